This is an optimization exercise on Yosys and OpenROAD, whose aim is small area, a short achievable clock period and few clock cycles per item, not a production implementation.
RTL that was checked went through simulation tests only; none was proved equivalent to the original.
Order is by start time. A run may have started before the one above it ended, and the first run may already hold edits.
Some runs may be left out. An edit can pass the tests and still lose a function that they never use.
The RTL of runs 3 and 6 to 8 was laid out without a check of its function.
Power and IR drop assume default switching activity.

File: design/flow/design.v
`timescale 1ns / 1ps
`default_nettype none
module Nbit_reg #(parameter n=1, r=0)
   (input  wire [n-1:0] in,
    output wire [n-1:0] out,
    input  wire         clk,
    input  wire         we,
    input  wire         gwe,
    input  wire         rst
    );
   reg [n-1:0] state;
   assign out = state;
   always @(posedge clk) 
     begin 
       if (gwe & rst) 
         state <= r;
       else if (gwe & we) 
         state <= in; 
     end
endmodule
`timescale 1ns / 1ps
`default_nettype none
module lc4_decoder(input  wire [15:0] insn,                
                   output wire [ 2:0] r1sel,               
                   output wire        r1re,                
                   output wire [ 2:0] r2sel,               
                   output wire        r2re,                
                   output wire [ 2:0] wsel,                
                   output wire        regfile_we,          
                   output wire        nzp_we,              
                   output wire        select_pc_plus_one,  
                   output wire        is_load,             
                   output wire        is_store,            
                   output wire        is_branch,           
                   output wire        is_control_insn      
                   );
   wire [3:0] opcode = insn[15:12];
   assign     is_branch = (opcode == 4'b0000 & insn != 0);
   wire       is_arith = (opcode == 4'b0001);
   wire       is_add = (is_arith & (insn[5:3] == 3'b000));
   wire       is_mul = (is_arith & (insn[5:3] == 3'b001));
   wire       is_sub = (is_arith & (insn[5:3] == 3'b010));
   wire       is_div = (is_arith & (insn[5:3] == 3'b011));
   wire       is_addi = (is_arith & insn[5]);
   wire       is_compare = (opcode == 4'b0010);
   wire       is_cmp = (is_compare & (insn[8:7] == 2'b00));
   wire       is_cmpu = (is_compare & (insn[8:7] == 2'b01));
   wire       is_cmpi = (is_compare & (insn[8:7] == 2'b10));
   wire       is_cmpiu = (is_compare & (insn[8:7] == 2'b11));
   wire       is_jsr = (insn[15:11] == 5'b01001);
   wire       is_jsrr = (insn[15:11] == 5'b01000);
   wire       is_logic = (opcode == 4'b0101);
   wire       is_and = (is_logic & (insn[5:3] == 3'b000));
   wire       is_not = (is_logic & (insn[5:3] == 3'b001));
   wire       is_or = (is_logic & (insn[5:3] == 3'b010));
   wire       is_xor = (is_logic & (insn[5:3] == 3'b011));
   wire       is_andi = (is_logic & insn[5]);
   wire       is_ldr = (opcode == 4'b0110);
   wire       is_str = (opcode == 4'b0111);
   wire       is_rti = (opcode == 4'b1000);
   wire       is_const = (opcode == 4'b1001);
   wire       is_shift = (opcode == 4'b1010);
   wire       is_sll = (is_shift & (insn[5:4] == 2'b00));
   wire       is_sra = (is_shift & (insn[5:4] == 2'b01));
   wire       is_srl = (is_shift & (insn[5:4] == 2'b10));
   wire       is_mod = (is_shift & (insn[5:4] == 2'b11));
   wire       is_jmpr = (insn[15:11] == 5'b11000);
   wire       is_jmp = (insn[15:11] == 5'b11001);
   wire       is_hiconst = (opcode == 4'b1101);
   wire       is_trap = (opcode == 4'b1111);
   assign r1sel = (is_compare | is_hiconst) ? insn[11:9] :   
                  (is_rti) ? 3'd7 : insn[8:6];
   assign r1re = is_arith | 
                 is_compare | 
                 is_jsrr | 
                 is_logic | 
                 is_ldr | 
                 is_str | 
                 is_rti | 
                 is_shift | 
                 is_jmpr |
                 is_hiconst
                 ;
   assign r2sel = (is_str) ? insn[11:9] : insn[2:0];  
   assign r2re = is_add | is_mul |  is_sub | is_div |
                 is_cmp | is_cmpu |
                 is_and | is_or | is_xor |
                 is_str |
                 is_mod;
   assign wsel = (is_jsr | is_jsrr | is_trap) ? 3'd7 : insn[11:9];   
   assign regfile_we = is_arith | is_jsr | is_jsrr | is_logic | is_ldr | is_const | is_shift | is_hiconst | is_trap;
   assign nzp_we = regfile_we | is_compare;
   assign select_pc_plus_one = is_trap | is_jsrr | is_jsr;
   assign is_load = is_ldr;
   assign is_store = is_str;
   assign is_control_insn =  is_jsr | is_jsrr | is_rti | is_jmpr | is_jmp | is_trap;
endmodule
`timescale 1ns / 1ps
`default_nettype none
module lc4_divider_one_iter(input  wire [15:0] i_dividend,
                            input  wire [15:0] i_divisor,
                            input  wire [15:0] i_remainder,
                            input  wire [15:0] i_quotient, 
                            output wire [15:0] o_dividend,
                            output wire [15:0] o_remainder,
                            output wire [15:0] o_quotient);
   wire [15:0] remainder_shift;
   wire [15:0] remainder_intermediate;
   wire [15:0] quotient_shift;
   wire dividend_msb;
   wire remainder_lt_divisor;
   assign remainder_shift = {i_remainder[14:0], 1'd0};
   assign dividend_msb = i_dividend[15];
   assign remainder_intermediate = remainder_shift | dividend_msb;
   assign quotient_shift = {i_quotient[14:0], 1'd0};
   assign remainder_lt_divisor = remainder_intermediate < i_divisor;
   assign o_quotient = remainder_lt_divisor ? (quotient_shift | 1'd0) : (quotient_shift | 1'd1);
   assign o_remainder = remainder_lt_divisor ? remainder_intermediate : remainder_intermediate - i_divisor;
   assign o_dividend = {i_dividend[14:0], 1'd0};
endmodule
module lc4_divider(input  wire [15:0] i_dividend,
                   input  wire [15:0] i_divisor,
                   output wire [15:0] o_remainder,
                   output wire [15:0] o_quotient);
   wire divisor_is_zero;
   wire [15:0] dividend_1, dividend_2, dividend_3, dividend_4, dividend_5, dividend_6, dividend_7, dividend_8,
               dividend_9, dividend_10, dividend_11, dividend_12, dividend_13, dividend_14, dividend_15, dividend_16;
   wire [15:0] remainder_1, remainder_2, remainder_3, remainder_4, remainder_5, remainder_6, remainder_7, remainder_8,
               remainder_9, remainder_10, remainder_11, remainder_12, remainder_13, remainder_14, remainder_15, remainder_16;
   wire [15:0] quotient_1, quotient_2, quotient_3, quotient_4, quotient_5, quotient_6, quotient_7, quotient_8,
               quotient_9, quotient_10, quotient_11, quotient_12, quotient_13, quotient_14, quotient_15, quotient_16;
   assign divisor_is_zero = i_divisor == 1'd0;
   assign o_remainder = divisor_is_zero ? 1'd0 : remainder_16;
   assign o_quotient = divisor_is_zero ? 1'd0 : quotient_16;
   lc4_divider_one_iter div1  (i_dividend, i_divisor, 1'd0, 1'd0, dividend_1, remainder_1, quotient_1);
   lc4_divider_one_iter div2  (dividend_1, i_divisor, remainder_1, quotient_1, dividend_2, remainder_2, quotient_2);
   lc4_divider_one_iter div3  (dividend_2, i_divisor, remainder_2, quotient_2, dividend_3, remainder_3, quotient_3);
   lc4_divider_one_iter div4  (dividend_3, i_divisor, remainder_3, quotient_3, dividend_4, remainder_4, quotient_4);
   lc4_divider_one_iter div5  (dividend_4, i_divisor, remainder_4, quotient_4, dividend_5, remainder_5, quotient_5);
   lc4_divider_one_iter div6  (dividend_5, i_divisor, remainder_5, quotient_5, dividend_6, remainder_6, quotient_6);
   lc4_divider_one_iter div7  (dividend_6, i_divisor, remainder_6, quotient_6, dividend_7, remainder_7, quotient_7);
   lc4_divider_one_iter div8  (dividend_7, i_divisor, remainder_7, quotient_7, dividend_8, remainder_8, quotient_8);
   lc4_divider_one_iter div9  (dividend_8, i_divisor, remainder_8, quotient_8, dividend_9, remainder_9, quotient_9);
   lc4_divider_one_iter div10 (dividend_9, i_divisor, remainder_9, quotient_9, dividend_10, remainder_10, quotient_10);
   lc4_divider_one_iter div11 (dividend_10, i_divisor, remainder_10, quotient_10, dividend_11, remainder_11, quotient_11);
   lc4_divider_one_iter div12 (dividend_11, i_divisor, remainder_11, quotient_11, dividend_12, remainder_12, quotient_12);
   lc4_divider_one_iter div13 (dividend_12, i_divisor, remainder_12, quotient_12, dividend_13, remainder_13, quotient_13);
   lc4_divider_one_iter div14 (dividend_13, i_divisor, remainder_13, quotient_13, dividend_14, remainder_14, quotient_14);
   lc4_divider_one_iter div15 (dividend_14, i_divisor, remainder_14, quotient_14, dividend_15, remainder_15, quotient_15);
   lc4_divider_one_iter div16 (dividend_15, i_divisor, remainder_15, quotient_15, dividend_16, remainder_16, quotient_16);
endmodule
`timescale 1ns / 1ps
`default_nettype none
module lc4_alu( input wire [15:0] i_isn,
                input wire [15:0] i_pc,
                input wire [15:0] i_r1data,
                input wire [15:0] i_r2data,
                output wire [15:0] o_result);
wire [3:0] opcode = i_isn[15:12];
wire [5:0] test = i_isn[5:0];
wire [2:0] subcode = i_isn[5:3];
wire add2_code = i_isn[5];
wire is_br = (opcode == 4'b0000);
wire is_arith = (opcode == 4'b0001);
wire is_add = is_arith ? (subcode == 3'b000) : 0;
wire is_mul = is_arith ? (subcode == 3'b001) : 0;
wire is_sub = is_arith ? (subcode == 3'b010) : 0;
wire is_div = is_arith ? (subcode == 3'b011) : 0;
wire is_add2 = is_arith ? (subcode[2] == 1) : 0; 
wire is_com = (opcode == 4'b0010);
wire [8:7] comcode = i_isn[8:7];
wire is_cmp = is_com ? (comcode == 3'b00) : 0;
wire is_cmpu = is_com ? (comcode == 3'b01) : 0;
wire is_cmpi = is_com ? (comcode == 3'b10) : 0;
wire is_cmpiu = is_com ? (comcode == 3'b11) : 0;
wire is_subrout = (opcode == 4'b0100);
wire is_jsrr = is_subrout ? (i_isn[11] == 0) : 0;
wire is_jsr = is_subrout ? (i_isn[11] == 1) : 0;
wire is_logic = (opcode == 4'b0101);
wire is_and = is_logic ? (subcode == 3'b000) : 0;
wire is_not = is_logic ? (subcode == 3'b001) : 0;
wire is_or = is_logic ? (subcode == 3'b010) : 0;
wire is_xor = is_logic ? (subcode == 3'b011) : 0;
wire is_and2 = is_logic ? (subcode[2] == 1) : 0;
wire is_shift = (opcode == 4'b1010);
wire [1:0] shift_code = subcode[2:1];
wire is_sll = is_shift ? (subcode[2:1] == 2'b00) : 0;
wire is_sra = is_shift ? (shift_code == 2'b01) : 0;
wire is_srl = is_shift ? (shift_code == 2'b10) : 0;
wire is_mod = is_shift ? (shift_code == 2'b11) : 0;
wire is_ldr = (opcode == 4'b0110);
wire is_str = (opcode == 4'b0111);
wire is_rti = (opcode == 4'b1000);
wire is_const = (opcode == 4'b1001);
wire is_jmpr = (opcode == 4'b1100) && (i_isn[11] == 0);
wire is_jmp = (opcode == 4'b1100) && (i_isn[11] == 1);
wire is_hicon = (opcode == 4'b1101);
wire is_trap = (opcode == 4'b1111); 
wire [15:0] calc_div;
wire [15:0] calc_mod;
lc4_divider divider (i_r1data, i_r2data, calc_mod, calc_div);                                                
wire [15:0] cmp_inst = {{9{i_isn[6]}},i_isn[6:0]};
wire [15:0] cmp_instu = {{9{1'b0}},i_isn[6:0]};
wire [15:0] calc_cmpu = (i_r1data > i_r2data) ? 1 :
                        (i_r2data > i_r1data) ? -1 :
                        0;
wire [15:0] calc_cmpiu =    (i_r1data > cmp_instu) ? 1 :
                            (cmp_instu > i_r1data) ? -1 :
                            0;
wire [15:0] calc_cmpii =   (i_r1data > cmp_inst) ? 1 :
                            (cmp_inst > i_r1data) ? -1 :
                            0;
wire [15:0] calc_cmpu_inv = (i_r2data > i_r1data) ? 1 :
                            (i_r1data > i_r2data) ? -1 :
                            0;                        
wire [15:0] calc_cmp = (i_r1data[15] == 0 && i_r2data[15] == 1) ? 1 :
                       (i_r1data[15] == 1 && i_r2data[15] == 0) ? -1 :
                       (i_r1data[15] == 0 && i_r2data[15] == 0) ? calc_cmpu : calc_cmpu;
wire [15:0] calc_cmpi = (i_r1data[15] == 0 && cmp_inst[15] == 1) ? 1 :
                        (i_r1data[15] == 1 && cmp_inst[15] == 0) ? -1 :
                        (i_r1data[15] == 0 && cmp_inst[15] == 0) ? (calc_cmpii) : calc_cmpii;
wire [15:0] calc_jsr;
lc4_sll jsr_sll({{5{1'b0}},i_isn[10:0]},16'b0000000000000100, calc_jsr);
wire [15:0] calc_sra;
lc4_sra sra(i_r1data,{{12{1'b0}},i_isn[3:0]},calc_sra);
wire [15:0] calc_srl;
lc4_srl srl(i_r1data,{{12{1'b0}},i_isn[3:0]},calc_srl);
wire [15:0] calc_sll;
lc4_sll sll(i_r1data,{{12{1'b0}},i_isn[3:0]},calc_sll);
wire [15:0] calc_hicon_sll;
lc4_sll hicon_sll({{8{1'b0}},i_isn[7:0]},16'b0000000000001000,calc_hicon_sll);
assign o_result =   (is_br)     ?   (i_pc + 1 + {{7{i_isn[8]}},i_isn[8:0]}) :
                    (is_add)    ?   (i_r1data + i_r2data) :
                    (is_mul)    ?   (i_r1data * i_r2data) :
                    (is_sub)    ?   (i_r1data - i_r2data) :
                    (is_div)    ?   (calc_div) :
                    (is_add2)   ?   (i_r1data + {{11{i_isn[4]}},i_isn[4:0]}) :                    
                    (is_cmp)    ?   (calc_cmp) :
                    (is_cmpu)   ?   (calc_cmpu) :
                    (is_cmpi)   ?   (calc_cmpi) :
                    (is_cmpiu)  ?   (calc_cmpiu) :
                    (is_jsrr)   ?   (i_r1data) :
                    (is_jsr)    ?   ({i_pc[15],calc_jsr[14:0]}) :
                    (is_and)    ?   (i_r1data & i_r2data) :
                    (is_not)    ?   (~ i_r1data) :
                    (is_or)     ?   (i_r1data | i_r2data) :
                    (is_xor)    ?   (i_r1data ^ i_r2data) :
                    (is_and2)   ?   (i_r1data & {{11{i_isn[4]}},i_isn[4:0]}) :
                    (is_ldr)    ?   (i_r1data + {{10{i_isn[5]}},i_isn[5:0]}) :
                    (is_str)    ?   (i_r1data + {{10{i_isn[5]}},i_isn[5:0]}) :
                    (is_rti)    ?   (i_r1data) :
                    (is_const)  ?   ({{7{i_isn[8]}},i_isn[8:0]}) :
                    (is_sll)    ?   (calc_sll) :
                    (is_sra)    ?   (calc_sra) :
                    (is_srl)    ?   (calc_srl) :  
                    (is_mod)    ?   (calc_mod) :
                    (is_jmpr)   ?   (i_r1data) :
                    (is_jmp)    ?   (i_pc + 1 + {{5{i_isn[10]}},i_isn[10:0]}) :
                    (is_hicon)  ?   ((i_r1data & 16'b0000000011111111) | calc_hicon_sll) :
                    (is_trap)   ?   (16'b1000000000000000 | {{8{1'b0}},i_isn[7:0]}) :
                        0;
endmodule
module lc4_sll( input wire [15:0] i_val,
                input wire [15:0] i_bit,
                output wire [15:0] o_shift);
wire [15:0] b1 = i_bit[3] ? {i_val[7:0],{8{1'b0}}} : i_val;
wire [15:0] b2 = i_bit[2] ? {b1[11:0], {4{1'b0}}} : b1; 
wire [15:0] b3 = i_bit[1] ? {b2[13:0], {2{1'b0}}} : b2;
wire [15:0] b4 = i_bit[0] ? {b3[14:0], {1{1'b0}}} : b3;
assign o_shift = b4;
endmodule
module lc4_srl( input wire [15:0] i_val,
                input wire [15:0] i_bit,
                output wire [15:0] o_shift);
wire [15:0] b1 = i_bit[3] ? {{8{1'b0}}, i_val[15:8]} : i_val;
wire [15:0] b2 = i_bit[2] ? {{4{1'b0}}, b1[15:4]} : b1; 
wire [15:0] b3 = i_bit[1] ? {{2{1'b0}}, b2[15:2]} : b2;
wire [15:0] b4 = i_bit[0] ? {{1{1'b0}}, b3[15:1]} : b3;
assign o_shift = b4;
endmodule
module lc4_sra( input wire [15:0] i_val,
                input wire [15:0] i_bit,
                output wire [15:0] o_shift);
wire [15:0] b1 = i_bit[3] ? {{8{i_val[15]}}, i_val[15:8]} : i_val;
wire [15:0] b2 = i_bit[2] ? {{4{b1[15]}}, b1[15:4]} : b1; 
wire [15:0] b3 = i_bit[1] ? {{2{b2[15]}}, b2[15:2]} : b2;
wire [15:0] b4 = i_bit[0] ? {{1{b3[15]}}, b3[15:1]} : b3;
assign o_shift = b4;
endmodule
`timescale 1ns / 1ps
`default_nettype none
module lc4_regfile #(parameter n = 16)
   (input  wire         clk,
    input  wire         gwe,
    input  wire         rst,
    input  wire [  2:0] i_rs,       
    output wire [n-1:0] o_rs_data,  
    input  wire [  2:0] i_rt,       
    output wire [n-1:0] o_rt_data,  
    input  wire [  2:0] i_rd,       
    input  wire [n-1:0] i_wdata,    
    input  wire         i_rd_we     
    );
   wire [n-1:0] r0v, r1v, r2v, r3v, r4v, r5v, r6v, r7v;
   Nbit_reg #(n) r0 (i_wdata, r0v, clk, (i_rd == 3'd0) & i_rd_we, gwe, rst);
   Nbit_reg #(n) r1 (i_wdata, r1v, clk, (i_rd == 3'd1) & i_rd_we, gwe, rst);
   Nbit_reg #(n) r2 (i_wdata, r2v, clk, (i_rd == 3'd2) & i_rd_we, gwe, rst);
   Nbit_reg #(n) r3 (i_wdata, r3v, clk, (i_rd == 3'd3) & i_rd_we, gwe, rst);
   Nbit_reg #(n) r4 (i_wdata, r4v, clk, (i_rd == 3'd4) & i_rd_we, gwe, rst);
   Nbit_reg #(n) r5 (i_wdata, r5v, clk, (i_rd == 3'd5) & i_rd_we, gwe, rst);
   Nbit_reg #(n) r6 (i_wdata, r6v, clk, (i_rd == 3'd6) & i_rd_we, gwe, rst);
   Nbit_reg #(n) r7 (i_wdata, r7v, clk, (i_rd == 3'd7) & i_rd_we, gwe, rst);
   Nbit_mux8to1 #(n) mux1 (i_rs, r0v, r1v, r2v, r3v, r4v, r5v, r6v, r7v, o_rs_data);
   Nbit_mux8to1 #(n) mux2 (i_rt, r0v, r1v, r2v, r3v, r4v, r5v, r6v, r7v, o_rt_data);
endmodule
module Nbit_mux8to1 #(parameter n = 16)
   (input  wire [  2:0] i_r,
    input  wire [n-1:0] r0v,
    input  wire [n-1:0] r1v,
    input  wire [n-1:0] r2v,
    input  wire [n-1:0] r3v,
    input  wire [n-1:0] r4v,
    input  wire [n-1:0] r5v,
    input  wire [n-1:0] r6v,
    input  wire [n-1:0] r7v,
    output wire [n-1:0] o_r_data
    );
    assign o_r_data = (i_r == 3'd0) ? r0v :
                      (i_r == 3'd1) ? r1v :
                      (i_r == 3'd2) ? r2v :
                      (i_r == 3'd3) ? r3v :
                      (i_r == 3'd4) ? r4v :
                      (i_r == 3'd5) ? r5v :
                      (i_r == 3'd6) ? r6v : r7v;
endmodule
`timescale 1ns / 1ps
`default_nettype none
module lc4_processor
(input  wire        clk,                 
 input  wire        rst,                 
 input  wire        gwe,                 
 output wire [15:0] o_cur_pc,            
 input  wire [15:0] i_cur_insn,          
 output wire [15:0] o_dmem_addr,         
 input  wire [15:0] i_cur_dmem_data,     
 output wire        o_dmem_we,           
 output wire [15:0] o_dmem_towrite,      
 output wire [1:0]  test_stall,          
 output wire [15:0] test_cur_pc,         
 output wire [15:0] test_cur_insn,       
 output wire        test_regfile_we,     
 output wire [2:0]  test_regfile_wsel,   
 output wire [15:0] test_regfile_data,   
 output wire        test_nzp_we,         
 output wire [2:0]  test_nzp_new_bits,   
 output wire        test_dmem_we,        
 output wire [15:0] test_dmem_addr,      
 output wire [15:0] test_dmem_data,      
 input  wire [7:0]  switch_data,         
 output wire [15:0] seven_segment_data,  
 output wire [7:0]  led_data             
 );
 wire [1:0] is_stall = 0;
 wire is_flush ;  
 wire [1:0] f_stall = 0;
 wire load_to_use_stall;
 wire [2:0]     w_wsel;
 wire           x_is_load;
 wire [2:0]     m_wsel;
 wire           m_nzp_we;
 wire           w_nzp_we;
 wire           w_regfile_we;
 wire [15:0] f_pc;
 wire [15:0] f_insn;
 wire [15:0] next_pc;
 Nbit_reg #(16, 16'h8200) f_pc_reg       (.in(next_pc), .out(f_pc), .clk(clk), .we(1'b1), .gwe(gwe), .rst(rst));  
 assign next_pc = (load_to_use_stall) ? f_pc : (is_flush) ? o_alu : f_pc + 1;   
 assign f_insn = (is_stall || load_to_use_stall) ? (d_insn) : 
 (is_flush) ? (16'h0000) : i_cur_insn;
 wire [15:0] f_temp_pc = (is_stall || load_to_use_stall) ? d_pc : f_pc;
 assign o_cur_pc = f_pc;
 wire [15:0] d_pc;
 wire [15:0] d_insn;    
 wire [1:0] d_stall;
 Nbit_reg #(16, 16'h0000)    d_pc_reg    (.in(f_temp_pc), .out(d_pc), .clk(clk), .we(1'b1), .gwe(gwe), .rst(rst));
 Nbit_reg #(16, 16'h0000)    d_insn_reg  (.in(f_insn), .out(d_insn), .clk(clk), .we(1'b1), .gwe(gwe), .rst(rst));
 wire [1:0] f_temp_stall = ( is_flush ) ? 2'd2 : f_stall;
 Nbit_reg #(2, 2'b10)        d_stall_reg (.in(f_temp_stall), .out(d_stall), .clk(clk), .we(1'b1), .gwe(gwe), .rst(rst));
 wire [2:0]     d_r1sel;
 wire [2:0]     d_r2sel;
 wire           d_r1re;
 wire           d_r2re;
 wire           d_select_pc_plus_one;
 wire           d_is_load;
 wire           d_is_store;
 wire           d_is_control_insn;
 wire           d_is_branch;
 wire [2:0]     d_wsel;
 wire           d_regfile_we;
 wire           d_nzp_we;
 wire [0:15]    d_ort_data;
 wire [0:15]    d_ors_data;
 wire [0:15]    d_rt_data;
 wire [0:15]    d_rs_data;
 lc4_decoder decoder (d_insn, d_r1sel, d_r1re, d_r2sel, d_r2re, d_wsel, d_regfile_we, d_nzp_we, d_select_pc_plus_one, d_is_load, d_is_store, d_is_branch, d_is_control_insn);
 lc4_regfile regfile (clk, gwe, rst, d_r1sel, d_ors_data, d_r2sel, d_ort_data, w_wsel, w_result, w_regfile_we);
 assign d_rs_data = (d_r1sel == w_wsel && w_regfile_we) ? w_result : d_ors_data;
 assign d_rt_data = (d_r2sel == w_wsel && w_regfile_we) ? w_result : d_ort_data;
 assign load_to_use_stall = ( x_is_load ) && (( d_r1sel == x_wsel && d_r1re ) || (( d_r2sel == x_wsel && d_r2re ) && (!d_is_store)) || d_is_branch);
 wire [15:0]    x_pc;
 wire [15:0]    x_insn;
 wire [2:0]     x_r1sel;
 wire [2:0]     x_r2sel;
 wire           x_r1re;
 wire           x_r2re;
 wire           x_select_pc_plus_one;
 wire           x_is_store;
 wire           x_is_control_insn;
 wire           x_is_branch;
 wire [2:0]     x_wsel;
 wire           x_regfile_we;
 wire           x_nzp_we;
 wire [15:0]    x_r1data;
 wire [15:0]    x_r2data;
 wire [1:0]     x_stall;
 wire [15:0] d_temp_insn =  ( d_stall ) ? (x_insn) : 
 (is_flush || load_to_use_stall) ? (16'h0000) : d_insn;
 wire xt_r1re = (is_flush || load_to_use_stall) ? 1'b0 : d_r1re;
 wire xt_r2re = (is_flush || load_to_use_stall) ? 1'b0 : d_r2re;
 wire xt_select_pc_plus_one  = (is_flush || load_to_use_stall) ? 1'b0 : d_select_pc_plus_one;
 wire xt_is_load = (is_flush || load_to_use_stall) ? 1'b0 : d_is_load;
 wire xt_is_store = (is_flush || load_to_use_stall) ? 1'b0 : d_is_store;
 wire xt_is_control_insn = (is_flush || load_to_use_stall) ? 1'b0 : d_is_control_insn;
 wire xt_is_branch = (is_flush || load_to_use_stall) ? 1'b0 : d_is_branch;
 wire xt_regfile_we = (is_flush || load_to_use_stall) ? 1'b0 : d_regfile_we;
 wire xt_nzp_we = (is_flush || load_to_use_stall) ? 1'b0 : d_nzp_we;
 Nbit_reg #(16, 16'h0000)    x_pc_reg                    (.in(d_pc), .out(x_pc), .clk(clk), .we(1'b1), .gwe(gwe), .rst(rst));
 Nbit_reg #(16, 16'h0000)    x_insn_reg                  (.in(d_temp_insn), .out(x_insn), .clk(clk), .we(1'b1), .gwe(gwe), .rst(rst));
 Nbit_reg #(3, 3'b000)       x_r1sel_reg                 (.in(d_r1sel), .out(x_r1sel), .clk(clk), .we(1'b1), .gwe(gwe), .rst(rst));
 Nbit_reg #(3, 3'b000)       x_r2sel_reg                 (.in(d_r2sel), .out(x_r2sel), .clk(clk), .we(1'b1), .gwe(gwe), .rst(rst));
 Nbit_reg #(1, 1'b0)         x_r1re_reg                  (.in(xt_r1re), .out(x_r1re), .clk(clk), .we(1'b1), .gwe(gwe), .rst(rst));
 Nbit_reg #(1, 1'b0)         x_r2re_reg                  (.in(xt_r2re), .out(x_r2re), .clk(clk), .we(1'b1), .gwe(gwe), .rst(rst));
 Nbit_reg #(1, 1'b0)         x_select_pc_plus_one_reg    (.in(xt_select_pc_plus_one), .out(x_select_pc_plus_one), .clk(clk), .we(1'b1), .gwe(gwe), .rst(rst));
 Nbit_reg #(1, 1'b0)         x_is_load_reg               (.in(xt_is_load), .out(x_is_load), .clk(clk), .we(1'b1), .gwe(gwe), .rst(rst));
 Nbit_reg #(1, 1'b0)         x_is_store_reg              (.in(xt_is_store), .out(x_is_store), .clk(clk), .we(1'b1), .gwe(gwe), .rst(rst));
 Nbit_reg #(1, 1'b0)         x_is_control_insn_reg       (.in(xt_is_control_insn), .out(x_is_control_insn), .clk(clk), .we(1'b1), .gwe(gwe), .rst(rst));
 Nbit_reg #(1, 1'b0)         x_is_branch_reg             (.in(xt_is_branch), .out(x_is_branch), .clk(clk), .we(1'b1), .gwe(gwe), .rst(rst));
 Nbit_reg #(3, 3'b000)       x_wsel_reg                  (.in(d_wsel), .out(x_wsel), .clk(clk), .we(1'b1), .gwe(gwe), .rst(rst));
 Nbit_reg #(3, 3'b000)       x_regfile_we_reg            (.in(xt_regfile_we), .out(x_regfile_we), .clk(clk), .we(1'b1), .gwe(gwe), .rst(rst));
 Nbit_reg #(1, 1'b0)         x_nzp_we_reg                (.in(xt_nzp_we), .out(x_nzp_we), .clk(clk), .we(1'b1), .gwe(gwe), .rst(rst));
 Nbit_reg #(16, 16'h0000)    x_r1data_reg                (.in(d_rs_data), .out(x_r1data), .clk(clk), .we(1'b1), .gwe(gwe), .rst(rst));
 Nbit_reg #(16, 16'h0000)    x_r2data_reg                (.in(d_rt_data), .out(x_r2data), .clk(clk), .we(1'b1), .gwe(gwe), .rst(rst));
 wire [1:0] d_temp_stall = ( load_to_use_stall ) ? 2'd3 : ( is_flush ) ? 2'd2 : d_stall;
 Nbit_reg #(2, 2'b10)         x_stall_reg                 (.in(d_temp_stall), .out(x_stall), .clk(clk), .we(1'b1), .gwe(gwe), .rst(rst));
 wire [2:0] curr_nzp;  
 wire [15:0] x_pc_plus_one = x_pc+1;
 wire [15:0] o_alu;
 wire [15:0] alu_1;
 assign alu_1 =  ( (x_r1sel == m_wsel) && (m_regfile_we) ) ? m_oresult : 
                 ( (x_r1sel == w_wsel) && (w_regfile_we) ) ? w_result : x_r1data;
 wire [15:0] alu_2;
 assign alu_2 = ( (x_r2sel == m_wsel) && (m_regfile_we) ) ? m_oresult :
                ( (x_r2sel == w_wsel) && (w_regfile_we) ) ? w_result : x_r2data;
 lc4_alu alu (x_insn, x_pc, alu_1, alu_2, o_alu);
 wire [15:0] x_oresult = ( x_select_pc_plus_one ) ? ( x_pc_plus_one ) : ( o_alu ); 
 wire [2:0] br_nzp;  
 assign br_nzp = ( m_nzp_we ) ? ( m_nzp_bits ) : 
 ( w_nzp_we ) ? ( w_temp_nzp_bits ) : ( curr_nzp );
 wire o_branch = !( ( x_insn[11:9] & br_nzp ) == 3'b000);
 assign is_flush = (( o_branch & x_is_branch ) | x_is_control_insn);  
 wire [2:0] x_nzp_bits;
 assign x_nzp_bits[2] = x_oresult[15];
 assign x_nzp_bits[1] = (x_oresult == 16'h0000);
 assign x_nzp_bits[0] = (!x_oresult[15]) & (!x_nzp_bits[1]);
 wire [15:0] x_temp_r2data = (x_is_store && x_r2sel == m_wsel && m_regfile_we) ? w_result : x_r2data;
 wire [15:0]    m_pc;
 wire [15:0]    m_insn;
 wire [2:0]     m_r1sel;
 wire [2:0]     m_r2sel;
 wire           m_is_load;
 wire           m_is_store;
  wire           m_regfile_we;
 wire [15:0]    m_r1data;
 wire [15:0]    m_r2data;
 wire [2:0]     m_nzp_bits;
 wire [15:0]    m_oresult;
 wire [15:0]    m_oalu;
 wire [15:0]    m_wdata;
 wire [1:0]     m_stall;
 Nbit_reg #(16, 16'h0000)    m_pc_reg                   (.in(x_pc), .out(m_pc), .clk(clk), .we(1'b1), .gwe(gwe), .rst(rst));
 Nbit_reg #(16, 16'h0000)    m_insn_reg                 (.in(x_insn), .out(m_insn), .clk(clk), .we(1'b1), .gwe(gwe), .rst(rst));
 Nbit_reg #(3, 3'b000)       m_r1sel_reg                (.in(x_r1sel), .out(m_r1sel), .clk(clk), .we(1'b1), .gwe(gwe), .rst(rst));
 Nbit_reg #(3, 3'b000)       m_r2sel_reg                (.in(x_r2sel), .out(m_r2sel), .clk(clk), .we(1'b1), .gwe(gwe), .rst(rst));
 Nbit_reg #(1, 1'b0)         m_is_load_reg              (.in(x_is_load), .out(m_is_load), .clk(clk), .we(1'b1), .gwe(gwe), .rst(rst));
 Nbit_reg #(1, 1'b0)         m_is_store_reg             (.in(x_is_store), .out(m_is_store), .clk(clk), .we(1'b1), .gwe(gwe), .rst(rst));
 Nbit_reg #(3, 3'b000)       m_wsel_reg                 (.in(x_wsel), .out(m_wsel), .clk(clk), .we(1'b1), .gwe(gwe), .rst(rst));
 Nbit_reg #(3, 3'b000)       m_regfile_we_reg           (.in(x_regfile_we), .out(m_regfile_we), .clk(clk), .we(1'b1), .gwe(gwe), .rst(rst));
 Nbit_reg #(1, 1'b0)         m_nzp_we_reg               (.in(x_nzp_we), .out(m_nzp_we), .clk(clk), .we(1'b1), .gwe(gwe), .rst(rst));
 Nbit_reg #(16, 16'h0000)    m_r1data_reg               (.in(alu_1), .out(m_r1data), .clk(clk), .we(1'b1), .gwe(gwe), .rst(rst));
 Nbit_reg #(16, 16'h0000)    m_r2data_reg               (.in(alu_2), .out(m_r2data), .clk(clk), .we(1'b1), .gwe(gwe), .rst(rst));
 Nbit_reg #(3, 3'b000)       m_nzp_reg                  (.in(x_nzp_bits), .out(m_nzp_bits), .clk(clk), .we(1'b1), .gwe(gwe), .rst(rst));
 Nbit_reg #(2, 2'b10)        m_stall_reg                (.in(x_stall), .out(m_stall), .clk(clk), .we(1'b1), .gwe(gwe), .rst(rst));
 Nbit_reg #(16, 16'h0000)    m_oresult_reg              (.in(x_oresult), .out(m_oresult), .clk(clk), .we(1'b1), .gwe(gwe), .rst(rst));
 Nbit_reg #(16, 16'h0000)    m_oalu_reg                 (.in(o_alu), .out(m_oalu), .clk(clk), .we(1'b1), .gwe(gwe), .rst(rst));
 wire [15:0]    m_dmem_data; 
 wire [15:0]    m_dmem_addr;
 wire [15:0]    m_dmem_towrite;
 wire           m_dmem_we;
 assign o_dmem_towrite = ( m_is_store ) ? ( ( w_regfile_we && ( w_wsel == m_r2sel ) ) ? w_result : m_r2data ) : 16'h0000;
 assign o_dmem_addr = ( m_is_load | m_is_store ) ? m_oalu : 16'h0000;
 assign o_dmem_we = m_is_store;
 assign m_dmem_towrite = o_dmem_towrite;
 assign m_dmem_data = ( m_is_load ) ? i_cur_dmem_data : 16'h0000;
 assign m_dmem_addr = o_dmem_addr;
 assign m_dmem_we = o_dmem_we;
 wire [15:0]    w_pc;
 wire [15:0]    w_insn;
 wire [2:0]     w_r1sel;
 wire [2:0]     w_r2sel;
 wire           w_is_load;
 wire [15:0]    w_r1data;
 wire [15:0]    w_r2data;
 wire [15:0]    w_wdata;
 wire [15:0]    w_oresult;
 wire [15:0]    w_result;
 wire [2:0]     w_nzp_bits;
 wire [15:0]    w_dmem_data; 
 wire [15:0]    w_dmem_towrite; 
 wire [15:0]    w_dmem_addr;
 wire           w_dmem_we;
 wire [1:0]     w_stall;
 Nbit_reg #(16, 16'h0000)    w_pc_reg                   (.in(m_pc), .out(w_pc), .clk(clk), .we(1'b1), .gwe(gwe), .rst(rst));
 Nbit_reg #(16, 16'h0000)    w_insn_reg                 (.in(m_insn), .out(w_insn), .clk(clk), .we(1'b1), .gwe(gwe), .rst(rst));
 Nbit_reg #(3, 3'b000)       w_r1sel_reg                (.in(m_r1sel), .out(w_r1sel), .clk(clk), .we(1'b1), .gwe(gwe), .rst(rst));
 Nbit_reg #(3, 3'b000)       w_r2sel_reg                (.in(m_r2sel), .out(w_r2sel), .clk(clk), .we(1'b1), .gwe(gwe), .rst(rst));
 Nbit_reg #(1, 1'b0)         w_is_load_reg              (.in(m_is_load), .out(w_is_load), .clk(clk), .we(1'b1), .gwe(gwe), .rst(rst));
 Nbit_reg #(3, 3'b000)       w_wsel_reg                 (.in(m_wsel), .out(w_wsel), .clk(clk), .we(1'b1), .gwe(gwe), .rst(rst));
 Nbit_reg #(3, 3'b000)       w_regfile_we_reg           (.in(m_regfile_we), .out(w_regfile_we), .clk(clk), .we(1'b1), .gwe(gwe), .rst(rst));
 Nbit_reg #(1, 1'b0)         w_nzp_we_reg               (.in(m_nzp_we), .out(w_nzp_we), .clk(clk), .we(1'b1), .gwe(gwe), .rst(rst));
 Nbit_reg #(16, 16'h0000)    w_r1data_reg               (.in(m_r1data), .out(w_r1data), .clk(clk), .we(1'b1), .gwe(gwe), .rst(rst));
 Nbit_reg #(16, 16'h0000)    w_r2data_reg               (.in(m_r2data), .out(w_r2data), .clk(clk), .we(1'b1), .gwe(gwe), .rst(rst));
 Nbit_reg #(3, 3'b000)       w_nzp_reg                  (.in(m_nzp_bits), .out(w_nzp_bits), .clk(clk), .we(1'b1), .gwe(gwe), .rst(rst));
 Nbit_reg #(2, 2'b10)        w_stall_reg                (.in(m_stall), .out(w_stall), .clk(clk), .we(1'b1), .gwe(gwe), .rst(rst));
 Nbit_reg #(16, 16'h0000)   w_oresult_reg               (.in(m_oresult), .out(w_oresult), .clk(clk), .we(1'b1), .gwe(gwe), .rst(rst));
 Nbit_reg #(16, 16'h0000)   w_dmem_data_reg             (.in(m_dmem_data), .out(w_dmem_data), .clk(clk), .we(1'b1), .gwe(gwe), .rst(rst));
 Nbit_reg #(16, 16'h0000)   w_dmem_towrite_reg          (.in(m_dmem_towrite), .out(w_dmem_towrite), .clk(clk), .we(1'b1), .gwe(gwe), .rst(rst));
 Nbit_reg #(16, 16'h0000)   w_dmem_addr_reg             (.in(m_dmem_addr), .out(w_dmem_addr), .clk(clk), .we(1'b1), .gwe(gwe), .rst(rst));
 Nbit_reg #(1, 1'b0)        w_dmem_we_reg               (.in(m_dmem_we), .out(w_dmem_we), .clk(clk), .we(1'b1), .gwe(gwe), .rst(rst));
 assign w_result = ( w_is_load ) ? w_dmem_data : w_oresult;
 wire [2:0] w_temp_nzp_bits;
 assign w_temp_nzp_bits[2] = ( w_is_load ) ? (w_result[15]) : (w_nzp_bits[2]);
 assign w_temp_nzp_bits[1] = ( w_is_load ) ? (w_result == 16'h0000) : w_nzp_bits[1];
 assign w_temp_nzp_bits[0] = ( w_is_load ) ? ((!w_result[15]) & (!w_temp_nzp_bits[1])) : w_nzp_bits[0];
 Nbit_reg #(3, 3'b000) nzp_reg (.in(w_temp_nzp_bits), .out(curr_nzp), .clk(clk), .we(w_nzp_we), .gwe(gwe), .rst(rst));    
 assign  test_stall = w_stall;                                       
 assign  test_cur_pc = w_pc;                                         
 assign  test_cur_insn = w_insn;                                     
 assign  test_regfile_we = w_regfile_we;                             
 assign  test_regfile_wsel = w_wsel;                                 
 assign  test_regfile_data = w_result;                               
 assign  test_nzp_we = w_nzp_we;                                     
 assign  test_nzp_new_bits[2] = w_temp_nzp_bits[2];                       
 assign  test_nzp_new_bits[1] = w_temp_nzp_bits[1];
 assign  test_nzp_new_bits[0] = w_temp_nzp_bits[0];
 assign  test_dmem_we = w_dmem_we;                                   
 assign  test_dmem_addr = w_dmem_addr;                               
 assign  test_dmem_data = w_is_load ? w_dmem_data : w_dmem_towrite;  
 assign seven_segment_data = 16'h0000;
 assign led_data = 8'h00;
 endmodule
File: design/flow/run.sh
#!/bin/bash
# synth_recipe.tcl (not shown) runs the flow's synth.tcl, then flattens the netlist and writes it again
# the make line also repeats each setting of config.mk as NAME=value (left out here)
make -C /OpenROAD-flow-scripts/flow DESIGN_CONFIG=/design/flow/config.mk WORK_HOME=/design/flow/orfs CLKGATE_MAP_FILE= SYNTH_SCRIPT=/design/flow/synth_recipe.tcl finish
File: design/flow/config.mk
export PLATFORM = sky130hd
export DESIGN_NAME = lc4_processor
export DESIGN_NICKNAME = lc4_processor
export VERILOG_FILES = /design/flow/design.v
export SDC_FILE = /design/flow/constraint.sdc
export NUM_CORES = 4
export LEC_CHECK = 0
export CAP_MARGIN = 20
export CORE_MARGIN = 2
export CORE_UTILIZATION = 40
export SLEW_MARGIN = 20
File: design/flow/constraint.sdc
create_clock -name core_clock -period 38.0 [get_ports {clk}]
set_input_delay 7.6000 -clock core_clock [delete_from_list [all_inputs] [get_ports {clk}]]
set_output_delay 7.6000 -clock core_clock [all_outputs]
set_load 0.01 [all_outputs]
==> impl_metrics.yaml, run 1 <==
cts:
  insertion_delay_ps: 620
  cts.path.max_buffers: 3
  cts-root-buf: "clkbuf_16"
  cts_tree: "yes"
  numCtsBuffers: 47
  htreeDepth: 2
  cts.sinks: 463
  clkSlewWorstSetupHoldPaths_ps: 60
worst_setup_path:
  r2r-end: "m_nzp_reg.state[0]$_SDFFE_PP0P_"
  reg2reg_setup_slack_ps: 2270
  worstPathMaxFanout: 16
  required_ps: 38450
  crit_path_start: "w_is_load_reg.state$_SDFFE_PP0P_"
  crit_path_max_incr_delay_ps: 620
  end_kind: "flip-flop"
  path_class: "flip-flop to flip-flop"
  reg2regPathDepth: 167
  rr_startpoint: "w_is_load_reg.state$_SDFFE_PP0P_"
  critPathLaunchType: "flip-flop"
  cp-endpoint: "m_nzp_reg.state[0]$_SDFFE_PP0P_"
  arrival_ps: 36180
  critPathSlowestCell: "o311ai_0"
  critPathMostFrequentCell: "o21ai_0"
cells_and_area:
  drive_gt1_share_pct: 14.83
  syn_to_final_growth_pct: 20.48
  fillers: 11950
  final_common_cell: "nand2_1"
  utilization_pct: 48.39
  final_cell_mix: "nand2_1 (777), buf_4 (712), nor2_1 (597), dfxtp_1 (456), ha_1 (421)"
  num-nets-final: 7498
  regArea_mm2: 0.009290
  stdcell_area_mm2: 0.05775
  multi_input_area_mm2: 0.03621
  fin_cells: 8590
floorplan:
  die-area_mm2: 0.1226
  core_area_mm2: 0.1193
  rows: 127
  die_w_um: 350.2
  initial_utilization_pct: 40.16
  io_pins: 207
  die_height_um: 350.2
synth:
  yosys_warnings: 12
  yosysTopAreaCellShare_pct: 19.34
  synth_top_family_by_area: "compound AO/OA/AOI/OAI gates"
  synthMuxAreaShare_pct: 3.119
  synth.yosys.seq_area_share_pct: 19.34
  synth_cell_type_count: 106
  synthCells: 6379
  synth-compound-area-share_pct: 31.70
  ys.flop_type: "dfxtp_1"
  ys_seq_elements: 463
  netlist_area_mm2: 0.04793
  synth_xor_area_share_pct: 5.432
  async_reset_ff_share_pct: 0
  synth_fa_ha_area_share_pct: 15.12
  synth_top_area_cell: "dfxtp_1"
  syn_area_per_cell_um2: 7.514
  synth_top_cells_by_area: "dfxtp_1 (19%), ha_1 (11%), nand2_1 (6.1%), nor2_1 (4.7%), a21oi_1 (4.2%)"
  synth-simple-area-share_pct: 18.96
  synth_edf_count: 0
sta:
  hold_viol_final: 0
  skew_ps: 42.00
  layout_min_cycle_time_ps: 35730
  fin_crit_sh_pct: 94.01
  setup_viol: 0
  tightest_slew_ps: 1298
  relSlewSlack_pct: 12.95
  finalMaxSlewViolations: 0
  fmax_ghz: 0.02799
  hold_slack_ps: 450.5
worst_hold_path:
  hold_class: "flip-flop to flip-flop"
flow_run:
  maxCapViolCount: 0
placed_design:
  portBuffers: 174
  place_congestion: 1.045
  dpl_cell_area_mm2: 0.05554
  dp.cells: 8465
  dp.final_hpwl_mm: 170.8
grt:
  grt_pass1_wl_mm: 332.3
  antenna_found_initial: 9
  grt-ovfl-total: 0
  globalRouteTotalUtil_pct: 36.00
  grt_max_degree: 146
  grt_pass1_vias: 50060
outcome:
  status: "finished clean"
route:
  drc: 0
  first_iter_violations: 5555
  via_per_inst: 6.160
  antenna_left: 0
  finalWirelength_mm: 228.6
  firstDrtPassIters: 6
  vias: 52910
  wl_per_cell_um: 26.62
stage by stage:
step	setup slack (ps)	TNS (ps)
2_1_floorplan	1273	0
3_3_place_gp	863.4	0
3_5_place_dp	589.9	0
4_1_cts	336.8	0
5_1_grt	-0.9024	-0.9024
6_report	2275	0
area by class of cell:
| class | instances | share of cell area [%] |
|---|---|---|
| Multi-Input combinational cell | 5178 | 62.70 |
| Sequential cell | 463 | 16.09 |
| Timing Repair Buffer | 896 | 12.54 |
| Tap cell | 1612 | 3.493 |
| Clock buffer | 68 | 2.398 |
| Inverter | 349 | 2.288 |
| Clock inverter | 19 | 0.4680 |
| Antenna cell | 5 | 0.02167 |
routing by layer:
| metal | global-route usage, % | up-vias | wire (um) |
|---|---|---|---|
| met5 | 0 | - | 13 |
| met4 | 19.52 | 2 | 14750 |
| met3 | 6.049 | 592 | 18180 |
| met2 | 58.12 | 2426 | 102200 |
| met1 | 45.72 | 25440 | 93510 |
| li1 | - | 24450 | - |
cell families after synthesis:
| logic type | count (synthesis) |
|---|---|
| fa+ha+maj | 520 |
| buf+inv | 769 |
| mux | 127 |
| simple gates | 2031 |
| xor+xnor | 290 |
| flops | 463 |
| compound gates | 2178 |
| other cells | 1 |
cells in the mapped netlist, types with 120 or more instances:
cell,count
dfxtp_1,463
clkbuf_1,337
o21ai_0,378
a22o_1,124
nand3_1,152
a211oi_1,211
a21o_1,120
a21oi_1,401
ha_1,421
xnor2_1,192
nor2_1,603
nand2_1,778
inv_1,325
o2bb2ai_1,127
timing repair:
item                       4_1_cts  5_1_grt
gates resized for setup          0       73
hold endpoints to repair         0        0
hold buffers                     0        0
buffers inserted                 0       31
setup endpoints to repair        0       50
worst max-delay path: cells and delay by family, from the launching register on:
family,cells,cell delay (ps)
AO/OA/AOI/OAI,86,18000
AND/OR/NAND/NOR,38,7590
adder cells (fa/ha/maj),15,3940
buffers and inverters,18,3270
multiplexers,5,1420
XOR/XNOR,5,810
flip-flops,1,480
worst min-delay path by stage:
stage / from / endpoint / slack (ps) / cells past startpoint
2_1_floorplan: w_nzp_reg.state[1]$_SDFFE_PP0P_ / w_nzp_reg.state[1]$_SDFFE_PP0P_ / 420 / 1
3_3_place_gp: x_insn_reg.state[3]$_SDFFE_PP0P_ / x_insn_reg.state[3]$_SDFFE_PP0P_ / 440 / 2
3_5_place_dp: x_stall_reg.state[0]$_SDFFE_PP0P_ / x_stall_reg.state[0]$_SDFFE_PP0P_ / 440 / 1
4_1_cts: x_insn_reg.state[3]$_SDFFE_PP0P_ / x_insn_reg.state[3]$_SDFFE_PP0P_ / 450 / 2
5_1_grt: d_pc_reg.state[7]$_SDFFE_PP0P_ / x_pc_reg.state[7]$_SDFFE_PP0P_ / 470 / 2
6_report: x_insn_reg.state[3]$_SDFFE_PP0P_ / x_insn_reg.state[3]$_SDFFE_PP0P_ / 450 / 2
Testbench counts, summed over its fixed seeds: cycles 81,432, instructions 64,000.
Power of run 1 is left out: the tool's default activity adds up to more than one toggle a clock period on the data nets, which glitch-free logic cannot reach.
==> run 2, diff against run 1 <==
==> design/flow/design.v (replaced) <==
`timescale 1ns / 1ps
`default_nettype none
`timescale 1ns / 1ps
`default_nettype none
module lc4_wdecode(input  wire [15:0] insn,
                   output wire        regfile_we,
                   output wire [2:0]  wsel,
                   output wire        nzp_we,
                   output wire        is_load,
                   output wire        is_store);
   wire [3:0] op = insn[15:12];
   wire       to_r7 = (op == 4'b0100) | (op == 4'b1111);      
   assign regfile_we = (op == 4'b0001) | (op == 4'b0101) | (op == 4'b0110) | (op == 4'b1001) |
                       (op == 4'b1010) | (op == 4'b1101) | to_r7;
   assign wsel   = to_r7 ? 3'd7 : insn[11:9];
   assign nzp_we = regfile_we | (op == 4'b0010);
   assign is_load  = (op == 4'b0110);
   assign is_store = (op == 4'b0111);
endmodule
module lc4_rdecode(input  wire [15:0] insn,
                   output wire [2:0]  r1sel,
                   output wire        r1re,
                   output wire [2:0]  r2sel,
                   output wire        r2re);
   wire [3:0] op = insn[15:12];
   wire is_arith = (op == 4'b0001);
   wire is_cmp   = (op == 4'b0010);
   wire is_jsrr  = (op == 4'b0100) & ~insn[11];
   wire is_logic = (op == 4'b0101);
   wire is_ldr   = (op == 4'b0110);
   wire is_str   = (op == 4'b0111);
   wire is_rti   = (op == 4'b1000);
   wire is_shift = (op == 4'b1010);
   wire is_jmpr  = (op == 4'b1100) & ~insn[11];
   wire is_hic   = (op == 4'b1101);
   assign r1sel = (is_cmp | is_hic) ? insn[11:9] : is_rti ? 3'd7 : insn[8:6];
   assign r2sel = is_str ? insn[11:9] : insn[2:0];
   assign r1re  = is_arith | is_cmp | is_jsrr | is_logic | is_ldr | is_str | is_rti |
                  is_shift | is_jmpr | is_hic;
   assign r2re  = (is_arith & ~insn[5]) | (is_cmp & ~insn[8]) | (is_logic & ~insn[5]) |
                  is_str | (is_shift & (insn[5:4] == 2'b11));
endmodule
`timescale 1ns / 1ps
`default_nettype none
module lc4_div_steps #(parameter K = 4)
   (input  wire [15:0]  r_in,
    input  wire [K-1:0] a_bits,
    input  wire [15:0]  b,
    output wire [15:0]  r_out,
    output wire [K-1:0] q_bits);
   wire [15:0] r [0:K];
   assign r[0] = r_in;
   genvar j;
   generate
      for (j = 0; j < K; j = j + 1) begin : step
         wire [16:0] sh = {r[j], a_bits[K-1-j]};
         wire [17:0] df = {1'b0, sh} - {2'b00, b};
         assign q_bits[K-1-j] = ~df[17];
         assign r[j+1] = df[17] ? sh[15:0] : df[15:0];
      end
   endgenerate
   assign r_out = r[K];
endmodule
`timescale 1ns / 1ps
`default_nettype none
module lc4_alu(input  wire [15:0] i_insn,
               input  wire [15:0] i_pc1,       
               input  wire [15:0] i_a,         
               input  wire [15:0] i_b,         
               output reg  [15:0] o_result);
   wire [3:0] op  = i_insn[15:12];
   wire [2:0] sub = i_insn[5:3];
   wire is_cmp   = (op == 4'b0010);
   wire cmp_sgn  = ~i_insn[7];
   wire [15:0] cmp_imm = {{9{i_insn[6] & cmp_sgn}}, i_insn[6:0]};
   wire [15:0] cmp_b   = i_insn[8] ? cmp_imm : i_b;
   wire do_sub = is_cmp | ((op == 4'b0001) & (sub == 3'b010));
   reg  [15:0] addb;
   always @(*) begin
      if (is_cmp)                   addb = cmp_b;
      else if (op == 4'b0001)       addb = i_insn[5] ? {{11{i_insn[4]}}, i_insn[4:0]} : i_b;
      else                          addb = {{10{i_insn[5]}}, i_insn[5:0]};
   end
   wire ea = is_cmp & cmp_sgn & i_a[15];
   wire eb = is_cmp & cmp_sgn & addb[15];
   wire [16:0] bx  = {eb, addb} ^ {17{do_sub}};
   wire [16:0] sum = {ea, i_a} + bx + {16'd0, do_sub};
   wire lt = sum[16];
   wire eq = (i_a == cmp_b);
   wire [15:0] cmp_res = lt ? 16'hFFFF : {15'd0, ~eq};
   wire left = (i_insn[5:4] == 2'b00);
   wire [15:0] a_rev, s_rev;
   genvar g;
   generate
      for (g = 0; g < 16; g = g + 1) begin : rev
         assign a_rev[g] = i_a[15-g];
      end
   endgenerate
   wire [15:0] s_in  = left ? a_rev : i_a;
   wire        fill  = (i_insn[5:4] == 2'b01) & i_a[15];
   wire [31:0] s_ext = {{16{fill}}, s_in} >> i_insn[3:0];
   wire [15:0] s_out = s_ext[15:0];
   generate
      for (g = 0; g < 16; g = g + 1) begin : rev2
         assign s_rev[g] = s_out[15-g];
      end
   endgenerate
   wire [15:0] shf = left ? s_rev : s_out;
   always @(*) begin
      case (op)
         4'b0001: o_result = (sub == 3'b001) ? i_a * i_b : sum[15:0];
         4'b0010: o_result = cmp_res;
         4'b0101: o_result = i_insn[5] ? (i_a & {{11{i_insn[4]}}, i_insn[4:0]}) :
                             (sub[1:0] == 2'b00) ? (i_a & i_b) :
                             (sub[1:0] == 2'b01) ? ~i_a :
                             (sub[1:0] == 2'b10) ? (i_a | i_b) : (i_a ^ i_b);
         4'b0110, 4'b0111: o_result = sum[15:0];
         4'b1001: o_result = {{7{i_insn[8]}}, i_insn[8:0]};
         4'b1010: o_result = shf;
         4'b1101: o_result = {i_insn[7:0], i_a[7:0]};
         default: o_result = i_pc1;         
      endcase
   end
endmodule
`timescale 1ns / 1ps
`default_nettype none
module lc4_regfile(input  wire        clk,
                   input  wire        gwe,
                   input  wire        rst,
                   input  wire [2:0]  i_rs,
                   output wire [15:0] o_rs_data,
                   input  wire [2:0]  i_rt,
                   output wire [15:0] o_rt_data,
                   input  wire [2:0]  i_rd,
                   input  wire [15:0] i_wdata,
                   input  wire        i_rd_we);
   reg [15:0] r [0:7];
   integer i;
   always @(posedge clk) begin
      if (gwe) begin
         for (i = 0; i < 8; i = i + 1) begin
            if (rst) r[i] <= 16'h0000;
            else if (i_rd_we && i_rd == i) r[i] <= i_wdata;
         end
      end
   end
   assign o_rs_data = r[i_rs];
   assign o_rt_data = r[i_rt];
endmodule
`timescale 1ns / 1ps
`default_nettype none
module lc4_processor
(input  wire        clk,
 input  wire        rst,
 input  wire        gwe,
 output wire [15:0] o_cur_pc,
 input  wire [15:0] i_cur_insn,
 output wire [15:0] o_dmem_addr,
 input  wire [15:0] i_cur_dmem_data,
 output wire        o_dmem_we,
 output wire [15:0] o_dmem_towrite,
 output wire [1:0]  test_stall,
 output wire [15:0] test_cur_pc,
 output wire [15:0] test_cur_insn,
 output wire        test_regfile_we,
 output wire [2:0]  test_regfile_wsel,
 output wire [15:0] test_regfile_data,
 output wire        test_nzp_we,
 output wire [2:0]  test_nzp_new_bits,
 output wire        test_dmem_we,
 output wire [15:0] test_dmem_addr,
 output wire [15:0] test_dmem_data,
 input  wire [7:0]  switch_data,
 output wire [15:0] seven_segment_data,
 output wire [7:0]  led_data);
   reg  [15:0] pc_f;
   reg         x_v;
   reg  [15:0] x_ir;
   reg  [2:0]  x_r1sel, x_r2sel;
   reg         x_r1re, x_r2re;
   reg         hit_a, hit_b;           
   reg         m_v;
   reg  [15:0] m_ir, m_pc, m_res, m_sd;
   reg         m_late;                 
   reg         m_dfast;                
   reg  [1:0]  m_alo, m_qhi;
   reg         w_v;
   reg  [15:0] w_ir, w_pc, w_data, w_addr;
   reg  [2:0]  nzp;
   reg  [3:0]  d_cnt;
   wire [2:0] f_r1sel, f_r2sel;
   wire       f_r1re, f_r2re;
   lc4_rdecode fdec (.insn(i_cur_insn), .r1sel(f_r1sel), .r1re(f_r1re),
                     .r2sel(f_r2sel), .r2re(f_r2re));
   wire [3:0] op = x_ir[15:12];
   wire is_br    = (op == 4'b0000);
   wire is_jsr   = (op == 4'b0100) &  x_ir[11];
   wire is_jsrr  = (op == 4'b0100) & ~x_ir[11];
   wire is_ldr   = (op == 4'b0110);
   wire is_rti   = (op == 4'b1000);
   wire is_jmpr  = (op == 4'b1100) & ~x_ir[11];
   wire is_jmp   = (op == 4'b1100) &  x_ir[11];
   wire is_trap  = (op == 4'b1111);
   wire is_div   = (op == 4'b0001) & (x_ir[5:3] == 3'b011);
   wire is_mod   = (op == 4'b1010) & (x_ir[5:4] == 2'b11);
   wire is_dm    = is_div | is_mod;
   wire is_ctl   = is_jsr | is_jsrr | is_rti | is_jmpr | is_jmp | is_trap;
   wire x_we, x_nzp_we, x_ld, x_st;
   wire [2:0] x_wsel;
   lc4_wdecode xdec (.insn(x_ir), .regfile_we(x_we), .wsel(x_wsel), .nzp_we(x_nzp_we),
                     .is_load(x_ld), .is_store(x_st));
   wire        m_we, m_nzp_we, m_ld, m_st;
   wire [2:0]  m_wsel;
   lc4_wdecode mdec (.insn(m_ir), .regfile_we(m_we), .wsel(m_wsel), .nzp_we(m_nzp_we),
                     .is_load(m_ld), .is_store(m_st));
   wire [15:0] mdv_r;
   wire [1:0]  mdv_q;
   lc4_div_steps #(2) mdv (.r_in(m_res), .a_bits(m_alo), .b(m_sd), .r_out(mdv_r), .q_bits(mdv_q));
   wire [15:0] m_div = (m_sd == 16'd0) ? 16'd0 :
                       (m_ir[15:12] == 4'b0001) ? {12'd0, m_qhi, mdv_q} : mdv_r;
   wire [15:0] m_alu = m_dfast ? m_div : m_res;
   wire [15:0] m_val = m_ld ? i_cur_dmem_data : m_alu;
   wire        wb_en = m_v & m_we;
   wire [15:0] rf_a, rf_b;
   lc4_regfile rf (.clk(clk), .gwe(gwe), .rst(rst),
                   .i_rs(x_r1sel), .o_rs_data(rf_a), .i_rt(x_r2sel), .o_rt_data(rf_b),
                   .i_rd(m_wsel), .i_wdata(m_val), .i_rd_we(wb_en));
   wire [15:0] opa = hit_a ? m_res : rf_a;
   wire [15:0] opb = hit_b ? m_res : rf_b;
   wire ld_stall = m_late & ((x_r1re & hit_a) | (x_r2re & hit_b) | is_br);
   wire first  = (d_cnt == 4'd0);
   wire last   = (d_cnt == 4'd8);
   wire b_zero = (opb == 16'd0);
   wire fast   = (opa[15:4] < opb) | b_zero;
   reg  [1:0] abits;
   always @(*) begin
      case (d_cnt[2:0])
         3'd1:    abits = opa[15:14];
         3'd2:    abits = opa[13:12];
         3'd3:    abits = opa[11:10];
         3'd4:    abits = opa[9:8];
         3'd5:    abits = opa[7:6];
         3'd6:    abits = opa[5:4];
         3'd7:    abits = opa[3:2];
         default: abits = first ? opa[3:2] : opa[1:0];
      endcase
   end
   wire [15:0] xdv_r;
   wire [1:0]  xdv_q;
   lc4_div_steps #(2) xdv (.r_in(first ? {4'd0, opa[15:4]} : m_res), .a_bits(abits), .b(opb),
                           .r_out(xdv_r), .q_bits(xdv_q));
   wire dm_done  = first ? fast : last;
   wire dm_stall = is_dm & ~dm_done;
   wire [15:0] pc1 = pc_f;
   wire [15:0] alu_res;
   lc4_alu alu (.i_insn(x_ir), .i_pc1(pc1), .i_a(opa), .i_b(opb), .o_result(alu_res));
   wire [15:0] x_res = ~is_dm ? alu_res :
                       first  ? xdv_r :
                       is_div ? {m_sd[13:0], xdv_q} : xdv_r;
   wire [2:0] cur_nzp = (m_v & m_nzp_we) ? {m_res[15], m_res == 16'd0, ~m_res[15] & (m_res != 16'd0)} : nzp;
   wire br_taken = |(x_ir[11:9] & cur_nzp);
   wire [15:0] rel = is_br ? {{7{x_ir[8]}}, x_ir[8:0]} : {{5{x_ir[10]}}, x_ir[10:0]};
   wire [15:0] rel_tgt = pc1 + rel;
   wire [15:0] x_pc = pc_f - 16'd1;
   reg  [15:0] target;
   always @(*) begin
      if (is_br | is_jmp)  target = rel_tgt;
      else if (is_jsr)     target = {x_pc[15], x_ir[10:0], 4'b0000};
      else if (is_trap)    target = {8'h80, x_ir[7:0]};
      else                 target = opa;                    
   end
   wire x_stall  = x_v & (ld_stall | dm_stall);
   wire x_go     = x_v & ~ld_stall & ~dm_stall;            
   wire redirect = x_go & (is_ctl | (is_br & br_taken));
   wire x_dm_run = x_v & is_dm & ~ld_stall;                 
   always @(posedge clk) begin
      if (gwe) begin
         if (rst) begin
            pc_f  <= 16'h8200;
            x_v   <= 1'b0;
            m_v   <= 1'b0;
            w_v   <= 1'b0;
            nzp   <= 3'b000;
            d_cnt <= 4'd0;
            hit_a <= 1'b0;
            hit_b <= 1'b0;
         end else begin
            if (redirect) begin
               pc_f <= target;
               x_v  <= 1'b0;
            end else if (!x_stall) begin
               pc_f <= pc_f + 16'd1;
               x_v  <= 1'b1;
            end
            if (x_dm_run)
               d_cnt <= dm_done ? 4'd0 : d_cnt + 4'd1;
            hit_a <= x_go & x_we & (x_wsel == f_r1sel);
            hit_b <= x_go & x_we & (x_wsel == f_r2sel);
            m_v <= x_go;
            w_v <= m_v;
            if (m_v & m_nzp_we) nzp <= {m_val[15], m_val == 16'd0, ~m_val[15] & (m_val != 16'd0)};
         end
         if (!x_stall) begin
            x_ir    <= i_cur_insn;
            x_r1sel <= f_r1sel;
            x_r2sel <= f_r2sel;
            x_r1re  <= f_r1re;
            x_r2re  <= f_r2re;
         end
         m_ir    <= x_ir;
         m_pc    <= x_pc;
         m_dfast <= x_go & is_dm & first;
         m_late  <= x_go & (x_ld | (is_dm & first));
         m_alo   <= opa[1:0];
         m_qhi   <= xdv_q;
         if (x_dm_run & ~first & ~dm_done) begin           
            m_res <= xdv_r;
            m_sd  <= {m_sd[13:0], xdv_q};
         end else if (x_dm_run & ~dm_done) begin  
            m_res <= 16'd0;
            m_sd  <= 16'd0;
         end else begin
            m_res <= x_res;
            m_sd  <= opb;
         end
         w_ir   <= m_ir;
         w_pc   <= m_pc;
         w_data <= m_st ? m_sd : m_val;
         w_addr <= (m_ld | m_st) ? m_res : 16'd0;
      end
   end
   assign o_cur_pc       = pc_f;
   assign o_dmem_addr    = m_res;
   assign o_dmem_we      = m_v & m_st;
   assign o_dmem_towrite = m_sd;
   wire w_we, w_nzp_we, w_ld, w_st;
   wire [2:0] w_wsel;
   lc4_wdecode wdec (.insn(w_ir), .regfile_we(w_we), .wsel(w_wsel), .nzp_we(w_nzp_we),
                     .is_load(w_ld), .is_store(w_st));
   assign test_stall        = w_v ? 2'd0 : 2'd2;
   assign test_cur_pc       = w_pc;
   assign test_cur_insn     = w_ir;
   assign test_regfile_we   = w_we;
   assign test_regfile_wsel = w_wsel;
   assign test_regfile_data = w_data;
   assign test_nzp_we       = w_nzp_we;
   assign test_nzp_new_bits = {w_data[15], w_data == 16'd0, ~w_data[15] & (w_data != 16'd0)};
   assign test_dmem_we      = w_st;
   assign test_dmem_addr    = w_addr;
   assign test_dmem_data    = (w_ld | w_st) ? w_data : 16'd0;
   assign seven_segment_data = 16'h0000;
   assign led_data = 8'h00;
endmodule
==> run 2 against run 1 <==
  * Sequential share of layout area rose by 12 points
  * Critical endpoint is now o_dmem_we
  * Hold slack got worse by 32 ps
  * Final cell count fell by 49%
  * Utilization fell by 2.7 points
  * Register-to-register slack improved by 26000 ps
  * Design area fell by 41%
  * Count of clock-buffer cells in the layout fell by 29
  * Maximum frequency rose to 3.3 times the previous value
  * Highest routed layer unchanged
  * Via count fell by 48%
  * Clock skew fell by 14 ps
  * Still clean on timing, DRC and antenna
  * Routed wire length fell by 48%
==> impl_metrics.yaml, run 2 <==
sta:
  fin_crit_sh_pct: 28.11
  rsz0062_at_grt: "false"
  finalSetupTns_ps: 0
  finalMaxSlewViolations: 0
  fmax_ghz: 0.09361
  skew_ps: 28.43
  setup_viol: 0
  layout_min_cycle_time_ps: 10680
  relSlewSlack_pct: 19.22
  tightest_slew_ps: 1181
  hold_viol_final: 0
worst_hold_path:
  hold_class: "flip-flop to flip-flop"
  min-delay-start: "m_pc[15]$_DFFE_PP_"
route:
  vias: 27670
  first_iter_violations: 3706
  finalWirelength_mm: 118.9
  drc: 0
  via_per_inst: 6.312
  antenna_left: 0
  firstDrtPassIters: 12
  wl_per_cell_um: 27.12
placed_design:
  place_congestion: 1.017
  portBuffers: 173
  dp.final_hpwl_mm: 85.27
worst_setup_path:
  critPathLaunchType: "flip-flop"
  path_class: "flip-flop to primary output"
  worstPathMaxFanout: 12
  crit_path_start: "m_ir[15]$_DFFE_PP_"
  rr_startpoint: "x_r2sel[1]$_DFFE_PP_"
  end_kind: "primary output"
  arrival_ps: 3080
  required_ps: 30400
synth:
  syn_area_per_cell_um2: 9.110
  synth.most_common_cell: "edfxtp_1"
  ys_seq_elements: 314
  synth_top_area_cell: "edfxtp_1"
  synth_edf_count: 314
  synth.yosys.seq_area_share_pct: 31.61
  async_reset_ff_share_pct: 0
  ys.flop_type: "edfxtp_1"
  synth_cell_type_count: 114
  yosysTopAreaCellShare_pct: 31.61
  synthCells: 3274
  yosys_warnings: 5
  synth_commonest_cells: "edfxtp_1 (314), nor2_1 (308), nand2_1 (259), inv_1 (240), a21oi_1 (204)"
  synth_top_cells_by_area: "edfxtp_1 (32%), ha_1 (8.3%), fa_1 (5.8%), nor2_1 (3.9%), a21oi_1 (3.4%)"
  netlist_area_mm2: 0.02982
cts:
  clkSlewWorstSetupHoldPaths_ps: 60
  cts_tree: "yes"
  hold_buffers: 0
  post_cts_resize_count: 0
  numCtsBuffers: 36
  cts.path.max_buffers: 3
  cts_setup_buffers: 0
  htreeDepth: 2
  insertion_delay_ps: 570
  cts-root-buf: "clkbuf_16"
  cts.sinks: 314
floorplan:
  io_pins: 207
  die_w_um: 277.1
  die-area_mm2: 0.07676
  core_area_mm2: 0.07407
  initial_utilization_pct: 40.27
  rows: 100
  die_height_um: 277.1
cells_and_area:
  final_common_cell: "edfxtp_1"
  largest_register_ffs: 128
  syn_to_final_growth_pct: 13.40
  final_cell_mix: "edfxtp_1 (314), nor2_1 (307), nand2_1 (259), inv_1 (240), a21oi_1 (203)"
  drive_gt1_share_pct: 8.878
  regMostFlops: "rf.r"
  num-nets-final: 3716
  fillers: 7176
grt:
  grt_pass1_wl_mm: 172.6
  use_met3_pct: 6.091
  globalRouteTotalUtil_pct: 30.04
  met2_usage_pct: 45.34
  grt_pass1_vias: 25880
  grtUsageMet1_pct: 40.50
  grt-ovfl-total: 0
  grt-busiest-layer: "met2"
  antenna_found_initial: 6
  grt_max_degree: 68
flow_run:
  maxCapViolCount: 0
outcome:
  status: "finished clean"
==> run 2: cell types whose count changed after synthesis, moves of 90 or more <==
cell / delta
nor2_1: -295
a21oi_1: -197
a21o_1: -90
nand3_1: -98
o2bb2ai_1: -123
a22o_1: -114
clkbuf_1: -208
xnor2_1: -103
nand2_1: -519
edfxtp_1: +314
ha_1: -222
a211oi_1: -164
o21ai_0: -179
dfxtp_1: -463
==> run 2: worst paths after layout <==
check | to | slack [ps] | depth (start not counted)
setup / recovery | o_dmem_we | 27320 | 4
hold reg to reg | w_pc[15]$_DFFE_PP_ | 420 | 0
setup reg to reg | m_res[15]$_DFFE_PP_ | 28220 | 25
hold / removal | w_pc[15]$_DFFE_PP_ | 420 | 0
==> run 2: worst max-delay path, cell delays in order (launching register included) <==
cell and delay, ps:
edfxtp_1 480, nand2b_1 390, nor2_1 830, and3_1 270, clkdlybuf4s50_1 540
==> run 2: logic make-up (layout without fill, tap and decap cells) <==
group,Yosys count,in the layout,share of synthesized area [%]
compound gates,915,915,21.04
xor+xnor,141,141,4.279
fa+ha+maj,285,285,14.12
buf+inv,472,587,6.771
flops,314,314,31.61
mux,142,142,5.936
other cells,1,26,0.01257
simple gates,1004,1004,16.22
==> run 2: layout make-up <==
type,count,area (um^2),area share (%)
diodes,1,2.502,0.007399
clock buffers,39,912.1,2.697
clock inverters,24,324.1,0.9581
multi-input cells,2512,18550,54.83
repair buffers,266,2426,7.173
flip-flops and latches,314,9429,27.88
well taps,969,1212,3.585
inverters,258,970.9,2.871
==> run 2: through the flow <==
stage	setup slack (ps)	cell area, um^2	hold slack [ps]	utilization [%]	instances
2_1_floorplan	27540	29910	400.3	-	3298
3_3_place_gp	27610	32570	400.2	43.98	4319
3_5_place_dp	27640	32570	404.5	43.98	4319
4_1_cts	27250	33810	419.1	45.65	4382
5_1_grt	27130	33820	425.7	45.66	4382
6_report	27320	33820	418.2	45.66	4383
==> run 2: routing by layer <==
metal  up-vias  wire [um]
met4         6       7257
li1      12220          -
met2      1798      51220
met1     13240      47030
met3       403      13320
met5         -         42
Testbench counts for the RTL of run 2, summed over its fixed seeds: cycles 73,498, instructions 64,000.
Power of run 2 is not shown: the default activity estimate is doubtful for this run.
==> run 3, diff against run 2 <==
--- a/design/flow/design.v
+++ b/design/flow/design.v
@@ -108,7 +108,7 @@
    wire [15:0] shf = left ? s_rev : s_out;
    always @(*) begin
       case (op)
-         4'b0001: o_result = (sub == 3'b001) ? i_a * i_b : sum[15:0];
+         4'b0001: o_result = sum[15:0];      
          4'b0010: o_result = cmp_res;
          4'b0101: o_result = i_insn[5] ? (i_a & {{11{i_insn[4]}}, i_insn[4:0]}) :
                              (sub[1:0] == 2'b00) ? (i_a & i_b) :
@@ -122,6 +122,431 @@
       endcase
    end
 endmodule
+module lc4_mul_csa(input wire [15:0] a, input wire [15:0] b,
+                   output wire [15:0] x, output wire [15:0] y);
+   wire [15:0] pp0 = a[15:0] & {16{b[0]}};
+   wire [14:0] pp1 = a[14:0] & {15{b[1]}};
+   wire [13:0] pp2 = a[13:0] & {14{b[2]}};
+   wire [12:0] pp3 = a[12:0] & {13{b[3]}};
+   wire [11:0] pp4 = a[11:0] & {12{b[4]}};
+   wire [10:0] pp5 = a[10:0] & {11{b[5]}};
+   wire [9:0] pp6 = a[9:0] & {10{b[6]}};
+   wire [8:0] pp7 = a[8:0] & {9{b[7]}};
+   wire [7:0] pp8 = a[7:0] & {8{b[8]}};
+   wire [6:0] pp9 = a[6:0] & {7{b[9]}};
+   wire [5:0] pp10 = a[5:0] & {6{b[10]}};
+   wire [4:0] pp11 = a[4:0] & {5{b[11]}};
+   wire [3:0] pp12 = a[3:0] & {4{b[12]}};
+   wire [2:0] pp13 = a[2:0] & {3{b[13]}};
+   wire [1:0] pp14 = a[1:0] & {2{b[14]}};
+   wire [0:0] pp15 = a[0:0] & {1{b[15]}};
+   wire t1;
+   wire t2;
+   wire t3;
+   wire t4;
+   wire t5;
+   wire t6;
+   wire t7;
+   wire t8;
+   wire t9;
+   wire t10;
+   wire t11;
+   wire t12;
+   wire t13;
+   wire t14;
+   wire t15;
+   wire t16;
+   wire t17;
+   wire t18;
+   wire t19;
+   wire t20;
+   wire t21;
+   wire t22;
+   wire t23;
+   wire t24;
+   wire t25;
+   wire t26;
+   wire t27;
+   wire t28;
+   wire t29;
+   wire t30;
+   wire t31;
+   wire t32;
+   wire t33;
+   wire t34;
+   wire t35;
+   wire t36;
+   wire t37;
+   wire t38;
+   wire t39;
+   wire t40;
+   wire t41;
+   wire t42;
+   wire t43;
+   wire t44;
+   wire t45;
+   wire t46;
+   wire t47;
+   wire t48;
+   wire t49;
+   wire t50;
+   wire t51;
+   wire t52;
+   wire t53;
+   wire t54;
+   wire t55;
+   wire t56;
+   wire t57;
+   wire t58;
+   wire t59;
+   wire t60;
+   wire t61;
+   wire t62;
+   wire t63;
+   wire t64;
+   wire t65;
+   wire t66;
+   wire t67;
+   wire t68;
+   wire t69;
+   wire t70;
+   wire t71;
+   wire t72;
+   wire t73;
+   wire t74;
+   wire t75;
+   wire t76;
+   wire t77;
+   wire t78;
+   wire t79;
+   wire t80;
+   wire t81;
+   wire t82;
+   wire t83;
+   wire t84;
+   wire t85;
+   wire t86;
+   wire t87;
+   wire t88;
+   wire t89;
+   wire t90;
+   wire t91;
+   wire t92;
+   wire t93;
+   wire t94;
+   wire t95;
+   wire t96;
+   wire t97;
+   wire t98;
+   wire t99;
+   wire t100;
+   wire t101;
+   wire t102;
+   wire t103;
+   wire t104;
+   wire t105;
+   wire t106;
+   wire t107;
+   wire t108;
+   wire t109;
+   wire t110;
+   wire t111;
+   wire t112;
+   wire t113;
+   wire t114;
+   wire t115;
+   wire t116;
+   wire t117;
+   wire t118;
+   wire t119;
+   wire t120;
+   wire t121;
+   wire t122;
+   wire t123;
+   wire t124;
+   wire t125;
+   wire t126;
+   wire t127;
+   wire t128;
+   wire t129;
+   wire t130;
+   wire t131;
+   wire t132;
+   wire t133;
+   wire t134;
+   wire t135;
+   wire t136;
+   wire t137;
+   wire t138;
+   wire t139;
+   wire t140;
+   wire t141;
+   wire t142;
+   wire t143;
+   wire t144;
+   wire t145;
+   wire t146;
+   wire t147;
+   wire t148;
+   wire t149;
+   wire t150;
+   wire t151;
+   wire t152;
+   wire t153;
+   wire t154;
+   wire t155;
+   wire t156;
+   wire t157;
+   wire t158;
+   wire t159;
+   wire t160;
+   wire t161;
+   wire t162;
+   wire t163;
+   wire t164;
+   wire t165;
+   wire t166;
+   wire t167;
+   wire t168;
+   wire t169;
+   wire t170;
+   wire t171;
+   wire t172;
+   wire t173;
+   wire t174;
+   wire t175;
+   wire t176;
+   wire t177;
+   wire t178;
+   wire t179;
+   wire t180;
+   wire t181;
+   wire t182;
+   wire t183;
+   wire t184;
+   wire t185;
+   wire t186;
+   wire t187;
+   wire t188;
+   wire t189;
+   wire t190;
+   wire t191;
+   wire t192;
+   wire t193;
+   wire t194;
+   wire t195;
+   wire t196;
+   wire t197;
+   wire t198;
+   wire t199;
+   wire t200;
+   wire t201;
+   wire t202;
+   assign t1 = pp0[2] ^ pp1[1] ^ pp2[0];
+   assign t2 = (pp0[2] & pp1[1]) | (pp0[2] & pp2[0]) | (pp1[1] & pp2[0]);
+   assign t3 = pp0[3] ^ pp1[2] ^ pp2[1];
+   assign t4 = (pp0[3] & pp1[2]) | (pp0[3] & pp2[1]) | (pp1[2] & pp2[1]);
+   assign t5 = pp0[4] ^ pp1[3] ^ pp2[2];
+   assign t6 = (pp0[4] & pp1[3]) | (pp0[4] & pp2[2]) | (pp1[3] & pp2[2]);
+   assign t7 = pp3[1] ^ pp4[0];
+   assign t8 = pp3[1] & pp4[0];
+   assign t9 = pp0[5] ^ pp1[4] ^ pp2[3];
+   assign t10 = (pp0[5] & pp1[4]) | (pp0[5] & pp2[3]) | (pp1[4] & pp2[3]);
+   assign t11 = pp3[2] ^ pp4[1] ^ pp5[0];
+   assign t12 = (pp3[2] & pp4[1]) | (pp3[2] & pp5[0]) | (pp4[1] & pp5[0]);
+   assign t13 = pp0[6] ^ pp1[5] ^ pp2[4];
+   assign t14 = (pp0[6] & pp1[5]) | (pp0[6] & pp2[4]) | (pp1[5] & pp2[4]);
+   assign t15 = pp3[3] ^ pp4[2] ^ pp5[1];
+   assign t16 = (pp3[3] & pp4[2]) | (pp3[3] & pp5[1]) | (pp4[2] & pp5[1]);
+   assign t17 = pp0[7] ^ pp1[6] ^ pp2[5];
+   assign t18 = (pp0[7] & pp1[6]) | (pp0[7] & pp2[5]) | (pp1[6] & pp2[5]);
+   assign t19 = pp3[4] ^ pp4[3] ^ pp5[2];
+   assign t20 = (pp3[4] & pp4[3]) | (pp3[4] & pp5[2]) | (pp4[3] & pp5[2]);
+   assign t21 = pp6[1] ^ pp7[0];
+   assign t22 = pp6[1] & pp7[0];
+   assign t23 = pp0[8] ^ pp1[7] ^ pp2[6];
+   assign t24 = (pp0[8] & pp1[7]) | (pp0[8] & pp2[6]) | (pp1[7] & pp2[6]);
+   assign t25 = pp3[5] ^ pp4[4] ^ pp5[3];
+   assign t26 = (pp3[5] & pp4[4]) | (pp3[5] & pp5[3]) | (pp4[4] & pp5[3]);
+   assign t27 = pp6[2] ^ pp7[1] ^ pp8[0];
+   assign t28 = (pp6[2] & pp7[1]) | (pp6[2] & pp8[0]) | (pp7[1] & pp8[0]);
+   assign t29 = pp0[9] ^ pp1[8] ^ pp2[7];
+   assign t30 = (pp0[9] & pp1[8]) | (pp0[9] & pp2[7]) | (pp1[8] & pp2[7]);
+   assign t31 = pp3[6] ^ pp4[5] ^ pp5[4];
+   assign t32 = (pp3[6] & pp4[5]) | (pp3[6] & pp5[4]) | (pp4[5] & pp5[4]);
+   assign t33 = pp6[3] ^ pp7[2] ^ pp8[1];
+   assign t34 = (pp6[3] & pp7[2]) | (pp6[3] & pp8[1]) | (pp7[2] & pp8[1]);
+   assign t35 = pp0[10] ^ pp1[9] ^ pp2[8];
+   assign t36 = (pp0[10] & pp1[9]) | (pp0[10] & pp2[8]) | (pp1[9] & pp2[8]);
+   assign t37 = pp3[7] ^ pp4[6] ^ pp5[5];
+   assign t38 = (pp3[7] & pp4[6]) | (pp3[7] & pp5[5]) | (pp4[6] & pp5[5]);
+   assign t39 = pp6[4] ^ pp7[3] ^ pp8[2];
+   assign t40 = (pp6[4] & pp7[3]) | (pp6[4] & pp8[2]) | (pp7[3] & pp8[2]);
+   assign t41 = pp9[1] ^ pp10[0];
+   assign t42 = pp9[1] & pp10[0];
+   assign t43 = pp0[11] ^ pp1[10] ^ pp2[9];
+   assign t44 = (pp0[11] & pp1[10]) | (pp0[11] & pp2[9]) | (pp1[10] & pp2[9]);
+   assign t45 = pp3[8] ^ pp4[7] ^ pp5[6];
+   assign t46 = (pp3[8] & pp4[7]) | (pp3[8] & pp5[6]) | (pp4[7] & pp5[6]);
+   assign t47 = pp6[5] ^ pp7[4] ^ pp8[3];
+   assign t48 = (pp6[5] & pp7[4]) | (pp6[5] & pp8[3]) | (pp7[4] & pp8[3]);
+   assign t49 = pp9[2] ^ pp10[1] ^ pp11[0];
+   assign t50 = (pp9[2] & pp10[1]) | (pp9[2] & pp11[0]) | (pp10[1] & pp11[0]);
+   assign t51 = pp0[12] ^ pp1[11] ^ pp2[10];
+   assign t52 = (pp0[12] & pp1[11]) | (pp0[12] & pp2[10]) | (pp1[11] & pp2[10]);
+   assign t53 = pp3[9] ^ pp4[8] ^ pp5[7];
+   assign t54 = (pp3[9] & pp4[8]) | (pp3[9] & pp5[7]) | (pp4[8] & pp5[7]);
+   assign t55 = pp6[6] ^ pp7[5] ^ pp8[4];
+   assign t56 = (pp6[6] & pp7[5]) | (pp6[6] & pp8[4]) | (pp7[5] & pp8[4]);
+   assign t57 = pp9[3] ^ pp10[2] ^ pp11[1];
+   assign t58 = (pp9[3] & pp10[2]) | (pp9[3] & pp11[1]) | (pp10[2] & pp11[1]);
+   assign t59 = pp0[13] ^ pp1[12] ^ pp2[11];
+   assign t60 = (pp0[13] & pp1[12]) | (pp0[13] & pp2[11]) | (pp1[12] & pp2[11]);
+   assign t61 = pp3[10] ^ pp4[9] ^ pp5[8];
+   assign t62 = (pp3[10] & pp4[9]) | (pp3[10] & pp5[8]) | (pp4[9] & pp5[8]);
+   assign t63 = pp6[7] ^ pp7[6] ^ pp8[5];
+   assign t64 = (pp6[7] & pp7[6]) | (pp6[7] & pp8[5]) | (pp7[6] & pp8[5]);
+   assign t65 = pp9[4] ^ pp10[3] ^ pp11[2];
+   assign t66 = (pp9[4] & pp10[3]) | (pp9[4] & pp11[2]) | (pp10[3] & pp11[2]);
+   assign t67 = pp12[1] ^ pp13[0];
+   assign t68 = pp12[1] & pp13[0];
+   assign t69 = pp0[14] ^ pp1[13] ^ pp2[12];
+   assign t70 = (pp0[14] & pp1[13]) | (pp0[14] & pp2[12]) | (pp1[13] & pp2[12]);
+   assign t71 = pp3[11] ^ pp4[10] ^ pp5[9];
+   assign t72 = (pp3[11] & pp4[10]) | (pp3[11] & pp5[9]) | (pp4[10] & pp5[9]);
+   assign t73 = pp6[8] ^ pp7[7] ^ pp8[6];
+   assign t74 = (pp6[8] & pp7[7]) | (pp6[8] & pp8[6]) | (pp7[7] & pp8[6]);
+   assign t75 = pp9[5] ^ pp10[4] ^ pp11[3];
+   assign t76 = (pp9[5] & pp10[4]) | (pp9[5] & pp11[3]) | (pp10[4] & pp11[3]);
+   assign t77 = pp12[2] ^ pp13[1] ^ pp14[0];
+   assign t78 = (pp12[2] & pp13[1]) | (pp12[2] & pp14[0]) | (pp13[1] & pp14[0]);
+   assign t79 = pp0[15] ^ pp1[14] ^ pp2[13];
+   assign t80 = pp3[12] ^ pp4[11] ^ pp5[10];
+   assign t81 = pp6[9] ^ pp7[8] ^ pp8[7];
+   assign t82 = pp9[6] ^ pp10[5] ^ pp11[4];
+   assign t83 = pp12[3] ^ pp13[2] ^ pp14[1];
+   assign t84 = t2 ^ t3 ^ pp3[0];
+   assign t85 = (t2 & t3) | (t2 & pp3[0]) | (t3 & pp3[0]);
+   assign t86 = t4 ^ t5 ^ t7;
+   assign t87 = (t4 & t5) | (t4 & t7) | (t5 & t7);
+   assign t88 = t6 ^ t8 ^ t9;
+   assign t89 = (t6 & t8) | (t6 & t9) | (t8 & t9);
+   assign t90 = t10 ^ t12 ^ t13;
+   assign t91 = (t10 & t12) | (t10 & t13) | (t12 & t13);
+   assign t92 = t15 ^ pp6[0];
+   assign t93 = t15 & pp6[0];
+   assign t94 = t14 ^ t16 ^ t17;
+   assign t95 = (t14 & t16) | (t14 & t17) | (t16 & t17);
+   assign t96 = t19 ^ t21;
+   assign t97 = t19 & t21;
+   assign t98 = t18 ^ t20 ^ t22;
+   assign t99 = (t18 & t20) | (t18 & t22) | (t20 & t22);
+   assign t100 = t23 ^ t25 ^ t27;
+   assign t101 = (t23 & t25) | (t23 & t27) | (t25 & t27);
+   assign t102 = t24 ^ t26 ^ t28;
+   assign t103 = (t24 & t26) | (t24 & t28) | (t26 & t28);
+   assign t104 = t29 ^ t31 ^ t33;
+   assign t105 = (t29 & t31) | (t29 & t33) | (t31 & t33);
+   assign t106 = t30 ^ t32 ^ t34;
+   assign t107 = (t30 & t32) | (t30 & t34) | (t32 & t34);
+   assign t108 = t35 ^ t37 ^ t39;
+   assign t109 = (t35 & t37) | (t35 & t39) | (t37 & t39);
+   assign t110 = t36 ^ t38 ^ t40;
+   assign t111 = (t36 & t38) | (t36 & t40) | (t38 & t40);
+   assign t112 = t42 ^ t43 ^ t45;
+   assign t113 = (t42 & t43) | (t42 & t45) | (t43 & t45);
+   assign t114 = t47 ^ t49;
+   assign t115 = t47 & t49;
+   assign t116 = t44 ^ t46 ^ t48;
+   assign t117 = (t44 & t46) | (t44 & t48) | (t46 & t48);
+   assign t118 = t50 ^ t51 ^ t53;
+   assign t119 = (t50 & t51) | (t50 & t53) | (t51 & t53);
+   assign t120 = t55 ^ t57 ^ pp12[0];
+   assign t121 = (t55 & t57) | (t55 & pp12[0]) | (t57 & pp12[0]);
+   assign t122 = t52 ^ t54 ^ t56;
+   assign t123 = (t52 & t54) | (t52 & t56) | (t54 & t56);
+   assign t124 = t58 ^ t59 ^ t61;
+   assign t125 = (t58 & t59) | (t58 & t61) | (t59 & t61);
+   assign t126 = t63 ^ t65 ^ t67;
+   assign t127 = (t63 & t65) | (t63 & t67) | (t65 & t67);
+   assign t128 = t60 ^ t62 ^ t64;
+   assign t129 = (t60 & t62) | (t60 & t64) | (t62 & t64);
+   assign t130 = t66 ^ t68 ^ t69;
+   assign t131 = (t66 & t68) | (t66 & t69) | (t68 & t69);
+   assign t132 = t71 ^ t73 ^ t75;
+   assign t133 = (t71 & t73) | (t71 & t75) | (t73 & t75);
+   assign t134 = t70 ^ t72 ^ t74;
+   assign t135 = t76 ^ t78 ^ t79;
+   assign t136 = t80 ^ t81 ^ t82;
+   assign t137 = t87 ^ t88 ^ t11;
+   assign t138 = (t87 & t88) | (t87 & t11) | (t88 & t11);
+   assign t139 = t89 ^ t90 ^ t92;
+   assign t140 = (t89 & t90) | (t89 & t92) | (t90 & t92);
+   assign t141 = t91 ^ t93 ^ t94;
+   assign t142 = (t91 & t93) | (t91 & t94) | (t93 & t94);
+   assign t143 = t95 ^ t97 ^ t98;
+   assign t144 = (t95 & t97) | (t95 & t98) | (t97 & t98);
+   assign t145 = t99 ^ t101 ^ t102;
+   assign t146 = (t99 & t101) | (t99 & t102) | (t101 & t102);
+   assign t147 = t104 ^ pp9[0];
+   assign t148 = t104 & pp9[0];
+   assign t149 = t103 ^ t105 ^ t106;
+   assign t150 = (t103 & t105) | (t103 & t106) | (t105 & t106);
+   assign t151 = t108 ^ t41;
+   assign t152 = t108 & t41;
+   assign t153 = t107 ^ t109 ^ t110;
+   assign t154 = (t107 & t109) | (t107 & t110) | (t109 & t110);
+   assign t155 = t112 ^ t114;
+   assign t156 = t112 & t114;
+   assign t157 = t111 ^ t113 ^ t115;
+   assign t158 = (t111 & t113) | (t111 & t115) | (t113 & t115);
+   assign t159 = t116 ^ t118 ^ t120;
+   assign t160 = (t116 & t118) | (t116 & t120) | (t118 & t120);
+   assign t161 = t117 ^ t119 ^ t121;
+   assign t162 = (t117 & t119) | (t117 & t121) | (t119 & t121);
+   assign t163 = t122 ^ t124 ^ t126;
+   assign t164 = (t122 & t124) | (t122 & t126) | (t124 & t126);
+   assign t165 = t123 ^ t125 ^ t127;
+   assign t166 = (t123 & t125) | (t123 & t127) | (t125 & t127);
+   assign t167 = t128 ^ t130 ^ t132;
+   assign t168 = (t128 & t130) | (t128 & t132) | (t130 & t132);
+   assign t169 = t129 ^ t131 ^ t133;
+   assign t170 = t134 ^ t135 ^ t136;
+   assign t171 = t140 ^ t141 ^ t96;
+   assign t172 = (t140 & t141) | (t140 & t96) | (t141 & t96);
+   assign t173 = t142 ^ t143 ^ t100;
+   assign t174 = (t142 & t143) | (t142 & t100) | (t143 & t100);
+   assign t175 = t144 ^ t145 ^ t147;
+   assign t176 = (t144 & t145) | (t144 & t147) | (t145 & t147);
+   assign t177 = t146 ^ t148 ^ t149;
+   assign t178 = (t146 & t148) | (t146 & t149) | (t148 & t149);
+   assign t179 = t150 ^ t152 ^ t153;
+   assign t180 = (t150 & t152) | (t150 & t153) | (t152 & t153);
+   assign t181 = t154 ^ t156 ^ t157;
+   assign t182 = (t154 & t156) | (t154 & t157) | (t156 & t157);
+   assign t183 = t158 ^ t160 ^ t161;
+   assign t184 = (t158 & t160) | (t158 & t161) | (t160 & t161);
+   assign t185 = t162 ^ t164 ^ t165;
+   assign t186 = (t162 & t164) | (t162 & t165) | (t164 & t165);
+   assign t187 = t167 ^ t77;
+   assign t188 = t167 & t77;
+   assign t189 = t166 ^ t168 ^ t169;
+   assign t190 = t170 ^ t83 ^ pp15[0];
+   assign t191 = t176 ^ t177 ^ t151;
+   assign t192 = (t176 & t177) | (t176 & t151) | (t177 & t151);
+   assign t193 = t178 ^ t179 ^ t155;
+   assign t194 = (t178 & t179) | (t178 & t155) | (t179 & t155);
+   assign t195 = t180 ^ t181 ^ t159;
+   assign t196 = (t180 & t181) | (t180 & t159) | (t181 & t159);
+   assign t197 = t182 ^ t183 ^ t163;
+   assign t198 = (t182 & t183) | (t182 & t163) | (t183 & t163);
+   assign t199 = t184 ^ t185 ^ t187;
+   assign t200 = (t184 & t185) | (t184 & t187) | (t185 & t187);
+   assign t201 = t186 ^ t188 ^ t189;
+   assign t202 = t200 ^ t201 ^ t190;
+   assign x = {t202, t198, t196, t194, t192, t191, t174, t172, t171, t138, t137, t85, t84, t1, pp0[1], pp0[0]};
+   assign y = {1'b0, t199, t197, t195, t193, 1'b0, t175, t173, 1'b0, t139, 1'b0, t86, 1'b0, 1'b0, pp1[0], 1'b0};
+endmodule
 `timescale 1ns / 1ps
 `default_nettype none
 module lc4_regfile(input  wire        clk,
@@ -175,36 +600,53 @@
  output wire [7:0]  led_data);
    reg  [15:0] pc_f;
    reg         x_v;
+   reg  [15:0] x_pc1;                  
+   reg         x_pred;                 
    reg  [15:0] x_ir;
    reg  [2:0]  x_r1sel, x_r2sel;
    reg         x_r1re, x_r2re;
    reg         hit_a, hit_b;           
    reg         m_v;
    reg  [15:0] m_ir, m_pc, m_res, m_sd;
+   reg         m_stw;                  
    reg         m_late;                 
-   reg         m_dfast;                
-   reg  [1:0]  m_alo, m_qhi;
+   reg         m_mul, m_dfast;
+   reg         m_alo;
+   reg  [1:0]  m_qhi;
    reg         w_v;
    reg  [15:0] w_ir, w_pc, w_data, w_addr;
+   reg         w_we, w_nzp_we, w_st, w_mem;
+   reg  [2:0]  w_wsel, w_nzp;
    reg  [2:0]  nzp;
    reg  [3:0]  d_cnt;
    wire [2:0] f_r1sel, f_r2sel;
    wire       f_r1re, f_r2re;
    lc4_rdecode fdec (.insn(i_cur_insn), .r1sel(f_r1sel), .r1re(f_r1re),
                      .r2sel(f_r2sel), .r2re(f_r2re));
+   wire [3:0]  f_op   = i_cur_insn[15:12];
+   wire        f_trap = (f_op == 4'b1111);
+   wire        f_jsr  = (f_op == 4'b0100) & i_cur_insn[11];
+   wire        f_jmp  = (f_op == 4'b1100) & i_cur_insn[11];
+   wire        f_brb  = (f_op == 4'b0000) & i_cur_insn[8] & (i_cur_insn[11:9] != 3'b000);
+   wire [15:0] f_rel  = f_jmp ? {{5{i_cur_insn[10]}}, i_cur_insn[10:0]} : {{7{i_cur_insn[8]}}, i_cur_insn[8:0]};
+   wire [15:0] f_pc1  = pc_f + 16'd1;
+   wire [15:0] f_rtgt = f_pc1 + f_rel;
+   wire        f_er   = f_trap | f_jsr | f_jmp | f_brb;
+   wire [15:0] f_tgt  = f_trap ? {8'h80, i_cur_insn[7:0]} :
+                        f_jsr  ? {pc_f[15], i_cur_insn[10:0], 4'b0000} : f_rtgt;
    wire [3:0] op = x_ir[15:12];
    wire is_br    = (op == 4'b0000);
    wire is_jsr   = (op == 4'b0100) &  x_ir[11];
    wire is_jsrr  = (op == 4'b0100) & ~x_ir[11];
-   wire is_ldr   = (op == 4'b0110);
    wire is_rti   = (op == 4'b1000);
    wire is_jmpr  = (op == 4'b1100) & ~x_ir[11];
    wire is_jmp   = (op == 4'b1100) &  x_ir[11];
    wire is_trap  = (op == 4'b1111);
+   wire is_mul   = (op == 4'b0001) & (x_ir[5:3] == 3'b001);
    wire is_div   = (op == 4'b0001) & (x_ir[5:3] == 3'b011);
    wire is_mod   = (op == 4'b1010) & (x_ir[5:4] == 2'b11);
    wire is_dm    = is_div | is_mod;
-   wire is_ctl   = is_jsr | is_jsrr | is_rti | is_jmpr | is_jmp | is_trap;
+   wire is_xctl  = is_jsrr | is_rti | is_jmpr;            
    wire x_we, x_nzp_we, x_ld, x_st;
    wire [2:0] x_wsel;
    lc4_wdecode xdec (.insn(x_ir), .regfile_we(x_we), .wsel(x_wsel), .nzp_we(x_nzp_we),
@@ -214,11 +656,11 @@
    lc4_wdecode mdec (.insn(m_ir), .regfile_we(m_we), .wsel(m_wsel), .nzp_we(m_nzp_we),
                      .is_load(m_ld), .is_store(m_st));
    wire [15:0] mdv_r;
-   wire [1:0]  mdv_q;
-   lc4_div_steps #(2) mdv (.r_in(m_res), .a_bits(m_alo), .b(m_sd), .r_out(mdv_r), .q_bits(mdv_q));
+   wire        mdv_q;
+   lc4_div_steps #(1) mdv (.r_in(m_res), .a_bits(m_alo), .b(m_sd), .r_out(mdv_r), .q_bits(mdv_q));
    wire [15:0] m_div = (m_sd == 16'd0) ? 16'd0 :
-                       (m_ir[15:12] == 4'b0001) ? {12'd0, m_qhi, mdv_q} : mdv_r;
-   wire [15:0] m_alu = m_dfast ? m_div : m_res;
+                       (m_ir[15:12] == 4'b0001) ? {13'd0, m_qhi, mdv_q} : mdv_r;
+   wire [15:0] m_alu = m_dfast ? m_div : m_mul ? m_res + m_sd : m_res;
    wire [15:0] m_val = m_ld ? i_cur_dmem_data : m_alu;
    wire        wb_en = m_v & m_we;
    wire [15:0] rf_a, rf_b;
@@ -231,7 +673,7 @@
    wire first  = (d_cnt == 4'd0);
    wire last   = (d_cnt == 4'd8);
    wire b_zero = (opb == 16'd0);
-   wire fast   = (opa[15:4] < opb) | b_zero;
+   wire fast   = (opa[15:3] < opb) | b_zero;
    reg  [1:0] abits;
    always @(*) begin
       case (d_cnt[2:0])
@@ -242,36 +684,27 @@
          3'd5:    abits = opa[7:6];
          3'd6:    abits = opa[5:4];
          3'd7:    abits = opa[3:2];
-         default: abits = first ? opa[3:2] : opa[1:0];
+         default: abits = first ? opa[2:1] : opa[1:0];
       endcase
    end
    wire [15:0] xdv_r;
    wire [1:0]  xdv_q;
-   lc4_div_steps #(2) xdv (.r_in(first ? {4'd0, opa[15:4]} : m_res), .a_bits(abits), .b(opb),
+   lc4_div_steps #(2) xdv (.r_in(first ? {3'd0, opa[15:3]} : m_res), .a_bits(abits), .b(opb),
                            .r_out(xdv_r), .q_bits(xdv_q));
    wire dm_done  = first ? fast : last;
    wire dm_stall = is_dm & ~dm_done;
-   wire [15:0] pc1 = pc_f;
-   wire [15:0] alu_res;
+   wire [15:0] pc1 = x_pc1;
+   wire [15:0] x_pc = x_pc1 - 16'd1;
+   wire [15:0] alu_res, mul_x, mul_y;
    lc4_alu alu (.i_insn(x_ir), .i_pc1(pc1), .i_a(opa), .i_b(opb), .o_result(alu_res));
-   wire [15:0] x_res = ~is_dm ? alu_res :
-                       first  ? xdv_r :
-                       is_div ? {m_sd[13:0], xdv_q} : xdv_r;
+   lc4_mul_csa mul (.a(opa), .b(opb), .x(mul_x), .y(mul_y));
    wire [2:0] cur_nzp = (m_v & m_nzp_we) ? {m_res[15], m_res == 16'd0, ~m_res[15] & (m_res != 16'd0)} : nzp;
    wire br_taken = |(x_ir[11:9] & cur_nzp);
-   wire [15:0] rel = is_br ? {{7{x_ir[8]}}, x_ir[8:0]} : {{5{x_ir[10]}}, x_ir[10:0]};
-   wire [15:0] rel_tgt = pc1 + rel;
-   wire [15:0] x_pc = pc_f - 16'd1;
-   reg  [15:0] target;
-   always @(*) begin
-      if (is_br | is_jmp)  target = rel_tgt;
-      else if (is_jsr)     target = {x_pc[15], x_ir[10:0], 4'b0000};
-      else if (is_trap)    target = {8'h80, x_ir[7:0]};
-      else                 target = opa;                    
-   end
+   wire [15:0] rel_tgt = pc1 + {{7{x_ir[8]}}, x_ir[8:0]};
+   wire [15:0] target = is_br ? (x_pred ? pc1 : rel_tgt) : opa;    
    wire x_stall  = x_v & (ld_stall | dm_stall);
    wire x_go     = x_v & ~ld_stall & ~dm_stall;            
-   wire redirect = x_go & (is_ctl | (is_br & br_taken));
+   wire redirect = x_go & (is_xctl | (is_br & (br_taken != x_pred)));
    wire x_dm_run = x_v & is_dm & ~ld_stall;                 
    always @(posedge clk) begin
       if (gwe) begin
@@ -279,6 +712,7 @@
             pc_f  <= 16'h8200;
             x_v   <= 1'b0;
             m_v   <= 1'b0;
+            m_stw <= 1'b0;
             w_v   <= 1'b0;
             nzp   <= 3'b000;
             d_cnt <= 4'd0;
@@ -289,19 +723,22 @@
                pc_f <= target;
                x_v  <= 1'b0;
             end else if (!x_stall) begin
-               pc_f <= pc_f + 16'd1;
+               pc_f <= f_er ? f_tgt : f_pc1;
                x_v  <= 1'b1;
             end
             if (x_dm_run)
                d_cnt <= dm_done ? 4'd0 : d_cnt + 4'd1;
             hit_a <= x_go & x_we & (x_wsel == f_r1sel);
             hit_b <= x_go & x_we & (x_wsel == f_r2sel);
-            m_v <= x_go;
-            w_v <= m_v;
+            m_v   <= x_go;
+            m_stw <= x_go & x_st;
+            w_v   <= m_v;
             if (m_v & m_nzp_we) nzp <= {m_val[15], m_val == 16'd0, ~m_val[15] & (m_val != 16'd0)};
          end
          if (!x_stall) begin
             x_ir    <= i_cur_insn;
+            x_pc1   <= f_pc1;
+            x_pred  <= f_brb;
             x_r1sel <= f_r1sel;
             x_r2sel <= f_r2sel;
             x_r1re  <= f_r1re;
@@ -309,45 +746,54 @@
          end
          m_ir    <= x_ir;
          m_pc    <= x_pc;
-         m_dfast <= x_go & is_dm & first;
-         m_late  <= x_go & (x_ld | (is_dm & first));
-         m_alo   <= opa[1:0];
+         m_mul   <= is_mul;
+         m_dfast <= is_dm & first;
+         m_late  <= x_go & (x_ld | is_mul | (is_dm & first));
+         m_alo   <= opa[0];
          m_qhi   <= xdv_q;
-         if (x_dm_run & ~first & ~dm_done) begin           
+         if (x_dm_run & ~first & ~dm_done) begin    
             m_res <= xdv_r;
             m_sd  <= {m_sd[13:0], xdv_q};
-         end else if (x_dm_run & ~dm_done) begin  
+         end else if (x_dm_run & ~dm_done) begin    
             m_res <= 16'd0;
             m_sd  <= 16'd0;
+         end else if (is_dm) begin                  
+            m_res <= first ? xdv_r : is_div ? {m_sd[13:0], xdv_q} : xdv_r;
+            m_sd  <= opb;
+         end else if (is_mul) begin
+            m_res <= mul_x;
+            m_sd  <= mul_y;
          end else begin
-            m_res <= x_res;
+            m_res <= alu_res;
             m_sd  <= opb;
          end
-         w_ir   <= m_ir;
-         w_pc   <= m_pc;
-         w_data <= m_st ? m_sd : m_val;
-         w_addr <= (m_ld | m_st) ? m_res : 16'd0;
+         w_ir     <= m_ir;
+         w_pc     <= m_pc;
+         w_data   <= m_st ? m_sd : m_val;
+         w_addr   <= (m_ld | m_st) ? m_res : 16'd0;
+         w_we     <= m_we;
+         w_wsel   <= m_wsel;
+         w_nzp_we <= m_nzp_we;
+         w_st     <= m_st;
+         w_mem    <= m_ld | m_st;
+         w_nzp    <= {m_val[15], m_val == 16'd0, ~m_val[15] & (m_val != 16'd0)};
       end
    end
    assign o_cur_pc       = pc_f;
    assign o_dmem_addr    = m_res;
-   assign o_dmem_we      = m_v & m_st;
+   assign o_dmem_we      = m_stw;
    assign o_dmem_towrite = m_sd;
-   wire w_we, w_nzp_we, w_ld, w_st;
-   wire [2:0] w_wsel;
-   lc4_wdecode wdec (.insn(w_ir), .regfile_we(w_we), .wsel(w_wsel), .nzp_we(w_nzp_we),
-                     .is_load(w_ld), .is_store(w_st));
-   assign test_stall        = w_v ? 2'd0 : 2'd2;
+   assign test_stall        = {~w_v, 1'b0};
    assign test_cur_pc       = w_pc;
    assign test_cur_insn     = w_ir;
    assign test_regfile_we   = w_we;
    assign test_regfile_wsel = w_wsel;
    assign test_regfile_data = w_data;
    assign test_nzp_we       = w_nzp_we;
-   assign test_nzp_new_bits = {w_data[15], w_data == 16'd0, ~w_data[15] & (w_data != 16'd0)};
+   assign test_nzp_new_bits = w_nzp;
    assign test_dmem_we      = w_st;
    assign test_dmem_addr    = w_addr;
-   assign test_dmem_data    = (w_ld | w_st) ? w_data : 16'd0;
+   assign test_dmem_data    = w_mem ? w_data : 16'd0;
    assign seven_segment_data = 16'h0000;
    assign led_data = 8'h00;
 endmodule
==> design/flow/flow/run.sh (new file) <==
#!/bin/bash
set -o pipefail
export SETUP_SLACK_MARGIN=${FLOW_MARGIN:-29}
bash standard.sh > standard.log 2>&1
==> design/flow/standard.sh (new file) <==
#!/bin/bash
# synth_recipe.tcl (not shown) runs the flow's synth.tcl, then flattens the netlist and writes it again
# the make line also repeats each setting of config.mk as NAME=value (left out here)
make -C /OpenROAD-flow-scripts/flow DESIGN_CONFIG=/design/flow/config.mk WORK_HOME=/design/flow/orfs CLKGATE_MAP_FILE= SYNTH_SCRIPT=/design/flow/synth_recipe.tcl "${@:-finish}"
removed: design/flow/run.sh
==> run 3 against run 2 <==
  * Still clean
  * Synthesized cell count rose by 0.67%
  * Maximum frequency rose by 7.9%
  * Flip-flop and latch count rose by 28
  * Area after synthesis rose by 2.6%
==> impl_metrics.yaml, run 3 <==
floorplan:
  core_area_mm2: 0.07582
  initial_utilization_pct: 40.37
  rows: 101
  die_w_um: 280.6
  io_pins: 207
  die-area_mm2: 0.07874
  die_height_um: 280.6
worst_setup_path:
  required_ps: 38330
  r2r-end: "m_res[14]$_DFFE_PP_"
  cp-endpoint: "pc_f[15]$_SDFFCE_PP1P_"
  end_kind: "flip-flop"
  crit_path_start: "i_cur_insn[13]"
  path_class: "primary input to flip-flop"
  critPathLaunchType: "primary input"
  worstPathMaxFanout: 11
  reg2regPathDepth: 30
  arrival_ps: 10230
  reg2reg_setup_slack_ps: 29220
  rr_startpoint: "x_r1sel[0]$_DFFE_PP_"
sta:
  hold_slack_ps: 417.7
  fmax_ghz: 0.1010
  relSlewSlack_pct: 31.03
  fin_crit_sh_pct: 26.06
  hold_viol_final: 0
  layout_min_cycle_time_ps: 9902
  rsz0062_at_grt: "true"
  finalSetupTns_ps: 0
  setup_viol: 0
  tightest_slew_ps: 1035
  skew_ps: 42.91
  finalMaxSlewViolations: 0
cells_and_area:
  utilization_pct: 47.91
  num-nets-final: 3820
  drive_gt1_share_pct: 14.76
  final_cell_mix: "edfxtp_1 (342), nor2_1 (318), nand2_1 (286), inv_1 (209), a21oi_1 (170)"
  fillers: 7176
  syn_to_final_growth_pct: 18.69
  fin_cells: 4523
  regMostFlops: "rf.r"
  largest_register_ffs: 128
  final_common_cell: "edfxtp_1"
synth:
  synthCells: 3296
  ys.flop_type: "edfxtp_1"
  synth.yosys.seq_area_share_pct: 33.55
  synth.most_common_cell: "edfxtp_1"
  synth_edf_count: 342
  synth_top_area_cell: "edfxtp_1"
  syn_area_per_cell_um2: 9.286
  synth_top_cells_by_area: "edfxtp_1 (34%), ha_1 (7.2%), fa_1 (5.9%), nor2_1 (4.0%), nand2_1 (3.5%)"
  netlist_area_mm2: 0.03061
  synth_commonest_cells: "edfxtp_1 (342), nor2_1 (324), nand2_1 (289), inv_1 (211), a21oi_1 (180)"
  synth_cell_type_count: 109
  yosys_warnings: 6
  ys_seq_elements: 342
  async_reset_ff_share_pct: 0
  yosysTopAreaCellShare_pct: 33.55
grt:
  grt_max_degree: 81
  antenna_found_initial: 7
  met2_usage_pct: 48.65
  grt_pass1_vias: 27420
  use_met3_pct: 7.994
  grt_pass1_wl_mm: 180.8
  grt-busiest-layer: "met2"
  grtUsageMet1_pct: 39.82
  grt-ovfl-total: 0
  globalRouteTotalUtil_pct: 30.95
pwr:
  power_density_mw_per_mm2: 55.85
  power_leakage_nw: 14.52
  total_power_mw: 2.029
  ir_drop_uv: 40.04
worst_hold_path:
  hold_class: "flip-flop to flip-flop"
  min-delay-start: "m_pc[10]$_DFFE_PP_"
route:
  via_per_inst: 6.342
  drc: 0
  firstDrtPassIters: 8
  finalWirelength_mm: 124.1
  vias: 28690
  first_iter_violations: 3635
  wl_per_cell_um: 27.44
  antenna_left: 0
cts:
  cts_tree: "yes"
  htreeDepth: 2
  clkSlewWorstSetupHoldPaths_ps: 60
  insertion_delay_ps: 600
  numCtsBuffers: 42
  cts.sinks: 342
  cts.path.max_buffers: 3
  cts-root-buf: "clkbuf_16"
outcome:
  status: "finished clean"
placed_design:
  place_congestion: 0.9854
  dp.final_hpwl_mm: 87.07
  portBuffers: 173
  dp.cells: 4360
flow_run:
  maxCapViolCount: 0
[run 3: cell types whose count changed after synthesis, moves of 12 or more]
| cell | delta |
|---|---|
| or3_1 | +16 |
| edfxtp_1 | +28 |
| a211oi_1 | -16 |
| mux2_2 | -12 |
| a21oi_1 | -24 |
| o21ai_0 | -29 |
| and3_1 | +20 |
| ha_1 | -22 |
| nand3_1 | +15 |
| o2bb2ai_1 | +12 |
| nor2_1 | +16 |
| inv_1 | -29 |
| nand2_1 | +30 |
| o211ai_1 | +14 |
[run 3: how the worst min path moves through the flow]
stage                          to  slack, ps  cells past startpoint
2_1_floorplan   w_ir[0]$_DFFE_PP_        400                      0
3_3_place_gp    w_ir[5]$_DFFE_PP_        400                      0
3_5_place_dp    w_pc[0]$_DFFE_PP_        400                      0
4_1_cts         w_ir[7]$_DFFE_PP_        420                      0
5_1_grt         w_ir[6]$_DFFE_PP_        430                      0
6_report       w_pc[10]$_DFFE_PP_        420                      0
[run 3: repair_timing]
item                       4_1_cts  5_1_grt
resized for setup              361       87
setup endpoints to repair      357       77
gates cloned                     1        0
hold buffers                     0        0
pin swaps                       47       45
setup buffers                   64       19
[run 3: power breakdown]
| part | internal (mW) | switching (mW) |
|---|---|---|
| sequential | 0.463 | 0.0267 |
| clock | 0.263 | 0.171 |
| combinational | 0.435 | 0.671 |
[run 3: worst max-delay path, stage by stage]
cell and delay (ps):
buf_12 120, nor2_4 100, nand2_4 70, nor2_4 160, mux2_4 340, buf_4 170, ha_4 270, nand2_1 80
o41ai_4 420, a31oi_1 160, xor2_1 190, inv_1 70, o21ai_2 70, a2111oi_4 300, o21bai_1 110
[run 3: cell type report]
cell class | instances | area [um^2] | area share, %
flip-flops and latches | 342 | 10270 | 28.27
multi-input cells | 2537 | 19270 | 53.03
inverters | 230 | 874.6 | 2.408
diodes | 1 | 2.502 | 0.006888
clock inverters | 32 | 400.4 | 1.102
repair buffers | 357 | 3203 | 8.817
clock buffers | 46 | 1087 | 2.993
well taps | 978 | 1224 | 3.368
[run 3: routing by layer]
metal | part of all wire, % | vias up
met4 | 5.3 | 12
li1 | - | 12620
met5 | 0.064 | -
met3 | 11 | 384
met2 | 44 | 1757
met1 | 39 | 13910
[run 3: stage by stage]
stage	setup slack, ps	cell area (um^2)
3_3_place_gp	26790	33590
6_report	28100	36330
2_1_floorplan	27660	30940
5_1_grt	28000	36320
3_5_place_dp	26720	33590
4_1_cts	28170	35840
[run 3: cell families after synthesis]
| logic type | count (synthesis) | synth area share, % |
|---|---|---|
| AND/OR/NAND/NOR | 1064 | 16.59 |
| AO/OA/AOI/OAI | 914 | 21.13 |
| buffers and inverters | 441 | 6.238 |
| flip-flops | 342 | 33.55 |
| adder cells (fa/ha/maj) | 267 | 13.12 |
| XOR/XNOR | 147 | 4.251 |
| multiplexers | 120 | 5.098 |
| other | 1 | 0.01225 |
==> run 4, diff against run 3 <==
--- a/design/flow/design.v
+++ b/design/flow/design.v
@@ -600,8 +600,6 @@
  output wire [7:0]  led_data);
    reg  [15:0] pc_f;
    reg         x_v;
-   reg  [15:0] x_pc1;                  
-   reg         x_pred;                 
    reg  [15:0] x_ir;
    reg  [2:0]  x_r1sel, x_r2sel;
    reg         x_r1re, x_r2re;
@@ -623,17 +621,6 @@
    wire       f_r1re, f_r2re;
    lc4_rdecode fdec (.insn(i_cur_insn), .r1sel(f_r1sel), .r1re(f_r1re),
                      .r2sel(f_r2sel), .r2re(f_r2re));
-   wire [3:0]  f_op   = i_cur_insn[15:12];
-   wire        f_trap = (f_op == 4'b1111);
-   wire        f_jsr  = (f_op == 4'b0100) & i_cur_insn[11];
-   wire        f_jmp  = (f_op == 4'b1100) & i_cur_insn[11];
-   wire        f_brb  = (f_op == 4'b0000) & i_cur_insn[8] & (i_cur_insn[11:9] != 3'b000);
-   wire [15:0] f_rel  = f_jmp ? {{5{i_cur_insn[10]}}, i_cur_insn[10:0]} : {{7{i_cur_insn[8]}}, i_cur_insn[8:0]};
-   wire [15:0] f_pc1  = pc_f + 16'd1;
-   wire [15:0] f_rtgt = f_pc1 + f_rel;
-   wire        f_er   = f_trap | f_jsr | f_jmp | f_brb;
-   wire [15:0] f_tgt  = f_trap ? {8'h80, i_cur_insn[7:0]} :
-                        f_jsr  ? {pc_f[15], i_cur_insn[10:0], 4'b0000} : f_rtgt;
    wire [3:0] op = x_ir[15:12];
    wire is_br    = (op == 4'b0000);
    wire is_jsr   = (op == 4'b0100) &  x_ir[11];
@@ -646,7 +633,7 @@
    wire is_div   = (op == 4'b0001) & (x_ir[5:3] == 3'b011);
    wire is_mod   = (op == 4'b1010) & (x_ir[5:4] == 2'b11);
    wire is_dm    = is_div | is_mod;
-   wire is_xctl  = is_jsrr | is_rti | is_jmpr;            
+   wire is_ctl   = is_jsr | is_jsrr | is_rti | is_jmpr | is_jmp | is_trap;
    wire x_we, x_nzp_we, x_ld, x_st;
    wire [2:0] x_wsel;
    lc4_wdecode xdec (.insn(x_ir), .regfile_we(x_we), .wsel(x_wsel), .nzp_we(x_nzp_we),
@@ -693,18 +680,25 @@
                            .r_out(xdv_r), .q_bits(xdv_q));
    wire dm_done  = first ? fast : last;
    wire dm_stall = is_dm & ~dm_done;
-   wire [15:0] pc1 = x_pc1;
-   wire [15:0] x_pc = x_pc1 - 16'd1;
+   wire [15:0] pc1 = pc_f;
    wire [15:0] alu_res, mul_x, mul_y;
    lc4_alu alu (.i_insn(x_ir), .i_pc1(pc1), .i_a(opa), .i_b(opb), .o_result(alu_res));
    lc4_mul_csa mul (.a(opa), .b(opb), .x(mul_x), .y(mul_y));
    wire [2:0] cur_nzp = (m_v & m_nzp_we) ? {m_res[15], m_res == 16'd0, ~m_res[15] & (m_res != 16'd0)} : nzp;
    wire br_taken = |(x_ir[11:9] & cur_nzp);
-   wire [15:0] rel_tgt = pc1 + {{7{x_ir[8]}}, x_ir[8:0]};
-   wire [15:0] target = is_br ? (x_pred ? pc1 : rel_tgt) : opa;    
+   wire [15:0] rel = is_br ? {{7{x_ir[8]}}, x_ir[8:0]} : {{5{x_ir[10]}}, x_ir[10:0]};
+   wire [15:0] rel_tgt = pc1 + rel;
+   wire [15:0] x_pc = pc_f - 16'd1;
+   reg  [15:0] target;
+   always @(*) begin
+      if (is_br | is_jmp)  target = rel_tgt;
+      else if (is_jsr)     target = {x_pc[15], x_ir[10:0], 4'b0000};
+      else if (is_trap)    target = {8'h80, x_ir[7:0]};
+      else                 target = opa;                    
+   end
    wire x_stall  = x_v & (ld_stall | dm_stall);
    wire x_go     = x_v & ~ld_stall & ~dm_stall;            
-   wire redirect = x_go & (is_xctl | (is_br & (br_taken != x_pred)));
+   wire redirect = x_go & (is_ctl | (is_br & br_taken));
    wire x_dm_run = x_v & is_dm & ~ld_stall;                 
    always @(posedge clk) begin
       if (gwe) begin
@@ -723,7 +717,7 @@
                pc_f <= target;
                x_v  <= 1'b0;
             end else if (!x_stall) begin
-               pc_f <= f_er ? f_tgt : f_pc1;
+               pc_f <= pc_f + 16'd1;
                x_v  <= 1'b1;
             end
             if (x_dm_run)
@@ -737,8 +731,6 @@
          end
          if (!x_stall) begin
             x_ir    <= i_cur_insn;
-            x_pc1   <= f_pc1;
-            x_pred  <= f_brb;
             x_r1sel <= f_r1sel;
             x_r2sel <= f_r2sel;
             x_r1re  <= f_r1re;
==> design/flow/flow/run.sh (replaced) <==
#!/bin/bash
set -o pipefail
export SETUP_SLACK_MARGIN=${FLOW_MARGIN:-29.2}
export BUFFER_PORTS_ARGS="-buffer_cell sky130_fd_sc_hd__buf_2"
bash standard.sh > standard.log 2>&1
--- a/design/flow/config.mk
+++ b/design/flow/config.mk
@@ -7,5 +7,5 @@
 export LEC_CHECK = 0
 export CAP_MARGIN = 20
 export CORE_MARGIN = 2
-export CORE_UTILIZATION = 40
+export CORE_UTILIZATION = 55
 export SLEW_MARGIN = 20
==> run 4 against run 3 <==
  * Sequential share of layout area is 1.0 points higher
  * Worst setup slack improved by 890 ps
  * Register-to-register slack better by 240 ps
==> impl_metrics.yaml, run 4 <==
pwr:
  power_frac_clock_pct: 19.6
  power_switching_mw: 0.8796
  total_power_mw: 2.016
  power_leakage_nw: 13.53
  p_sw_share_pct: 43.63
  ir_drop_uv: 53.04
  internal_power_mw: 1.136
  combinationalPowerShare_pct: 57.1
  power_frac_seq_pct: 23.3
  power_density_mw_per_mm2: 60.48
floorplan:
  io_pins: 207
  rows: 83
  initial_utilization_pct: 55.76
  die_height_um: 232.3
  die-area_mm2: 0.05396
  die_w_um: 232.3
  core_area_mm2: 0.05141
cells_and_area:
  regArea_mm2: 0.009759
  regMostFlops: "rf.r"
  final_common_cell: "nor2_1"
  final_cell_mix: "nor2_1 (336), edfxtp_1 (325), nand2_1 (269), inv_1 (186), o21ai_0 (172)"
  syn_to_final_growth_pct: 16.30
  fillers: 4175
  drive_gt1_share_pct: 18.39
  multi_input_area_mm2: 0.01771
  largest_register_ffs: 128
  num-nets-final: 3599
synth:
  synth.most_common_cell: "nor2_1"
  ys.flop_type: "edfxtp_1"
  yosysTopAreaCellShare_pct: 34.05
  synth_top_area_cell: "edfxtp_1"
  synth_top_cells_by_area: "edfxtp_1 (34%), ha_1 (7.1%), fa_1 (6.2%), nor2_1 (4.5%), nand2_1 (3.5%)"
  netlist_area_mm2: 0.02866
  synth_edf_count: 325
  synth_commonest_cells: "nor2_1 (341), edfxtp_1 (325), nand2_1 (271), inv_1 (191), o21ai_0 (179)"
  synth_cell_type_count: 99
  synth.yosys.seq_area_share_pct: 34.05
  yosys_warnings: 6
  syn_area_per_cell_um2: 9.282
  synthCells: 3088
  ys_seq_elements: 325
  async_reset_ff_share_pct: 0
sta:
  fmax_ghz: 0.1109
  hold_viol_final: 0
  finalMaxSlewViolations: 0
  layout_min_cycle_time_ps: 9017
  fin_crit_sh_pct: 23.73
  rsz0062_at_grt: "true"
  setup_viol: 0
  relSlewSlack_pct: 33.00
  finalSetupTns_ps: 0
  skew_ps: 29.33
  tightest_slew_ps: 1005
worst_setup_path:
  cp_top_family: "flip-flops"
  reg2regPathDepth: 27
  worstPathMaxFanout: 8
  worstPathCellList: "buf_6 > and2_4 > buf_6"
  critPathSlowestCell: "edfxtp_1"
  required_ps: 30400
  cp-endpoint: "test_dmem_data[7]"
  r2r-end: "m_res[0]$_DFFE_PP_"
  critPathMostFrequentCell: "buf_6"
  arrival_ps: 1420
  rr_startpoint: "x_r2sel[1]$_DFFE_PP_"
  worst-path-buf-inv: 2
  crit_path_max_incr_delay_ps: 420
  path_class: "flip-flop to primary output"
  critPathLaunchType: "flip-flop"
  crit_path_start: "w_mem$_DFFE_PP_"
  critical_path_depth: 3
  end_kind: "primary output"
  reg2reg_setup_slack_ps: 29460
cts:
  insertion_delay_ps: 600
  numCtsBuffers: 39
  cts_tree: "yes"
  htreeDepth: 2
  hold_buffers: 0
  cts.path.max_buffers: 3
  cts-root-buf: "clkbuf_16"
  cts.sinks: 325
  clkSlewWorstSetupHoldPaths_ps: 50
grt:
  grt-ovfl-total: 0
  grtUsageMet1_pct: 56.83
  grt_pass1_wl_mm: 172.6
  globalRouteTotalUtil_pct: 43.68
  antenna_found_initial: 10
  use_met3_pct: 13.80
  grt_pass1_vias: 26090
  grt-busiest-layer: "met2"
  grt_max_degree: 70
  met2_usage_pct: 63.83
route:
  firstDrtPassIters: 8
  drc: 0
  first_iter_violations: 4095
  vias: 27850
  finalWirelength_mm: 120.0
  via_per_inst: 6.929
  antenna_left: 0
  wl_per_cell_um: 29.85
placed_design:
  place_congestion: 1.013
  portBuffers: 173
  dp.final_hpwl_mm: 80.83
outcome:
  status: "finished clean"
flow_run:
  maxCapViolCount: 0
worst_hold_path:
  hold_class: "flip-flop to flip-flop"
## run 4: cell types whose count changed after synthesis, sizes merged, moves of 12 or more
| cell | delta |
|---|---|
| o2bb2ai | -15 |
| or3 | -20 |
| nand3 | -12 |
| a211oi | +14 |
| nor2 | +15 |
| nand2 | -17 |
| a221o | -23 |
| a22oi | +14 |
| nor3 | -20 |
| ha | -15 |
| mux2i | +18 |
| inv | -27 |
| edfxtp | -17 |
## run 4: routing by layer
layer / vias up / share of wire (%)
met5: - / 0.060
met4: 12 / 7.1
met3: 540 / 14
met2: 2143 / 42
met1: 13390 / 37
li1: 11760 / -
## run 4: layout make-up
class / count / share of cell area (%)
tap: 680 / 2.552
multi-input combinational: 2372 / 53.14
sequential: 325 / 29.28
antenna: 5 / 0.03753
clock buffer: 43 / 2.973
timing repair buffer: 358 / 8.562
clock inverter: 27 / 1.047
inverter: 209 / 2.410
## run 4: how the worst min path moves through the flow
stage                           start                end  slack, ps  depth (start not counted)
global route        m_pc[4]$_DFFE_PP_  w_pc[4]$_DFFE_PP_        420                          0
detailed placement  m_ir[4]$_DFFE_PP_  w_ir[4]$_DFFE_PP_        400                          0
finish              m_pc[4]$_DFFE_PP_  w_pc[4]$_DFFE_PP_        420                          0
CTS                 m_ir[4]$_DFFE_PP_  w_ir[4]$_DFFE_PP_        420                          0
floorplan           m_ir[0]$_DFFE_PP_  w_ir[0]$_DFFE_PP_        400                          0
global placement    m_pc[7]$_DFFE_PP_  w_pc[7]$_DFFE_PP_        400                          0
## run 4: power groups by stage
stage               Sequential (mW)  Clock [mW]  Combinational (mW)
finish                        0.469       0.395                1.15
global route                  0.471       0.410                1.22
CTS                           0.467       0.397                1.09
detailed placement            0.481           0                1.04
global placement              0.480           0                1.02
floorplan                     0.480           0               0.721
## run 4: stage by stage
step	util, %	setup slack (ps)	hold WS [ps]	area [um^2]	cells
floorplan	-	28770	400.3	28940	3112
global placement	59.26	27650	400.6	30460	3862
detailed placement	59.29	27590	404.5	30480	3863
CTS	63.82	28990	418.0	32810	3996
global route	64.82	28960	423.1	33320	4014
finish	64.85	28980	416.4	33330	4019
## run 4: kinds of logic (layout without fill, tap and decap cells)
group	count (synthesis)	count (layout)	synth area share, %
AO/OA/AOI/OAI	831	832	19.70
XOR/XNOR	141	141	4.405
AND/OR/NAND/NOR	979	979	15.80
other	1	30	0.01308
buffers and inverters	416	637	6.234
multiplexers	144	144	6.504
adder cells (fa/ha/maj)	251	251	13.29
flip-flops	325	325	34.05
## run 4: what timing repair did
item,CTS,global route
endpoints found under the setup margin,235,132
setup buffers,61,16
pin swaps,6,7
cloned,2,1
gates resized for setup,108,75
## run 4: worst reg2reg max path, stage by stage (launching register included)
cell	delay [ps]
edfxtp_1	320
buf_4	450
nor2b_1	640
a221oi_1	170
o22ai_1	640
mux2_2	580
inv_1	400
ha_1	460
a21o_1	170
a21o_1	200
a211o_1	270
a21oi_1	210
o211ai_1	140
buf_4	260
mux2i_2	320
ha_1	280
nor2b_1	130
o21ai_0	220
a21oi_1	200
o211ai_1	370
a21oi_1	180
o221a_2	300
a21oi_1	190
o21ai_2	70
buf_4	240
mux2i_1	240
mux2i_1	160
a2111oi_4	500
Testbench counts for the RTL of run 4, summed over its fixed seeds: cycles 73,652, instructions 64,000.
==> run 5, diff against run 4 <==
==> design/flow/flow/run.sh (replaced) <==
#!/bin/bash
set -o pipefail
export SETUP_SLACK_MARGIN=${FLOW_MARGIN:-29}
bash standard.sh > standard.log 2>&1
--- a/design/flow/config.mk
+++ b/design/flow/config.mk
@@ -7,5 +7,5 @@
 export LEC_CHECK = 0
 export CAP_MARGIN = 20
 export CORE_MARGIN = 2
-export CORE_UTILIZATION = 55
+export CORE_UTILIZATION = 40
 export SLEW_MARGIN = 20
==> run 5 against run 4 <==
  * Synthesized cell count stayed put
  * Global-route usage is 10 points lower
  * Final cell count is 6.5% higher
  * Combinational power hardly changed
  * Routed wire length is 6.1% higher
  * Utilization is 17 points lower
  * Non-clock buffer count is 4 lower
  * Critical path type unchanged
  * Largest cell class unchanged
==> impl_metrics.yaml, run 5 <==
synth:
  ys.flop_type: "edfxtp_1"
  netlist_area_mm2: 0.02866
  ys_seq_elements: 325
  synthCells: 3088
  synth_top_cells_by_area: "edfxtp_1 (34%), ha_1 (7.1%), fa_1 (6.2%), nor2_1 (4.5%), nand2_1 (3.5%)"
  synth.most_common_cell: "nor2_1"
  synth_edf_count: 325
  yosysTopAreaCellShare_pct: 34.05
  synth_commonest_cells: "nor2_1 (341), edfxtp_1 (325), nand2_1 (271), inv_1 (191), o21ai_0 (179)"
  synth_top_area_cell: "edfxtp_1"
  synth.yosys.seq_area_share_pct: 34.05
  syn_area_per_cell_um2: 9.282
  async_reset_ff_share_pct: 0
  synth_cell_type_count: 99
  yosys_warnings: 6
route:
  wl_per_cell_um: 29.71
  vias: 27480
  antenna_left: 0
  first_iter_violations: 3991
  drc: 0
  finalWirelength_mm: 127.2
  via_per_inst: 6.418
  firstDrtPassIters: 9
sta:
  fin_crit_sh_pct: 24.07
  layout_min_cycle_time_ps: 9148
  finalSetupTns_ps: 0
  tightest_slew_ps: 1072
  hold_slack_ps: 417.1
  rsz0062_at_grt: "true"
  hold_viol_final: 0
  skew_ps: 15.75
  finalMaxSlewViolations: 0
  setup_viol: 0
  fmax_ghz: 0.1093
  relSlewSlack_pct: 28.40
cells_and_area:
  final_cell_mix: "nor2_1 (337), edfxtp_1 (325), nand2_1 (268), inv_1 (190), o21ai_0 (172)"
  syn_to_final_growth_pct: 17.82
  final_common_cell: "nor2_1"
  utilization_pct: 47.40
  largest_register_ffs: 128
  regMostFlops: "rf.r"
  drive_gt1_share_pct: 13.83
  num-nets-final: 3595
worst_setup_path:
  crit_path_start: "w_mem$_DFFE_PP_"
  end_kind: "primary output"
  cp-endpoint: "test_dmem_data[11]"
  critPathSlowestCell: "edfxtp_1"
  rr_startpoint: "x_r2sel[0]$_DFFE_PP_"
  worstPathCellList: "clkbuf_16 > and2_4 > buf_6"
  reg2regPathDepth: 27
  r2r-end: "m_res[0]$_DFFE_PP_"
  path_class: "flip-flop to primary output"
  required_ps: 30400
  critPathLaunchType: "flip-flop"
  arrival_ps: 1550
  worstPathMaxFanout: 6
  crit_path_max_incr_delay_ps: 500
  reg2reg_setup_slack_ps: 29320
pwr:
  combinationalPowerShare_pct: 57.3
  power_frac_clock_pct: 19.1
  power_frac_seq_pct: 23.6
  power_leakage_nw: 13.54
  ir_drop_uv: 73.21
  total_power_mw: 1.984
  power_switching_mw: 0.8707
  internal_power_mw: 1.113
  p_sw_share_pct: 43.89
  power_density_mw_per_mm2: 58.74
grt:
  grt_pass1_vias: 26200
  grt_pass1_wl_mm: 181.4
  grt_max_degree: 68
  grt-ovfl-total: 0
  globalRouteTotalUtil_pct: 33.50
  antenna_found_initial: 9
worst_hold_path:
  hold_class: "flip-flop to flip-flop"
flow_run:
  maxCapViolCount: 0
floorplan:
  initial_utilization_pct: 40.23
  rows: 98
  die_w_um: 271.7
  core_area_mm2: 0.07124
  io_pins: 207
  die_height_um: 271.7
  die-area_mm2: 0.07381
cts:
  clkSlewWorstSetupHoldPaths_ps: 60
  numCtsBuffers: 39
  cts.path.max_buffers: 3
  insertion_delay_ps: 600
  cts-root-buf: "clkbuf_16"
  cts_tree: "yes"
  cts.sinks: 325
  htreeDepth: 2
placed_design:
  place_congestion: 1.036
  portBuffers: 173
  dp.final_hpwl_mm: 87.65
outcome:
  status: "finished clean"
run 5: logic make-up after synthesis:
kind of cell               count (synthesis)  share of synthesized area, %
xor gates and xnor gates                 141                         4.405
AOI/OAI and AO/OA                        831                         19.70
other                                      1                       0.01308
DFF                                      325                         34.05
and+or+nand+nor                          979                         15.80
adders and majority gates                251                         13.29
buffers and inverters                    416                         6.234
muxes                                    144                         6.504
run 5: layout make-up:
cell class / count / area [um^2]
fill: 6756 / 37470
multi-input combinational: 2372 / 17590
sequential: 325 / 9759
timing repair buffer: 354 / 3159
tap: 950 / 1189
clock buffer: 41 / 983.4
inverter: 209 / 797.0
clock inverter: 25 / 275.3
antenna: 6 / 15.01
run 5: worst min path at each step:
stage                 startpoint                 to  slack (ps)  cells past startpoint
3_5_place_dp   m_pc[2]$_DFFE_PP_  w_pc[2]$_DFFE_PP_         410                      0
2_1_floorplan  m_ir[0]$_DFFE_PP_  w_ir[0]$_DFFE_PP_         400                      0
4_1_cts        m_pc[0]$_DFFE_PP_  w_pc[0]$_DFFE_PP_         420                      0
5_1_grt        m_pc[0]$_DFFE_PP_  w_pc[0]$_DFFE_PP_         420                      0
6_report       m_pc[2]$_DFFE_PP_  w_pc[2]$_DFFE_PP_         420                      0
3_3_place_gp   m_pc[3]$_DFFE_PP_  w_pc[3]$_DFFE_PP_         400                      0
run 5: metrics by stage:
| stage | cell area, um^2 | std cells | setup WS (ps) |
|---|---|---|---|
| after floorplan | 28860 | 3112 | 28540 |
| after global placement | 31700 | 4145 | 27470 |
| after detailed placement | 31710 | 4145 | 27390 |
| after CTS | 33620 | 4272 | 28780 |
| after global routing | 33760 | 4277 | 28820 |
| final | 33770 | 4282 | 28850 |
run 5: power by group through the flow:
stage	Sequential, mW	Combinational [mW]	Clock, mW
global placement	0.482	1.04	0
global route	0.471	1.22	0.395
CTS	0.467	1.10	0.383
finish	0.468	1.14	0.380
floorplan	0.479	0.720	0
detailed placement	0.484	1.06	0
run 5: repair_timing:
action                                  4_1_cts  5_1_grt
hold buffers                                  0        0
resized for setup                           279      110
gates cloned                                  2        1
endpoints found under the setup margin      333       71
buffers inserted                             59        3
pin swaps                                    15        7
run 5: routing by layer:
metal	part of all wire (%)	GRT usage, %	up-vias
li1	-	-	11760
met1	39	43.01	13420
met2	43	50.98	1863
met3	12	10.31	434
met4	6.2	16.73	14
met5	0.069	0.7702	-
run 5: worst max-delay path, delay by kind of cell, from the launching register on:
family	cells	cell delay, ps
simple gates	1	130
flops	1	500
buf+inv	2	320
==> run 6, diff against run 5 <==
--- a/design/flow/design.v
+++ b/design/flow/design.v
@@ -86,7 +86,7 @@
    wire [16:0] bx  = {eb, addb} ^ {17{do_sub}};
    wire [16:0] sum = {ea, i_a} + bx + {16'd0, do_sub};
    wire lt = sum[16];
-   wire eq = (i_a == cmp_b);
+   wire eq = (sum[15:0] == 16'd0);      
    wire [15:0] cmp_res = lt ? 16'hFFFF : {15'd0, ~eq};
    wire left = (i_insn[5:4] == 2'b00);
    wire [15:0] a_rev, s_rev;
@@ -552,10 +552,10 @@
 module lc4_regfile(input  wire        clk,
                    input  wire        gwe,
                    input  wire        rst,
-                   input  wire [2:0]  i_rs,
-                   output wire [15:0] o_rs_data,
-                   input  wire [2:0]  i_rt,
-                   output wire [15:0] o_rt_data,
+                   input  wire [7:0]  i_rs,       
+                   output reg  [15:0] o_rs_data,
+                   input  wire [7:0]  i_rt,       
+                   output reg  [15:0] o_rt_data,
                    input  wire [2:0]  i_rd,
                    input  wire [15:0] i_wdata,
                    input  wire        i_rd_we);
@@ -569,8 +569,14 @@
          end
       end
    end
-   assign o_rs_data = r[i_rs];
-   assign o_rt_data = r[i_rt];
+   always @(*) begin
+      o_rs_data = 16'h0000;
+      o_rt_data = 16'h0000;
+      for (i = 0; i < 8; i = i + 1) begin
+         o_rs_data = o_rs_data | (r[i] & {16{i_rs[i]}});
+         o_rt_data = o_rt_data | (r[i] & {16{i_rt[i]}});
+      end
+   end
 endmodule
 `timescale 1ns / 1ps
 `default_nettype none
@@ -604,6 +610,7 @@
    reg  [2:0]  x_r1sel, x_r2sel;
    reg         x_r1re, x_r2re;
    reg         hit_a, hit_b;           
+   reg  [7:0]  x_s1, x_s2;             
    reg         m_v;
    reg  [15:0] m_ir, m_pc, m_res, m_sd;
    reg         m_stw;                  
@@ -652,10 +659,10 @@
    wire        wb_en = m_v & m_we;
    wire [15:0] rf_a, rf_b;
    lc4_regfile rf (.clk(clk), .gwe(gwe), .rst(rst),
-                   .i_rs(x_r1sel), .o_rs_data(rf_a), .i_rt(x_r2sel), .o_rt_data(rf_b),
+                   .i_rs(x_s1), .o_rs_data(rf_a), .i_rt(x_s2), .o_rt_data(rf_b),
                    .i_rd(m_wsel), .i_wdata(m_val), .i_rd_we(wb_en));
-   wire [15:0] opa = hit_a ? m_res : rf_a;
-   wire [15:0] opb = hit_b ? m_res : rf_b;
+   wire [15:0] opa = (m_res & {16{hit_a}}) | rf_a;
+   wire [15:0] opb = (m_res & {16{hit_b}}) | rf_b;
    wire ld_stall = m_late & ((x_r1re & hit_a) | (x_r2re & hit_b) | is_br);
    wire first  = (d_cnt == 4'd0);
    wire last   = (d_cnt == 4'd8);
@@ -700,6 +707,10 @@
    wire x_go     = x_v & ~ld_stall & ~dm_stall;            
    wire redirect = x_go & (is_ctl | (is_br & br_taken));
    wire x_dm_run = x_v & is_dm & ~ld_stall;                 
+   wire [2:0] n_r1sel = x_stall ? x_r1sel : f_r1sel;
+   wire [2:0] n_r2sel = x_stall ? x_r2sel : f_r2sel;
+   wire nhit_a = x_go & x_we & (x_wsel == f_r1sel);
+   wire nhit_b = x_go & x_we & (x_wsel == f_r2sel);
    always @(posedge clk) begin
       if (gwe) begin
          if (rst) begin
@@ -712,6 +723,8 @@
             d_cnt <= 4'd0;
             hit_a <= 1'b0;
             hit_b <= 1'b0;
+            x_s1  <= 8'd0;
+            x_s2  <= 8'd0;
          end else begin
             if (redirect) begin
                pc_f <= target;
@@ -722,8 +735,10 @@
             end
             if (x_dm_run)
                d_cnt <= dm_done ? 4'd0 : d_cnt + 4'd1;
-            hit_a <= x_go & x_we & (x_wsel == f_r1sel);
-            hit_b <= x_go & x_we & (x_wsel == f_r2sel);
+            hit_a <= nhit_a;
+            hit_b <= nhit_b;
+            x_s1  <= nhit_a ? 8'd0 : (8'd1 << n_r1sel);
+            x_s2  <= nhit_b ? 8'd0 : (8'd1 << n_r2sel);
             m_v   <= x_go;
             m_stw <= x_go & x_st;
             w_v   <= m_v;
==> design/flow/flow/run.sh (replaced) <==
#!/bin/bash
set -o pipefail
export SETUP_SLACK_MARGIN=${FLOW_MARGIN:-29.2}
export BUFFER_PORTS_ARGS="-buffer_cell sky130_fd_sc_hd__buf_2"
bash standard.sh > standard.log 2>&1
--- a/design/flow/config.mk
+++ b/design/flow/config.mk
@@ -7,5 +7,5 @@
 export LEC_CHECK = 0
 export CAP_MARGIN = 20
 export CORE_MARGIN = 2
-export CORE_UTILIZATION = 40
+export CORE_UTILIZATION = 55
 export SLEW_MARGIN = 20
==> run 6 against run 5 <==
  * Sequential share of layout area increased by 2.3 points
  * Count of clock-buffer cells in the layout unchanged
  * Via count decreased by 2.7%
  * Register-to-register slack improved by 130 ps
  * Design area decreased by 3.0%
  * Still clean
  * Synthesized cell count decreased by 6.0%
  * Clock power increased by 5.5%
  * Critical path type unchanged
  * Flip-flop and latch count increased by 16
  * Area after synthesis decreased by 2.0%
  * Hold slack got worse by 1.4 ps
  * Non-clock buffer count increased by 22
  * Global-route usage increased by 9.3 points
==> impl_metrics.yaml, run 6 <==
outcome:
  status: "finished clean"
sta:
  setup_viol: 0
  finalSetupTns_ps: 0
  layout_min_cycle_time_ps: 9060
  hold_viol_final: 0
  worst_slack_ps: 28940
  relSlewSlack_pct: 33.18
  finalMaxSlewViolations: 0
  fin_crit_sh_pct: 23.84
  tightest_slew_ps: 1000
  rsz0062_at_grt: "true"
  fmax_ghz: 0.1104
  skew_ps: 45.85
  hold_slack_ps: 415.7
worst_setup_path:
  critPathLaunchType: "flip-flop"
  worstPathMaxFanout: 16
  r2r-end: "m_res[10]$_DFFE_PP_"
  cp-endpoint: "test_dmem_data[2]"
  reg2reg_setup_slack_ps: 29450
  reg2regPathDepth: 31
  path_class: "flip-flop to primary output"
  end_kind: "primary output"
  required_ps: 30400
  arrival_ps: 1460
  crit_path_start: "w_mem$_DFFE_PP_"
  rr_startpoint: "m_res[3]$_DFFE_PP_"
cells_and_area:
  largest_register_ffs: 128
  drive_gt1_share_pct: 19.48
  regMostFlops: "rf.r"
  num-nets-final: 3431
  final_cell_mix: "edfxtp_1 (341), nor2_1 (272), nand2_1 (202), inv_1 (198), buf_4 (176)"
  final_common_cell: "edfxtp_1"
  syn_to_final_growth_pct: 16.70
  fin_cells: 3845
placed_design:
  dp_slack_ps: 28090
  place_congestion: 0.9931
  dp.cells: 3656
  dp.final_hpwl_mm: 77.79
  portBuffers: 173
grt:
  grt_max_degree: 88
  grt_pass1_vias: 25100
  grt_pass1_wl_mm: 166.3
  antenna_found_initial: 6
  globalRouteTotalUtil_pct: 42.82
  grt-ovfl-total: 0
floorplan:
  die_height_um: 230.0
  io_pins: 207
  core_area_mm2: 0.05027
  rows: 82
  initial_utilization_pct: 55.86
  die-area_mm2: 0.05288
  die_w_um: 230.0
synth:
  synth_top_cells_by_area: "edfxtp_1 (36%), ha_1 (7.2%), fa_1 (6.3%), nor2_1 (3.7%), xnor2_1 (3.4%)"
  synth_xor_area_share_pct: 4.460
  async_reset_ff_share_pct: 0
  synth.most_common_cell: "edfxtp_1"
  synth_fa_ha_area_share_pct: 13.56
  ys.flop_type: "edfxtp_1"
  netlist_area_mm2: 0.02808
  synth_commonest_cells: "edfxtp_1 (341), nor2_1 (274), nand2_1 (206), inv_1 (201), a21oi_1 (163)"
  synth_cell_type_count: 89
  yosys_warnings: 6
  synth-simple-area-share_pct: 13.86
  synthCells: 2903
  syn_area_per_cell_um2: 9.673
  yosysTopAreaCellShare_pct: 36.46
  synth.yosys.seq_area_share_pct: 36.46
  synth_top_area_cell: "edfxtp_1"
  synth_top_family_by_area: "compound AO/OA/AOI/OAI gates"
  synthMuxAreaShare_pct: 5.716
  ys_seq_elements: 341
  synth_edf_count: 341
  synth-compound-area-share_pct: 19.75
route:
  first_iter_violations: 4120
  drc: 0
  wl_per_cell_um: 30.29
  via_per_inst: 6.954
  finalWirelength_mm: 116.5
  firstDrtPassIters: 9
  vias: 26740
  antenna_left: 0
cts:
  cts_tree: "yes"
  cts.path.max_buffers: 3
  clkSlewWorstSetupHoldPaths_ps: 60
  htreeDepth: 2
  cts.sinks: 341
  hold_buffers: 0
  insertion_delay_ps: 610
  cts-root-buf: "clkbuf_16"
  numCtsBuffers: 40
pwr:
  power_density_mw_per_mm2: 64.81
  power_leakage_nw: 13.46
  ir_drop_uv: 71.85
  total_power_mw: 2.124
worst_hold_path:
  hold_class: "flip-flop to flip-flop"
flow_run:
  maxCapViolCount: 0
## run 6: cell type report
cell class                 count  area, um^2
fill                        4107       17500
inverter                     211       809.5
sequential                   341       10240
clock inverter                31       349.1
multi-input combinational   2167       16760
tap                          672       840.8
antenna                        6       15.01
timing repair buffer         376        2756
clock buffer                  41        1005
## run 6: cells by family (layout without fill, tap and decap cells)
kind of cell | count (synthesis) | count (layout)
AOI/OAI and AO/OA | 800 | 800
xor gates and xnor gates | 143 | 143
adders and majority gates | 251 | 251
buffers and inverters | 419 | 659
DFF | 341 | 341
muxes | 115 | 115
other | 1 | 31
and+or+nand+nor | 833 | 833
## run 6: power breakdown
| part | leakage [nW] | internal [mW] | switching [mW] |
|---|---|---|---|
| sequential | 3.33 | 0.465 | 0.0284 |
| combinational | 9.46 | 0.491 | 0.739 |
| clock | 0.663 | 0.230 | 0.171 |
| total | 13.5 | 1.19 | 0.938 |
## run 6: metal layers
metal	share of wire (%)	track usage [%]	routed length (um)	vias up
met1	37	57.09	42760	12880
met3	14	12.02	16150	492
met4	6.3	23.73	7315	6
met2	43	63.05	50210	2124
met5	0.033	0	38	-
li1	-	-	-	11230
## run 6: metrics by stage
step	util, %	area, um^2
2_1_floorplan	-	28430
3_3_place_gp	59.45	29890
3_5_place_dp	59.48	29900
4_1_cts	64.37	32360
5_1_grt	65.16	32760
6_report	65.19	32770
## run 6: worst min path at each step
stage | to | cells past startpoint | slack [ps] | from
after floorplan | w_ir[0]$_DFFE_PP_ | 0 | 400 | m_ir[0]$_DFFE_PP_
after global placement | w_pc[12]$_DFFE_PP_ | 0 | 400 | m_pc[12]$_DFFE_PP_
after detailed placement | w_pc[13]$_DFFE_PP_ | 0 | 400 | m_pc[13]$_DFFE_PP_
after CTS | w_ir[8]$_DFFE_PP_ | 0 | 420 | m_ir[8]$_DFFE_PP_
after global routing | w_ir[8]$_DFFE_PP_ | 0 | 420 | m_ir[8]$_DFFE_PP_
final | w_pc[11]$_DFFE_PP_ | 0 | 420 | m_pc[11]$_DFFE_PP_
## run 6: repair_timing
item                       CTS  global route
buffers inserted            78            33
pin swaps                   24            17
resized for setup           88            29
setup endpoints to repair  219           141
## run 6: critical path, cell delays in order, from the launching register on
cell      delay [ps]
edfxtp_1         390
buf_6            160
and2_1           150
buf_2            150
==> run 7, diff against run 6 <==
--- a/design/flow/config.mk
+++ b/design/flow/config.mk
@@ -8,4 +8,5 @@
 export CAP_MARGIN = 20
 export CORE_MARGIN = 2
 export CORE_UTILIZATION = 55
+export CTS_BUF_LIST = sky130_fd_sc_hd__clkbuf_4 sky130_fd_sc_hd__clkbuf_8
 export SLEW_MARGIN = 20
==> run 7 against run 6 <==
  * Combinational power hardly changed
  * Maximum frequency down 0.97%
  * Highest routed layer unchanged
  * Routed wire length down 0.18%
==> impl_metrics.yaml, run 7 <==
cts:
  cts.sinks: 341
  insertion_delay_ps: 700
  hold_buffers: 0
  clkSlewWorstSetupHoldPaths_ps: 80
  cts-root-buf: "clkbuf_8"
  cts.path.max_buffers: 3
  htreeDepth: 2
  cts_tree: "yes"
  numCtsBuffers: 58
synth:
  synth.most_common_cell: "edfxtp_1"
  synthCells: 2903
  yosys_warnings: 6
  synth.yosys.seq_area_share_pct: 36.46
  netlist_area_mm2: 0.02808
  synth_edf_count: 341
  ys.flop_type: "edfxtp_1"
  ys_seq_elements: 341
  synth_top_cells_by_area: "edfxtp_1 (36%), ha_1 (7.2%), fa_1 (6.3%), nor2_1 (3.7%), xnor2_1 (3.4%)"
  synth_top_area_cell: "edfxtp_1"
  synth_commonest_cells: "edfxtp_1 (341), nor2_1 (274), nand2_1 (206), inv_1 (201), a21oi_1 (163)"
  async_reset_ff_share_pct: 0
  yosysTopAreaCellShare_pct: 36.46
  syn_area_per_cell_um2: 9.673
  synth_cell_type_count: 89
floorplan:
  die_w_um: 230.0
  core_area_mm2: 0.05027
  die-area_mm2: 0.05288
  rows: 82
  initial_utilization_pct: 55.86
  io_pins: 207
  die_height_um: 230.0
cells_and_area:
  final_cell_mix: "edfxtp_1 (341), nor2_1 (271), nand2_1 (203), inv_1 (198), buf_4 (175)"
  drive_gt1_share_pct: 19.87
  utilization_pct: 64.83
  final_common_cell: "edfxtp_1"
  stdcell_area_mm2: 0.03259
  num-nets-final: 3448
  fillers: 4137
  regArea_mm2: 0.01024
  regMostFlops: "rf.r"
  largest_register_ffs: 128
  fin_cells: 3879
  multi_input_area_mm2: 0.01674
  syn_to_final_growth_pct: 16.06
worst_setup_path:
  required_ps: 30400
  path_class: "flip-flop to primary output"
  worstPathCellList: "buf_6 > and2_1 > buf_2"
  end_kind: "primary output"
  rr_startpoint: "m_res[9]$_DFFE_PP_"
  crit_path_start: "w_mem$_DFFE_PP_"
  critPathSlowestCell: "edfxtp_1"
  arrival_ps: 1550
  crit_path_max_incr_delay_ps: 400
  worstPathMaxFanout: 16
  worst-path-buf-inv: 2
  cp_top_family: "flip-flops"
  critPathLaunchType: "flip-flop"
sta:
  hold_viol_final: 0
  setup_viol: 0
  finalSetupTns_ps: 0
  rsz0062_at_grt: "true"
  hold_slack_ps: 396.0
  tightest_slew_ps: 989.7
  fin_crit_sh_pct: 24.07
  skew_ps: 38.92
  relSlewSlack_pct: 33.89
  fmax_ghz: 0.1093
  finalMaxSlewViolations: 0
  layout_min_cycle_time_ps: 9148
  worst_slack_ps: 28850
grt:
  grt_max_degree: 88
  grt_pass1_vias: 25190
  grt_pass1_wl_mm: 166.8
  antenna_found_initial: 10
  grt-ovfl-total: 0
  globalRouteTotalUtil_pct: 42.94
route:
  vias: 26900
  via_per_inst: 6.935
  wl_per_cell_um: 29.97
  finalWirelength_mm: 116.3
  firstDrtPassIters: 7
  first_iter_violations: 4184
  antenna_left: 0
  drc: 0
placed_design:
  dp.cells: 3656
  dp.final_hpwl_mm: 77.79
  dpl_cell_area_mm2: 0.02990
  dp_slack_ps: 28090
  place_congestion: 0.9931
  portBuffers: 173
worst_hold_path:
  min-delay-start: "m_pc[12]$_DFFE_PP_"
  hold_class: "flip-flop to flip-flop"
pwr:
  power_leakage_nw: 13.39
  power_density_mw_per_mm2: 63.52
  ir_drop_uv: 71.01
  total_power_mw: 2.070
outcome:
  status: "finished clean"
flow_run:
  maxCapViolCount: 0
==> run 7: logic make-up (layout without fill, tap and decap cells) <==
| logic type | after synthesis | after routing | synth area share, % |
|---|---|---|---|
| other cells | 1 | 31 | 0.01335 |
| xor+xnor | 143 | 143 | 4.460 |
| buf+inv | 419 | 693 | 6.171 |
| fa+ha+maj | 251 | 251 | 13.56 |
| simple gates | 833 | 833 | 13.86 |
| flops | 341 | 341 | 36.46 |
| mux | 115 | 115 | 5.716 |
| compound gates | 800 | 800 | 19.75 |
==> run 7: report_power, final <==
group          internal [mW]  switching, mW
sequential             0.465         0.0282
clock                  0.177          0.167
combinational          0.493          0.740
total                   1.13          0.936
==> run 7: area by class of cell <==
| cell class | instances | share of cell area (%) |
|---|---|---|
| Sequential cell | 341 | 31.42 |
| Timing Repair Buffer | 375 | 8.488 |
| Antenna cell | 6 | 0.04607 |
| Tap cell | 672 | 2.580 |
| Clock buffer | 69 | 2.703 |
| Multi-Input combinational cell | 2167 | 51.35 |
| Clock inverter | 38 | 0.9137 |
| Inverter | 211 | 2.499 |
==> run 7: worst paths after layout <==
| path | to | slack (ps) | cells past startpoint |
|---|---|---|---|
| min | w_pc[12]$_DFFE_PP_ | 400 | 0 |
| max reg2reg | m_res[10]$_DFFE_PP_ | 29420 | 31 |
| min reg2reg | w_pc[12]$_DFFE_PP_ | 400 | 0 |
| max | test_dmem_data[2] | 28850 | 3 |
==> run 7: worst register-to-register path, delay by kind of cell (launching register included) <==
kind                       cells  cell delay (ps)
buffers and inverters          4              940
DFF                            1              520
AOI/OAI and AO/OA             17             4460
adders and majority gates      2              640
muxes                          2              710
and+or+nand+nor                6              950
==> run 7: routing by layer <==
layer  wire length, um  part of all wire [%]  up-vias  global-route usage [%]
li1                  -                     -    11280                       -
met1             43020                    37    13030                   57.51
met2             50230                    43     2111                   62.93
met3             15720                    14      479                   11.56
met4              7247                   6.2        8                   24.58
met5                53                 0.046        -                       0
==> run 7: timing repair <==
action,CTS,global route
setup endpoints to repair,233,191
pin swaps,19,21
resized for setup,78,37
buffers inserted,73,37
==> run 8, diff against run 7 <==
--- a/design/flow/design.v
+++ b/design/flow/design.v
@@ -606,6 +606,8 @@
  output wire [7:0]  led_data);
    reg  [15:0] pc_f;
    reg         x_v;
+   reg  [15:0] x_pc1;                  
+   reg         x_pred;                 
    reg  [15:0] x_ir;
    reg  [2:0]  x_r1sel, x_r2sel;
    reg         x_r1re, x_r2re;
@@ -628,6 +630,20 @@
    wire       f_r1re, f_r2re;
    lc4_rdecode fdec (.insn(i_cur_insn), .r1sel(f_r1sel), .r1re(f_r1re),
                      .r2sel(f_r2sel), .r2re(f_r2re));
+   wire [15:0] fi     = i_cur_insn;
+   wire [15:0] f_pc1  = pc_f + 16'd1;
+   wire        f_trap = (fi[15:12] == 4'b1111);
+   wire        f_jsr  = (fi[15:11] == 5'b01001);
+   wire        f_jmp  = (fi[15:11] == 5'b11001);
+   wire        f_brb  = (fi[15:12] == 4'b0000) & fi[8] & (fi[11:9] != 3'b000);
+   wire [9:0]  f_lo9  = {1'b0, f_pc1[8:0]} + {1'b0, fi[8:0]};
+   wire [11:0] f_lo11 = {1'b0, f_pc1[10:0]} + {1'b0, fi[10:0]};
+   wire        f_brp  = f_brb & f_lo9[9];
+   wire        f_jmpp = f_jmp & (f_lo11[11] == fi[10]);
+   wire        f_er   = f_trap | f_jsr | f_jmpp | f_brp;
+   wire [15:0] f_tgt  = f_trap ? {8'h80, fi[7:0]} :
+                        f_jsr  ? {pc_f[15], fi[10:0], 4'b0000} :
+                        f_jmp  ? {f_pc1[15:11], f_lo11[10:0]} : {f_pc1[15:9], f_lo9[8:0]};
    wire [3:0] op = x_ir[15:12];
    wire is_br    = (op == 4'b0000);
    wire is_jsr   = (op == 4'b0100) &  x_ir[11];
@@ -640,7 +656,7 @@
    wire is_div   = (op == 4'b0001) & (x_ir[5:3] == 3'b011);
    wire is_mod   = (op == 4'b1010) & (x_ir[5:4] == 2'b11);
    wire is_dm    = is_div | is_mod;
-   wire is_ctl   = is_jsr | is_jsrr | is_rti | is_jmpr | is_jmp | is_trap;
+   wire is_xctl  = is_jsrr | is_rti | is_jmpr | (is_jmp & ~x_pred);    
    wire x_we, x_nzp_we, x_ld, x_st;
    wire [2:0] x_wsel;
    lc4_wdecode xdec (.insn(x_ir), .regfile_we(x_we), .wsel(x_wsel), .nzp_we(x_nzp_we),
@@ -687,7 +703,7 @@
                            .r_out(xdv_r), .q_bits(xdv_q));
    wire dm_done  = first ? fast : last;
    wire dm_stall = is_dm & ~dm_done;
-   wire [15:0] pc1 = pc_f;
+   wire [15:0] pc1 = x_pc1;
    wire [15:0] alu_res, mul_x, mul_y;
    lc4_alu alu (.i_insn(x_ir), .i_pc1(pc1), .i_a(opa), .i_b(opb), .o_result(alu_res));
    lc4_mul_csa mul (.a(opa), .b(opb), .x(mul_x), .y(mul_y));
@@ -695,17 +711,11 @@
    wire br_taken = |(x_ir[11:9] & cur_nzp);
    wire [15:0] rel = is_br ? {{7{x_ir[8]}}, x_ir[8:0]} : {{5{x_ir[10]}}, x_ir[10:0]};
    wire [15:0] rel_tgt = pc1 + rel;
-   wire [15:0] x_pc = pc_f - 16'd1;
-   reg  [15:0] target;
-   always @(*) begin
-      if (is_br | is_jmp)  target = rel_tgt;
-      else if (is_jsr)     target = {x_pc[15], x_ir[10:0], 4'b0000};
-      else if (is_trap)    target = {8'h80, x_ir[7:0]};
-      else                 target = opa;                    
-   end
+   wire [15:0] x_pc = x_pc1 - 16'd1;
+   wire [15:0] target = (is_br & x_pred) ? pc1 : (is_br | is_jmp) ? rel_tgt : opa;   
    wire x_stall  = x_v & (ld_stall | dm_stall);
    wire x_go     = x_v & ~ld_stall & ~dm_stall;            
-   wire redirect = x_go & (is_ctl | (is_br & br_taken));
+   wire redirect = x_go & (is_xctl | (is_br & (br_taken != x_pred)));
    wire x_dm_run = x_v & is_dm & ~ld_stall;                 
    wire [2:0] n_r1sel = x_stall ? x_r1sel : f_r1sel;
    wire [2:0] n_r2sel = x_stall ? x_r2sel : f_r2sel;
@@ -730,7 +740,7 @@
                pc_f <= target;
                x_v  <= 1'b0;
             end else if (!x_stall) begin
-               pc_f <= pc_f + 16'd1;
+               pc_f <= f_er ? f_tgt : f_pc1;
                x_v  <= 1'b1;
             end
             if (x_dm_run)
@@ -746,6 +756,8 @@
          end
          if (!x_stall) begin
             x_ir    <= i_cur_insn;
+            x_pc1   <= f_pc1;
+            x_pred  <= f_brp | f_jmpp;
             x_r1sel <= f_r1sel;
             x_r2sel <= f_r2sel;
             x_r1re  <= f_r1re;
--- a/design/flow/config.mk
+++ b/design/flow/config.mk
@@ -8,5 +8,4 @@
 export CAP_MARGIN = 20
 export CORE_MARGIN = 2
 export CORE_UTILIZATION = 55
-export CTS_BUF_LIST = sky130_fd_sc_hd__clkbuf_4 sky130_fd_sc_hd__clkbuf_8
 export SLEW_MARGIN = 20
==> run 8 against run 7 <==
  * Still clean
  * Total power is 6.7% higher
  * Register-to-register slack improved by 50 ps
  * Die area up 5.2%
  * Area after synthesis rose by 5.2%
  * Via count grew 5.1%
  * Synthesized cell count grew 6.2%
  * Sequential power increased by 4.5%
  * Routed wire length increased by 6.5%
  * Maximum frequency down 3.3%
  * Critical path type is now primary input to flip-flop
==> impl_metrics.yaml, run 8 <==
outcome:
  status: "finished clean"
pwr:
  total_power_mw: 2.209
  power_density_mw_per_mm2: 63.41
  power_leakage_nw: 14.26
  ir_drop_uv: 116.7
worst_setup_path:
  critPathLaunchType: "primary input"
  cp-endpoint: "pc_f[3]$_SDFFCE_PP0P_"
  reg2regPathDepth: 23
  rr_startpoint: "x_s2[2]$_SDFFCE_PP0P_"
  r2r-end: "m_res[4]$_DFFE_PP_"
  arrival_ps: 9890
  end_kind: "flip-flop"
  path_class: "primary input to flip-flop"
  crit_path_start: "i_cur_insn[5]"
  reg2reg_setup_slack_ps: 29470
  worstPathMaxFanout: 8
  required_ps: 38430
synth:
  synth_top_cells_by_area: "edfxtp_1 (36%), ha_1 (7.3%), fa_1 (6.1%), nor2_1 (3.6%), nand2_1 (3.2%)"
  synth_edf_count: 358
  yosys_warnings: 6
  synth.yosys.seq_area_share_pct: 36.37
  synth_commonest_cells: "edfxtp_1 (358), nor2_1 (282), nand2_1 (252), inv_1 (201), ha_1 (173)"
  ys_seq_elements: 358
  syn_area_per_cell_um2: 9.589
  yosysTopAreaCellShare_pct: 36.37
  ys.flop_type: "edfxtp_1"
  synth_cell_type_count: 92
  synth.most_common_cell: "edfxtp_1"
  async_reset_ff_share_pct: 0
  synthCells: 3082
  synth_top_area_cell: "edfxtp_1"
  netlist_area_mm2: 0.02955
floorplan:
  initial_utilization_pct: 55.91
  rows: 84
  core_area_mm2: 0.05287
  die_w_um: 235.8
  die_height_um: 235.8
  io_pins: 207
  die-area_mm2: 0.05561
cells_and_area:
  fin_cells: 4060
  drive_gt1_share_pct: 20.32
  multi_input_area_mm2: 0.01800
  syn_to_final_growth_pct: 17.88
  largest_register_ffs: 128
  regArea_mm2: 0.01075
  final_common_cell: "edfxtp_1"
  final_cell_mix: "edfxtp_1 (358), nor2_1 (278), nand2_1 (248), inv_1 (196), buf_4 (193)"
  num-nets-final: 3647
  regMostFlops: "rf.r"
  fillers: 4121
sta:
  fin_crit_sh_pct: 24.89
  relSlewSlack_pct: 23.18
  layout_min_cycle_time_ps: 9458
  tightest_slew_ps: 1137
  setup_viol: 0
  hold_viol_final: 0
  fmax_ghz: 0.1057
  finalSetupTns_ps: 0
  rsz0062_at_grt: "true"
  finalMaxSlewViolations: 0
  skew_ps: 47.57
route:
  finalWirelength_mm: 123.8
  antenna_left: 0
  drc: 0
  via_per_inst: 6.964
  first_iter_violations: 3995
  wl_per_cell_um: 30.49
  firstDrtPassIters: 10
  vias: 28270
placed_design:
  place_congestion: 1.027
  portBuffers: 173
  dp.final_hpwl_mm: 83.21
  dp.cells: 3844
grt:
  grt_pass1_vias: 26730
  grt_max_degree: 76
  antenna_found_initial: 4
  grt-ovfl-total: 0
  grt_pass1_wl_mm: 176.3
  globalRouteTotalUtil_pct: 42.86
cts:
  numCtsBuffers: 40
  insertion_delay_ps: 600
  clkSlewWorstSetupHoldPaths_ps: 70
  cts.path.max_buffers: 3
  cts_tree: "yes"
  cts.sinks: 358
  htreeDepth: 2
  cts-root-buf: "clkbuf_16"
flow_run:
  maxCapViolCount: 0
worst_hold_path:
  hold_class: "flip-flop to flip-flop"
-- run 8: metal layers --
layer,vias to the layer above,track usage [%],routed length (um)
li1,11890,-,-
met5,-,0,54
met2,2204,64.70,53400
met4,8,26.79,9452
met1,13630,55.15,44330
met3,539,11.19,16560
-- run 8: critical path, stage by stage --
cell     delay (ps)
buf_2           160
ha_1            280
nor3_2          220
o21ai_2         100
nand3_2          90
nand3_2          90
and3_4          200
o31a_4          390
nand2_8         110
buf_4           120
nor2_1           30
a311o_1         320
a21oi_2         160
-- run 8: cell families after synthesis --
logic type	after synthesis	synth area share, %
multiplexers	121	5.711
adder cells (fa/ha/maj)	263	13.42
buffers and inverters	427	5.965
other	1	0.01269
flip-flops	358	36.37
AO/OA/AOI/OAI	833	19.38
AND/OR/NAND/NOR	940	15.02
XOR/XNOR	139	4.119
-- run 8: through the flow --
step | setup WS [ps] | hold slack (ps) | instance area, um^2 | util (%)
floorplan | 28290 | 400.3 | 30080 | -
global placement | 27570 | 405.5 | 31460 | 59.50
detailed placement | 27570 | 405.6 | 31460 | 59.50
CTS | 28570 | 419.4 | 34080 | 64.47
global route | 28490 | 429.9 | 34840 | 65.90
finish | 28540 | 416.0 | 34840 | 65.90
-- run 8: worst min-delay path by stage --
stage                            from                 to  slack, ps  cells past startpoint
floorplan           m_ir[0]$_DFFE_PP_  w_ir[0]$_DFFE_PP_        400                      0
global placement    m_pc[2]$_DFFE_PP_  w_pc[2]$_DFFE_PP_        410                      0
detailed placement  m_pc[1]$_DFFE_PP_  w_pc[1]$_DFFE_PP_        410                      0
CTS                 m_pc[7]$_DFFE_PP_  w_pc[7]$_DFFE_PP_        420                      0
global route        m_pc[7]$_DFFE_PP_  w_pc[7]$_DFFE_PP_        430                      0
finish              m_pc[7]$_DFFE_PP_  w_pc[7]$_DFFE_PP_        420                      0
-- run 8: area by class of cell --
type                    count  area share, %
well taps                 688          2.471
flip-flops and latches    358          30.86
diodes                      1       0.007183
multi-input cells        2322          51.67
clock inverters            24         0.8260
inverters                 217          2.359
clock buffers              48          2.959
repair buffers            402          8.849
-- run 8: timing repair --
action                                  in CTS  in global routing
gates cloned                                 2                  0
hold buffers                                 0                  0
endpoints found under the setup margin     261                219
setup buffers                               78                 63
pin swaps                                   45                 16
gates resized for setup                    126                 42
-- run 8: report_power, final --
part | switching, mW | internal [mW] | leakage, nW
registers | 0.0285 | 0.486 | 3.49
logic | 0.782 | 0.512 | 10.1
clock network | 0.171 | 0.230 | 0.649
total | 0.981 | 1.23 | 14.3
==> run 9, diff against run 8 <==
--- a/design/flow/design.v
+++ b/design/flow/design.v
@@ -638,9 +638,7 @@
    wire        f_brb  = (fi[15:12] == 4'b0000) & fi[8] & (fi[11:9] != 3'b000);
    wire [9:0]  f_lo9  = {1'b0, f_pc1[8:0]} + {1'b0, fi[8:0]};
    wire [11:0] f_lo11 = {1'b0, f_pc1[10:0]} + {1'b0, fi[10:0]};
-   wire        f_brp  = f_brb & f_lo9[9];
-   wire        f_jmpp = f_jmp & (f_lo11[11] == fi[10]);
-   wire        f_er   = f_trap | f_jsr | f_jmpp | f_brp;
+   wire        f_er   = f_trap | f_jsr | f_jmp | f_brb;
    wire [15:0] f_tgt  = f_trap ? {8'h80, fi[7:0]} :
                         f_jsr  ? {pc_f[15], fi[10:0], 4'b0000} :
                         f_jmp  ? {f_pc1[15:11], f_lo11[10:0]} : {f_pc1[15:9], f_lo9[8:0]};
@@ -656,7 +654,7 @@
    wire is_div   = (op == 4'b0001) & (x_ir[5:3] == 3'b011);
    wire is_mod   = (op == 4'b1010) & (x_ir[5:4] == 2'b11);
    wire is_dm    = is_div | is_mod;
-   wire is_xctl  = is_jsrr | is_rti | is_jmpr | (is_jmp & ~x_pred);    
+   wire is_xctl  = is_jsrr | is_rti | is_jmpr;            
    wire x_we, x_nzp_we, x_ld, x_st;
    wire [2:0] x_wsel;
    lc4_wdecode xdec (.insn(x_ir), .regfile_we(x_we), .wsel(x_wsel), .nzp_we(x_nzp_we),
@@ -712,15 +710,18 @@
    wire [15:0] rel = is_br ? {{7{x_ir[8]}}, x_ir[8:0]} : {{5{x_ir[10]}}, x_ir[10:0]};
    wire [15:0] rel_tgt = pc1 + rel;
    wire [15:0] x_pc = x_pc1 - 16'd1;
-   wire [15:0] target = (is_br & x_pred) ? pc1 : (is_br | is_jmp) ? rel_tgt : opa;   
+   wire [15:0] target = (is_br & x_pred & ~br_taken) ? pc1 : (is_br | is_jmp) ? rel_tgt : opa;   
    wire x_stall  = x_v & (ld_stall | dm_stall);
    wire x_go     = x_v & ~ld_stall & ~dm_stall;            
-   wire redirect = x_go & (is_xctl | (is_br & (br_taken != x_pred)));
+   wire blk_miss = is_br ? (rel_tgt[15:9] != pc1[15:9]) : (rel_tgt[15:11] != pc1[15:11]);
+   wire redirect = x_go & (is_xctl | (is_br & (br_taken != x_pred)) |
+                           ((is_br & br_taken | is_jmp) & x_pred & blk_miss));
    wire x_dm_run = x_v & is_dm & ~ld_stall;                 
    wire [2:0] n_r1sel = x_stall ? x_r1sel : f_r1sel;
    wire [2:0] n_r2sel = x_stall ? x_r2sel : f_r2sel;
-   wire nhit_a = x_go & x_we & (x_wsel == f_r1sel);
-   wire nhit_b = x_go & x_we & (x_wsel == f_r2sel);
+   wire [7:0] xw_dec = (x_go & x_we) ? (8'd1 << x_wsel) : 8'd0;    
+   wire nhit_a = |((8'd1 << f_r1sel) & xw_dec);
+   wire nhit_b = |((8'd1 << f_r2sel) & xw_dec);
    always @(posedge clk) begin
       if (gwe) begin
          if (rst) begin
@@ -747,8 +748,8 @@
                d_cnt <= dm_done ? 4'd0 : d_cnt + 4'd1;
             hit_a <= nhit_a;
             hit_b <= nhit_b;
-            x_s1  <= nhit_a ? 8'd0 : (8'd1 << n_r1sel);
-            x_s2  <= nhit_b ? 8'd0 : (8'd1 << n_r2sel);
+            x_s1  <= (8'd1 << n_r1sel) & ~xw_dec;
+            x_s2  <= (8'd1 << n_r2sel) & ~xw_dec;
             m_v   <= x_go;
             m_stw <= x_go & x_st;
             w_v   <= m_v;
@@ -757,7 +758,7 @@
          if (!x_stall) begin
             x_ir    <= i_cur_insn;
             x_pc1   <= f_pc1;
-            x_pred  <= f_brp | f_jmpp;
+            x_pred  <= f_brb | f_jmp;
             x_r1sel <= f_r1sel;
             x_r2sel <= f_r2sel;
             x_r1re  <= f_r1re;
--- a/design/flow/config.mk
+++ b/design/flow/config.mk
@@ -8,4 +8,5 @@
 export CAP_MARGIN = 20
 export CORE_MARGIN = 2
 export CORE_UTILIZATION = 55
+export CTS_BUF_LIST = sky130_fd_sc_hd__clkbuf_4 sky130_fd_sc_hd__clkbuf_8
 export SLEW_MARGIN = 20
==> run 9 against run 8 <==
  * Clock skew fell by 17 ps
  * Combinational power decreased by 11%
  * Flip-flop and latch count did not move
  * Critical path type unchanged
  * Still clean on timing, DRC and antenna
  * Final cell count is 2.2% higher
  * Utilization is 2.2 points lower
  * Total power down 6.7%
==> impl_metrics.yaml, run 9 <==
synth:
  synth_top_area_cell: "edfxtp_1"
  synth_commonest_cells: "edfxtp_1 (358), nor2_1 (293), nand2_1 (265), inv_1 (204), a21oi_1 (193)"
  ys_seq_elements: 358
  synth.most_common_cell: "edfxtp_1"
  async_reset_ff_share_pct: 0
  synth_edf_count: 358
  synth.yosys.seq_area_share_pct: 36.12
  syn_area_per_cell_um2: 9.488
  yosys_warnings: 6
  synth_top_cells_by_area: "edfxtp_1 (36%), ha_1 (7.2%), fa_1 (6.1%), nor2_1 (3.7%), nand2_1 (3.3%)"
  yosysTopAreaCellShare_pct: 36.12
  synthCells: 3137
  netlist_area_mm2: 0.02976
  ys.flop_type: "edfxtp_1"
  synth_cell_type_count: 95
worst_setup_path:
  arrival_ps: 9640
  required_ps: 38430
  critPathLaunchType: "primary input"
  critPathMostFrequentCell: "o21ai_1"
  worstPathCellList: "buf_2 > ha_4 > nor2b_2 > o21ai_2 > a21boi_1 > o21ai_1 > a21oi_2 > o21a_1 > o311ai_2 > mux2i_1 > o21ai_1 > nand3_1 > a21oi_1"
  worst-path-buf-inv: 1
  worstPathMaxFanout: 5
  critPathSlowestCell: "ha_4"
  end_kind: "flip-flop"
  cp_top_family: "compound AO/OA/AOI/OAI gates"
  crit_path_max_incr_delay_ps: 270
  path_class: "primary input to flip-flop"
route:
  firstDrtPassIters: 12
  finalWirelength_mm: 124.2
  antenna_left: 0
  via_per_inst: 7.005
  drc: 0
  wl_per_cell_um: 29.94
  vias: 29060
  first_iter_violations: 4616
placed_design:
  portBuffers: 173
  dp_slack_ps: 27600
  dpl_cell_area_mm2: 0.03163
  place_congestion: 1.002
  dp.final_hpwl_mm: 84.39
  dp.cells: 3925
cts:
  cts_tree: "yes"
  htreeDepth: 2
  cts.sinks: 358
  cts.path.max_buffers: 3
  clkSlewWorstSetupHoldPaths_ps: 80
  cts-root-buf: "clkbuf_8"
  insertion_delay_ps: 720
  numCtsBuffers: 60
  hold_buffers: 0
pwr:
  ir_drop_uv: 92.99
  power_density_mw_per_mm2: 60.22
  total_power_mw: 2.062
  power_leakage_nw: 14.06
sta:
  fmax_ghz: 0.1086
  fin_crit_sh_pct: 24.24
  finalMaxSlewViolations: 0
  setup_viol: 0
  rsz0062_at_grt: "true"
  worst_slack_ps: 28790
  skew_ps: 30.22
  finalSetupTns_ps: 0
  hold_viol_final: 0
  relSlewSlack_pct: 26.87
  tightest_slew_ps: 1097
  hold_slack_ps: 414.9
  layout_min_cycle_time_ps: 9212
floorplan:
  core_area_mm2: 0.05371
  die-area_mm2: 0.05599
  die_height_um: 236.6
  initial_utilization_pct: 55.42
  die_w_um: 236.6
  rows: 85
  io_pins: 207
cells_and_area:
  regArea_mm2: 0.01075
  syn_to_final_growth_pct: 15.03
  fin_cells: 4148
  utilization_pct: 63.75
  largest_register_ffs: 128
  final_cell_mix: "edfxtp_1 (358), nor2_1 (290), nand2_1 (260), inv_1 (197), a21oi_1 (186)"
  num-nets-final: 3702
  fillers: 4406
  final_common_cell: "edfxtp_1"
  regMostFlops: "rf.r"
  drive_gt1_share_pct: 18.13
  multi_input_area_mm2: 0.01769
  stdcell_area_mm2: 0.03424
grt:
  grt-ovfl-total: 0
  grt_max_degree: 82
  grt_pass1_wl_mm: 179.5
  globalRouteTotalUtil_pct: 43.45
  grt_pass1_vias: 27320
  antenna_found_initial: 8
flow_run:
  maxCapViolCount: 0
worst_hold_path:
  hold_class: "flip-flop to flip-flop"
outcome:
  status: "finished clean"
## run 9: changes by cell type after synthesis, sizes merged, moves of 11 or more
cell / delta
a211oi: +18
o21ai: +12
buf: -15
a21oi: +41
nor4: +18
nand3: -12
or2: -11
and3: +11
nor3: -19
nand2: +13
## run 9: routing by layer
metal	up-vias	global-route usage [%]	part of all wire (%)
met4	6	25.58	7.0
met2	2403	61.78	41
met5	-	0	0.033
li1	12240	-	-
met3	550	12.19	14
met1	13860	59.25	37
## run 9: kinds of logic after synthesis
group | Yosys count | synth area share, %
and+or+nand+nor | 944 | 14.82
AOI/OAI and AO/OA | 916 | 21.19
buffers and inverters | 416 | 5.717
DFF | 358 | 36.12
adders and majority gates | 262 | 13.28
xor gates and xnor gates | 140 | 4.120
muxes | 100 | 4.734
other | 1 | 0.01260
## run 9: final cells by class
| class | count | area share, % |
|---|---|---|
| diodes | 4 | 0.02924 |
| clock buffers | 76 | 2.763 |
| clock inverters | 37 | 1.232 |
| inverters | 218 | 2.441 |
| multi-input cells | 2387 | 51.68 |
| flip-flops and latches | 358 | 31.40 |
| well taps | 696 | 2.544 |
| repair buffers | 371 | 7.898 |
| repair inverters | 1 | 0.01462 |
## run 9: timing repair
action | CTS | global route
gates resized for setup | 75 | 14
endpoints found under the hold margin | 0 | 0
endpoints found under the setup margin | 285 | 213
buffers inserted | 68 | 36
pin swaps | 20 | 17
cloned | 1 | 0
## run 9: worst paths after layout
| kind | startpoint | endpoint | slack (ps) | depth (start not counted) |
|---|---|---|---|---|
| setup / recovery | i_cur_insn[2] | pc_f[10]$_SDFFCE_PP0P_ | 28790 | 13 |
| hold / removal | m_ir[1]$_DFFE_PP_ | w_ir[1]$_DFFE_PP_ | 410 | 0 |
| setup reg to reg | x_s1[4]$_SDFFCE_PP0P_ | m_res[9]$_DFFE_PP_ | 29210 | 26 |
| hold reg to reg | m_ir[1]$_DFFE_PP_ | w_ir[1]$_DFFE_PP_ | 410 | 0 |
## run 9: where the power goes
group          switching, mW  internal [mW]
registers             0.0309          0.482
clock network          0.177          0.221
logic                  0.686          0.465
Testbench counts for the RTL of run 9, summed over its fixed seeds: cycles 68,117, instructions 64,000.
==> run 10, diff against run 9 <==
--- a/design/flow/design.v
+++ b/design/flow/design.v
@@ -606,8 +606,6 @@
  output wire [7:0]  led_data);
    reg  [15:0] pc_f;
    reg         x_v;
-   reg  [15:0] x_pc1;                  
-   reg         x_pred;                 
    reg  [15:0] x_ir;
    reg  [2:0]  x_r1sel, x_r2sel;
    reg         x_r1re, x_r2re;
@@ -630,18 +628,6 @@
    wire       f_r1re, f_r2re;
    lc4_rdecode fdec (.insn(i_cur_insn), .r1sel(f_r1sel), .r1re(f_r1re),
                      .r2sel(f_r2sel), .r2re(f_r2re));
-   wire [15:0] fi     = i_cur_insn;
-   wire [15:0] f_pc1  = pc_f + 16'd1;
-   wire        f_trap = (fi[15:12] == 4'b1111);
-   wire        f_jsr  = (fi[15:11] == 5'b01001);
-   wire        f_jmp  = (fi[15:11] == 5'b11001);
-   wire        f_brb  = (fi[15:12] == 4'b0000) & fi[8] & (fi[11:9] != 3'b000);
-   wire [9:0]  f_lo9  = {1'b0, f_pc1[8:0]} + {1'b0, fi[8:0]};
-   wire [11:0] f_lo11 = {1'b0, f_pc1[10:0]} + {1'b0, fi[10:0]};
-   wire        f_er   = f_trap | f_jsr | f_jmp | f_brb;
-   wire [15:0] f_tgt  = f_trap ? {8'h80, fi[7:0]} :
-                        f_jsr  ? {pc_f[15], fi[10:0], 4'b0000} :
-                        f_jmp  ? {f_pc1[15:11], f_lo11[10:0]} : {f_pc1[15:9], f_lo9[8:0]};
    wire [3:0] op = x_ir[15:12];
    wire is_br    = (op == 4'b0000);
    wire is_jsr   = (op == 4'b0100) &  x_ir[11];
@@ -654,7 +640,7 @@
    wire is_div   = (op == 4'b0001) & (x_ir[5:3] == 3'b011);
    wire is_mod   = (op == 4'b1010) & (x_ir[5:4] == 2'b11);
    wire is_dm    = is_div | is_mod;
-   wire is_xctl  = is_jsrr | is_rti | is_jmpr;            
+   wire is_ctl   = is_jsr | is_jsrr | is_rti | is_jmpr | is_jmp | is_trap;
    wire x_we, x_nzp_we, x_ld, x_st;
    wire [2:0] x_wsel;
    lc4_wdecode xdec (.insn(x_ir), .regfile_we(x_we), .wsel(x_wsel), .nzp_we(x_nzp_we),
@@ -701,7 +687,7 @@
                            .r_out(xdv_r), .q_bits(xdv_q));
    wire dm_done  = first ? fast : last;
    wire dm_stall = is_dm & ~dm_done;
-   wire [15:0] pc1 = x_pc1;
+   wire [15:0] pc1 = pc_f;
    wire [15:0] alu_res, mul_x, mul_y;
    lc4_alu alu (.i_insn(x_ir), .i_pc1(pc1), .i_a(opa), .i_b(opb), .o_result(alu_res));
    lc4_mul_csa mul (.a(opa), .b(opb), .x(mul_x), .y(mul_y));
@@ -709,13 +695,17 @@
    wire br_taken = |(x_ir[11:9] & cur_nzp);
    wire [15:0] rel = is_br ? {{7{x_ir[8]}}, x_ir[8:0]} : {{5{x_ir[10]}}, x_ir[10:0]};
    wire [15:0] rel_tgt = pc1 + rel;
-   wire [15:0] x_pc = x_pc1 - 16'd1;
-   wire [15:0] target = (is_br & x_pred & ~br_taken) ? pc1 : (is_br | is_jmp) ? rel_tgt : opa;   
+   wire [15:0] x_pc = pc_f - 16'd1;
+   reg  [15:0] target;
+   always @(*) begin
+      if (is_br | is_jmp)  target = rel_tgt;
+      else if (is_jsr)     target = {x_pc[15], x_ir[10:0], 4'b0000};
+      else if (is_trap)    target = {8'h80, x_ir[7:0]};
+      else                 target = opa;                    
+   end
    wire x_stall  = x_v & (ld_stall | dm_stall);
    wire x_go     = x_v & ~ld_stall & ~dm_stall;            
-   wire blk_miss = is_br ? (rel_tgt[15:9] != pc1[15:9]) : (rel_tgt[15:11] != pc1[15:11]);
-   wire redirect = x_go & (is_xctl | (is_br & (br_taken != x_pred)) |
-                           ((is_br & br_taken | is_jmp) & x_pred & blk_miss));
+   wire redirect = x_go & (is_ctl | (is_br & br_taken));
    wire x_dm_run = x_v & is_dm & ~ld_stall;                 
    wire [2:0] n_r1sel = x_stall ? x_r1sel : f_r1sel;
    wire [2:0] n_r2sel = x_stall ? x_r2sel : f_r2sel;
@@ -741,7 +731,7 @@
                pc_f <= target;
                x_v  <= 1'b0;
             end else if (!x_stall) begin
-               pc_f <= f_er ? f_tgt : f_pc1;
+               pc_f <= pc_f + 16'd1;
                x_v  <= 1'b1;
             end
             if (x_dm_run)
@@ -757,8 +747,6 @@
          end
          if (!x_stall) begin
             x_ir    <= i_cur_insn;
-            x_pc1   <= f_pc1;
-            x_pred  <= f_brb | f_jmp;
             x_r1sel <= f_r1sel;
             x_r2sel <= f_r2sel;
             x_r1re  <= f_r1re;
==> run 10 against run 9 <==
  * Flip-flop and latch count is 17 lower
  * Area after synthesis is 5.7% lower
  * First-iteration DRC count is 9.5% lower
  * Highest routed layer unchanged
  * Clock power is 17% lower
  * Maximum frequency is 0.16% higher
  * Worst setup slack better by 15 ps
  * Synthesized cell count is 6.3% lower
  * Sequential share of layout area is 0.40 points higher
  * Design area is 5.9% lower
==> impl_metrics.yaml, run 10 <==
worst_setup_path:
  critPathLaunchType: "flip-flop"
  reg2reg_setup_slack_ps: 29350
  worstPathMaxFanout: 8
  rr_startpoint: "x_s1[0]$_SDFFCE_PP0P_"
  arrival_ps: 1600
  end_kind: "primary output"
  path_class: "flip-flop to primary output"
  required_ps: 30400
  crit_path_start: "w_mem$_DFFE_PP_"
floorplan:
  io_pins: 207
  rows: 82
  die-area_mm2: 0.05285
  initial_utilization_pct: 55.83
  core_area_mm2: 0.05027
  die_w_um: 229.9
  die_height_um: 229.9
synth:
  synth_commonest_cells: "edfxtp_1 (341), nor2_1 (281), nand2_1 (247), inv_1 (185), o21ai_0 (184)"
  yosys_warnings: 6
  synth_top_area_cell: "edfxtp_1"
  ys_seq_elements: 341
  synth.yosys.seq_area_share_pct: 36.49
  synth_edf_count: 341
  yosysTopAreaCellShare_pct: 36.49
  synth.most_common_cell: "edfxtp_1"
  netlist_area_mm2: 0.02807
  ys.flop_type: "edfxtp_1"
  async_reset_ff_share_pct: 0
  synthCells: 2940
  synth_top_cells_by_area: "edfxtp_1 (36%), ha_1 (7.2%), fa_1 (6.3%), nor2_1 (3.8%), nand2_1 (3.3%)"
  syn_area_per_cell_um2: 9.546
  synth_cell_type_count: 93
route:
  firstDrtPassIters: 9
  antenna_left: 0
  finalWirelength_mm: 116.2
  drc: 0
  via_per_inst: 6.875
  vias: 26850
  wl_per_cell_um: 29.76
  first_iter_violations: 4177
worst_hold_path:
  hold_class: "flip-flop to flip-flop"
  min-delay-start: "m_pc[12]$_DFFE_PP_"
pwr:
  power_density_mw_per_mm2: 63.62
  ir_drop_uv: 67.75
  power_leakage_nw: 13.19
outcome:
  status: "finished clean"
cts:
  cts_tree: "yes"
  clkSlewWorstSetupHoldPaths_ps: 60
  cts.sinks: 341
  insertion_delay_ps: 720
  cts-root-buf: "clkbuf_8"
  numCtsBuffers: 56
  hold_buffers: 0
  cts.path.max_buffers: 3
  htreeDepth: 2
sta:
  relSlewSlack_pct: 18.35
  rsz0062_at_grt: "true"
  worst_slack_ps: 28800
  fmax_ghz: 0.1087
  skew_ps: 52.22
  finalSetupTns_ps: 0
  layout_min_cycle_time_ps: 9197
  setup_viol: 0
  hold_viol_final: 0
  tightest_slew_ps: 1212
  finalMaxSlewViolations: 0
  fin_crit_sh_pct: 24.20
placed_design:
  dp_slack_ps: 27910
  place_congestion: 1.044
  dp.final_hpwl_mm: 77.40
  dpl_cell_area_mm2: 0.02977
  portBuffers: 173
grt:
  globalRouteTotalUtil_pct: 42.90
  grt_pass1_vias: 25310
  grt-ovfl-total: 0
  grt_max_degree: 88
  antenna_found_initial: 7
  grt_pass1_wl_mm: 166.9
cells_and_area:
  regMostFlops: "rf.r"
  largest_register_ffs: 128
  stdcell_area_mm2: 0.03220
  fillers: 4158
  final_cell_mix: "edfxtp_1 (341), nor2_1 (281), nand2_1 (245), inv_1 (179), o21ai_0 (179)"
  syn_to_final_growth_pct: 14.74
  final_common_cell: "edfxtp_1"
  utilization_pct: 64.05
  num-nets-final: 3476
  drive_gt1_share_pct: 18.77
flow_run:
  maxCapViolCount: 0
==> run 10: layer usage <==
layer | GRT usage (%) | wire length [um]
met1 | 56.09 | 42320
met5 | 0 | 10
met4 | 23.53 | 7750
met3 | 11.88 | 15930
met2 | 64.62 | 50180
==> run 10: kinds of logic (layout without fill, tap and decap cells) <==
| logic type | Yosys count | count (layout) | synth area share (%) |
|---|---|---|---|
| and+or+nand+nor | 900 | 900 | 15.16 |
| adders and majority gates | 251 | 251 | 13.57 |
| muxes | 99 | 99 | 4.766 |
| AOI/OAI and AO/OA | 817 | 817 | 20.02 |
| other | 1 | 30 | 0.01336 |
| xor gates and xnor gates | 131 | 131 | 4.088 |
| buffers and inverters | 400 | 664 | 5.898 |
| DFF | 341 | 341 | 36.49 |
==> run 10: final timing paths <==
kind / end / cells after the start
worst min-delay path: w_pc[12]$_DFFE_PP_ / 0
worst max-delay path: test_dmem_data[4] / 3
worst min register to register: w_pc[12]$_DFFE_PP_ / 0
worst max register to register: m_res[13]$_DFFE_PP_ / 30
==> run 10: critical path, stage by stage (launching register included) <==
cell and delay, ps:
edfxtp_1 460, buf_6 180, and2_4 140, buf_6 110
==> run 10: where the power goes <==
group          total (mW)  leakage [nW]  switching [mW]  internal (mW)
Combinational        1.23          9.27           0.741          0.489
Sequential          0.489          3.33          0.0258          0.463
Clock               0.330         0.589           0.166          0.165
Total                2.05          13.2           0.932           1.12
==> run 10: final cells by class <==
cell class              count  area (um^2)  share of cell area [%]
well taps                 672        840.8                   2.611
inverters                 198        757.0                   2.351
flip-flops and latches    341        10240                   31.80
multi-input cells        2223        16500                   51.25
clock buffers              73        898.4                   2.790
diodes                      5        12.51                 0.03885
repair buffers            362         2726                   8.466
clock inverters            31        225.2                  0.6994
==> run 10: timing repair <==
action                                 CTS  global route
setup endpoints to repair              196           187
pin swaps                                1             5
endpoints found under the hold margin    0             0
resized for setup                       86            41
buffers inserted                        89             9
==> run 10: metrics by stage <==
| step | hold slack, ps | instances | power (mW) |
|---|---|---|---|
| 4_1_cts | 419.5 | 3891 | 2.006 |
| 3_5_place_dp | 406.5 | 3698 | 1.637 |
| 5_1_grt | 431.3 | 3900 | 2.151 |
| 2_1_floorplan | 400.3 | 2964 | 1.248 |
| 6_report | 416.4 | 3905 | 2.049 |
| 3_3_place_gp | 401.8 | 3698 | 1.616 |
Testbench counts for the RTL of run 10, summed over its fixed seeds: cycles 73,652, instructions 64,000.
==> run 11, diff against run 10 <==
--- a/design/flow/design.v
+++ b/design/flow/design.v
@@ -619,8 +619,8 @@
    reg         m_alo;
    reg  [1:0]  m_qhi;
    reg         w_v;
-   reg  [15:0] w_ir, w_pc, w_data, w_addr;
-   reg         w_we, w_nzp_we, w_st, w_mem;
+   reg  [15:0] w_ir, w_pc, w_data, w_addr, w_dmd;
+   reg         w_we, w_nzp_we, w_st;
    reg  [2:0]  w_wsel, w_nzp;
    reg  [2:0]  nzp;
    reg  [3:0]  d_cnt;
@@ -779,11 +779,11 @@
          w_pc     <= m_pc;
          w_data   <= m_st ? m_sd : m_val;
          w_addr   <= (m_ld | m_st) ? m_res : 16'd0;
+         w_dmd    <= m_ld ? i_cur_dmem_data : m_st ? m_sd : 16'd0;
          w_we     <= m_we;
          w_wsel   <= m_wsel;
          w_nzp_we <= m_nzp_we;
          w_st     <= m_st;
-         w_mem    <= m_ld | m_st;
          w_nzp    <= {m_val[15], m_val == 16'd0, ~m_val[15] & (m_val != 16'd0)};
       end
    end
@@ -801,7 +801,7 @@
    assign test_nzp_new_bits = w_nzp;
    assign test_dmem_we      = w_st;
    assign test_dmem_addr    = w_addr;
-   assign test_dmem_data    = w_mem ? w_data : 16'd0;
+   assign test_dmem_data    = w_dmd;
    assign seven_segment_data = 16'h0000;
    assign led_data = 8'h00;
 endmodule
==> run 11 against run 10 <==
  * Die area grew 3.3%
  * Synthesized cell count grew 2.7%
  * Critical path type unchanged
  * Routed wire length grew 1.1%
  * Utilization shrank 0.39 points
  * Critical path depth shrank 1
==> impl_metrics.yaml, run 11 <==
route:
  wl_per_cell_um: 29.48
  wl_met1_mm: 41.76
  vias: 27440
  firstDrtPassIters: 8
  met3_length_mm: 15.53
  finalWirelength_mm: 117.5
  antenna_left: 0
  via_per_inst: 6.888
  first_iter_violations: 3634
  wl_met2_mm: 51.88
  drc: 0
  top_layer: "met5"
synth:
  synth_top_area_cell: "edfxtp_1"
  synth_commonest_cells: "edfxtp_1 (356), nor2_1 (285), nand2_1 (243), inv_1 (196), a21oi_1 (179)"
  synth.most_common_cell: "edfxtp_1"
  ys.flop_type: "edfxtp_1"
  ys_seq_elements: 356
  synth_top_cells_by_area: "edfxtp_1 (37%), ha_1 (7.0%), fa_1 (6.1%), nor2_1 (3.7%), nand2_1 (3.1%)"
  synthCells: 3018
  syn_area_per_cell_um2: 9.612
  yosys_warnings: 6
  synth.yosys.seq_area_share_pct: 36.85
  async_reset_ff_share_pct: 0
  synth_edf_count: 356
  synth_cell_type_count: 97
  yosysTopAreaCellShare_pct: 36.85
  netlist_area_mm2: 0.02901
sta:
  rsz0062_at_grt: "true"
  fmax_ghz: 0.1100
  finalSetupTns_ps: 0
  hold_viol_final: 0
  finalMaxSlewViolations: 0
  fin_crit_sh_pct: 23.92
  relSlewSlack_pct: 25.95
  setup_viol: 0
  tightest_slew_ps: 1111
  layout_min_cycle_time_ps: 9088
  worst_slack_ps: 28910
  skew_ps: 54.94
  hold_slack_ps: 414.7
placed_design:
  dpl_cell_area_mm2: 0.03075
  dp_slack_ps: 27870
  place_congestion: 1.007
  portBuffers: 173
  dp.cells: 3778
  dp.final_hpwl_mm: 79.11
cells_and_area:
  regMostFlops: "rf.r"
  utilization_pct: 63.66
  syn_to_final_growth_pct: 14.85
  final_common_cell: "edfxtp_1"
  largest_register_ffs: 128
  final_cell_mix: "edfxtp_1 (356), nor2_1 (285), nand2_1 (239), inv_1 (193), a21oi_1 (172)"
  stdcell_area_mm2: 0.03332
  drive_gt1_share_pct: 18.58
  fin_cells: 3984
  num-nets-final: 3542
  fillers: 4351
flow_run:
  maxCapViolCount: 0
cts:
  cts_tree: "yes"
  insertion_delay_ps: 730
  numCtsBuffers: 60
  hold_buffers: 0
  clkSlewWorstSetupHoldPaths_ps: 60
  cts-root-buf: "clkbuf_8"
  cts.sinks: 356
  cts.path.max_buffers: 3
  htreeDepth: 2
worst_setup_path:
  reg2reg_setup_slack_ps: 29550
  critPathMostFrequentCell: "buf_6"
  critPathSlowestCell: "edfxtp_1"
  arrival_ps: 1490
  required_ps: 30400
  critPathLaunchType: "flip-flop"
  end_kind: "primary output"
  path_class: "flip-flop to primary output"
  worstPathCellList: "buf_6 > buf_6"
  worstPathMaxFanout: 2
  crit_path_max_incr_delay_ps: 500
grt:
  globalRouteTotalUtil_pct: 42.26
  antenna_found_initial: 4
  grt_pass1_wl_mm: 168.1
  grt-ovfl-total: 0
  grt_pass1_vias: 25860
  grt_max_degree: 89
pwr:
  power_density_mw_per_mm2: 60.99
  power_switching_mw: 0.8876
  power_leakage_nw: 13.63
  p_sw_share_pct: 43.67
  power_frac_clock_pct: 18.6
  power_frac_seq_pct: 25.0
  total_power_mw: 2.032
  internal_power_mw: 1.145
  ir_drop_uv: 112.7
  combinationalPowerShare_pct: 56.4
floorplan:
  die_height_um: 233.7
  die-area_mm2: 0.05460
  rows: 84
  core_area_mm2: 0.05234
  initial_utilization_pct: 55.43
  io_pins: 207
  die_w_um: 233.7
worst_hold_path:
  hold_class: "flip-flop to flip-flop"
outcome:
  status: "finished clean"
==> run 11: kinds of logic after synthesis <==
kind of cell,share of synthesized area (%)
fa+ha+maj,13.13
xor+xnor,3.942
mux,5.559
buf+inv,5.978
other cells,0.01293
simple gates,14.63
flops,36.85
compound gates,19.90
==> run 11: power by group through the flow <==
stage	logic, mW	clock network (mW)	registers, mW
after floorplan	0.707	0	0.514
after detailed placement	1.06	0	0.523
after global placement	1.03	0	0.522
after CTS	1.10	0.380	0.507
after global routing	1.22	0.396	0.510
final	1.15	0.377	0.509
==> run 11: repair_timing <==
action                     4_1_cts  5_1_grt
pin swaps                        5       11
resized for setup               71       47
buffers inserted                70       26
cloned                           0        0
setup endpoints to repair      270      174
==> run 11: layout make-up <==
type | instances | area, um^2 | area share, %
multi-input combinational | 2265 | 17040 | 51.13
tap | 688 | 860.8 | 2.584
clock buffer | 77 | 953.4 | 2.861
antenna | 3 | 7.507 | 0.02253
timing repair buffer | 360 | 2658 | 7.976
clock inverter | 30 | 334.1 | 1.003
sequential | 356 | 10690 | 32.08
inverter | 205 | 779.5 | 2.339
==> run 11: final timing paths <==
kind                                             from             endpoint  depth (start not counted)
worst max-delay path               m_res[9]$_DFFE_PP_       o_dmem_addr[9]                          2
worst min-delay path                m_pc[4]$_DFFE_PP_    w_pc[4]$_DFFE_PP_                          0
worst min register to register      m_pc[4]$_DFFE_PP_    w_pc[4]$_DFFE_PP_                          0
worst max register to register  x_s1[0]$_SDFFCE_PP0P_  m_res[13]$_DFFE_PP_                         27
==> run 11: critical path: cells and delay by family, from the launching register on <==
kind / cells / cell delay (ps)
buffers and inverters: 2 / 300
flip-flops: 1 / 500
==> run 11: routing by layer <==
layer  up-vias  GRT usage, %
met5         -             0
li1      11660             -
met3       517         11.30
met2      2167         64.77
met1     13090         53.11
met4         4         26.46
Testbench counts for the RTL of run 11, summed over its fixed seeds: cycles 73,652, instructions 64,000.
==> run 12, diff against run 11 <==
--- a/design/flow/design.v
+++ b/design/flow/design.v
@@ -606,6 +606,8 @@
  output wire [7:0]  led_data);
    reg  [15:0] pc_f;
    reg         x_v;
+   reg  [15:0] x_pc1;                  
+   reg         x_pred;                 
    reg  [15:0] x_ir;
    reg  [2:0]  x_r1sel, x_r2sel;
    reg         x_r1re, x_r2re;
@@ -628,6 +630,18 @@
    wire       f_r1re, f_r2re;
    lc4_rdecode fdec (.insn(i_cur_insn), .r1sel(f_r1sel), .r1re(f_r1re),
                      .r2sel(f_r2sel), .r2re(f_r2re));
+   wire [15:0] fi     = i_cur_insn;
+   wire [15:0] f_pc1  = pc_f + 16'd1;
+   wire        f_trap = (fi[15:12] == 4'b1111);
+   wire        f_jsr  = (fi[15:11] == 5'b01001);
+   wire        f_jmp  = (fi[15:11] == 5'b11001);
+   wire        f_brb  = (fi[15:12] == 4'b0000) & fi[8] & (fi[11:9] != 3'b000);
+   wire [9:0]  f_lo9  = {1'b0, f_pc1[8:0]} + {1'b0, fi[8:0]};
+   wire [11:0] f_lo11 = {1'b0, f_pc1[10:0]} + {1'b0, fi[10:0]};
+   wire        f_er   = f_trap | f_jsr | f_jmp | f_brb;
+   wire [15:0] f_tgt  = f_trap ? {8'h80, fi[7:0]} :
+                        f_jsr  ? {pc_f[15], fi[10:0], 4'b0000} :
+                        f_jmp  ? {f_pc1[15:11], f_lo11[10:0]} : {f_pc1[15:9], f_lo9[8:0]};
    wire [3:0] op = x_ir[15:12];
    wire is_br    = (op == 4'b0000);
    wire is_jsr   = (op == 4'b0100) &  x_ir[11];
@@ -640,7 +654,7 @@
    wire is_div   = (op == 4'b0001) & (x_ir[5:3] == 3'b011);
    wire is_mod   = (op == 4'b1010) & (x_ir[5:4] == 2'b11);
    wire is_dm    = is_div | is_mod;
-   wire is_ctl   = is_jsr | is_jsrr | is_rti | is_jmpr | is_jmp | is_trap;
+   wire is_xctl  = is_jsrr | is_rti | is_jmpr;            
    wire x_we, x_nzp_we, x_ld, x_st;
    wire [2:0] x_wsel;
    lc4_wdecode xdec (.insn(x_ir), .regfile_we(x_we), .wsel(x_wsel), .nzp_we(x_nzp_we),
@@ -687,7 +701,7 @@
                            .r_out(xdv_r), .q_bits(xdv_q));
    wire dm_done  = first ? fast : last;
    wire dm_stall = is_dm & ~dm_done;
-   wire [15:0] pc1 = pc_f;
+   wire [15:0] pc1 = x_pc1;
    wire [15:0] alu_res, mul_x, mul_y;
    lc4_alu alu (.i_insn(x_ir), .i_pc1(pc1), .i_a(opa), .i_b(opb), .o_result(alu_res));
    lc4_mul_csa mul (.a(opa), .b(opb), .x(mul_x), .y(mul_y));
@@ -695,17 +709,13 @@
    wire br_taken = |(x_ir[11:9] & cur_nzp);
    wire [15:0] rel = is_br ? {{7{x_ir[8]}}, x_ir[8:0]} : {{5{x_ir[10]}}, x_ir[10:0]};
    wire [15:0] rel_tgt = pc1 + rel;
-   wire [15:0] x_pc = pc_f - 16'd1;
-   reg  [15:0] target;
-   always @(*) begin
-      if (is_br | is_jmp)  target = rel_tgt;
-      else if (is_jsr)     target = {x_pc[15], x_ir[10:0], 4'b0000};
-      else if (is_trap)    target = {8'h80, x_ir[7:0]};
-      else                 target = opa;                    
-   end
+   wire [15:0] x_pc = x_pc1 - 16'd1;
+   wire [15:0] target = (is_br & x_pred & ~br_taken) ? pc1 : (is_br | is_jmp) ? rel_tgt : opa;   
    wire x_stall  = x_v & (ld_stall | dm_stall);
    wire x_go     = x_v & ~ld_stall & ~dm_stall;            
-   wire redirect = x_go & (is_ctl | (is_br & br_taken));
+   wire blk_miss = is_br ? (rel_tgt[15:9] != pc1[15:9]) : (rel_tgt[15:11] != pc1[15:11]);
+   wire redirect = x_go & (is_xctl | (is_br & (br_taken != x_pred)) |
+                           ((is_br & br_taken | is_jmp) & x_pred & blk_miss));
    wire x_dm_run = x_v & is_dm & ~ld_stall;                 
    wire [2:0] n_r1sel = x_stall ? x_r1sel : f_r1sel;
    wire [2:0] n_r2sel = x_stall ? x_r2sel : f_r2sel;
@@ -731,7 +741,7 @@
                pc_f <= target;
                x_v  <= 1'b0;
             end else if (!x_stall) begin
-               pc_f <= pc_f + 16'd1;
+               pc_f <= f_er ? f_tgt : f_pc1;
                x_v  <= 1'b1;
             end
             if (x_dm_run)
@@ -747,6 +757,8 @@
          end
          if (!x_stall) begin
             x_ir    <= i_cur_insn;
+            x_pc1   <= f_pc1;
+            x_pred  <= f_brb | f_jmp;
             x_r1sel <= f_r1sel;
             x_r2sel <= f_r2sel;
             x_r1re  <= f_r1re;
==> run 12 against run 11 <==
  * Still clean on timing, DRC and antenna
  * Register-to-register slack lost 100 ps
  * Final cell count up 4.8%
  * Die area increased by 4.8%
  * Clock skew fell by 1.1 ps
  * Sequential share of layout area rose by 0.16 points
  * Area after synthesis grew 4.9%
  * Non-clock buffer count is 3 lower
  * First-iteration DRC count is 17% higher
  * Clock power decreased by 3%
  * Flip-flop and latch count is 17 higher
  * Global-route usage is 0.19 points lower
  * Critical path type is now primary input to flip-flop
  * Largest cell class unchanged
==> impl_metrics.yaml, run 12 <==
outcome:
  status: "finished clean"
floorplan:
  io_pins: 207
  initial_utilization_pct: 55.47
  core_area_mm2: 0.05488
  rows: 86
  die_height_um: 239.3
  die-area_mm2: 0.05724
  die_w_um: 239.3
synth:
  ys.flop_type: "edfxtp_1"
  synth_top_cells_by_area: "edfxtp_1 (37%), ha_1 (7.1%), fa_1 (5.9%), nor2_1 (4.3%), nand2_1 (3.2%)"
  yosys_warnings: 6
  synth.yosys.seq_area_share_pct: 36.80
  synth_edf_count: 373
  synth_commonest_cells: "edfxtp_1 (373), nor2_1 (346), nand2_1 (262), inv_1 (183), o21ai_0 (173)"
  synth_cell_type_count: 102
  async_reset_ff_share_pct: 0
  yosysTopAreaCellShare_pct: 36.80
  synth.most_common_cell: "edfxtp_1"
  synthCells: 3183
  netlist_area_mm2: 0.03044
  ys_seq_elements: 373
  synth_top_area_cell: "edfxtp_1"
  syn_area_per_cell_um2: 9.563
route:
  drc: 0
  vias: 28680
  via_per_inst: 6.869
  finalWirelength_mm: 122.6
  wl_per_cell_um: 29.36
  firstDrtPassIters: 8
  first_iter_violations: 4244
  antenna_left: 0
worst_hold_path:
  min-delay-start: "m_ir[3]$_DFFE_PP_"
  hold_class: "flip-flop to flip-flop"
  whs_path_depth: 0
  hold_end: "w_ir[3]$_DFFE_PP_"
sta:
  rsz0062_at_grt: "true"
  skew_ps: 53.89
  fin_crit_sh_pct: 24.69
  layout_min_cycle_time_ps: 9383
  tightest_slew_ps: 1106
  hold_viol_final: 0
  finalSetupTns_ps: 0
  setup_viol: 0
  finalMaxSlewViolations: 0
  relSlewSlack_pct: 25.84
  fmax_ghz: 0.1066
  worst_slack_ps: 28620
pwr:
  internal_power_mw: 1.138
  combinationalPowerShare_pct: 55.8
  total_power_mw: 2.019
  power_leakage_nw: 14.21
  power_frac_clock_pct: 18.0
  ir_drop_uv: 86.07
  p_sw_share_pct: 43.61
  power_frac_seq_pct: 26.2
  power_density_mw_per_mm2: 58.11
  power_switching_mw: 0.8802
grt:
  globalRouteTotalUtil_pct: 42.07
  grt_pass1_vias: 27380
  grt_pass1_wl_mm: 176.7
  antenna_found_initial: 6
  grt-ovfl-total: 0
  grt_max_degree: 90
cells_and_area:
  regMostFlops: "rf.r"
  final_cell_mix: "edfxtp_1 (373), nor2_1 (337), nand2_1 (257), inv_1 (180)"
  stdcell_area_mm2: 0.03473
  num-nets-final: 3725
  syn_to_final_growth_pct: 14.11
  final_common_cell: "edfxtp_1"
  drive_gt1_share_pct: 18.16
  fillers: 4459
  largest_register_ffs: 128
cts:
  hold_buffers: 0
  htreeDepth: 2
  cts-root-buf: "clkbuf_8"
  cts.sinks: 373
  cts_tree: "yes"
  clkSlewWorstSetupHoldPaths_ps: 60
  insertion_delay_ps: 720
  cts.path.max_buffers: 3
  numCtsBuffers: 60
placed_design:
  dpl_cell_area_mm2: 0.03238
  portBuffers: 173
  place_congestion: 1.049
  dp.final_hpwl_mm: 85.19
  dp_slack_ps: 27690
worst_setup_path:
  rr_startpoint: "m_res[7]$_DFFE_PP_"
  path_class: "primary input to flip-flop"
  reg2reg_setup_slack_ps: 29450
  r2r-end: "m_res[8]$_DFFE_PP_"
  arrival_ps: 9810
  critPathLaunchType: "primary input"
  required_ps: 38430
  worstPathMaxFanout: 2
  reg2regPathDepth: 29
  end_kind: "flip-flop"
flow_run:
  maxCapViolCount: 0
run 12: cell types whose count changed in the layout (fill, tap and decap cells not counted), moves of 10 or more:
cell,before,now
nor2_1,285,337
nand3_1,72,92
nand2_1,239,257
edfxtp_1,356,373
a21oi_1,172,159
inv_1,193,180
mux2i_1,61,73
mux4_2,33,22
nor2b_1,41,30
o211ai_1,30,19
and3_1,46,36
o21ai_1,5,15
xnor2_1,84,94
run 12: per-stage QoR:
step / hold WS, ps / instances / utilization [%]
final: 416.4 / 4175 / 63.29
after global routing: 428.2 / 4175 / 63.29
after CTS: 417.8 / 4156 / 62.83
after detailed placement: 405.4 / 3980 / 59.00
after global placement: 401.0 / 3980 / 59.00
after floorplan: 400.3 / 3207 / -
run 12: cell type report:
cell class | instances | area, um^2 | area share [%]
diodes | 1 | 2.502 | 0.007204
clock buffers | 73 | 923.4 | 2.658
clock inverters | 39 | 315.3 | 0.9077
inverters | 198 | 747.0 | 2.150
multi-input cells | 2430 | 18070 | 52.04
flip-flops and latches | 373 | 11200 | 32.25
well taps | 704 | 880.8 | 2.536
repair buffers | 357 | 2590 | 7.456
run 12: what timing repair did:
| item | in CTS | in global routing |
|---|---|---|
| setup buffers | 64 | 18 |
| pin swaps | 24 | 14 |
| endpoints found under the setup margin | 238 | 170 |
| resized for setup | 91 | 24 |
| endpoints found under the hold margin | 0 | 0 |
run 12: cell families (layout without fill, tap and decap cells):
logic type,Yosys count,count (layout),share of synthesized area (%)
AOI/OAI and AO/OA,871,871,19.86
xor gates and xnor gates,143,143,4.205
adders and majority gates,262,262,12.99
buffers and inverters,404,667,5.631
DFF,373,373,36.80
muxes,123,123,5.109
other,1,26,0.01232
and+or+nand+nor,1006,1006,15.40
run 12: worst max-delay path, cell delays in order:
cell     delay (ps)
buf_12          100
ha_4            190
a21o_1          160
a21oi_2         180
o21ai_2          90
o41ai_2         280
o21ai_1         160
xor2_1          180
o21ai_1         160
a22oi_1         120
o22ai_1         220
nor2_1           80
a311o_1         290
run 12: per-layer routing:
metal | up-vias | share of wire [%] | track usage (%)
met2 | 2140 | 44 | 64.19
li1 | 12280 | - | -
met5 | - | 0.046 | 0
met4 | 10 | 7.7 | 27.10
met1 | 13710 | 36 | 54.08
met3 | 542 | 12 | 9.519
run 12: power groups by stage:
stage	clock network (mW)	registers [mW]	logic, mW
4_1_cts	0.366	0.528	1.10
3_5_place_dp	0	0.539	1.06
5_1_grt	0.383	0.531	1.21
2_1_floorplan	0	0.536	0.703
3_3_place_gp	0	0.537	1.04
6_report	0.364	0.529	1.13
run 12: worst max-delay path by stage:
stage                  startpoint                     to  slack (ps)  cells past startpoint
floorplan           i_cur_insn[1]  pc_f[9]$_SDFFCE_PP1P_       28250                     12
global placement    i_cur_insn[1]  pc_f[9]$_SDFFCE_PP1P_       27750                     13
detailed placement  i_cur_insn[1]  pc_f[9]$_SDFFCE_PP1P_       27690                     13
CTS                 i_cur_insn[1]  pc_f[9]$_SDFFCE_PP1P_       28690                     13
global route        i_cur_insn[1]  pc_f[9]$_SDFFCE_PP1P_       28530                     13
finish              i_cur_insn[1]  pc_f[9]$_SDFFCE_PP1P_       28620                     13
Testbench counts for the RTL of run 12, summed over its fixed seeds: cycles 68,117, instructions 64,000.
==> run 13, diff against run 12 <==
==> design/flow/design.v: back to that of run 10 <==
--- a/design/flow/config.mk
+++ b/design/flow/config.mk
@@ -7,6 +7,6 @@
 export LEC_CHECK = 0
 export CAP_MARGIN = 20
 export CORE_MARGIN = 2
-export CORE_UTILIZATION = 55
+export CORE_UTILIZATION = 65
 export CTS_BUF_LIST = sky130_fd_sc_hd__clkbuf_4 sky130_fd_sc_hd__clkbuf_8
 export SLEW_MARGIN = 20
==> run 13 against run 12 <==
  * Die area is 22% lower
  * Count of clock-buffer cells in the layout is 8 lower
  * Critical path type is now flip-flop to primary output
  * Non-clock buffer count is 11 higher
  * First-iteration DRC count is 13% higher
  * Register-to-register slack better by 220 ps
  * Still clean on timing, DRC and antenna
  * Synthesized cell count is 7.6% lower
==> impl_metrics.yaml, run 13 <==
placed_design:
  dp.final_hpwl_mm: 75.39
  portBuffers: 173
  place_congestion: 1.066
synth:
  yosysTopAreaCellShare_pct: 36.49
  ys.flop_type: "edfxtp_1"
  syn_area_per_cell_um2: 9.546
  synth.most_common_cell: "edfxtp_1"
  synth_edf_count: 341
  synth_commonest_cells: "edfxtp_1 (341), nor2_1 (281), nand2_1 (247), inv_1 (185), o21ai_0 (184)"
  synth_top_area_cell: "edfxtp_1"
  yosys_warnings: 6
  async_reset_ff_share_pct: 0
  synthCells: 2940
  synth_top_cells_by_area: "edfxtp_1 (36%), ha_1 (7.2%), fa_1 (6.3%), nor2_1 (3.8%), nand2_1 (3.3%)"
  synth_cell_type_count: 93
  synth.yosys.seq_area_share_pct: 36.49
  netlist_area_mm2: 0.02807
  ys_seq_elements: 341
route:
  met3_length_mm: 20.50
  drc: 0
  wl_met1_mm: 38.13
  finalWirelength_mm: 117.9
  vias: 27790
  wl_met2_mm: 48.68
  wl_per_cell_um: 30.86
  first_iter_violations: 4802
  via_per_inst: 7.272
  top_layer: "met5"
  firstDrtPassIters: 8
  antenna_left: 0
cts:
  htreeDepth: 2
  cts.sinks: 341
  cts-root-buf: "clkbuf_8"
  cts_tree: "yes"
  clkSlewWorstSetupHoldPaths_ps: 70
  cts.path.max_buffers: 3
  numCtsBuffers: 55
  insertion_delay_ps: 730
worst_hold_path:
  min-delay-start: "m_ir[2]$_DFFE_PP_"
  hold_end: "w_ir[2]$_DFFE_PP_"
  hold_class: "flip-flop to flip-flop"
  whs_path_depth: 0
sta:
  setup_viol: 0
  rsz0062_at_grt: "true"
  tightest_slew_ps: 1145
  fmax_ghz: 0.1088
  skew_ps: 68.04
  fin_crit_sh_pct: 24.19
  layout_min_cycle_time_ps: 9191
  hold_viol_final: 0
  finalMaxSlewViolations: 0
  finalSetupTns_ps: 0
  relSlewSlack_pct: 22.86
grt:
  grt_pass1_vias: 26400
  grt_pass1_wl_mm: 166.8
  globalRouteTotalUtil_pct: 50.96
  grt_max_degree: 118
  antenna_found_initial: 2
  grt-ovfl-total: 0
cells_and_area:
  utilization_pct: 75.00
  drive_gt1_share_pct: 18.46
  final_common_cell: "edfxtp_1"
  regMostFlops: "rf.r"
  syn_to_final_growth_pct: 14.60
  num-nets-final: 3481
  largest_register_ffs: 128
  final_cell_mix: "edfxtp_1 (341), nor2_1 (281), nand2_1 (246), inv_1 (179), o21ai_0 (177)"
worst_setup_path:
  arrival_ps: 1590
  path_class: "flip-flop to primary output"
  critPathLaunchType: "flip-flop"
  rr_startpoint: "x_s1[1]$_SDFFCE_PP0P_"
  reg2reg_setup_slack_ps: 29670
  worstPathMaxFanout: 16
  r2r-end: "m_res[10]$_DFFE_PP_"
  end_kind: "primary output"
  required_ps: 30400
  reg2regPathDepth: 31
floorplan:
  die_height_um: 211.8
  die_w_um: 211.8
  die-area_mm2: 0.04486
  initial_utilization_pct: 65.44
  core_area_mm2: 0.04289
  io_pins: 207
  rows: 76
pwr:
  power_density_mw_per_mm2: 64.43
  total_power_mw: 2.072
  ir_drop_uv: 95.82
  power_leakage_nw: 13.25
outcome:
  status: "finished clean"
flow_run:
  maxCapViolCount: 0
==> run 13: layout make-up <==
class,count,area [um^2]
Clock buffer,65,832.0
Timing Repair Buffer,368,2736
Antenna cell,2,5.005
Clock inverter,39,361.6
Inverter,198,754.5
Multi-Input combinational cell,2223,16500
Sequential cell,341,10240
Fill cell,2878,10720
Tap cell,585,732.0
==> run 13: worst max path at each step <==
stage | start | cells after the start | end
global route | w_mem$_DFFE_PP_ | 3 | test_dmem_data[14]
floorplan | i_cur_insn[12] | 10 | hit_a$_SDFFCE_PP0P_
CTS | w_mem$_DFFE_PP_ | 3 | test_dmem_data[14]
detailed placement | rst | 5 | pc_f[0]$_SDFFCE_PP0P_
global placement | rst | 5 | pc_f[0]$_SDFFCE_PP0P_
finish | w_mem$_DFFE_PP_ | 3 | test_dmem_data[14]
==> run 13: metrics by stage <==
| step | hold WS, ps | area (um^2) | setup slack [ps] | instances |
|---|---|---|---|---|
| floorplan | 400.3 | 28290 | 28680 | 2964 |
| global placement | 402.1 | 29640 | 28040 | 3608 |
| detailed placement | 405.2 | 29640 | 28000 | 3608 |
| CTS | 416.1 | 31810 | 28780 | 3799 |
| global route | 426.5 | 32160 | 28780 | 3819 |
| finish | 419.8 | 32160 | 28810 | 3821 |
==> run 13: worst max-delay path, cell delays in order (launching register included) <==
cell,delay [ps]
edfxtp_1,420
buf_12,170
and2_1,140
buf_2,150
==> run 13: cell families after synthesis <==
family / synth area share [%]
DFF: 36.49
buffers and inverters: 5.898
and+or+nand+nor: 15.16
adders and majority gates: 13.57
xor gates and xnor gates: 4.088
other: 0.01336
AOI/OAI and AO/OA: 20.02
muxes: 4.766
==> run 13: where the power goes <==
part	internal (mW)	switching, mW	leakage [nW]
Sequential	0.463	0.0264	3.33
Combinational	0.484	0.741	9.30
Clock	0.184	0.175	0.624
Total	1.13	0.942	13.3
==> run 13: layer usage <==
metal	vias up	track usage (%)
li1	11410	-
met1	12870	63.47
met2	2763	72.58
met3	743	19.40
met4	2	36.69
met5	-	0
==> run 13: what timing repair did <==
action | CTS | global route
setup endpoints to repair | 271 | 181
hold buffers | 0 | 0
pin swaps | 3 | 7
cloned | 0 | 1
gates resized for setup | 65 | 42
buffers inserted | 87 | 19
Testbench counts for the RTL of run 13, summed over its fixed seeds: cycles 73,652, instructions 64,000.
==> run 14, diff against run 13 <==
==> design/flow/design.v: back to that of run 9 <==
==> run 14 against run 13 <==
  * Still clean
  * Combinational power down 7%
  * Sequential share of layout area rose by 0.20 points
  * Global-route usage down 0.96 points
  * Worst setup slack got worse by 37 ps
  * Clock power rose by 4%
  * Largest power group unchanged
==> impl_metrics.yaml, run 14 <==
cts:
  insertion_delay_ps: 730
  clkSlewWorstSetupHoldPaths_ps: 90
  hold_buffers: 0
  htreeDepth: 2
  cts_tree: "yes"
  cts-root-buf: "clkbuf_8"
  cts.sinks: 358
  numCtsBuffers: 56
  cts.path.max_buffers: 3
sta:
  layout_min_cycle_time_ps: 9228
  worst_slack_ps: 28770
  setup_viol: 0
  hold_viol_final: 0
  fin_crit_sh_pct: 24.29
  finalMaxSlewViolations: 0
  rsz0062_at_grt: "true"
  tightest_slew_ps: 1179
  skew_ps: 47.80
  finalSetupTns_ps: 0
  fmax_ghz: 0.1084
  relSlewSlack_pct: 21.38
worst_setup_path:
  critPathLaunchType: "primary input"
  r2r-end: "m_res[9]$_DFFE_PP_"
  end_kind: "flip-flop"
  reg2reg_setup_slack_ps: 29250
  reg2regPathDepth: 26
  path_class: "primary input to flip-flop"
  worstPathMaxFanout: 3
  required_ps: 38550
  rr_startpoint: "x_s1[3]$_SDFFCE_PP0P_"
  arrival_ps: 9770
grt:
  globalRouteTotalUtil_pct: 50.00
  grt-ovfl-total: 0
  grt_max_degree: 80
  antenna_found_initial: 12
  grt_pass1_vias: 27950
  grt_pass1_wl_mm: 175.1
worst_hold_path:
  min-delay-start: "m_ir[7]$_DFFE_PP_"
  hold_class: "flip-flop to flip-flop"
  whs_path_depth: 0
  hold_end: "w_ir[7]$_DFFE_PP_"
cells_and_area:
  drive_gt1_share_pct: 16.92
  fin_cells: 4001
  stdcell_area_mm2: 0.03355
  final_common_cell: "edfxtp_1"
  final_cell_mix: "edfxtp_1 (358), nor2_1 (290), nand2_1 (262), inv_1 (198), a21oi_1 (186)"
  syn_to_final_growth_pct: 12.73
  regMostFlops: "rf.r"
  num-nets-final: 3657
  largest_register_ffs: 128
synth:
  syn_area_per_cell_um2: 9.488
  synth_cell_type_count: 95
  synthCells: 3137
  ys.flop_type: "edfxtp_1"
  ys_seq_elements: 358
  synth_top_area_cell: "edfxtp_1"
  synth.yosys.seq_area_share_pct: 36.12
  yosysTopAreaCellShare_pct: 36.12
  netlist_area_mm2: 0.02976
  synth.most_common_cell: "edfxtp_1"
  yosys_warnings: 6
  synth_top_cells_by_area: "edfxtp_1 (36%), ha_1 (7.2%), fa_1 (6.1%), nor2_1 (3.7%), nand2_1 (3.3%)"
  synth_commonest_cells: "edfxtp_1 (358), nor2_1 (293), nand2_1 (265), inv_1 (204), a21oi_1 (193)"
  synth_edf_count: 358
  async_reset_ff_share_pct: 0
pwr:
  power_leakage_nw: 13.76
  ir_drop_uv: 192.5
  power_density_mw_per_mm2: 60.52
flow_run:
  maxCapViolCount: 0
route:
  first_iter_violations: 5357
  via_per_inst: 7.386
  finalWirelength_mm: 121.1
  firstDrtPassIters: 10
  drc: 0
  wl_per_cell_um: 30.26
  antenna_left: 0
  vias: 29550
placed_design:
  dp_slack_ps: 27570
  place_congestion: 1.049
  dp.final_hpwl_mm: 81.00
  dp.cells: 3815
  portBuffers: 173
  dpl_cell_area_mm2: 0.03141
floorplan:
  rows: 78
  die_w_um: 218.0
  initial_utilization_pct: 65.72
  die_height_um: 218.0
  core_area_mm2: 0.04528
  io_pins: 207
  die-area_mm2: 0.04752
outcome:
  status: "finished clean"
==> run 14: cell types whose count changed after synthesis, sizes merged, moves of 11 or more <==
cell,before,now
edfxtp,341,358
inv,188,214
a21oi,153,194
and3,42,54
nor2,282,293
nand2,247,265
a22oi,78,94
o211ai,19,32
==> run 14: how the worst max path moves through the flow <==
| stage | to | cells after the start | startpoint |
|---|---|---|---|
| after detailed placement | rf.r[0][11]$_SDFFCE_PP0P_ | 5 | rst |
| after global routing | pc_f[10]$_SDFFCE_PP0P_ | 15 | i_cur_insn[0] |
| after global placement | rf.r[0][11]$_SDFFCE_PP0P_ | 5 | rst |
| after floorplan | pc_f[10]$_SDFFCE_PP0P_ | 14 | i_cur_insn[0] |
| final | pc_f[8]$_SDFFCE_PP0P_ | 13 | i_cur_insn[0] |
| after CTS | pc_f[10]$_SDFFCE_PP0P_ | 15 | i_cur_insn[0] |
==> run 14: area by class of cell <==
type                    count  area [um^2]
diodes                      2        5.005
clock buffers              68        860.8
clock inverters            37        382.9
fillers                  3129        11730
inverters                 218        832.0
multi-input cells        2387        17710
flip-flops and latches    358        10750
well taps                 600        750.7
repair buffers            331         2263
==> run 14: power breakdown <==
group          switching [mW]  total [mW]  internal, mW  leakage [nW]
clock network           0.178       0.373         0.195         0.648
registers              0.0360       0.518         0.482          3.49
logic                   0.685        1.14         0.454          9.62
==> run 14: through the flow <==
stage	total power [mW]	hold slack (ps)	util (%)
after floorplan	1.247	400.3	-
after global placement	1.545	402.5	69.36
after detailed placement	1.583	404.5	69.36
after CTS	1.971	402.0	73.47
after global routing	2.114	415.1	74.08
final	2.030	394.7	74.09
==> run 14: cell families (layout without fill, tap and decap cells) <==
group	count (synthesis)	count (layout)	share of synthesized area [%]
flip-flops	358	358	36.12
AO/OA/AOI/OAI	916	916	21.19
adder cells (fa/ha/maj)	262	262	13.28
other	1	27	0.01260
AND/OR/NAND/NOR	944	944	14.82
buffers and inverters	416	654	5.717
XOR/XNOR	140	140	4.120
multiplexers	100	100	4.734
==> run 14: critical path, stage by stage <==
cell	delay, ps
buf_12	80
ha_4	130
inv_2	50
fa_2	350
nor2b_1	120
o21ai_1	90
a21boi_1	170
o21ai_2	100
a21oi_2	170
nor3_1	60
or3_1	350
a311o_1	340
a21oi_1	160
==> run 14: repair_timing <==
| item | in CTS | in global routing |
|---|---|---|
| resized for setup | 46 | 20 |
| setup buffers | 55 | 24 |
| setup endpoints to repair | 346 | 192 |
| pin swaps | 17 | 11 |
==> run 14: metal layers <==
metal | part of all wire [%] | track usage, %
met1 | 33 | 63.90
met2 | 40 | 70.19
met3 | 17 | 18.08
met4 | 8.7 | 35.53
met5 | 0.051 | 0
Testbench counts for the RTL of run 14, summed over its fixed seeds: cycles 68,117, instructions 64,000.
==> run 15, diff against run 14 <==
==> design/flow/flow/run.sh (replaced) <==
#!/bin/bash
set -o pipefail
export SETUP_SLACK_MARGIN=${FLOW_MARGIN:-29.5}
export BUFFER_PORTS_ARGS="-buffer_cell sky130_fd_sc_hd__buf_2"
bash standard.sh > standard.log 2>&1
==> run 15 against run 14 <==
  * Critical path depth is the same
  * Critical path type unchanged
  * Maximum frequency shrank 2.0%
  * Still clean on timing, DRC and antenna
  * Clock skew shrank 5.7 ps
  * Die area is the same
  * Utilization grew 2.3 points
  * First-iteration DRC count grew 9.3%
  * Critical endpoint unchanged
  * Design area grew 3.2%
  * Register-to-register slack gained 270 ps
==> impl_metrics.yaml, run 15 <==
outcome:
  status: "finished clean"
placed_design:
  dp.final_hpwl_mm: 81.73
  dp_slack_ps: 27860
  dpl_cell_area_mm2: 0.03152
  portBuffers: 173
  place_congestion: 1.063
worst_setup_path:
  path_class: "primary input to flip-flop"
  required_ps: 38570
  worstPathCellList: "buf_12 > ha_4 > inv_2 > fa_2 > nor2b_2 > o21ai_2 > a21boi_2 > o21ai_2 > a21oi_2 > o21a_1 > or3_1 > a311o_1 > a21oi_2"
  arrival_ps: 9990
  critPathLaunchType: "primary input"
  crit_path_max_incr_delay_ps: 410
  rr_startpoint: "x_s1[6]$_SDFFCE_PP0P_"
  end_kind: "flip-flop"
  worstPathMaxFanout: 3
  reg2regPathDepth: 29
  crit_path_start: "i_cur_insn[0]"
  critPathSlowestCell: "or3_1"
floorplan:
  core_area_mm2: 0.04528
  rows: 78
  io_pins: 207
  die-area_mm2: 0.04752
  initial_utilization_pct: 65.72
  die_height_um: 218.0
  die_w_um: 218.0
cells_and_area:
  largest_register_ffs: 128
  multi_input_area_mm2: 0.01805
  regMostFlops: "rf.r"
  final_common_cell: "edfxtp_1"
  stdcell_area_mm2: 0.03461
  num-nets-final: 3729
  syn_to_final_growth_pct: 16.29
  drive_gt1_share_pct: 19.78
  regArea_mm2: 0.01075
  final_cell_mix: "edfxtp_1 (358), nor2_1 (287), nand2_1 (260), inv_1 (195), buf_4 (192)"
  fillers: 2998
route:
  drc: 0
  finalWirelength_mm: 128.0
  first_iter_violations: 5854
  vias: 30730
  firstDrtPassIters: 10
  wl_per_cell_um: 31.43
  antenna_left: 0
  via_per_inst: 7.543
synth:
  ys_seq_elements: 358
  synth_commonest_cells: "edfxtp_1 (358), nor2_1 (293), nand2_1 (265), inv_1 (204), a21oi_1 (193)"
  ys.flop_type: "edfxtp_1"
  synth_top_area_cell: "edfxtp_1"
  synth_edf_count: 358
  synth.yosys.seq_area_share_pct: 36.12
  synth_top_cells_by_area: "edfxtp_1 (36%), ha_1 (7.2%), fa_1 (6.1%), nor2_1 (3.7%), nand2_1 (3.3%)"
  syn_area_per_cell_um2: 9.488
  netlist_area_mm2: 0.02976
  yosysTopAreaCellShare_pct: 36.12
  synth_cell_type_count: 95
  synthCells: 3137
  async_reset_ff_share_pct: 0
  yosys_warnings: 6
  synth.most_common_cell: "edfxtp_1"
sta:
  fmax_ghz: 0.1061
  finalSetupTns_ps: 0
  setup_viol: 0
  layout_min_cycle_time_ps: 9421
  relSlewSlack_pct: 29.78
  finalMaxSlewViolations: 0
  skew_ps: 42.10
  rsz0062_at_grt: "true"
  hold_viol_final: 0
  tightest_slew_ps: 1053
  worst_slack_ps: 28580
  fin_crit_sh_pct: 24.79
worst_hold_path:
  hold_class: "flip-flop to flip-flop"
  min-delay-start: "m_ir[0]$_DFFE_PP_"
  whs_path_depth: 0
cts:
  clkSlewWorstSetupHoldPaths_ps: 90
  cts_tree: "yes"
  cts.sinks: 358
  cts-root-buf: "clkbuf_8"
  htreeDepth: 2
  numCtsBuffers: 59
  cts.path.max_buffers: 3
  insertion_delay_ps: 750
grt:
  grt_pass1_vias: 28700
  grt_max_degree: 107
  grt_pass1_wl_mm: 178.7
  grt-ovfl-total: 0
  antenna_found_initial: 4
  globalRouteTotalUtil_pct: 50.59
flow_run:
  maxCapViolCount: 0
pwr:
  power_density_mw_per_mm2: 59.86
  ir_drop_uv: 199.5
  power_leakage_nw: 14.23
## run 15: cell counts after synthesis
Identical to the previous run, type by type.
## run 15: area by class of cell
cell class | count | share of cell area [%]
Antenna cell | 6 | 0.04338
Clock buffer | 72 | 2.628
Clock inverter | 33 | 0.8640
Inverter | 218 | 2.433
Multi-Input combinational cell | 2387 | 52.15
Sequential cell | 358 | 31.06
Tap cell | 600 | 2.169
Timing Repair Buffer | 399 | 8.640
Timing Repair inverter | 1 | 0.01446
## run 15: kinds of logic (layout without fill, tap and decap cells)
group,after synthesis,count (layout),synth area share [%]
simple gates,944,944,14.82
xor+xnor,140,140,4.120
mux,100,100,4.734
fa+ha+maj,262,262,13.28
compound gates,916,916,21.19
flops,358,358,36.12
other cells,1,31,0.01260
buf+inv,416,723,5.717
## run 15: path summary, 6_finish.rpt
check,to,slack [ps]
setup / recovery,pc_f[8]$_SDFFCE_PP0P_,28580
hold / removal,w_ir[0]$_DFFE_PP_,400
setup reg to reg,m_res[10]$_DFFE_PP_,29520
hold reg to reg,w_ir[0]$_DFFE_PP_,400
## run 15: what timing repair did
item / in CTS / in global routing
endpoints found under the setup margin: 402 / 279
cloned: 1 / 0
pin swaps: 28 / 32
resized for setup: 88 / 64
hold buffers: 0 / 0
buffers inserted: 77 / 70
## run 15: worst max-delay path: cells and delay by family
family          cells  cell delay (ps)
compound gates      7             1420
fa+ha+maj           2              360
buf+inv             2              150
simple gates        2              460
## run 15: where the power goes
group          total, mW  internal [mW]  switching [mW]
Combinational       1.19          0.472           0.717
Clock              0.369          0.187           0.181
Sequential         0.515          0.482          0.0326
## run 15: metal layers
| layer | global-route usage (%) | vias to the layer above | part of all wire [%] |
|---|---|---|---|
| li1 | - | 12280 | - |
| met1 | 63.53 | 14290 | 33 |
| met2 | 71.70 | 3186 | 41 |
| met3 | 20.04 | 962 | 17 |
| met4 | 33.61 | 12 | 9.3 |
| met5 | 3.125 | - | 0.20 |
## run 15: stage by stage
stage                     instances  utilization, %  power, mW  hold slack (ps)
after floorplan                3161               -      1.248            400.3
after global placement         3814           69.61      1.550            401.0
after detailed placement       3814           69.61      1.588            404.5
after CTS                      3997           74.44      1.973            403.9
after global routing           4068           76.40      2.148            419.0
final                          4074           76.43      2.072            397.4

==> what the ideal ports hide <==
In the flow no input, the clock included, has a driving cell. The finished layouts below were timed again as built, in two steps.
Step 1, drivers: a clkbuf_16 drives clk and a buf_2 each remaining input, both assumed.
Step 2 also shifts input and output timing later by t, the mid clock arrival at the registers, as if the neighbouring blocks saw the same clock.
Slacks: ideal ports / drivers / drivers and shift; pairs: ideal ports / drivers.
run | t (ns) | setup WS [ns] | slew at the worst register clock pin (ns)
run 1 | 0.670 | 2.275 / 2.275 / 2.275 | 0.07 / 0.07
run 2 | 0.626 | 27.318 / 27.251 / 27.509 | 0.07 / 0.07
run 3 | 0.643 | 28.098 / 28.119 / 27.476 | 0.06 / 0.06
run 4 | 0.649 | 28.983 / 28.921 / 28.537 | 0.07 / 0.07
run 5 | 0.653 | 28.852 / 28.789 / 28.361 | 0.07 / 0.07
run 6 | 0.652 | 28.940 / 28.878 / 28.311 | 0.07 / 0.07
run 7 | 0.743 | 28.852 / 28.794 / 28.289 | 0.08 / 0.08
run 8 | 0.647 | 28.542 / 28.585 / 27.939 | 0.07 / 0.07
run 9 | 0.762 | 28.788 / 28.783 / 28.065 | 0.08 / 0.08
run 10 | 0.749 | 28.803 / 28.743 / 28.516 | 0.08 / 0.08
run 11 | 0.768 | 28.912 / 28.848 / 28.410 | 0.07 / 0.07
run 12 | 0.755 | 28.617 / 28.627 / 27.872 | 0.07 / 0.07
run 13 | 0.756 | 28.809 / 28.748 / 28.344 | 0.08 / 0.08
run 14 | 0.766 | 28.772 / 28.759 / 27.993 | 0.09 / 0.09
run 15 | 0.780 | 28.579 / 28.577 / 27.797 | 0.09 / 0.09
After both steps setup and hold are still met in every run listed. For run 15, which loses most, drivers alone change the setup slack by -0.002 ns; drivers and shift together by -0.782 ns.
